This is an optimization exercise on Yosys and OpenROAD, whose aim is small area and few clock cycles, not a production implementation. Only simulation tests tie the RTL to the original design; equivalence was not proved. Runs are listed by start time; runs that overlapped did not see each other's results, and the first one shown may already differ from the original design. Some runs may be left out. An edit can pass the tests and still lose a function that they never use.

[config.mk]
export PLATFORM = sky130hd
export DESIGN_NAME = Apply
export DESIGN_NICKNAME = Apply
export VERILOG_FILES = /design/flow/design.v
export SDC_FILE = /design/flow/constraint.sdc
export NUM_CORES = 4
export LEC_CHECK = 0
export CAP_MARGIN = 20
export CORE_MARGIN = 2
export CORE_UTILIZATION = 40
export PLACE_DENSITY = 0.6
export SLEW_MARGIN = 20
[run.sh]
#!/bin/bash
# synth_recipe.tcl (not shown) runs the flow's synth.tcl, then flattens the netlist and writes it again
# the make line also repeats each setting of config.mk as NAME=value (left out here)
make -C /OpenROAD-flow-scripts/flow DESIGN_CONFIG=/design/flow/config.mk WORK_HOME=/design/flow/orfs CLKGATE_MAP_FILE= SYNTH_SCRIPT=/design/flow/synth_recipe.tcl finish
[design.v]
`timescale 10 ns / 10 ns
module BufferedPipeline #(parameter
		DATA_END = 0
	)(
		input wire validIn,  
		input wire [DATA_END:0] dataIn,  
		input wire busyIn,	  
		input wire validOut,  
		output wire busyOut,  
		output wire [DATA_END:0] currentData,  
		output wire validData,  
		output wire memoryTransfer,  
		input clk,
		input reset
	);
reg [DATA_END:0] inputData,storedData;
reg validInput,validStored;
assign busyOut = validStored;  
assign validData = validInput;
assign currentData = inputData;  
assign memoryTransfer = (validOut & !busyIn);  
always @(posedge clk)
begin
	if(!validInput)  
	begin
		if(validIn)
		begin
			inputData <= dataIn;
			validInput <= 1'b1;
		end
	end
	else if(memoryTransfer)  
	begin
		if(validStored)  
		begin
			inputData <= storedData;
			storedData <= 0;  
			validStored <= 1'b0;
		end
		else if(validIn)  
		begin
			inputData <= dataIn;
			validInput <= 1'b1;  
		end
		else 
		begin
			validInput <= 1'b0;  
			inputData <= 0;
		end
	end
	else if(validIn & !validStored)  
	begin
		storedData <= dataIn;
		validStored <= 1'b1; 
	end
	if(reset)
	begin
		validInput <= 1'b0;
		validStored <= 1'b0;
		inputData <= 0;
		storedData <= 0;
	end
end
endmodule
module MultiCycleBufferedPipeline #(parameter
		DATA_END = 0,
		MAXIMUM_CYCLES_BITS = 8
	)(
		input wire validIn,
		input wire [DATA_END:0] dataIn,
		input wire busyIn,
		output wire busyOut,
		output wire [DATA_END:0] currentData,
		output wire validData,
		output wire [MAXIMUM_CYCLES_BITS-1:0] currentCycles,
		input  wire [MAXIMUM_CYCLES_BITS-1:0] maximumCycles,
		input wire increment,		 
		output wire memoryTransfer,  
		output wire earlyEnd,
		output wire validOut, 		 
		input clk,
		input reset
	);
reg [MAXIMUM_CYCLES_BITS-1:0] cycleCounter;
assign currentCycles = cycleCounter;
assign validOut = (validData & (earlyEnd | (cycleCounter == maximumCycles)));
assign earlyEnd = ((cycleCounter + 1 == maximumCycles) & increment & !busyIn);
BufferedPipeline #(.DATA_END(DATA_END)) pipeline(
		.validIn(validIn),
		.dataIn(dataIn),
		.busyIn(busyIn),
		.validOut(earlyEnd | validOut),  
		.busyOut(busyOut),
		.currentData(currentData),
		.validData(validData),
		.memoryTransfer(memoryTransfer),
		.clk(clk),
		.reset(reset)
	);
always @(posedge clk)
begin
	if(increment)
	begin
		cycleCounter <= cycleCounter + 1;
	end
	if(reset | memoryTransfer | earlyEnd)  
	begin
		cycleCounter <= 0;
	end
end
endmodule
module FSMBufferedPipeline #(parameter
		DATA_END = 0,
		MAXIMUM_STATE_BITS = 8
	)(
		input wire validIn,
		input wire [DATA_END:0] dataIn,
		input wire busyIn,
		output wire busyOut,
		output wire [DATA_END:0] currentData,
		output wire validData,
		output reg [MAXIMUM_STATE_BITS-1:0] currentState,
		input  wire [MAXIMUM_STATE_BITS-1:0] nextState,
		output wire memoryTransfer,  
		input wire validOut,
		input clk,
		input reset
	);
BufferedPipeline #(.DATA_END(DATA_END)) pipeline(
		.validIn(validIn),
		.dataIn(dataIn),
		.busyIn(busyIn),
		.validOut(validOut), 
		.busyOut(busyOut),
		.currentData(currentData),
		.validData(validData),
		.memoryTransfer(memoryTransfer),
		.clk(clk),
		.reset(reset)
	);
wire cannotProgress = (validOut & busyIn);
always @(posedge clk)
begin
	if(validData & !cannotProgress)  
	begin
		currentState <= nextState;
	end
	if(reset)
	begin
		currentState <= 0;
	end
end
endmodule
`timescale 10 ns / 10 ns
module AndTerminalCase(
		input wire [29:0] f,
		input wire [29:0] g,
		output wire hit,
		output reg [29:0] result
	);
wire equal_f_zero,equal_g_zero,equal_negate,equal_f_g,equal_g_one,equal_f_one;
assign equal_f_zero = (f == 30'h3fffffff);
assign equal_g_zero = (g == 30'h3fffffff);
assign equal_negate = ((f[29:1] == g[29:1] && f[0] != g[0]));
assign equal_f_g = (f == g);
assign equal_g_one = (g == 30'h3ffffffe);
assign equal_f_one = (f == 30'h3ffffffe);
wire return_zero,return_f,return_g;
assign return_zero = (equal_f_zero | equal_g_zero | equal_negate);
assign return_f = (equal_f_g | equal_g_one);
assign return_g = equal_f_one;
assign hit = (return_zero | return_f | return_g);
always @*
begin
	casez({return_zero,return_f,return_g})  
	3'b000: begin
		result = 30'h00000000;  
	end
	3'b001: begin
		result = g;
	end
	3'b01?: begin
		result = f;
	end
	3'b1??: begin
		result = 30'h3fffffff;
	end
	endcase
end
endmodule
`timescale 10 ns / 10 ns
module ExistTerminalCase(
		input wire [29:0] f,
		input wire [10-1:0] top,
		input wire [10-1:0] cubeLastVar,
		output wire hit,
		output wire [29:0] result
	);
wire topBigger,equal_f_zero,equal_f_one;
assign topBigger = (top > cubeLastVar);
assign equal_f_zero = (f == 30'h3fffffff);
assign equal_f_one = (f == 30'h3ffffffe);
assign hit = (topBigger | equal_f_zero | equal_f_one);
assign result = f;
endmodule
module ExistTerminalCaseNoVar(
		input wire [29:0] f,
		output wire hit,
		output wire [29:0] result
	);
wire equal_f_zero,equal_f_one;
assign equal_f_zero = (f == 30'h3fffffff);
assign equal_f_one = (f == 30'h3ffffffe);
assign hit = (equal_f_zero | equal_f_one);
assign result = f;
endmodule
`timescale 10 ns / 10 ns
module AbstractTerminalCase(
		input wire [29:0] f,
		input wire [29:0] g,
		output wire hit,
		output wire [29:0] result
	);
wire equal_f_zero,equal_g_zero,equal_negate,equal_f_one,equal_g_one;
assign equal_f_zero = (f == 30'h3fffffff);
assign equal_g_zero = (g == 30'h3fffffff);
assign equal_negate = ((f[29:1] == g[29:1] && f[0] != g[0]));
assign equal_f_one = (f == 30'h3ffffffe);
assign equal_g_one = (g == 30'h3ffffffe);
wire return_zero,return_one;
assign return_zero = (equal_f_zero | equal_g_zero | equal_negate);
assign return_one = (equal_f_one && equal_g_one);
assign hit = (return_zero | return_one);
assign result = return_one ? 30'h3ffffffe : 30'h3fffffff;
endmodule
`timescale 10 ns / 10 ns
module ApplySimpleCasesNoVar(
		input wire [(2-1):0] typeIn,
		input wire [29:0] f,
		input wire [29:0] g,
		output reg [(2-1):0] outType,
		output reg [29:0] outF,
		output reg [29:0] outG,
		output reg hit,
		output reg [29:0] result
	);
wire equal_f_one,equal_f_g,equal_g_one;
assign equal_f_one = (f == 30'h3ffffffe);
assign equal_f_g = (f == g);
assign equal_g_one = (g == 30'h3ffffffe);
wire typeEqualAbstract,transformExistG,transformExistF;
assign typeEqualAbstract = (typeIn == 2);
assign transformExistG = (equal_f_one | equal_f_g);
assign transformExistF = equal_g_one;
reg checkExistGSimpleCase;
always @*
begin
	checkExistGSimpleCase = 0;
	casez({typeEqualAbstract,transformExistG,transformExistF})
	4'b11?: begin
		checkExistGSimpleCase = 1;
		outF = g;
		outG = 30'h3fffffff;  
		outType = 1;
	end
	4'b101:begin
		outF = f; 
		outG = 30'h3fffffff;  
		outType = 1;
	end
	default:begin
		outF = f;
		outG = g;
		outType = typeIn;
	end
	endcase
end
wire andHit;
wire [29:0] andResult;
AndTerminalCase terminalAnd(
		.f(f),
		.g(g),
		.hit(andHit),
		.result(andResult));
wire existHit;
wire [29:0] existResult;
ExistTerminalCaseNoVar terminalExist(
		.f(f),
		.hit(existHit),
		.result(existResult));
wire transformedExistHit;
wire [29:0] transformedExistResult;
ExistTerminalCaseNoVar transformedTerminalExist(  
		.f(g),
		.hit(transformedExistHit),
		.result(transformedExistResult));
wire abstractHit;
wire [29:0] abstractResult;
AbstractTerminalCase terminalAbstract(
		.f(f),
		.g(g),
		.hit(abstractHit),
		.result(abstractResult));
wire existFinalHit;
wire [29:0] existFinalResult;
assign existFinalHit = (checkExistGSimpleCase ? transformedExistHit : existHit);
assign existFinalResult = (checkExistGSimpleCase ? transformedExistResult : existResult);
always @*
begin
	case(typeIn)
		0:begin
			hit = andHit;
			result = andResult;
		end
		1:begin
			hit = existFinalHit;
			result = existFinalResult;
		end
		2:begin
			hit = abstractHit;
			result = abstractResult;
		end
		3:begin
			hit = (f == 30'h3fffffff | f == 30'h3ffffffe);
			result = f;
		end
		default:begin
			hit = 1'b0;
			result = 30'h00000000;  
		end
	endcase
end
endmodule
`timescale 10 ns / 10 ns
module ApplySimpleCases(
		input wire [(2-1):0] typeIn,
		input wire [29:0] f,
		input wire [29:0] g,
		input wire [10-1:0] top,
		input wire [10-1:0] cubeLastVar,
		output reg [(2-1):0]  outType,
		output reg [29:0] outF,
		output reg [29:0] outG,
		output reg hit,
		output reg [29:0] result
	);
wire topBigger,equal_f_one,equal_f_g,equal_g_one;
assign topBigger = (top > cubeLastVar);
assign equal_f_one = (f == 30'h3ffffffe);
assign equal_f_g = (f == g);
assign equal_g_one = (g == 30'h3ffffffe);
wire typeEqualAbstract,transformAnd,transformExistG,transformExistF;
assign typeEqualAbstract = (typeIn == 2);
assign transformAnd = topBigger;
assign transformExistG = (equal_f_one | equal_f_g);
assign transformExistF = equal_g_one;
reg checkExistGSimpleCase;
always @*
begin
	checkExistGSimpleCase = 0;
	casez({typeEqualAbstract,transformAnd,transformExistG,transformExistF})
	4'b11??: begin
		outF = f;
		outG = g;
		outType = 0;
	end
	4'b101?: begin
		checkExistGSimpleCase = 1;
		outF = g;
		outG = 30'h3fffffff;  
		outType = 1;
	end
	4'b1001:begin
		outF = f; 
		outG = 30'h3fffffff;  
		outType = 1;
	end
	default:begin
		outF = f;
		outG = g;
		outType = typeIn;
	end
	endcase
end
wire andHit;
wire [29:0] andResult;
AndTerminalCase terminalAnd(
		.f(f),
		.g(g),
		.hit(andHit),
		.result(andResult));
wire existHit;
wire [29:0] existResult;
ExistTerminalCase terminalExist(
		.f(f),
		.top(top),
		.cubeLastVar(cubeLastVar),
		.hit(existHit),
		.result(existResult));
wire transformedExistHit;
wire [29:0] transformedExistResult;
ExistTerminalCase transformedTerminalExist(  
		.f(g),
		.top(top),
		.cubeLastVar(cubeLastVar),
		.hit(transformedExistHit),
		.result(transformedExistResult));
wire abstractHit;
wire [29:0] abstractResult;
AbstractTerminalCase terminalAbstract(
		.f(f),
		.g(g),
		.hit(abstractHit),
		.result(abstractResult));
wire existFinalHit;
wire [29:0] existFinalResult;
assign existFinalHit = (checkExistGSimpleCase ? transformedExistHit : existHit);
assign existFinalResult = (checkExistGSimpleCase ? transformedExistResult : existResult);
always @*
begin
	case(typeIn)
		0:begin
			hit = andHit;
			result = andResult;
		end
		1:begin
			hit = existFinalHit;
			result = existFinalResult;
		end
		2:begin
			hit = abstractHit;
			result = abstractResult;
		end
		3:begin
			hit = (f == 30'h3fffffff | f == 30'h3ffffffe);
			result = f;
		end
		default:begin
			hit = 1'b0;
			result = 30'h00000000;  
		end
	endcase
end
endmodule
`timescale 10 ns / 10 ns
module Apply (
		input wire [29:0] f,
		input wire [29:0] g,
		input wire [(2-1):0]  typeIn,
		input wire valid,
		input wire negate,
		input [2:0] index,
		output wire applyBusy,
		output wire simpleCaseHit,
		output wire [29:0] simpleCaseResult,
		output wire [29:0] fn,
		output wire [29:0] fnv,
		output wire [29:0] gn,
		output wire [29:0] gnv,
		output wire quantifyOut,
		output wire [29:0] outF,
		output wire [29:0] outG,
		output wire [(2-1):0] outType,
		output wire [10-1:0] topOut,
		output wire validOut,
		output wire negateOut,
		input wire applyBusyIn,
		output wire [2:0] outIndex,
		input wire insertValueIntoSimpleCache,
		input wire [18-1:0] simpleCacheIndex,
		input wire [2-1:0] simpleCacheValue, 
		input wire [15:0] avs_config_address, 
		input wire avs_config_write,
		input wire [31:0] avs_config_writedata,
		input wire avs_config_read,
		output wire [31:0] avs_config_readdata,
		output wire avs_config_readdatavalid,
		output wire avs_config_waitrequest,
		output reg [127:0] aso_var_request_data,
		input wire aso_var_request_ready,
		output reg aso_var_request_valid,
		output reg [127:0] aso_node_request_data,
		input wire aso_node_request_ready,
		output reg aso_node_request_valid,
		output reg [127:0] aso_cache_request_data,
		input wire aso_cache_request_ready,
		output reg aso_cache_request_valid,
		input wire [95:0] asi_result_data,
		input wire [1:0] asi_result_channel,
		output wire asi_result_ready,
		input wire asi_result_valid,
		input wire [15:0] asi_var_data,
		output wire asi_var_ready,
		input wire asi_var_valid,
		input wire clk,
		input wire reset
	);
assign avs_config_waitrequest = 1'b0;
assign asi_var_ready = 1'b1;
assign asi_result_ready = 1'b1;
reg [10-1:0] cubeLastVar;
reg [31:0] quantify [1:0];  
reg [1:0] simpleCache [63:0];  
reg [10-1:0] nextVar [63:0];  
reg doInsertValueIntoSimpleCache;
reg [18-1:0] storedSimpleCacheIndex;
reg [2-1:0] storedSimpleCacheValue; 
always @(posedge clk)
begin
	doInsertValueIntoSimpleCache <= insertValueIntoSimpleCache;
	storedSimpleCacheIndex <= simpleCacheIndex;
	storedSimpleCacheValue <= simpleCacheValue; 
	if(doInsertValueIntoSimpleCache)
	begin
		simpleCache[storedSimpleCacheIndex[5:0]] <= storedSimpleCacheValue;
	end
	if(reset)
	begin
		doInsertValueIntoSimpleCache <= 0;
		storedSimpleCacheIndex <= 0;
		storedSimpleCacheValue <= 0;
	end
end
reg hpsPerformWrite;
reg hpsCubeLastVarOperation;
reg [15:0] hpsQuantifyIndex;
reg [31:0] valueToWriteOrRead,quantifyValueRead;
reg hpsPerformRead;
reg hpsReturnData;
reg quantifyDoRead,hpsPerformNextVarRead;
reg hpsPerformNextVarWrite;
reg [10-1:0] hpsNextVarIndex,valueForNextVar,hpsNextVarIndexToRead;
localparam 	SET_CUBE_LAST_VAR = 15'h0005,
			SET_QUANTIFY = 128,
			SET_NEXT_VAR = 256;
always @(posedge clk)
begin
	hpsPerformWrite <= 1'b0;
	hpsCubeLastVarOperation <= 1'b0;
	hpsQuantifyIndex <= 0;
	valueToWriteOrRead <= 0;
	hpsPerformRead <= 1'b0;
	hpsReturnData <= 1'b0;
	quantifyDoRead <= 0;
	hpsPerformNextVarWrite <= 1'b0;
	hpsPerformNextVarRead <= 1'b0;
	if(avs_config_write)
	begin
		if(avs_config_address >= SET_NEXT_VAR)
		begin
			hpsPerformNextVarWrite <= 1'b1;
			hpsNextVarIndex <= avs_config_address - SET_NEXT_VAR;
			valueForNextVar <= avs_config_writedata; 
		end
		else if(avs_config_address >= SET_QUANTIFY)
		begin
			hpsPerformWrite <= 1'b1;
			hpsQuantifyIndex <= avs_config_address - SET_QUANTIFY;
			valueToWriteOrRead <= avs_config_writedata;
		end
		else 
		if(avs_config_address == SET_CUBE_LAST_VAR)
		begin
			hpsPerformWrite <= 1'b1;
			hpsCubeLastVarOperation <= 1'b1;
			valueToWriteOrRead <= avs_config_writedata;
		end
	end
	if(hpsPerformNextVarWrite)
	begin
		nextVar[hpsNextVarIndex[5:0]] <= valueForNextVar;
	end
	if(avs_config_read)
	begin
		if(avs_config_address >= SET_NEXT_VAR)
		begin
			hpsPerformNextVarRead <= 1'b1;
			hpsNextVarIndexToRead <= avs_config_address - SET_NEXT_VAR;
		end
		else if(avs_config_address >= SET_QUANTIFY)
		begin
			hpsPerformRead <= 1'b1;
			hpsQuantifyIndex <= avs_config_address - SET_QUANTIFY;
		end
		else if(avs_config_address == SET_CUBE_LAST_VAR)
		begin
			hpsPerformRead <= 1'b1;
			hpsCubeLastVarOperation <= 1'b1;
		end
	end
	if(hpsPerformNextVarRead)
	begin
		hpsReturnData <= 1'b1;
		valueToWriteOrRead <= nextVar[hpsNextVarIndexToRead[5:0]];
	end
	if(hpsPerformWrite)
	begin
		if(hpsCubeLastVarOperation)
		begin
			cubeLastVar <= valueToWriteOrRead[11:0];
		end
		else 
		begin
			quantify[hpsQuantifyIndex[0]] <= valueToWriteOrRead;	
		end
	end
	else
	if(hpsPerformRead)
	begin
		if(hpsCubeLastVarOperation)
		begin
			hpsReturnData <= 1'b1;
			valueToWriteOrRead <= cubeLastVar;
		end
		else 
		begin
			quantifyValueRead <= quantify[hpsQuantifyIndex[0]];	
			quantifyDoRead <= 1;
		end
	end
	if(quantifyDoRead)
	begin
		hpsReturnData <= 1'b1;
		valueToWriteOrRead <= quantifyValueRead;
	end
	if(reset)
	begin
		quantifyValueRead <= 0;
		hpsNextVarIndex <= 0;
		valueForNextVar <= 0;
		hpsNextVarIndexToRead <= 0;
	end
end
assign avs_config_readdata = hpsReturnData ? valueToWriteOrRead : 0;
assign avs_config_readdatavalid = hpsReturnData;
reg [66:0] apply_input;
always @*
begin
	apply_input = 0;
	apply_input[2:0] = index;
	apply_input[3:3] = negate;
	apply_input[33:4] = f;
	apply_input[63:34] = g;
	apply_input[66:64] = typeIn;
end
wire stage_1_validData;
wire stage_21_busy;
wire [66:0] stage_1_data;
BufferedPipeline #(.DATA_END(66)) stage_1(
		.validIn(valid),
		.busyOut(applyBusy),
		.busyIn(stage_21_busy),
		.dataIn(apply_input),
		.validData(stage_1_validData),
		.currentData(stage_1_data),
		.memoryTransfer(),
		.validOut(stage_1_validData),
		.clk(clk),
		.reset(reset)
	);
wire [29:0] stage_1_f = stage_1_data[33:4];
wire [29:0] stage_1_g = stage_1_data[63:34];
wire [(2-1):0] stage_1_type = stage_1_data[66:64];
wire [29:0] stage_1_simpleResult;
wire stage_1_hit;
wire [(2-1):0] stage_1_typeOut;
wire [29:0] stage_1_fOut,stage_1_gOut;
ApplySimpleCasesNoVar stage_1_simple_case_no_var(
		.typeIn(stage_1_type),
		.f(stage_1_f),
		.g(stage_1_g),
		.outType(stage_1_typeOut),
		.outF(stage_1_fOut),
		.outG(stage_1_gOut),
		.hit(stage_1_hit),
		.result(stage_1_simpleResult)
	);
wire stage_1_f_bigger = (stage_1_f > stage_1_g);
wire stage_1_reorder = (stage_1_typeOut != 1 && stage_1_typeOut != 3);
wire [29:0] stage_1_finalF = (stage_1_reorder & stage_1_f_bigger) ? stage_1_gOut : stage_1_fOut;
wire [29:0] stage_1_finalG = (stage_1_reorder & stage_1_f_bigger) ? stage_1_fOut : stage_1_gOut;
reg [97:0] stage_12_data;
always @*
begin
	stage_12_data = 0;
	stage_12_data[2:0] = stage_1_data[2:0];
	stage_12_data[3:3] = stage_1_data[3:3];
	stage_12_data[33:4] = stage_1_finalF;
	stage_12_data[63:34] = stage_1_finalG;
	stage_12_data[66:64] = stage_1_typeOut;
	stage_12_data[96:67] = stage_1_simpleResult;
	stage_12_data[97:97] = stage_1_hit;
end
wire stage_2_validData;
wire stage_32_busy;
wire [97:0] stage_2_data;
reg stage_2_validOut;
wire [3:0] stage_2_state;
reg [3:0] stage_2_next_state;
FSMBufferedPipeline #(.DATA_END(97),.MAXIMUM_STATE_BITS(4)) stage_2(
		.validIn(stage_1_validData),
		.busyOut(stage_21_busy),
		.busyIn(stage_32_busy),
		.dataIn(stage_12_data),
		.validData(stage_2_validData),
		.currentData(stage_2_data),
		.currentState(stage_2_state),
		.nextState(stage_2_next_state),
		.memoryTransfer(),
		.validOut(stage_2_validOut),
		.clk(clk),
		.reset(reset)
	);
wire stage_2_responseValid = asi_var_valid;
reg [10-1:0] stage_2_stored_f_var,stage_2_stored_g_var;
reg stage_2_storeFirstRegister,stage_2_storeSecondRegister,stage_2_clearStoredRegisters;
always @(posedge clk)
begin
	if(stage_2_storeFirstRegister)
	begin
		stage_2_stored_f_var <= asi_var_data;
	end
	if(stage_2_storeSecondRegister)
	begin
		stage_2_stored_g_var <= asi_var_data;
	end
	if(stage_2_clearStoredRegisters)
	begin
		stage_2_stored_f_var <= 12'hfff;  
		stage_2_stored_g_var <= 12'hfff;
	end
	if(reset)
	begin
		stage_2_stored_f_var <= 0;
		stage_2_stored_g_var <= 0;
	end
end
wire stage_2_simpleCase = stage_2_data[97:97];
wire [29:0] stage_2_f = stage_2_data[33:4];
wire [29:0] stage_2_g = stage_2_data[63:34];
wire [(2-1):0] stage_2_type = stage_2_data[66:64];
always @*
begin
	stage_2_validOut = 1'b0;
	stage_2_next_state = 0;
	aso_var_request_data = 0;
	aso_var_request_valid = 0;
	stage_2_storeFirstRegister = 1'b0;
	stage_2_storeSecondRegister = 1'b0;
	stage_2_clearStoredRegisters = 1'b0;
	if(stage_2_validData)
	begin
		stage_2_next_state = stage_2_state;  
		casez(stage_2_state)
		4'b0000:begin  
			stage_2_clearStoredRegisters = 1'b1;
			if(stage_2_simpleCase)
			begin
				stage_2_validOut = 1'b1;
				stage_2_next_state = 0;
			end
			else
			begin
				aso_var_request_valid = 1'b1;
				aso_var_request_data[31:3] = stage_2_f[29:1];
				aso_var_request_data[2:0] = 3'b010;
				if(aso_var_request_ready)
				begin
					stage_2_next_state[0] = 1;  
					if(stage_2_type == 1 | stage_2_type == 3)
					begin
						stage_2_next_state[1] = 1;  
					end
				end
			end
		end
		4'b0001: begin  
			aso_var_request_valid = 1'b1;
			aso_var_request_data[31:3] = stage_2_g[29:1];
			aso_var_request_data[2:0] = 3'b010;
			if(stage_2_responseValid)
			begin
				stage_2_storeFirstRegister = 1'b1;
				stage_2_next_state[2] = 1;  
			end
			if(aso_var_request_ready)
			begin
				stage_2_next_state[1] = 1;  
			end
		end
		4'b001?: begin  
			if(stage_2_responseValid)
			begin
				stage_2_storeFirstRegister = 1'b1;
				stage_2_next_state[2] = 1;  
				if(stage_2_type == 1 | stage_2_type == 3)
				begin
					stage_2_next_state[3] = 1;  
				end
			end
		end
		4'b010?: begin  
			aso_var_request_valid = 1'b1;
			aso_var_request_data[31:3] = stage_2_g[29:1];
			aso_var_request_data[2:0] = 3'b010;
			if(aso_var_request_ready)
			begin
				stage_2_next_state[1] = 1;  
			end
		end
		4'b011?: begin  
			if(stage_2_responseValid)
			begin
				stage_2_storeSecondRegister = 1'b1;
				stage_2_next_state[3] = 1;  
			end
		end
		4'b1???: begin  
			stage_2_next_state = 0;
			stage_2_validOut = 1'b1;
		end
		endcase
	end
end
reg [109:0] stage_23_data;
wire [10-1:0] stage_2_top = (stage_2_stored_f_var < stage_2_stored_g_var ? stage_2_stored_f_var : stage_2_stored_g_var);
always @*
begin
	stage_23_data = 0;	
	stage_23_data[97:0] = stage_2_data;
	stage_23_data[109:100] = stage_2_top;
	stage_23_data[98:98] = (stage_2_stored_f_var == stage_2_top);
	stage_23_data[99:99] = (stage_2_stored_g_var == stage_2_top);
end
wire [109:0] stage_3_data;
wire stage_3_validData;
wire stage_43_busy;
BufferedPipeline #(.DATA_END(109)) stage_3(
		.validIn(stage_2_validOut),
		.dataIn(stage_23_data),
		.busyIn(stage_43_busy),
		.validOut(stage_3_validData),  
		.busyOut(stage_32_busy),
		.currentData(stage_3_data),
		.validData(stage_3_validData),
		.memoryTransfer(),
		.clk(clk),
		.reset(reset)
	);
wire [10-1:0] stage_3_top = stage_3_data[109:100];
wire [(2-1):0] stage_3_type = stage_3_data[66:64];
wire [29:0] stage_3_f = stage_3_data[33:4];
wire [29:0] stage_3_g = stage_3_data[63:34];
wire [29:0] stage_3_outF,stage_3_outG,stage_3_simpleResult;
wire [(2-1):0] stage_3_typeOut;
wire stage_3_hit;
ApplySimpleCases stage_3_simple_case(
		.typeIn(stage_3_type),
		.f(stage_3_f),
		.g(stage_3_g),
		.top(stage_3_top),
		.cubeLastVar(cubeLastVar),
		.outType(stage_3_typeOut),
		.outF(stage_3_outF),
		.outG(stage_3_outG),
		.hit(stage_3_hit),
		.result(stage_3_simpleResult)
	);
reg [120:0] stage_34_data;
wire [31:0] stage_3_quantifyData = quantify[stage_3_top[5]];
always @*
begin
	stage_34_data = 0;
	stage_34_data[109:0] = stage_3_data;
	stage_34_data[33:4] = stage_3_outF;
	stage_34_data[63:34] = stage_3_outG;
	stage_34_data[66:64] = stage_3_typeOut;
	stage_34_data[97:97] = stage_3_hit;  
	stage_34_data[96:67] = stage_3_simpleResult;
	stage_34_data[110:110] = stage_3_quantifyData[stage_3_top[4:0]];
	stage_34_data[120:111] = nextVar[stage_3_top[5:0]];
end
wire [120:0] stage_4_data;
wire stage_4_validData;
wire stage_54_busy;
BufferedPipeline #(.DATA_END(120)) stage_4(
		.validIn(stage_3_validData),
		.dataIn(stage_34_data),
		.busyIn(stage_54_busy),
		.validOut(stage_4_validData),  
		.busyOut(stage_43_busy),
		.currentData(stage_4_data),
		.validData(stage_4_validData),
		.memoryTransfer(),
		.clk(clk),
		.reset(reset)
	);
wire [29:0] stage_4_f = stage_4_data[33:4];
wire [29:0] stage_4_g = stage_4_data[63:34];
wire [(2-1):0] stage_4_type = stage_4_data[66:64];
wire stage_4_stored_quantify = stage_4_data[110:110];
wire [10-1:0] stage_4_top = stage_4_data[109:100];
wire [10-1:0] stage_4_nextTop = stage_4_data[120:111];
wire stage_4_quantify = (stage_4_type == 0 | stage_4_type == 3 ? 1'b0 : stage_4_stored_quantify);
reg [130:0] stage_45_data;
always @*
begin
	stage_45_data = 0;	
	stage_45_data[109:0] = stage_4_data[109:0];
	stage_45_data[110:110] = stage_4_quantify;
	stage_45_data[130:113] = ((stage_4_f + stage_4_g + stage_4_type) ^ stage_4_quantify);
	stage_45_data[112:111] = ((^stage_4_f) * 2 + (^stage_4_g) + stage_4_type + stage_4_quantify);
	stage_45_data[109:100] = (stage_4_type == 3 ? stage_4_nextTop : stage_4_top);
end
wire [130:0] stage_5_data;
wire stage_5_validData;
wire stage_65_busy;
BufferedPipeline #(.DATA_END(130)) stage_5(
		.validIn(stage_4_validData),
		.dataIn(stage_45_data),
		.busyIn(stage_65_busy),
		.validOut(stage_5_validData),  
		.busyOut(stage_54_busy),
		.currentData(stage_5_data),
		.validData(stage_5_validData),
		.memoryTransfer(),
		.clk(clk),
		.reset(reset)
	);
wire [18-1:0] stage_5_hashIndex = stage_5_data[130:113];
reg [132:0] stage_56_data;
always @*
begin
	stage_56_data = 0;	
	stage_56_data[130:0] = stage_5_data;
	stage_56_data[132:131] = simpleCache[stage_5_hashIndex[5:0]];
end
wire stage_6_validData;
wire stage_76_busy;
wire [132:0] stage_6_data;
reg stage_6_validOut;
wire [1:0] stage_6_state;
reg [1:0] stage_6_next_state;
FSMBufferedPipeline #(.DATA_END(132),.MAXIMUM_STATE_BITS(2)) stage_6(
		.validIn(stage_5_validData),
		.busyOut(stage_65_busy),
		.busyIn(stage_76_busy),
		.dataIn(stage_56_data),
		.validData(stage_6_validData),
		.currentData(stage_6_data),
		.currentState(stage_6_state),
		.nextState(stage_6_next_state),
		.memoryTransfer(),
		.validOut(stage_6_validOut),
		.clk(clk),
		.reset(reset)
	);
localparam [1:0] STAGE_6_ID = 2'b10;
wire stage_6_responseValid = (asi_result_valid & asi_result_channel == STAGE_6_ID);
reg [95:0] stage_6_storedCacheEntry;
reg stage_6_storeRegister;
always @(posedge clk)
begin
	if(stage_6_storeRegister)
	begin
		stage_6_storedCacheEntry <= asi_result_data;
	end
	if(reset)
	begin
		stage_6_storedCacheEntry <= 0;
	end
end
wire stage_6_simpleCase = stage_6_data[97:97];
wire [18-1:0] stage_6_cache_hash = stage_6_data[130:113];
wire [2-1:0] stage_6_simpleHash = stage_6_data[112:111];
wire [2-1:0] stage_6_storedSimpleHash = stage_6_data[132:131];
always @*
begin
	stage_6_validOut = 1'b0;
	stage_6_next_state = 0;
	aso_cache_request_data = 0;
	aso_cache_request_valid = 0;
	stage_6_storeRegister = 1'b0;
	if(stage_6_validData)
	begin
		stage_6_next_state = stage_6_state;  
		casez(stage_6_state)
		4'b00:begin  
			if(stage_6_simpleCase | stage_6_simpleHash != stage_6_storedSimpleHash)  
			begin
				stage_6_validOut = 1'b1;
				stage_6_next_state = 0;
			end
			else
			begin
				aso_cache_request_valid = 1'b1;
				aso_cache_request_data[31:3] = stage_6_cache_hash;
				aso_cache_request_data[2:0] = 3'b011;
				if(aso_cache_request_ready)
				begin
					stage_6_next_state[0] = 1;
				end
			end
		end
		4'b01: begin  
			if(stage_6_responseValid)
			begin
				stage_6_storeRegister = 1'b1;
				stage_6_next_state[1] = 1;  
			end
		end
		4'b1?: begin  
			stage_6_next_state = 0;
			stage_6_validOut = 1'b1;
		end
		endcase
	end
end
wire [29:0] stage_6_f = stage_6_data[33:4];
wire [29:0] stage_6_g = stage_6_data[63:34];
wire [(2-1):0] stage_6_type = stage_6_data[66:64];
wire stage_6_quantify = stage_6_data[110:110];
wire [29:0] stage_6_cache_result = stage_6_storedCacheEntry[93:64];
wire stage_6_equal_f = (stage_6_f == stage_6_storedCacheEntry[29:0]);
wire stage_6_equal_g = (stage_6_g == stage_6_storedCacheEntry[61:32]);
wire stage_6_equal_type = (stage_6_type == stage_6_storedCacheEntry[95:94]);
wire stage_6_equal_quantify = (stage_6_quantify == stage_6_storedCacheEntry[30:30]);
wire stage_6_equal_to_cache_entry = (stage_6_equal_f & stage_6_equal_g & stage_6_equal_type & stage_6_equal_quantify);
reg [132:0] stage_67_data;
always @*
begin
	stage_67_data = stage_6_data;	
	if(stage_6_equal_to_cache_entry & !stage_6_simpleCase & stage_6_simpleHash == stage_6_storedSimpleHash)
	begin
		stage_67_data[97:97] = 1;
		stage_67_data[96:67] = stage_6_cache_result;
	end
end
wire stage_7_validData;
wire [132:0] stage_7_data;
reg stage_7_validOut;
wire [3:0] stage_7_state;
reg [3:0] stage_7_next_state;
FSMBufferedPipeline #(.DATA_END(132),.MAXIMUM_STATE_BITS(4)) stage_7(
		.validIn(stage_6_validOut),
		.busyOut(stage_76_busy),
		.busyIn(applyBusyIn),
		.dataIn(stage_67_data),
		.validData(stage_7_validData),
		.currentData(stage_7_data),
		.currentState(stage_7_state),
		.nextState(stage_7_next_state),
		.memoryTransfer(),
		.validOut(stage_7_validOut),
		.clk(clk),
		.reset(reset)
	);
localparam [1:0] STAGE_7_ID = 2'b01;
wire stage_7_responseValid = (asi_result_valid & asi_result_channel == STAGE_7_ID);
wire [29:0] stage_7_f,stage_7_g;
assign stage_7_f = stage_7_data[33:4];
assign stage_7_g = stage_7_data[63:34];
wire stage_7_fetchF = stage_7_data[98:98];
wire stage_7_fetchG = stage_7_data[99:99];
reg [64-1:0] stage_7_stored_f_node,stage_7_stored_g_node;
reg stage_7_storeFirstRegister,stage_7_storeSecondRegister,stage_7_clearStoredRegisters;
wire stage_7_simpleCase = stage_7_data[97:97];
always @(posedge clk)
begin
	if(stage_7_storeFirstRegister)
	begin
		stage_7_stored_f_node <= asi_result_data;
	end
	if(stage_7_storeSecondRegister)
	begin
		stage_7_stored_g_node <= asi_result_data;
	end
	if(stage_7_clearStoredRegisters)
	begin
		stage_7_stored_f_node <= {2'b0,stage_7_f,2'b0,stage_7_f};
		stage_7_stored_g_node <= {2'b0,stage_7_g,2'b0,stage_7_g};
	end
	if(reset)
	begin
		stage_7_stored_f_node <= 0;
		stage_7_stored_g_node <= 0;
	end
end
always @*
begin
	stage_7_validOut = 1'b0;
	stage_7_next_state = 0;
	aso_node_request_data = 0;
	aso_node_request_valid = 0;
	stage_7_storeFirstRegister = 1'b0;
	stage_7_storeSecondRegister = 1'b0;
	stage_7_clearStoredRegisters = 1'b0;
	if(stage_7_validData)
	begin
		stage_7_next_state = stage_7_state;  
		casez(stage_7_state)
		4'b0000:begin  
			stage_7_clearStoredRegisters = 1'b1;
			if(stage_7_simpleCase)
			begin
				stage_7_validOut = 1'b1;
				stage_7_next_state = 0;
			end
			else
			begin
				aso_node_request_valid = 1'b1;
				aso_node_request_data[2:0] = 3'b001;  
				if(stage_7_fetchF)
				begin
					aso_node_request_data[31:3] = stage_7_f[29:1];
					if(aso_node_request_ready)
					begin
						stage_7_next_state[0] = 1;
					end
				end
				else 
				begin 
					aso_node_request_data[31:3] = stage_7_g[29:1];
					if(aso_node_request_ready)
					begin
						stage_7_next_state[0] = 1;
						stage_7_next_state[2] = 1;
						stage_7_next_state[1] = 1;
					end
				end
			end
		end
		4'b0001: begin  
			if(stage_7_fetchG)
			begin
				aso_node_request_valid = 1'b1;
				aso_node_request_data[31:3] = stage_7_g[29:1];
				aso_node_request_data[2:0] = 3'b001;
				if(aso_node_request_ready)
				begin
					stage_7_next_state[1] = 1;  
				end
			end
			if(stage_7_responseValid)
			begin
				stage_7_storeFirstRegister = 1'b1;
				stage_7_next_state[2] = 1;  
			end
		end
		4'b001?: begin  
			if(stage_7_responseValid)
			begin
				stage_7_storeFirstRegister = 1'b1;
				stage_7_next_state[2] = 1;  
			end
		end
		4'b010?: begin  
			if(stage_7_fetchG)
			begin
				aso_node_request_valid = 1'b1;
				aso_node_request_data[31:3] = stage_7_g[29:1];
				aso_node_request_data[2:0] = 3'b001;
				if(aso_node_request_ready)
				begin
					stage_7_next_state[1] = 1;  
				end
			end
			else 
			begin
				stage_7_next_state[1] = 1;
				stage_7_next_state[3] = 1;
			end
		end
		4'b011?: begin  
			if(stage_7_responseValid)
			begin
				stage_7_storeSecondRegister = 1'b1;
				stage_7_next_state[3] = 1;  
			end
		end
		4'b1???: begin  
			stage_7_next_state = 0;
			stage_7_validOut = 1'b1;
		end
		endcase
	end
end
wire [1:0] stage_7_type = stage_7_data[66:64];
wire stage_7_negateF = (stage_7_f[0]);
wire [29:0] stage_7_finalFn = {stage_7_stored_f_node[61:33],stage_7_stored_f_node[32] ^ (stage_7_fetchF & stage_7_negateF)};
wire [29:0] stage_7_finalFnv = {stage_7_stored_f_node[29:1],stage_7_stored_f_node[0] ^ (stage_7_fetchF & stage_7_negateF)};
wire [29:0] stage_7_finalGn = {stage_7_stored_g_node[61:33],stage_7_stored_g_node[32] ^ (stage_7_fetchG & stage_7_g[0])};
wire [29:0] stage_7_finalGnv = {stage_7_stored_g_node[29:1],stage_7_stored_g_node[0] ^ (stage_7_fetchG & stage_7_g[0])};
assign simpleCaseHit = stage_7_simpleCase; 
assign simpleCaseResult = stage_7_data[96:67];
assign quantifyOut = stage_7_data[110:110];
assign outType = stage_7_type;
assign fn = stage_7_finalFn;
assign fnv = stage_7_finalFnv;
assign gn = stage_7_finalGn;
assign gnv = stage_7_finalGnv;
assign outF = stage_7_data[33:4];
assign outG = stage_7_data[63:34];
assign topOut = stage_7_data[109:100];
assign validOut = stage_7_validOut;
assign negateOut = stage_7_data[3:3];
assign outIndex = stage_7_data[2:0];
endmodule
[constraint.sdc]
create_clock -name core_clock -period 10.0 [get_ports {clk}]
set_input_delay 2.0000 -clock core_clock [delete_from_list [all_inputs] [get_ports {clk}]]
set_output_delay 2.0000 -clock core_clock [all_outputs]
set_load 0.01 [all_outputs]
==> run_results.csv, run 1 <==
group,metric,value,unit
synthesis,synth_seq_cells,2626,
final_layout,multiInputGateArea,48400,sq um
global_route,grt_pass1_wl,541,mm
detailed_routing,drt_iter0_drc,9761,
synthesis,synthesis.yosys.warnings,13,
final_layout,area.sequential,61000,sq um
clocking,post_cts.resized_instances,0,
synthesis,synth_adder_area_share,0.991,%
run_status,run_status,"timing/DRC/antenna clean",
synthesis,synth_enable_flop_cells,842,
critical_path,timing_worst_setup_path_type,"flip-flop to primary output",
clocking,clock_tree.root_cell,"sky130_fd_sc_hd__clkbuf_16",
synthesis,yosys-mux-area-fraction,10.7,%
synthesis,netlist.top_cell.by_area,"sky130_fd_sc_hd__dfxtp_1",
critical_path,crit_slowest_cell,"sky130_fd_sc_hd__nor4_1",
detailed_routing,drcViolationCount,0,
timing,setup_repair_after_global_routing_missed_its_margin,"false",
synthesis,asyncSetResetFlopFracSynth,0,%
final_layout,nNetsFinal,11197,
job,cap_violations,0,
synthesis,synth_top_area_share,30.9,%
synthesis,synth_area_per_cell,10.6,sq um
place,place_hpwl,241,mm
final_layout,fillCellCount,26257,
floorplanning,initial_utilization,40.1,%
clocking,ctsLongestPathBuffers,4,
critical_path,path_delay_family,"buffers and inverters",
critical_path,path_max_fanout,29,
global_route,gr-usage-all-layers,23.9,%
clocking,cts_num_sinks,2626,
detailed_routing,final_routed_wirelength,367,mm
synthesis,netlist-cell-type-count,87,
floorplanning,die_area,293000,sq um
clocking,tritoncts,"yes",
timing,fmaxAchievable,167,MHz
floorplanning,io_count,913,
synthesis,syn_area,115000,sq um
detailed_routing,route.top_layer_used,"met5",
detailed_routing,met3_length,32.3,mm
timing,layout_min_cycle_time,5.98,ns
synthesis,ys_seq_area_share,52.8,%
synthesis,post-synth-top-count-cell,"sky130_fd_sc_hd__dfxtp_1",
critical_path,max_stage_delay,0.64,ns
clocking,clk_pin_slew_worst_paths,0.06,ns
floorplanning,die_x,541,microns
final_layout,drive_gt1_share,11.2,%
synthesis,synth_top_family_by_area,"compound AO/OA/AOI/OAI gates",
clocking,ctsHtreeMaxLevel,5,
detailed_routing,vias,88310,
synthesis,yosys-top-cells-count,"sky130_fd_sc_hd__dfxtp_1 (1784), sky130_fd_sc_hd__nor2_1 (1506), sky130_fd_sc_hd__nand2_1 (904)",
synthesis,synth_top_cells_by_area,"sky130_fd_sc_hd__dfxtp_1 (31%), sky130_fd_sc_hd__edfxtp_1 (22%), sky130_fd_sc_hd__mux4_2 (9.2%), sky130_fd_sc_hd__nor2_1 (4.9%), sky130_fd_sc_hd__a221oi_1 (3.3%)",
clocking,cts_hold_buffers,0,
synthesis,synth_cells,10893,
detailed_routing,route.detailed.vias_per_inst,5.94,
detailed_routing,drtAntennaViolNets,0,
global_route,grt_antenna_before_repair,16,
global_route,grt_max_degree,209,
synthesis,synth-simple-area-share,12.2,%
floorplanning,rows,197,
hold_path,hold_class,"flip-flop to flip-flop",
timing,worst_clock_skew,0.0941,ns
place,final_replace_weighted_congestion,0.895,
place,place.port_buffers,584,
detailed_routing,drt_first_pass_iters,6,
critical_path,worst_setup_path_end_kind,"primary output",
detailed_routing,drt-wirelength-per-cell,24.7,microns
timing,hold_viol_final,0,
timing,setup_viol_count_final,0,
timing,worst_slew_margin_rel,20.0,%
timing,finalSetupTns,0,ns
critical_path,worst-endpoint-arrival,3.98,ns
timing,final.period_utilization,59.8,%
critical_path,timing.critical_path.buf_inv,2,
detailed_routing,routedLengthMet1,157,mm
timing,timing_max_transition_violations_final,0,
synthesis,synth-compound-area-share,15.4,%
synthesis,postSynth.topFlopCell,"sky130_fd_sc_hd__dfxtp_1",
clocking,cts.repair_timing.setup_buffer_count,0,
global_route,grt_pass1_vias,81734,
critical_path,worstPathCellList,"nor4_1 -> nor2b_1 -> o21a_1 -> a21boi_2 -> buf_4 -> a22o_1 -> clkdlybuf4s50_1",
floorplanning,fp.coreArea,288000,sq um
clocking,cts_made_buffers,290,
synthesis,yosys.area_share.xor_xnor,1.38,%
critical_path,timing.critical_path.from_type,"flip-flop",
floorplanning,die_height,541,microns
global_route,grt_overflow,0,
detailed_routing,met2WireLength,162,mm
clocking,clock_latency,0.93,ns
critical_path,data_required_critical_path,8.00,ns
timing,worst_max_slew_pin_slew,1.20,ns
final_layout,syn_to_final_growth,14.0,%
## worst reg2reg max path, delay by kind of cell, from the launching register on
| family | cells | cell delay [ns] |
|---|---|---|
| compound gates | 3 | 1.30 |
| fa+ha+maj | 1 | 0.31 |
| buf+inv | 3 | 0.95 |
| flops | 1 | 0.57 |
| simple gates | 4 | 1.25 |
## state kept, by name (all words and copies together) (netlist names), 78 cells and up, named ones only
| signal | cells |
|---|---|
| nextVar | 640 |
| simpleCache | 128 |
| stage_3.inputData | 78 |
| stage_3.storedData | 78 |
| stage_4.inputData | 120 |
| stage_4.storedData | 120 |
| stage_5.inputData | 130 |
| stage_5.storedData | 130 |
| stage_6.pipeline.inputData | 132 |
| stage_6.pipeline.storedData | 132 |
| stage_6_storedCacheEntry | 93 |
| stage_7.pipeline.inputData | 110 |
| stage_7.pipeline.storedData | 110 |
## metal layers
metal / GRT usage [%] / up-vias
met5: 0 / -
met4: 9.31 / 6
met3: 4.35 / 605
met2: 35.9 / 4211
met1: 34.2 / 43938
li1: - / 39550
## cell families (layout without fill, tap and decap cells)
kind of cell,after synthesis,in the layout
other,2,313
buffers and inverters,1493,1372
XOR/XNOR,182,182
AO/OA/AOI/OAI,2544,2544
AND/OR/NAND/NOR,3315,3315
adder cells (fa/ha/maj),89,89
multiplexers,642,642
flip-flops,2626,2626
## cells in the final DEF, fill, tap and decap left out, types with 134 or more instances in the layout
cell type and count:
sky130_fd_sc_hd__o21ai_0 306, sky130_fd_sc_hd__a22oi_1 476, sky130_fd_sc_hd__nor3_1 491, sky130_fd_sc_hd__mux4_2 473, sky130_fd_sc_hd__a211oi_1 158, sky130_fd_sc_hd__a221oi_1 438, sky130_fd_sc_hd__conb_1 307, sky130_fd_sc_hd__dfxtp_1 1773
sky130_fd_sc_hd__buf_4 163, sky130_fd_sc_hd__clkbuf_16 299, sky130_fd_sc_hd__nor2_1 1500, sky130_fd_sc_hd__nand2_1 896, sky130_fd_sc_hd__a31oi_1 175, sky130_fd_sc_hd__clkdlybuf4s50_1 583, sky130_fd_sc_hd__edfxtp_1 842, sky130_fd_sc_hd__a21oi_1 501
sky130_fd_sc_hd__mux2i_1 134
## path summary, 6_finish.rpt
kind,startpoint,endpoint,slack (ns),depth (start not counted)
max reg2reg,stage_1.inputData[46]$_SDFFE_PP0P_,stage_2.pipeline.inputData[8]$_SDFFE_PP0P_,5.54,11
min reg2reg,valueToWriteOrRead[13]$_DFF_P_,quantify[0][13]$_DFFE_PP_,0.38,0
min,valueToWriteOrRead[13]$_DFF_P_,quantify[0][13]$_DFFE_PP_,0.38,0
max,stage_7.currentState[1]$_SDFFE_PP0P_,aso_node_request_data[27],4.02,7
## area by class of cell
type	instances	area share, %
clock inverter	106	0.932
sequential	2626	46.4
inverter	91	0.263
timing repair buffer	760	5.57
antenna	6	0.0114
clock buffer	415	6.46
multi-input combinational	7079	36.8
tap	3781	3.59
## through the flow
| stage | cells | cell area, sq um | util (%) | setup WS [ns] | hold WS, ns |
|---|---|---|---|---|---|
| final | 14864 | 132000 | 45.8 | 4.02 | 0.379 |
| after global routing | 14863 | 132000 | 45.8 | 3.92 | 0.400 |
| after CTS | 14852 | 131000 | 45.7 | 3.98 | 0.383 |
| after detailed placement | 14331 | 122000 | 42.3 | 4.85 | 0.430 |
| after global placement | 14329 | 122000 | 42.3 | 4.74 | 0.426 |
| after floorplan | 11198 | 117000 | - | 5.82 | 0.415 |
Testbench counts, summed over its fixed seeds: cycles 26,729.
Power of run 1 is not shown: the default activity estimate is doubtful for this run.
==> run 2, diff against run 1 <==
==> design.v (replaced) <==
`timescale 10 ns / 10 ns
module BufferedPipeline #(parameter
		DATA_END = 0
	)(
		input wire validIn,  
		input wire [DATA_END:0] dataIn,  
		input wire busyIn,	  
		input wire validOut,  
		output wire busyOut,  
		output wire [DATA_END:0] currentData,  
		output wire validData,  
		output wire memoryTransfer,  
		input clk,
		input reset
	);
reg [DATA_END:0] inputData,storedData;
reg validInput,validStored;
assign busyOut = validStored;  
assign validData = validInput;
assign currentData = inputData;  
assign memoryTransfer = (validOut & !busyIn);  
always @(posedge clk)
begin
	if(!validInput)  
	begin
		if(validIn)
		begin
			inputData <= dataIn;
			validInput <= 1'b1;
		end
	end
	else if(memoryTransfer)  
	begin
		if(validStored)  
		begin
			inputData <= storedData;
			storedData <= 0;  
			validStored <= 1'b0;
		end
		else if(validIn)  
		begin
			inputData <= dataIn;
			validInput <= 1'b1;  
		end
		else 
		begin
			validInput <= 1'b0;  
			inputData <= 0;
		end
	end
	else if(validIn & !validStored)  
	begin
		storedData <= dataIn;
		validStored <= 1'b1; 
	end
	if(reset)
	begin
		validInput <= 1'b0;
		validStored <= 1'b0;
		inputData <= 0;
		storedData <= 0;
	end
end
endmodule
module MultiCycleBufferedPipeline #(parameter
		DATA_END = 0,
		MAXIMUM_CYCLES_BITS = 8
	)(
		input wire validIn,
		input wire [DATA_END:0] dataIn,
		input wire busyIn,
		output wire busyOut,
		output wire [DATA_END:0] currentData,
		output wire validData,
		output wire [MAXIMUM_CYCLES_BITS-1:0] currentCycles,
		input  wire [MAXIMUM_CYCLES_BITS-1:0] maximumCycles,
		input wire increment,		 
		output wire memoryTransfer,  
		output wire earlyEnd,
		output wire validOut, 		 
		input clk,
		input reset
	);
reg [MAXIMUM_CYCLES_BITS-1:0] cycleCounter;
assign currentCycles = cycleCounter;
assign validOut = (validData & (earlyEnd | (cycleCounter == maximumCycles)));
assign earlyEnd = ((cycleCounter + 1 == maximumCycles) & increment & !busyIn);
BufferedPipeline #(.DATA_END(DATA_END)) pipeline(
		.validIn(validIn),
		.dataIn(dataIn),
		.busyIn(busyIn),
		.validOut(earlyEnd | validOut),  
		.busyOut(busyOut),
		.currentData(currentData),
		.validData(validData),
		.memoryTransfer(memoryTransfer),
		.clk(clk),
		.reset(reset)
	);
always @(posedge clk)
begin
	if(increment)
	begin
		cycleCounter <= cycleCounter + 1;
	end
	if(reset | memoryTransfer | earlyEnd)  
	begin
		cycleCounter <= 0;
	end
end
endmodule
module FSMBufferedPipeline #(parameter
		DATA_END = 0,
		MAXIMUM_STATE_BITS = 8
	)(
		input wire validIn,
		input wire [DATA_END:0] dataIn,
		input wire busyIn,
		output wire busyOut,
		output wire [DATA_END:0] currentData,
		output wire validData,
		output reg [MAXIMUM_STATE_BITS-1:0] currentState,
		input  wire [MAXIMUM_STATE_BITS-1:0] nextState,
		output wire memoryTransfer,  
		input wire validOut,
		input clk,
		input reset
	);
BufferedPipeline #(.DATA_END(DATA_END)) pipeline(
		.validIn(validIn),
		.dataIn(dataIn),
		.busyIn(busyIn),
		.validOut(validOut), 
		.busyOut(busyOut),
		.currentData(currentData),
		.validData(validData),
		.memoryTransfer(memoryTransfer),
		.clk(clk),
		.reset(reset)
	);
wire cannotProgress = (validOut & busyIn);
always @(posedge clk)
begin
	if(validData & !cannotProgress)  
	begin
		currentState <= nextState;
	end
	if(reset)
	begin
		currentState <= 0;
	end
end
endmodule
`timescale 10 ns / 10 ns
module AndTerminalCase(
		input wire [29:0] f,
		input wire [29:0] g,
		output wire hit,
		output reg [29:0] result
	);
wire equal_f_zero,equal_g_zero,equal_negate,equal_f_g,equal_g_one,equal_f_one;
assign equal_f_zero = (f == 30'h3fffffff);
assign equal_g_zero = (g == 30'h3fffffff);
assign equal_negate = ((f[29:1] == g[29:1] && f[0] != g[0]));
assign equal_f_g = (f == g);
assign equal_g_one = (g == 30'h3ffffffe);
assign equal_f_one = (f == 30'h3ffffffe);
wire return_zero,return_f,return_g;
assign return_zero = (equal_f_zero | equal_g_zero | equal_negate);
assign return_f = (equal_f_g | equal_g_one);
assign return_g = equal_f_one;
assign hit = (return_zero | return_f | return_g);
always @*
begin
	casez({return_zero,return_f,return_g})  
	3'b000: begin
		result = 30'h00000000;  
	end
	3'b001: begin
		result = g;
	end
	3'b01?: begin
		result = f;
	end
	3'b1??: begin
		result = 30'h3fffffff;
	end
	endcase
end
endmodule
`timescale 10 ns / 10 ns
module ExistTerminalCase(
		input wire [29:0] f,
		input wire [10-1:0] top,
		input wire [10-1:0] cubeLastVar,
		output wire hit,
		output wire [29:0] result
	);
wire topBigger,equal_f_zero,equal_f_one;
assign topBigger = (top > cubeLastVar);
assign equal_f_zero = (f == 30'h3fffffff);
assign equal_f_one = (f == 30'h3ffffffe);
assign hit = (topBigger | equal_f_zero | equal_f_one);
assign result = f;
endmodule
module ExistTerminalCaseNoVar(
		input wire [29:0] f,
		output wire hit,
		output wire [29:0] result
	);
wire equal_f_zero,equal_f_one;
assign equal_f_zero = (f == 30'h3fffffff);
assign equal_f_one = (f == 30'h3ffffffe);
assign hit = (equal_f_zero | equal_f_one);
assign result = f;
endmodule
`timescale 10 ns / 10 ns
module AbstractTerminalCase(
		input wire [29:0] f,
		input wire [29:0] g,
		output wire hit,
		output wire [29:0] result
	);
wire equal_f_zero,equal_g_zero,equal_negate,equal_f_one,equal_g_one;
assign equal_f_zero = (f == 30'h3fffffff);
assign equal_g_zero = (g == 30'h3fffffff);
assign equal_negate = ((f[29:1] == g[29:1] && f[0] != g[0]));
assign equal_f_one = (f == 30'h3ffffffe);
assign equal_g_one = (g == 30'h3ffffffe);
wire return_zero,return_one;
assign return_zero = (equal_f_zero | equal_g_zero | equal_negate);
assign return_one = (equal_f_one && equal_g_one);
assign hit = (return_zero | return_one);
assign result = return_one ? 30'h3ffffffe : 30'h3fffffff;
endmodule
`timescale 10 ns / 10 ns
module ApplySimpleCasesNoVar(
		input wire [(2-1):0] typeIn,
		input wire [29:0] f,
		input wire [29:0] g,
		output reg [(2-1):0] outType,
		output reg [29:0] outF,
		output reg [29:0] outG,
		output reg hit,
		output reg [29:0] result
	);
wire equal_f_one,equal_f_g,equal_g_one;
assign equal_f_one = (f == 30'h3ffffffe);
assign equal_f_g = (f == g);
assign equal_g_one = (g == 30'h3ffffffe);
wire typeEqualAbstract,transformExistG,transformExistF;
assign typeEqualAbstract = (typeIn == 2);
assign transformExistG = (equal_f_one | equal_f_g);
assign transformExistF = equal_g_one;
reg checkExistGSimpleCase;
always @*
begin
	checkExistGSimpleCase = 0;
	casez({typeEqualAbstract,transformExistG,transformExistF})
	4'b11?: begin
		checkExistGSimpleCase = 1;
		outF = g;
		outG = 30'h3fffffff;  
		outType = 1;
	end
	4'b101:begin
		outF = f; 
		outG = 30'h3fffffff;  
		outType = 1;
	end
	default:begin
		outF = f;
		outG = g;
		outType = typeIn;
	end
	endcase
end
wire andHit;
wire [29:0] andResult;
AndTerminalCase terminalAnd(
		.f(f),
		.g(g),
		.hit(andHit),
		.result(andResult));
wire existHit;
wire [29:0] existResult;
ExistTerminalCaseNoVar terminalExist(
		.f(f),
		.hit(existHit),
		.result(existResult));
wire transformedExistHit;
wire [29:0] transformedExistResult;
ExistTerminalCaseNoVar transformedTerminalExist(  
		.f(g),
		.hit(transformedExistHit),
		.result(transformedExistResult));
wire abstractHit;
wire [29:0] abstractResult;
AbstractTerminalCase terminalAbstract(
		.f(f),
		.g(g),
		.hit(abstractHit),
		.result(abstractResult));
wire existFinalHit;
wire [29:0] existFinalResult;
assign existFinalHit = (checkExistGSimpleCase ? transformedExistHit : existHit);
assign existFinalResult = (checkExistGSimpleCase ? transformedExistResult : existResult);
always @*
begin
	case(typeIn)
		0:begin
			hit = andHit;
			result = andResult;
		end
		1:begin
			hit = existFinalHit;
			result = existFinalResult;
		end
		2:begin
			hit = abstractHit;
			result = abstractResult;
		end
		3:begin
			hit = (f == 30'h3fffffff | f == 30'h3ffffffe);
			result = f;
		end
		default:begin
			hit = 1'b0;
			result = 30'h00000000;  
		end
	endcase
end
endmodule
`timescale 10 ns / 10 ns
module ApplySimpleCases(
		input wire [(2-1):0] typeIn,
		input wire [29:0] f,
		input wire [29:0] g,
		input wire [10-1:0] top,
		input wire [10-1:0] cubeLastVar,
		output reg [(2-1):0]  outType,
		output reg [29:0] outF,
		output reg [29:0] outG,
		output reg hit,
		output reg [29:0] result
	);
wire topBigger,equal_f_one,equal_f_g,equal_g_one;
assign topBigger = (top > cubeLastVar);
assign equal_f_one = (f == 30'h3ffffffe);
assign equal_f_g = (f == g);
assign equal_g_one = (g == 30'h3ffffffe);
wire typeEqualAbstract,transformAnd,transformExistG,transformExistF;
assign typeEqualAbstract = (typeIn == 2);
assign transformAnd = topBigger;
assign transformExistG = (equal_f_one | equal_f_g);
assign transformExistF = equal_g_one;
reg checkExistGSimpleCase;
always @*
begin
	checkExistGSimpleCase = 0;
	casez({typeEqualAbstract,transformAnd,transformExistG,transformExistF})
	4'b11??: begin
		outF = f;
		outG = g;
		outType = 0;
	end
	4'b101?: begin
		checkExistGSimpleCase = 1;
		outF = g;
		outG = 30'h3fffffff;  
		outType = 1;
	end
	4'b1001:begin
		outF = f; 
		outG = 30'h3fffffff;  
		outType = 1;
	end
	default:begin
		outF = f;
		outG = g;
		outType = typeIn;
	end
	endcase
end
wire andHit;
wire [29:0] andResult;
AndTerminalCase terminalAnd(
		.f(f),
		.g(g),
		.hit(andHit),
		.result(andResult));
wire existHit;
wire [29:0] existResult;
ExistTerminalCase terminalExist(
		.f(f),
		.top(top),
		.cubeLastVar(cubeLastVar),
		.hit(existHit),
		.result(existResult));
wire transformedExistHit;
wire [29:0] transformedExistResult;
ExistTerminalCase transformedTerminalExist(  
		.f(g),
		.top(top),
		.cubeLastVar(cubeLastVar),
		.hit(transformedExistHit),
		.result(transformedExistResult));
wire abstractHit;
wire [29:0] abstractResult;
AbstractTerminalCase terminalAbstract(
		.f(f),
		.g(g),
		.hit(abstractHit),
		.result(abstractResult));
wire existFinalHit;
wire [29:0] existFinalResult;
assign existFinalHit = (checkExistGSimpleCase ? transformedExistHit : existHit);
assign existFinalResult = (checkExistGSimpleCase ? transformedExistResult : existResult);
always @*
begin
	case(typeIn)
		0:begin
			hit = andHit;
			result = andResult;
		end
		1:begin
			hit = existFinalHit;
			result = existFinalResult;
		end
		2:begin
			hit = abstractHit;
			result = abstractResult;
		end
		3:begin
			hit = (f == 30'h3fffffff | f == 30'h3ffffffe);
			result = f;
		end
		default:begin
			hit = 1'b0;
			result = 30'h00000000;  
		end
	endcase
end
endmodule
`timescale 10 ns / 10 ns
module Apply (
		input wire [29:0] f,
		input wire [29:0] g,
		input wire [(2-1):0]  typeIn,
		input wire valid,
		input wire negate,
		input [2:0] index,
		output wire applyBusy,
		output wire simpleCaseHit,
		output wire [29:0] simpleCaseResult,
		output wire [29:0] fn,
		output wire [29:0] fnv,
		output wire [29:0] gn,
		output wire [29:0] gnv,
		output wire quantifyOut,
		output wire [29:0] outF,
		output wire [29:0] outG,
		output wire [(2-1):0] outType,
		output wire [10-1:0] topOut,
		output wire validOut,
		output wire negateOut,
		input wire applyBusyIn,
		output wire [2:0] outIndex,
		input wire insertValueIntoSimpleCache,
		input wire [18-1:0] simpleCacheIndex,
		input wire [2-1:0] simpleCacheValue,
		input wire [15:0] avs_config_address,
		input wire avs_config_write,
		input wire [31:0] avs_config_writedata,
		input wire avs_config_read,
		output wire [31:0] avs_config_readdata,
		output wire avs_config_readdatavalid,
		output wire avs_config_waitrequest,
		output reg [127:0] aso_var_request_data,
		input wire aso_var_request_ready,
		output reg aso_var_request_valid,
		output reg [127:0] aso_node_request_data,
		input wire aso_node_request_ready,
		output reg aso_node_request_valid,
		output reg [127:0] aso_cache_request_data,
		input wire aso_cache_request_ready,
		output reg aso_cache_request_valid,
		input wire [95:0] asi_result_data,
		input wire [1:0] asi_result_channel,
		output wire asi_result_ready,
		input wire asi_result_valid,
		input wire [15:0] asi_var_data,
		output wire asi_var_ready,
		input wire asi_var_valid,
		input wire clk,
		input wire reset
	);
localparam LN = 3;        
localparam NSLOT = 1 << LN;
localparam LD = 2;        
localparam ND = 1 << LD;
assign avs_config_waitrequest = 1'b0;
assign asi_var_ready = 1'b1;
assign asi_result_ready = 1'b1;
reg [10-1:0] cubeLastVar;
reg [31:0] quantify [1:0];
reg [1:0] simpleCache [63:0];
reg [10-1:0] nextVar [63:0];
always @(posedge clk)
begin
	if(insertValueIntoSimpleCache)
		simpleCache[simpleCacheIndex[5:0]] <= simpleCacheValue;
end
wire cfgNext = (avs_config_address[15:8] != 0);
wire cfgQuant = !cfgNext & avs_config_address[7];
wire cfgCube = (avs_config_address == 16'd5);
always @(posedge clk)
begin
	if(avs_config_write)
	begin
		if(cfgNext)
			nextVar[avs_config_address[5:0]] <= avs_config_writedata[9:0];
		else if(cfgQuant)
			quantify[avs_config_address[0]] <= avs_config_writedata;
		else if(cfgCube)
			cubeLastVar <= avs_config_writedata[9:0];
	end
end
wire [10-1:0] vTop;
wire [5:0] tableAddr = avs_config_read ? {(cfgQuant ? avs_config_address[0] : avs_config_address[5]), avs_config_address[4:0]} : vTop[5:0];
wire [10-1:0] nextVarRead = nextVar[tableAddr];
wire [31:0] quantWord = quantify[tableAddr[5]];
wire quantBit = quantWord[vTop[4:0]];
reg readValid;
reg [31:0] readData;
always @(posedge clk)
begin
	readValid <= avs_config_read & (cfgNext | cfgQuant | cfgCube);
	if(cfgNext)
		readData <= {22'b0, nextVarRead};
	else if(cfgQuant)
		readData <= quantWord;
	else
		readData <= {22'b0, cubeLastVar};
	if(reset)
		readValid <= 1'b0;
end
assign avs_config_readdata = readData;
assign avs_config_readdatavalid = readValid;
wire [29:0] sF [0:NSLOT-1];   
wire [29:0] sG [0:NSLOT-1];
wire [(2-1):0] sTy [0:NSLOT-1];   
wire sNeg [0:NSLOT-1];
wire [2:0] sIdx [0:NSLOT-1];
wire [10-1:0] sTop [0:NSLOT-1];   
wire sFF [0:NSLOT-1];
wire sFG [0:NSLOT-1];
wire sTB [0:NSLOT-1];             
wire sQ [0:NSLOT-1];
wire sHit [0:NSLOT-1];            
wire sHitC [0:NSLOT-1];           
wire sAlloc [0:NSLOT-1];
wire sVDone [0:NSLOT-1];
wire sPDone [0:NSLOT-1];
wire sCPend [0:NSLOT-1];
reg [LN-1:0] tail, head, pvp;
localparam [29:0] ZERO = 30'h3fffffff;
localparam [29:0] ONE = 30'h3ffffffe;
reg s1v, s1st;
reg [29:0] s1f, s1g;
reg [(2-1):0] s1ty;
reg s1neg;
reg [2:0] s1idx;
wire eqFZ = (s1f == ZERO);
wire eqGZ = (s1g == ZERO);
wire eqFO = (s1f == ONE);
wire eqGO = (s1g == ONE);
wire eqFG = (s1f == s1g);
wire eqNeg = (s1f[29:1] == s1g[29:1] && s1f[0] != s1g[0]);
reg s1_hit;
reg [29:0] s1_result, s1_fOut, s1_gOut;
reg [(2-1):0] s1_type;
always @*
begin
	s1_hit = 1'b0;
	s1_result = s1f;
	s1_type = s1ty;
	s1_fOut = s1f;
	s1_gOut = s1g;
	case(s1ty)
	0: begin
		s1_hit = eqFZ | eqGZ | eqNeg | eqFG | eqGO | eqFO;
		s1_result = (eqFZ | eqGZ | eqNeg) ? ZERO : (eqFG | eqGO) ? s1f : s1g;
	end
	2: begin
		s1_hit = eqFZ | eqGZ | eqNeg | (eqFO & eqGO);
		s1_result = (eqFO & eqGO) ? ONE : ZERO;
		if(eqFO | eqFG)
		begin
			s1_type = 1;
			s1_fOut = s1g;
			s1_gOut = ZERO;
		end
		else if(eqGO)
		begin
			s1_type = 1;
			s1_gOut = ZERO;
		end
	end
	default: begin  
		s1_hit = eqFZ | eqFO;
	end
	endcase
end
wire s1_need2 = !s1_type[0];     
wire s1_swap = s1_need2 & (s1f > s1g);
wire [29:0] s1_finalF = s1_swap ? s1_gOut : s1_fOut;
wire [29:0] s1_finalG = s1_swap ? s1_fOut : s1_gOut;
reg [LN:0] tq [0:NSLOT-1];
reg [LN-1:0] tqHead, tqTail;
wire robFull = sAlloc[tail];
reg s1push, s1done;
always @*
begin
	s1push = 1'b0;
	s1done = 1'b0;
	aso_var_request_valid = 1'b0;
	aso_var_request_data = 0;
	aso_var_request_data[2:0] = 3'b010;
	aso_var_request_data[31:3] = s1st ? s1_finalG[29:1] : s1_finalF[29:1];
	if(s1v)
	begin
		if(!s1st)
		begin
			if(s1_hit)
			begin
				s1push = !robFull;
				s1done = !robFull;
			end
			else
			begin
				aso_var_request_valid = !robFull;
				if(aso_var_request_ready & !robFull)
				begin
					s1push = 1'b1;
					s1done = !s1_need2;
				end
			end
		end
		else
		begin
			aso_var_request_valid = 1'b1;
			s1done = aso_var_request_ready;
		end
	end
end
assign applyBusy = s1v & !s1done;
always @(posedge clk)
begin
	if(s1push & !s1done)
		s1st <= 1'b1;
	if(s1done)
	begin
		s1v <= 1'b0;
		s1st <= 1'b0;
	end
	if(valid & !applyBusy)
	begin
		s1v <= 1'b1;
		s1st <= 1'b0;
		s1f <= f;
		s1g <= g;
		s1ty <= typeIn;
		s1neg <= negate;
		s1idx <= index;
	end
	if(reset)
	begin
		s1v <= 1'b0;
		s1st <= 1'b0;
	end
end
reg vFirst;
reg [10-1:0] vTmp;
wire [LN-1:0] vSlot = tq[tqHead][LN-1:0];
wire vNeed2 = tq[tqHead][LN];
wire vLast = asi_var_valid & (!vNeed2 | vFirst);
wire [10-1:0] vF = vNeed2 ? vTmp : asi_var_data[9:0];
wire [10-1:0] vG = vNeed2 ? asi_var_data[9:0] : 10'h3ff;
assign vTop = (vF < vG) ? vF : vG;
wire vTB = (vTop > cubeLastVar);
wire [(2-1):0] vTy = sTy[vSlot];
wire vQ = quantBit & ((vTy == 1) | ((vTy == 2) & !vTB));
wire [10-1:0] vTopOut = (vTy == 3) ? nextVarRead : vTop;
always @(posedge clk)
begin
	if(asi_var_valid & vNeed2 & !vFirst)
	begin
		vFirst <= 1'b1;
		vTmp <= asi_var_data[9:0];
	end
	if(vLast)
	begin
		vFirst <= 1'b0;
		tqHead <= tqHead + 1'b1;
	end
	if(s1push & !s1_hit)
	begin
		tq[tqTail] <= {s1_need2, tail};
		tqTail <= tqTail + 1'b1;
	end
	if(reset)
	begin
		vFirst <= 1'b0;
		tqHead <= 0;
		tqTail <= 0;
	end
end
wire pValid = sAlloc[pvp] & !sPDone[pvp];
wire [29:0] pF = sF[pvp];
wire [29:0] pG = sG[pvp];
wire [(2-1):0] pTy1 = sTy[pvp];
wire pTB = sTB[pvp];
wire pQ = sQ[pvp];
wire pFF = sFF[pvp];
wire pFG = sFG[pvp];
wire pHit3 = (pTy1 == 1) & pTB;
wire [(2-1):0] pTy = ((pTy1 == 2) & pTB) ? 0 : pTy1;
wire [18-1:0] pHash = ((pF + pG + pTy) ^ pQ);
wire [1:0] pSimpleHash = ((^pF) * 2 + (^pG) + pTy + pQ);
wire pNeedC = (pSimpleHash == simpleCache[pHash[5:0]]);
reg [LN-1:0] cq [0:NSLOT-1];
reg [LN-1:0] cqHead, cqTail;
reg [LD:0] nCredit;     
wire nSpace = (nCredit != ND);
reg pCDone, pNFDone, pNGDone;
reg pAdvance, pCIssue, pNIssue, pNIsF, pFirst;
always @*
begin
	pAdvance = 1'b0;
	pCIssue = 1'b0;
	pNIssue = 1'b0;
	pFirst = 1'b0;
	pNIsF = pFF & !pNFDone;
	aso_cache_request_valid = 1'b0;
	aso_cache_request_data = 0;
	aso_cache_request_data[2:0] = 3'b011;
	aso_cache_request_data[3+18-1:3] = pHash;
	aso_node_request_valid = 1'b0;
	aso_node_request_data = 0;
	aso_node_request_data[2:0] = 3'b001;
	aso_node_request_data[31:3] = pNIsF ? pF[29:1] : pG[29:1];
	if(pValid)
	begin
		if(sHit[pvp] | (sVDone[pvp] & pHit3))
			pAdvance = 1'b1;
		else if(sVDone[pvp])
		begin
			pFirst = !(pCDone | pNFDone | pNGDone);
			aso_cache_request_valid = pNeedC & !pCDone;
			pCIssue = aso_cache_request_valid & aso_cache_request_ready;
			aso_node_request_valid = ((pFF & !pNFDone) | (pFG & !pNGDone)) & nSpace;
			pNIssue = aso_node_request_valid & aso_node_request_ready;
			pAdvance = (!pNeedC | pCDone | pCIssue) &
			           (!pFF | pNFDone | (pNIssue & pNIsF)) &
			           (!pFG | pNGDone | (pNIssue & !pNIsF));
		end
	end
end
always @(posedge clk)
begin
	if(pCIssue)
	begin
		pCDone <= 1'b1;
		cq[cqTail] <= pvp;
		cqTail <= cqTail + 1'b1;
	end
	if(pNIssue)
	begin
		if(pNIsF)
			pNFDone <= 1'b1;
		else
			pNGDone <= 1'b1;
	end
	if(cAns)
		cqHead <= cqHead + 1'b1;
	if(pAdvance)
	begin
		pvp <= pvp + 1'b1;
		pCDone <= 1'b0;
		pNFDone <= 1'b0;
		pNGDone <= 1'b0;
	end
	if(reset)
	begin
		pvp <= 0;
		pCDone <= 1'b0;
		pNFDone <= 1'b0;
		pNGDone <= 1'b0;
		cqHead <= 0;
		cqTail <= 0;
	end
end
wire cAns = asi_result_valid & (asi_result_channel == 2'b10);
wire [LN-1:0] cSlot = cq[cqHead];
wire [(2-1):0] cTy = ((sTy[cSlot] == 2) & sTB[cSlot]) ? 0 : sTy[cSlot];
wire cEqual = (sF[cSlot] == asi_result_data[29:0]) & (sG[cSlot] == asi_result_data[61:32]) &
              (cTy == asi_result_data[95:94]) & (sQ[cSlot] == asi_result_data[30]);
wire nAns = asi_result_valid & (asi_result_channel == 2'b01);
reg [59:0] nBuf [0:ND-1];
reg [LD-1:0] nHead, nTail;
reg [LD:0] nCount;      
always @(posedge clk)
begin
	if(nAns)
	begin
		nBuf[nTail] <= {asi_result_data[61:32], asi_result_data[29:0]};
		nTail <= nTail + 1'b1;
	end
	if(reset)
		nTail <= 0;
end
wire [29:0] hF = sF[head];
wire [29:0] hG = sG[head];
wire [(2-1):0] hTy1 = sTy[head];
wire hTB = sTB[head];
wire hHit = sHit[head] | ((hTy1 == 1) & hTB);
wire hFF = sFF[head];
wire hFG = sFG[head];
wire [1:0] hNeed = hHit ? 2'd0 : ({1'b0, hFF} + {1'b0, hFG});
wire hReady = sAlloc[head] & sPDone[head] & !sCPend[head] & (nCount >= {{(LD-1){1'b0}}, hNeed});
assign validOut = hReady;
wire deliver = hReady & !applyBusyIn;
wire [59:0] n0 = nBuf[nHead];
wire [59:0] n1 = nBuf[nHead + 1'b1];
wire [59:0] fNode = hFF ? n0 : {hF, hF};
wire [59:0] gNode = hFG ? (hFF ? n1 : n0) : {hG, hG};
wire fNeg = hFF & hF[0];
wire gNeg = hFG & hG[0];
assign simpleCaseHit = hHit | sHitC[head];
assign simpleCaseResult = hF;
assign fn = {fNode[59:31], fNode[30] ^ fNeg};
assign fnv = {fNode[29:1], fNode[0] ^ fNeg};
assign gn = {gNode[59:31], gNode[30] ^ gNeg};
assign gnv = {gNode[29:1], gNode[0] ^ gNeg};
assign quantifyOut = sQ[head];
assign outF = hF;
assign outG = hG;
assign outType = ((hTy1 == 2) & hTB) ? 0 : hTy1;
assign topOut = sTop[head];
assign negateOut = sNeg[head];
assign outIndex = sIdx[head];
wire [1:0] nPop = deliver ? hNeed : 2'd0;
always @(posedge clk)
begin
	nHead <= nHead + nPop;
	nCount <= nCount + nAns - nPop;
	nCredit <= nCredit + pNIssue - nPop;
	if(deliver)
		head <= head + 1'b1;
	if(s1push)
		tail <= tail + 1'b1;
	if(reset)
	begin
		nHead <= 0;
		nCount <= 0;
		nCredit <= 0;
		head <= 0;
		tail <= 0;
	end
end
genvar i;
generate
for(i = 0; i < NSLOT; i = i + 1)
begin : slot
	wire pushHere = s1push & (tail == i);
	wire varHere = vLast & (vSlot == i);
	wire cacheHere = cAns & (cSlot == i);
	reg [29:0] rF, rG;
	reg [(2-1):0] rTy;
	reg rNeg, rFF, rFG, rTB, rQ, rHit, rHitC, rAlloc, rVDone, rPDone, rCPend;
	reg [2:0] rIdx;
	reg [10-1:0] rTop;
	assign sF[i] = rF;
	assign sG[i] = rG;
	assign sTy[i] = rTy;
	assign sNeg[i] = rNeg;
	assign sIdx[i] = rIdx;
	assign sTop[i] = rTop;
	assign sFF[i] = rFF;
	assign sFG[i] = rFG;
	assign sTB[i] = rTB;
	assign sQ[i] = rQ;
	assign sHit[i] = rHit;
	assign sHitC[i] = rHitC;
	assign sAlloc[i] = rAlloc;
	assign sVDone[i] = rVDone;
	assign sPDone[i] = rPDone;
	assign sCPend[i] = rCPend;
	always @(posedge clk)
	begin
		if(pushHere)
		begin
			rF <= s1_hit ? s1_result : s1_finalF;
			rG <= s1_finalG;
			rTy <= s1_type;
			rNeg <= s1neg;
			rIdx <= s1idx;
			rHit <= s1_hit;
			rHitC <= 1'b0;
			rVDone <= 1'b0;
			rPDone <= 1'b0;
			rCPend <= 1'b0;
			rTB <= 1'b0;
			rAlloc <= 1'b1;
		end
		if(varHere)
		begin
			rTop <= vTopOut;
			rFF <= (vF == vTop);
			rFG <= (vG == vTop);
			rTB <= vTB;
			rQ <= vQ;
			rVDone <= 1'b1;
		end
		if(pFirst & (pvp == i))
			rCPend <= pNeedC;
		if(pAdvance & (pvp == i))
			rPDone <= 1'b1;
		if(cacheHere)
		begin
			rCPend <= 1'b0;
			if(cEqual)
			begin
				rHitC <= 1'b1;
				rF <= asi_result_data[93:64];
			end
		end
		if(deliver & (head == i))
			rAlloc <= 1'b0;
		if(reset)
			rAlloc <= 1'b0;
	end
end
endgenerate
endmodule
==> run 2 against run 1 <==
Against the previous run:
- still clean
- register-to-register slack got worse by 4.2 ns
- final cell count is 15% lower
- non-clock buffer count up 79
- global-route usage up 5.7 points
- fmax decreased by 39%
- wire length grew 5.4%
- critical path type unchanged
==> run_results.csv, run 2 <==
group,metric,value,unit
clocking,clock_tree.root_cell,"sky130_fd_sc_hd__clkbuf_16",
critical_path,timing.critical_path.from_type,"flip-flop",
detailed_routing,drcViolationCount,0,
critical_path,worst-endpoint-arrival,7.74,ns
critical_path,r2r-end,"slot[0].rQ$_DFFE_PP_",
final_layout,drive_gt1_share,13.5,%
global_route,grt_max_degree,121,
timing,finalSetupTns,0,ns
timing,layout_min_cycle_time,9.74,ns
final_layout,top_library_cells_by_usage_in_the_layout_fill_and_taps_aside,"sky130_fd_sc_hd__nand2_1 (1624), sky130_fd_sc_hd__edfxtp_1 (1622), sky130_fd_sc_hd__clkdlybuf4s50_1 (569)",
synthesis,synth_seq_cells,1978,
synthesis,ys_seq_area_share,56.6,%
critical_path,crit_slowest_cell,"sky130_fd_sc_hd__fa_1",
global_route,grt_antenna_before_repair,31,
synthesis,yosys-top-cells-count,"sky130_fd_sc_hd__nand2_1 (1627), sky130_fd_sc_hd__edfxtp_1 (1622), sky130_fd_sc_hd__nor2_1 (517)",
critical_path,worst-r2r-cell-count,26,
floorplanning,fp.coreArea,245000,sq um
final_layout,largest_register_ffs,640,
synthesis,syn_area,98600,sq um
critical_path,crit_start,"pvp[1]$_SDFFE_PP0P_",
synthesis,synth_area_per_cell,11.2,sq um
global_route,grt_pass1_wl,537,mm
timing,setup_repair_after_global_routing_missed_its_margin,"false",
clocking,cts_made_buffers,208,
place,place_hpwl,256,mm
synthesis,netlist-cell-type-count,97,
detailed_routing,drt-wirelength-per-cell,30.7,microns
synthesis,asyncSetResetFlopFracSynth,0,%
synthesis,postSynth.topFlopCell,"sky130_fd_sc_hd__edfxtp_1",
floorplanning,initial_utilization,40.2,%
place,place.port_buffers,580,
timing,final.period_utilization,97.4,%
job,cap_violations,0,
critical_path,worstSetupEndpoint,"aso_cache_request_valid",
final_layout,syn_to_final_growth,15.9,%
timing,fmaxAchievable,103,MHz
synthesis,netlist.top_cell.by_area,"sky130_fd_sc_hd__edfxtp_1",
clocking,ctsHtreeMaxLevel,4,
critical_path,reg2reg_setup_slack,1.35,ns
hold_path,hold_path.startpoint,"slot[0].rVDone$_SDFFE_PP1P_",
final_layout,layout.cells.most_common,"sky130_fd_sc_hd__nand2_1",
synthesis,post-synth-top-count-cell,"sky130_fd_sc_hd__nand2_1",
clocking,ctsLongestPathBuffers,3,
detailed_routing,final_routed_wirelength,387,mm
floorplanning,io_count,913,
global_route,gr-usage-all-layers,29.6,%
clocking,clock_latency,0.92,ns
detailed_routing,drt_iter0_drc,11977,
critical_path,data_required_critical_path,8.00,ns
clocking,cts_hold_buffers,0,
timing,setup_viol_count_final,0,
critical_path,worst_setup_path_end_kind,"primary output",
timing,worst_max_slew_pin_slew,1.32,ns
synthesis,synth_top_area_share,49.4,%
global_route,grt_overflow,0,
clocking,clk_pin_slew_worst_paths,0.06,ns
floorplanning,die_x,501,microns
synthesis,synth_top_cells_by_area,"sky130_fd_sc_hd__edfxtp_1 (49%), sky130_fd_sc_hd__dfxtp_1 (7.2%), sky130_fd_sc_hd__nand2_1 (6.2%), sky130_fd_sc_hd__mux2_2 (4.5%), sky130_fd_sc_hd__mux4_2 (3.2%)",
timing,worst_clock_skew,0.0830,ns
run_status,run_status,"timing/DRC/antenna clean",
detailed_routing,drt_first_pass_iters,22,
hold_path,hold_class,"flip-flop to flip-flop",
synthesis,synthesis.yosys.warnings,1,
critical_path,max_stage_delay,0.80,ns
timing,timing_max_transition_violations_final,0,
global_route,grt_pass1_vias,72932,
synthesis,synth_enable_flop_cells,1622,
place,final_replace_weighted_congestion,0.992,
clocking,cts_num_sinks,1978,
floorplanning,rows,182,
detailed_routing,drtAntennaViolNets,0,
critical_path,timing_worst_setup_path_type,"flip-flop to primary output",
detailed_routing,route.detailed.vias_per_inst,6.15,
synthesis,synth_cells,8785,
critical_path,path_max_fanout,29,
floorplanning,die_height,501,microns
timing,worst_slew_margin_rel,11.4,%
timing,hold_viol_final,0,
critical_path,worstPathCellList,"ha_1 -> ha_4 -> buf_4 -> a222oi_1 -> a41o_1 -> inv_1 -> fa_1 -> ha_1 -> fa_1 -> and2_2 -> o21ai_0 -> a21oi_1 -> a222oi_1 -> and4_1 -> a41o_1 -> or4_1 -> and3_1 -> nand2_2 -> nor2_1 -> clkdlybuf4s50_1",
final_layout,nNetsFinal,9579,
floorplanning,die_area,251000,sq um
clocking,tritoncts,"yes",
detailed_routing,vias,77556,
-- run 2: cell types whose count changed after synthesis, moves of 170 or more --
cell	change
sky130_fd_sc_hd__edfxtp_1	+780
sky130_fd_sc_hd__a22oi_1	-347
sky130_fd_sc_hd__dfxtp_1	-1428
sky130_fd_sc_hd__nor3_1	-414
sky130_fd_sc_hd__nor2_1	-989
sky130_fd_sc_hd__clkbuf_1	-372
sky130_fd_sc_hd__mux4_2	-335
sky130_fd_sc_hd__a222oi_1	+170
sky130_fd_sc_hd__mux2_2	+362
sky130_fd_sc_hd__nand2_1	+723
sky130_fd_sc_hd__nand3_1	+195
sky130_fd_sc_hd__a21oi_1	-240
sky130_fd_sc_hd__a221oi_1	-382
-- run 2: kinds of logic (layout without fill, tap and decap cells) --
family	count (synthesis)	count (layout)	share of synthesized area [%]
fa+ha+maj	123	123	1.61
mux	715	715	9.58
compound gates	1762	1762	12.3
flops	1978	1978	56.6
buf+inv	1140	1422	5.86
simple gates	2927	2928	12.8
xor+xnor	138	138	1.27
other cells	2	325	0.00762
-- run 2: final cells by class --
type	count	area [sq um]
multi-input cells	5977	38700
diodes	14	35.0
flip-flops and latches	1978	55900
repair buffers	839	7930
clock inverters	129	1330
well taps	3220	4030
inverters	192	731
clock buffers	262	5700
fillers	22130	131000
-- run 2: repair_timing --
item,in CTS,in global routing
setup buffers,1,0
endpoints found under the setup margin,1,2
pin swaps,1,1
gates resized for setup,1,4
gates cloned,0,1
-- run 2: layer usage --
| metal | up-vias | share of wire, % | GRT usage [%] |
|---|---|---|---|
| met5 | - | 0.056 | 0 |
| met4 | 32 | 8.1 | 20.3 |
| met3 | 1199 | 11 | 7.79 |
| met2 | 5280 | 44 | 45.7 |
| met1 | 37976 | 36 | 36.4 |
| li1 | 33069 | - | - |
-- run 2: through the flow --
step | hold WS [ns] | setup WS (ns) | utilization, % | cells | area (sq um)
2_1_floorplan | 0.419 | 1.54 | - | 9094 | 99800
3_3_place_gp | 0.429 | 0.932 | 43.6 | 12202 | 107000
3_5_place_dp | 0.431 | 0.830 | 43.7 | 12203 | 107000
4_1_cts | 0.442 | 0.0443 | 46.5 | 12595 | 114000
5_1_grt | 0.456 | 0.0146 | 46.6 | 12599 | 114000
6_report | 0.443 | 0.262 | 46.6 | 12611 | 114000
-- run 2: critical path: cells and delay by family, from the launching register on --
kind	cells	cell delay [ns]
flops	1	0.52
buf+inv	3	1.06
compound gates	6	1.27
simple gates	6	1.55
fa+ha+maj	5	2.40
-- run 2: worst min-delay path by stage --
stage	end	slack, ns	depth (start not counted)
after floorplan	slot[0].rVDone$_SDFFE_PP1P_	0.42	2
after CTS	slot[0].rVDone$_SDFFE_PP1P_	0.44	2
final	slot[0].rVDone$_SDFFE_PP1P_	0.44	2
after global placement	slot[0].rVDone$_SDFFE_PP1P_	0.43	2
after global routing	slot[5].rVDone$_SDFFE_PP1P_	0.46	2
after detailed placement	slot[0].rVDone$_SDFFE_PP1P_	0.43	2
Testbench counts for the RTL of run 2, summed over its fixed seeds: cycles 11,866.
Power of run 2 is not shown: the default activity estimate is doubtful for this run.
==> run 3, diff against run 2 <==
--- a/design.v
+++ b/design.v
@@ -733,8 +733,11 @@
 reg [LN-1:0] cqHead, cqTail;
 reg [LD:0] nCredit;     
 wire nSpace = (nCredit != ND);
-reg pCDone, pNFDone, pNGDone;
+reg pCDone, pNFDone, pNGDone, pEval, pNeedCR;
+reg [18-1:0] pHashR;
 reg pAdvance, pCIssue, pNIssue, pNIsF, pFirst;
+wire pNodesDone = (!pFF | pNFDone | (pNIssue & pNIsF)) &
+                  (!pFG | pNGDone | (pNIssue & !pNIsF));
 always @*
 begin
 	pAdvance = 1'b0;
@@ -745,7 +748,7 @@
 	aso_cache_request_valid = 1'b0;
 	aso_cache_request_data = 0;
 	aso_cache_request_data[2:0] = 3'b011;
-	aso_cache_request_data[3+18-1:3] = pHash;
+	aso_cache_request_data[3+18-1:3] = pHashR;
 	aso_node_request_valid = 1'b0;
 	aso_node_request_data = 0;
 	aso_node_request_data[2:0] = 3'b001;
@@ -756,19 +759,23 @@
 			pAdvance = 1'b1;
 		else if(sVDone[pvp])
 		begin
-			pFirst = !(pCDone | pNFDone | pNGDone);
-			aso_cache_request_valid = pNeedC & !pCDone;
+			pFirst = !pEval;
+			aso_cache_request_valid = pEval & pNeedCR & !pCDone;
 			pCIssue = aso_cache_request_valid & aso_cache_request_ready;
 			aso_node_request_valid = ((pFF & !pNFDone) | (pFG & !pNGDone)) & nSpace;
 			pNIssue = aso_node_request_valid & aso_node_request_ready;
-			pAdvance = (!pNeedC | pCDone | pCIssue) &
-			           (!pFF | pNFDone | (pNIssue & pNIsF)) &
-			           (!pFG | pNGDone | (pNIssue & !pNIsF));
+			pAdvance = (pEval ? (!pNeedCR | pCDone | pCIssue) : !pNeedC) & pNodesDone;
 		end
 	end
 end
 always @(posedge clk)
 begin
+	if(pFirst)
+	begin
+		pEval <= 1'b1;
+		pNeedCR <= pNeedC;
+		pHashR <= pHash;
+	end
 	if(pCIssue)
 	begin
 		pCDone <= 1'b1;
@@ -787,6 +794,7 @@
 	if(pAdvance)
 	begin
 		pvp <= pvp + 1'b1;
+		pEval <= 1'b0;
 		pCDone <= 1'b0;
 		pNFDone <= 1'b0;
 		pNGDone <= 1'b0;
@@ -794,6 +802,7 @@
 	if(reset)
 	begin
 		pvp <= 0;
+		pEval <= 1'b0;
 		pCDone <= 1'b0;
 		pNFDone <= 1'b0;
 		pNGDone <= 1'b0;
@@ -828,11 +837,13 @@
 wire hFF = sFF[head];
 wire hFG = sFG[head];
 wire [1:0] hNeed = hHit ? 2'd0 : ({1'b0, hFF} + {1'b0, hFG});
-wire hReady = sAlloc[head] & sPDone[head] & !sCPend[head] & (nCount >= {{(LD-1){1'b0}}, hNeed});
+wire [LD:0] nAvail = nCount + nAns;
+wire hReady = sAlloc[head] & sPDone[head] & !sCPend[head] & (nAvail >= {{(LD-1){1'b0}}, hNeed});
 assign validOut = hReady;
 wire deliver = hReady & !applyBusyIn;
-wire [59:0] n0 = nBuf[nHead];
-wire [59:0] n1 = nBuf[nHead + 1'b1];
+wire [59:0] nLive = {asi_result_data[61:32], asi_result_data[29:0]};
+wire [59:0] n0 = (nCount == 0) ? nLive : nBuf[nHead];
+wire [59:0] n1 = (nCount == 1) ? nLive : nBuf[nHead + 1'b1];
 wire [59:0] fNode = hFF ? n0 : {hF, hF};
 wire [59:0] gNode = hFG ? (hFF ? n1 : n0) : {hG, hG};
 wire fNeg = hFF & hF[0];
--- a/config.mk
+++ b/config.mk
@@ -8,5 +8,8 @@
 export CAP_MARGIN = 20
 export CORE_MARGIN = 2
 export CORE_UTILIZATION = 40
+export CTS_BUF_LIST = sky130_fd_sc_hd__clkbuf_16
+export CTS_CLUSTER_DIAMETER = 100
+export CTS_CLUSTER_SIZE = 24
 export PLACE_DENSITY = 0.6
 export SLEW_MARGIN = 20
==> run 3 against run 2 <==
Against the previous run:
- non-clock buffer count decreased by 3
- flip-flop and latch count increased by 20
- final cell count decreased by 1.6%
- setup slack improved by 1.2 ns
- register-to-register slack improved by 0.17 ns
- clock skew increased by 0.020 ns
- highest routed layer unchanged
==> run_results.csv, run 3 <==
group,metric,value,unit
clocking,ctsLongestPathBuffers,3,
detailed_routing,met3_length,45.4,mm
synthesis,postSynth.topFlopCell,"sky130_fd_sc_hd__edfxtp_1",
critical_path,worst_setup_path_end_kind,"primary output",
clocking,tritoncts,"yes",
detailed_routing,drt_iter0_drc,12299,
synthesis,netlist-cell-type-count,93,
final_layout,fin_area,113000,sq um
synthesis,post-synth-top-count-cell,"sky130_fd_sc_hd__edfxtp_1",
critical_path,timing.critical_path.from_type,"flip-flop",
place,place_hpwl,270,mm
timing,setup_repair_after_global_routing_missed_its_margin,"false",
clocking,clk_pin_slew_worst_paths,0.09,ns
synthesis,asyncSetResetFlopFracSynth,0,%
detailed_routing,drt-wirelength-per-cell,31.9,microns
critical_path,crit_slowest_cell,"sky130_fd_sc_hd__and2_4",
detailed_routing,met2WireLength,174,mm
timing,finalSetupTns,0,ns
critical_path,worst-endpoint-arrival,6.58,ns
detailed_routing,route.top_layer_used,"met5",
floorplanning,io_count,913,
global_route,grt_max_degree,196,
floorplanning,die_height,506,microns
timing,layout_min_cycle_time,8.58,ns
timing,worst_slack,1.42,ns
detailed_routing,drt_first_pass_iters,12,
critical_path,r2r-end,"slot[4].rPDone$_SDFFE_PP1P_",
clocking,clock_latency,0.87,ns
floorplanning,initial_utilization,40.1,%
critical_path,worstPathCellList,"inv_1 -> ha_1 -> and2_4 -> nor3_1 -> nand2_4 -> buf_4 -> nand4_1 -> o21ai_4 -> buf_4 -> nand2_1 -> o21ai_0 -> clkdlybuf4s50_1",
detailed_routing,drcViolationCount,0,
place,post-place-ws,1.49,ns
floorplanning,fp.coreArea,251000,sq um
timing,setup_viol_count_final,0,
global_route,grt_pass1_wl,548,mm
final_layout,drive_gt1_share,11.8,%
final_layout,layout.cells.most_common,"sky130_fd_sc_hd__edfxtp_1",
global_route,grt_overflow,0,
clocking,ctsHtreeMaxLevel,3,
synthesis,synth_top_cells_by_area,"sky130_fd_sc_hd__edfxtp_1 (49%), sky130_fd_sc_hd__dfxtp_1 (7.1%), sky130_fd_sc_hd__nand2_1 (4.3%), sky130_fd_sc_hd__mux4_2 (4.1%), sky130_fd_sc_hd__mux2_2 (3.8%)",
run_status,run_status,"timing/DRC/antenna clean",
synthesis,ys_seq_area_share,56.0,%
place,post_dp_cell_area,110000,sq um
critical_path,max_stage_delay,0.84,ns
critical_path,reg2reg_setup_slack,1.52,ns
detailed_routing,vias,77659,
floorplanning,die_x,506,microns
timing,final.period_utilization,85.8,%
timing,worst_max_slew_pin_slew,1.29,ns
clocking,post_cts.resized_instances,0,
critical_path,crit-reg2reg-launch,"pvp[2]$_SDFFE_PP0P_",
detailed_routing,final_routed_wirelength,396,mm
floorplanning,die_area,256000,sq um
critical_path,worst-r2r-cell-count,21,
final_layout,finalNonFillerCells,12404,
critical_path,worst_path_most_repeated_cell,"sky130_fd_sc_hd__buf_4",
detailed_routing,drtAntennaViolNets,0,
synthesis,synth_top_area_share,48.9,%
timing,hold_viol_final,0,
synthesis,synth_area_per_cell,11.7,sq um
synthesis,synth_seq_cells,1998,
place,placedCellCount,12179,
synthesis,synth_cells,8615,
critical_path,data_required_critical_path,8.00,ns
critical_path,timing_worst_setup_path_type,"flip-flop to primary output",
final_layout,fillCellCount,22657,
synthesis,synth_enable_flop_cells,1641,
clocking,clock_tree.root_cell,"sky130_fd_sc_hd__clkbuf_16",
floorplanning,rows,184,
timing,timing_max_transition_violations_final,0,
final_layout,nNetsFinal,9322,
critical_path,crit_start,"head[0]$_SDFFE_PP0N_",
timing,worst_slew_margin_rel,13.7,%
place,place.port_buffers,580,
global_route,grt_pass1_vias,71916,
job,cap_violations,0,
final_layout,top_library_cells_by_usage_in_the_layout_fill_and_taps_aside,"sky130_fd_sc_hd__edfxtp_1 (1641), sky130_fd_sc_hd__nand2_1 (1147), sky130_fd_sc_hd__nor2_1 (666)",
final_layout,syn_to_final_growth,12.3,%
global_route,gr-usage-all-layers,29.6,%
synthesis,syn_area,101000,sq um
timing,fmaxAchievable,117,MHz
clocking,cts.repair_timing.setup_buffer_count,0,
place,final_replace_weighted_congestion,1.02,
critical_path,path_max_fanout,89,
clocking,cts_made_buffers,104,
synthesis,yosys-top-cells-count,"sky130_fd_sc_hd__edfxtp_1 (1641), sky130_fd_sc_hd__nand2_1 (1150), sky130_fd_sc_hd__nor2_1 (682)",
detailed_routing,route.detailed.vias_per_inst,6.26,
timing,worst_clock_skew,0.103,ns
hold_path,hold_class,"flip-flop to flip-flop",
synthesis,synthesis.yosys.warnings,1,
detailed_routing,routedLengthMet1,152,mm
clocking,cts_num_sinks,1998,
final_layout,largest_register_ffs,640,
clocking,cts_hold_buffers,0,
critical_path,worstSetupEndpoint,"gnv[12]",
synthesis,netlist.top_cell.by_area,"sky130_fd_sc_hd__edfxtp_1",
global_route,grt_antenna_before_repair,42,
==> run 3: cell count changes after synthesis, sizes merged, moves of 54 or more <==
| cell | change |
|---|---|
| nor2 | +166 |
| mux2 | +120 |
| nand4 | -97 |
| o21ai | +54 |
| nand3 | -103 |
| a21oi | +98 |
| nand2 | -479 |
| mux2i | +133 |
| a31oi | -95 |
==> run 3: metrics by stage <==
| stage | hold slack (ns) | util [%] |
|---|---|---|
| 2_1_floorplan | 0.421 | - |
| 3_3_place_gp | 0.427 | 43.7 |
| 3_5_place_dp | 0.434 | 43.7 |
| 4_1_cts | 0.449 | 45.0 |
| 5_1_grt | 0.464 | 45.1 |
| 6_report | 0.446 | 45.1 |
==> run 3: logic make-up after synthesis <==
group / after synthesis / synth area share, %
xor gates and xnor gates: 134 / 1.22
AOI/OAI and AO/OA: 1843 / 12.4
adders and majority gates: 123 / 1.57
and+or+nand+nor: 2437 / 10.4
other: 2 / 0.00745
buffers and inverters: 1066 / 5.36
DFF: 1998 / 56.0
muxes: 1012 / 13.0
==> run 3: how the worst min path moves through the flow <==
stage,from,end,depth (start not counted)
after global placement,slot[0].rHitC$_DFF_P_,slot[0].rHitC$_DFF_P_,1
after CTS,slot[4].rVDone$_SDFFE_PP1P_,slot[4].rVDone$_SDFFE_PP1P_,2
final,slot[4].rVDone$_SDFFE_PP1P_,slot[4].rVDone$_SDFFE_PP1P_,2
after global routing,slot[5].rVDone$_SDFFE_PP1P_,slot[5].rVDone$_SDFFE_PP1P_,2
after floorplan,slot[0].rHitC$_DFF_P_,slot[0].rHitC$_DFF_P_,1
after detailed placement,slot[4].rVDone$_SDFFE_PP1P_,slot[4].rVDone$_SDFFE_PP1P_,2
==> run 3: worst max-delay path, delay by kind of cell (launching register included) <==
kind / cells / cell delay, ns
flip-flops: 1 / 0.38
AO/OA/AOI/OAI: 2 / 0.50
AND/OR/NAND/NOR: 5 / 2.11
adder cells (fa/ha/maj): 1 / 0.44
buffers and inverters: 4 / 2.14
==> run 3: per-layer routing <==
metal  vias to the layer above  GRT usage [%]
met5                         -              0
met4                        24           15.3
met3                      1030           7.05
met2                      5402           45.0
met1                     38549           39.5
li1                      32654              -
==> run 3: final cells by class <==
cell class	count	area (sq um)	area share (%)
tap	3348	4190	3.70
clock inverter	91	763	0.674
clock buffer	106	2650	2.34
multi-input combinational	5860	40700	35.9
antenna	25	62.6	0.0553
timing repair buffer	836	7870	6.95
sequential	1998	56400	49.9
inverter	140	529	0.468
Testbench counts for the RTL of run 3, summed over its fixed seeds: cycles 11,769.
Power of run 3 is not shown: the default activity estimate is doubtful for this run.
==> run 4, diff against run 3 <==
--- a/config.mk
+++ b/config.mk
@@ -8,8 +8,8 @@
 export CAP_MARGIN = 20
 export CORE_MARGIN = 2
 export CORE_UTILIZATION = 40
-export CTS_BUF_LIST = sky130_fd_sc_hd__clkbuf_16
-export CTS_CLUSTER_DIAMETER = 100
-export CTS_CLUSTER_SIZE = 24
+export CTS_BUF_LIST = sky130_fd_sc_hd__clkbuf_8 sky130_fd_sc_hd__clkbuf_16
+export CTS_CLUSTER_DIAMETER = 80
+export CTS_CLUSTER_SIZE = 20
 export PLACE_DENSITY = 0.6
 export SLEW_MARGIN = 20
==> run 4 against run 3 <==
Against the previous run:
- sequential share of layout area decreased by 0.43 points
- synthesized area unchanged
- final cell count increased by 0.15%
- critical path depth unchanged
- final area increased by 0.87%
- synthesized cell count unchanged
- core utilization increased by 0.39 points
- die area unchanged
- global-route usage increased by 0.12 points
- register-to-register slack got worse by 0.04 ns
- critical path type unchanged
- largest cell class unchanged
==> run_results.csv, run 4 <==
group,metric,value,unit
critical_path,timing.critical_path.from_type,"flip-flop",
clocking,clk_pin_slew_worst_paths,0.08,ns
clocking,cts.repair_timing.setup_buffer_count,0,
global_route,grt_antenna_before_repair,38,
critical_path,worst-r2r-cell-count,21,
global_route,grt_max_degree,196,
hold_path,timing.hold.worst_endpoint,"slot[1].rVDone$_SDFFE_PP1P_",
synthesis,synth_seq_cells,1998,
final_layout,fin_area,114000,sq um
critical_path,reg2reg_setup_slack,1.48,ns
timing,fmaxAchievable,117,MHz
timing,hold_viol_final,0,
clocking,clock_latency,0.88,ns
synthesis,netlist-cell-type-count,93,
synthesis,ys_seq_area_share,56.0,%
global_route,grt_overflow,0,
clocking,ctsLongestPathBuffers,3,
global_route,grt_pass1_vias,72394,
synthesis,synth_top_cells_by_area,"sky130_fd_sc_hd__edfxtp_1 (49%), sky130_fd_sc_hd__dfxtp_1 (7.1%), sky130_fd_sc_hd__nand2_1 (4.3%), sky130_fd_sc_hd__mux4_2 (4.1%), sky130_fd_sc_hd__mux2_2 (3.8%)",
final_layout,nNetsFinal,9351,
critical_path,worst-endpoint-arrival,6.56,ns
timing,setup_viol_count_final,0,
place,place_hpwl,270,mm
synthesis,synth_cells,8615,
synthesis,synth_top_area_share,48.9,%
timing,layout_min_cycle_time,8.56,ns
timing,worst_clock_skew,0.0776,ns
synthesis,syn_area,101000,sq um
floorplanning,rows,184,
synthesis,synth_area_per_cell,11.7,sq um
critical_path,timing_worst_setup_path_type,"flip-flop to primary output",
place,post_dp_cell_area,110000,sq um
clocking,cts_made_buffers,134,
synthesis,postSynth.topFlopCell,"sky130_fd_sc_hd__edfxtp_1",
synthesis,yosys-top-cells-count,"sky130_fd_sc_hd__edfxtp_1 (1641), sky130_fd_sc_hd__nand2_1 (1150), sky130_fd_sc_hd__nor2_1 (682)",
floorplanning,fp.coreArea,251000,sq um
final_layout,top_library_cells_by_usage_in_the_layout_fill_and_taps_aside,"sky130_fd_sc_hd__edfxtp_1 (1641), sky130_fd_sc_hd__nand2_1 (1147), sky130_fd_sc_hd__nor2_1 (666)",
place,final_replace_weighted_congestion,1.02,
synthesis,synth_enable_flop_cells,1641,
clocking,cts_hold_buffers,0,
final_layout,syn_to_final_growth,13.3,%
global_route,grt_pass1_wl,549,mm
final_layout,finalNonFillerCells,12423,
detailed_routing,final_routed_wirelength,397,mm
timing,timing_max_transition_violations_final,0,
timing,worst_max_slew_pin_slew,1.33,ns
critical_path,crit-reg2reg-launch,"pvp[2]$_SDFFE_PP0P_",
detailed_routing,drt_first_pass_iters,12,
detailed_routing,drtAntennaViolNets,0,
clocking,ctsHtreeMaxLevel,4,
final_layout,drive_gt1_share,12.3,%
final_layout,layout.cells.most_common,"sky130_fd_sc_hd__edfxtp_1",
timing,setup_repair_after_global_routing_missed_its_margin,"false",
detailed_routing,route.detailed.vias_per_inst,6.26,
critical_path,data_required_critical_path,8.00,ns
clocking,post_cts.resized_instances,0,
floorplanning,initial_utilization,40.1,%
detailed_routing,drt_iter0_drc,12332,
place,placedCellCount,12179,
critical_path,worst_setup_path_end_kind,"primary output",
final_layout,largest_register_ffs,640,
hold_path,min_path_cells,2,
floorplanning,die_area,256000,sq um
floorplanning,die_x,506,microns
timing,timing.hold.ws,0.447,ns
timing,finalSetupTns,0,ns
synthesis,synthesis.yosys.warnings,1,
synthesis,asyncSetResetFlopFracSynth,0,%
detailed_routing,drcViolationCount,0,
detailed_routing,drt-wirelength-per-cell,32.0,microns
place,place.port_buffers,580,
critical_path,r2r-end,"slot[1].rPDone$_SDFFE_PP1P_",
timing,final.period_utilization,85.6,%
final_layout,fillCellCount,22506,
clocking,clock_tree.root_cell,"sky130_fd_sc_hd__clkbuf_16",
clocking,tritoncts,"yes",
global_route,gr-usage-all-layers,29.8,%
timing,worst_slew_margin_rel,10.8,%
floorplanning,io_count,913,
synthesis,netlist.top_cell.by_area,"sky130_fd_sc_hd__edfxtp_1",
synthesis,post-synth-top-count-cell,"sky130_fd_sc_hd__edfxtp_1",
job,cap_violations,0,
critical_path,path_max_fanout,89,
hold_path,hold_path.startpoint,"slot[1].rVDone$_SDFFE_PP1P_",
detailed_routing,vias,77712,
hold_path,hold_class,"flip-flop to flip-flop",
run_status,run_status,"timing/DRC/antenna clean",
clocking,cts_num_sinks,1998,
floorplanning,die_height,506,microns
==> run 4: layout make-up <==
type                            instances  area, sq um  share of cell area, %
Tap cell                             3348         4190                   3.67
Antenna cell                           14         35.0                 0.0307
Clock inverter                         92         1060                  0.931
Timing Repair Buffer                  835         7860                   6.89
Sequential cell                      1998        56400                   49.4
Multi-Input combinational cell       5860        40700                   35.6
Inverter                              140          529                  0.464
Clock buffer                          136         3380                   2.96
==> run 4: worst max path at each step <==
stage | from | slack (ns) | end | cells after the start
5_1_grt | s1g[16]$_DFFE_PP_ | 1.22 | aso_var_request_data[16] | 13
3_5_place_dp | asi_var_data[6] | 1.49 | slot[6].rTop[1]$_DFFE_PP_ | 19
6_report | head[0]$_SDFFE_PP0N_ | 1.44 | gnv[12] | 12
2_1_floorplan | pvp[2]$_SDFFE_PP0P_ | 2.12 | pvp[2]$_SDFFE_PP0P_ | 34
4_1_cts | head[0]$_SDFFE_PP0N_ | 1.49 | gnv[12] | 12
3_3_place_gp | asi_var_data[6] | 1.58 | slot[2].rTop[1]$_DFFE_PP_ | 19
==> run 4: metrics by stage <==
| stage | utilization (%) | setup slack [ns] |
|---|---|---|
| floorplan | - | 2.12 |
| global placement | 43.7 | 1.58 |
| detailed placement | 43.7 | 1.49 |
| CTS | 45.5 | 1.49 |
| global route | 45.5 | 1.22 |
| finish | 45.5 | 1.44 |
==> run 4: kinds of logic after synthesis <==
| group | share of synthesized area (%) |
|---|---|
| other | 0.00745 |
| buffers and inverters | 5.36 |
| AO/OA/AOI/OAI | 12.4 |
| AND/OR/NAND/NOR | 10.4 |
| XOR/XNOR | 1.22 |
| flip-flops | 56.0 |
| adder cells (fa/ha/maj) | 1.57 |
| multiplexers | 13.0 |
==> run 4: critical path, stage by stage (launching register included) <==
cell and delay [ns]:
sky130_fd_sc_hd__dfxtp_1 0.37, sky130_fd_sc_hd__inv_1 0.14, sky130_fd_sc_hd__ha_1 0.45, sky130_fd_sc_hd__and2_4 0.83, sky130_fd_sc_hd__nor3_1 0.17, sky130_fd_sc_hd__nand2_4 0.44, sky130_fd_sc_hd__buf_4 0.63, sky130_fd_sc_hd__nand4_1 0.29
sky130_fd_sc_hd__o21ai_4 0.18, sky130_fd_sc_hd__buf_4 0.71, sky130_fd_sc_hd__nand2_1 0.36, sky130_fd_sc_hd__o21ai_0 0.33, sky130_fd_sc_hd__clkdlybuf4s50_1 0.65
==> run 4: per-layer routing <==
layer	routed length (microns)	up-vias	track usage [%]
li1	-	32723	-
met1	152000	38501	39.3
met2	173000	5387	45.0
met3	46800	1071	7.74
met4	24600	30	15.6
met5	229	-	0
Power of run 4 is not shown: the default activity estimate is doubtful for this run.
==> run 5, diff against run 4 <==
--- a/design.v
+++ b/design.v
@@ -716,14 +716,17 @@
 		tqTail <= 0;
 	end
 end
-wire pValid = sAlloc[pvp] & !sPDone[pvp];
-wire [29:0] pF = sF[pvp];
-wire [29:0] pG = sG[pvp];
-wire [(2-1):0] pTy1 = sTy[pvp];
-wire pTB = sTB[pvp];
-wire pQ = sQ[pvp];
-wire pFF = sFF[pvp];
-wire pFG = sFG[pvp];
+wire cAns = asi_result_valid & (asi_result_channel == 2'b10);
+wire [LN-1:0] cSlot;
+wire [LN-1:0] rdSlot = cAns ? cSlot : pvp;
+wire pValid = sAlloc[pvp] & !sPDone[pvp] & !cAns;
+wire [29:0] pF = sF[rdSlot];
+wire [29:0] pG = sG[rdSlot];
+wire [(2-1):0] pTy1 = sTy[rdSlot];
+wire pTB = sTB[rdSlot];
+wire pQ = sQ[rdSlot];
+wire pFF = sFF[rdSlot];
+wire pFG = sFG[rdSlot];
 wire pHit3 = (pTy1 == 1) & pTB;
 wire [(2-1):0] pTy = ((pTy1 == 2) & pTB) ? 0 : pTy1;
 wire [18-1:0] pHash = ((pF + pG + pTy) ^ pQ);
@@ -810,11 +813,9 @@
 		cqTail <= 0;
 	end
 end
-wire cAns = asi_result_valid & (asi_result_channel == 2'b10);
-wire [LN-1:0] cSlot = cq[cqHead];
-wire [(2-1):0] cTy = ((sTy[cSlot] == 2) & sTB[cSlot]) ? 0 : sTy[cSlot];
-wire cEqual = (sF[cSlot] == asi_result_data[29:0]) & (sG[cSlot] == asi_result_data[61:32]) &
-              (cTy == asi_result_data[95:94]) & (sQ[cSlot] == asi_result_data[30]);
+assign cSlot = cq[cqHead];
+wire cEqual = (pF == asi_result_data[29:0]) & (pG == asi_result_data[61:32]) &
+              (pTy == asi_result_data[95:94]) & (pQ == asi_result_data[30]);
 wire nAns = asi_result_valid & (asi_result_channel == 2'b01);
 reg [59:0] nBuf [0:ND-1];
 reg [LD-1:0] nHead, nTail;
--- a/config.mk
+++ b/config.mk
@@ -8,8 +8,8 @@
 export CAP_MARGIN = 20
 export CORE_MARGIN = 2
 export CORE_UTILIZATION = 40
-export CTS_BUF_LIST = sky130_fd_sc_hd__clkbuf_8 sky130_fd_sc_hd__clkbuf_16
-export CTS_CLUSTER_DIAMETER = 80
-export CTS_CLUSTER_SIZE = 20
+export CTS_BUF_LIST = sky130_fd_sc_hd__clkbuf_16
+export CTS_CLUSTER_DIAMETER = 100
+export CTS_CLUSTER_SIZE = 24
 export PLACE_DENSITY = 0.6
 export SLEW_MARGIN = 20
==> run 5 against run 4 <==
Against the previous run:
- critical endpoint is now aso_node_request_data[21]
- global-route usage fell by 3.5 points
- wire length fell by 14%
- sequential share of layout area rose by 1.7 points
- critical path type is now input port to primary output
- highest routed layer unchanged
- still clean
- synthesized area fell by 2.3%
- critical path depth rose by 1
- final cell count fell by 6.2%
- register-to-register slack got worse by 0.13 ns
- synthesized cell count fell by 7.6%
- core utilization fell by 0.50 points
- setup slack got worse by 0.44 ns
- first-iteration DRC count fell by 20%
- fmax fell by 4.9%
==> run_results.csv, run 5 <==
group,metric,value,unit
synthesis,netlist.top_cell.by_area,"sky130_fd_sc_hd__edfxtp_1",
final_layout,nNetsFinal,8706,
floorplanning,fp.coreArea,245000,sq um
synthesis,synth_enable_flop_cells,1641,
timing,setup_repair_after_global_routing_missed_its_margin,"false",
timing,layout_min_cycle_time,9.01,ns
run_status,run_status,"timing/DRC/antenna clean",
final_layout,fillCellCount,21982,
timing,hold_viol_final,0,
synthesis,synth_seq_cells,1998,
place,final_replace_weighted_congestion,0.947,
detailed_routing,final_routed_wirelength,342,mm
synthesis,yosys-top-cells-count,"sky130_fd_sc_hd__edfxtp_1 (1641), sky130_fd_sc_hd__nand2_1 (965), sky130_fd_sc_hd__mux2_2 (573)",
floorplanning,rows,182,
place,place_hpwl,231,mm
hold_path,hold_path.startpoint,"slot[3].rHitC$_DFF_P_",
timing,finalSetupTns,0,ns
synthesis,synth_cells,7962,
critical_path,worst-endpoint-arrival,7.01,ns
final_layout,drive_gt1_share,14.5,%
timing,setup_viol_count_final,0,
detailed_routing,drt-wirelength-per-cell,29.3,microns
hold_path,timing.hold.worst_endpoint,"slot[3].rHitC$_DFF_P_",
critical_path,data_required_critical_path,8.00,ns
clocking,post_cts.resized_instances,0,
synthesis,netlist-cell-type-count,103,
synthesis,ys_seq_area_share,57.3,%
synthesis,post-synth-top-count-cell,"sky130_fd_sc_hd__edfxtp_1",
floorplanning,die_height,500,microns
global_route,grt_overflow,0,
hold_path,hold_class,"flip-flop to flip-flop",
clocking,cts_num_sinks,1998,
timing,worst_slew_margin_rel,18.6,%
clocking,tritoncts,"yes",
final_layout,fin_area,110000,sq um
place,place.port_buffers,580,
final_layout,syn_to_final_growth,12.1,%
synthesis,synth_area_per_cell,12.4,sq um
clocking,cts_made_buffers,102,
floorplanning,die_area,250000,sq um
clocking,ctsLongestPathBuffers,3,
timing,fmaxAchievable,111,MHz
detailed_routing,drt_first_pass_iters,10,
critical_path,reg2reg_setup_slack,1.35,ns
synthesis,synth_top_area_share,50.1,%
floorplanning,initial_utilization,40.1,%
global_route,grt_max_degree,100,
detailed_routing,drt_iter0_drc,9842,
place,post_dp_cell_area,107000,sq um
timing,final.period_utilization,90.1,%
timing,worst_max_slew_pin_slew,1.22,ns
final_layout,multiInputGateArea,38300,sq um
global_route,grt_pass1_wl,480,mm
detailed_routing,vias,70005,
floorplanning,die_x,500,microns
detailed_routing,route.detailed.vias_per_inst,6.01,
final_layout,layout.cells.most_common,"sky130_fd_sc_hd__edfxtp_1",
synthesis,synth_top_cells_by_area,"sky130_fd_sc_hd__edfxtp_1 (50%), sky130_fd_sc_hd__dfxtp_1 (7.3%), sky130_fd_sc_hd__mux2_2 (6.6%), sky130_fd_sc_hd__nand2_1 (3.7%), sky130_fd_sc_hd__mux4_2 (3.5%)",
clocking,cts_hold_buffers,0,
clocking,clock_tree.root_cell,"sky130_fd_sc_hd__clkbuf_16",
global_route,gr-usage-all-layers,26.2,%
global_route,grt_antenna_before_repair,36,
detailed_routing,drtAntennaViolNets,0,
synthesis,asyncSetResetFlopFracSynth,0,%
clocking,cts.repair_timing.setup_buffer_count,0,
clocking,ctsHtreeMaxLevel,3,
critical_path,worst_setup_path_end_kind,"primary output",
floorplanning,io_count,913,
final_layout,area.sequential,56400,sq um
clocking,clk_pin_slew_worst_paths,0.09,ns
job,cap_violations,0,
global_route,grt_pass1_vias,65909,
timing,timing_max_transition_violations_final,0,
final_layout,top_library_cells_by_usage_in_the_layout_fill_and_taps_aside,"sky130_fd_sc_hd__edfxtp_1 (1641), sky130_fd_sc_hd__nand2_1 (962), sky130_fd_sc_hd__mux2_2 (572)",
critical_path,worst-r2r-cell-count,20,
hold_path,min_path_cells,2,
critical_path,timing.critical_path.from_type,"input port",
detailed_routing,drcViolationCount,0,
synthesis,syn_area,98500,sq um
clocking,clock_latency,0.84,ns
critical_path,r2r-end,"slot[6].rPDone$_SDFFE_PP1P_",
timing,worst_clock_skew,0.0725,ns
synthesis,synthesis.yosys.warnings,1,
critical_path,timing_worst_setup_path_type,"input port to primary output",
final_layout,largest_register_ffs,640,
critical_path,path_max_fanout,30,
synthesis,postSynth.topFlopCell,"sky130_fd_sc_hd__edfxtp_1",
-- run 5: cell types whose count changed in the layout (fill, tap and decap cells not counted), sizes merged, moves of 51 or more --
cell and change:
a41oi -55, a21oi -85, a222oi -68, mux2 +165, nor2 -117, and3 +66
o21ai -287, a31oi +51, nand2 -176, a211oi +80
-- run 5: kinds of logic after synthesis --
logic type      synth area share, %
compound gates                 10.3
flops                          57.3
simple gates                   9.34
mux                            14.6
other cells                 0.00763
fa+ha+maj                      1.61
buf+inv                        5.45
xor+xnor                       1.46
-- run 5: layer usage --
metal / wire length, microns / GRT usage, % / up-vias
li1: - / - / 30223
met1: 135000 / 35.3 / 35039
met2: 154000 / 40.6 / 4084
met3: 34900 / 5.37 / 647
met4: 18000 / 12.4 / 12
met5: 84 / 0 / -
-- run 5: cell type report --
type | count | area share, %
Sequential cell | 1998 | 51.1
Multi-Input combinational cell | 5274 | 34.7
Timing Repair Buffer | 807 | 6.96
Tap cell | 3220 | 3.65
Clock buffer | 104 | 2.36
Clock inverter | 90 | 0.686
Inverter | 141 | 0.493
Antenna cell | 21 | 0.0476
-- run 5: through the flow --
| step | util (%) | setup WS [ns] | hold slack [ns] | cells |
|---|---|---|---|---|
| 6_report | 45.0 | 0.994 | 0.450 | 11655 |
| 5_1_grt | 45.0 | 0.876 | 0.464 | 11647 |
| 4_1_cts | 45.0 | 1.20 | 0.447 | 11634 |
| 3_5_place_dp | 43.6 | 0.351 | 0.432 | 11440 |
| 3_3_place_gp | 43.6 | 0.402 | 0.426 | 11439 |
| 2_1_floorplan | - | 1.32 | 0.417 | 8271 |
-- run 5: worst max-delay path, cell delays in order --
cell and delay [ns]:
sky130_fd_sc_hd__clkdlybuf4s50_1 0.49, sky130_fd_sc_hd__and3b_1 0.31, sky130_fd_sc_hd__nor2_1 0.63, sky130_fd_sc_hd__a21o_2 0.39, sky130_fd_sc_hd__buf_12 0.30, sky130_fd_sc_hd__nand2_1 0.16
sky130_fd_sc_hd__o21ai_0 0.17, sky130_fd_sc_hd__nor2_1 0.06, sky130_fd_sc_hd__a31oi_1 0.35, sky130_fd_sc_hd__or3_1 0.74, sky130_fd_sc_hd__buf_4 0.39, sky130_fd_sc_hd__mux2i_1 0.28
sky130_fd_sc_hd__clkdlybuf4s50_1 0.68
-- run 5: worst max path at each step --
stage | start | endpoint | slack, ns | cells after the start
after CTS | asi_result_channel[0] | aso_node_request_data[21] | 1.20 | 13
after detailed placement | asi_result_channel[0] | slot[6].rPDone$_SDFFE_PP1P_ | 0.35 | 23
final | asi_result_channel[0] | aso_node_request_data[21] | 0.99 | 13
after global placement | asi_result_channel[1] | slot[6].rPDone$_SDFFE_PP1P_ | 0.40 | 21
after floorplan | asi_result_channel[0] | slot[0].rPDone$_SDFFE_PP1P_ | 1.32 | 27
after global routing | asi_result_channel[0] | slot[6].rPDone$_SDFFE_PP1P_ | 0.88 | 27
Testbench counts for the RTL of run 5, summed over its fixed seeds: cycles 11,869.
Power of run 5 is not shown: the default activity estimate is doubtful for this run.
==> run 6, diff against run 5 <==
--- a/design.v
+++ b/design.v
@@ -564,6 +564,7 @@
 wire sPDone [0:NSLOT-1];
 wire sCPend [0:NSLOT-1];
 reg [LN-1:0] tail, head, pvp;
+wire cAns = asi_result_valid & (asi_result_channel == 2'b10);
 localparam [29:0] ZERO = 30'h3fffffff;
 localparam [29:0] ONE = 30'h3ffffffe;
 reg s1v, s1st;
@@ -634,13 +635,13 @@
 		begin
 			if(s1_hit)
 			begin
-				s1push = !robFull;
-				s1done = !robFull;
+				s1push = !robFull & !cAns;
+				s1done = !robFull & !cAns;
 			end
 			else
 			begin
-				aso_var_request_valid = !robFull;
-				if(aso_var_request_ready & !robFull)
+				aso_var_request_valid = !robFull & !cAns;
+				if(aso_var_request_ready & !robFull & !cAns)
 				begin
 					s1push = 1'b1;
 					s1done = !s1_need2;
@@ -716,7 +717,6 @@
 		tqTail <= 0;
 	end
 end
-wire cAns = asi_result_valid & (asi_result_channel == 2'b10);
 wire [LN-1:0] cSlot;
 wire [LN-1:0] rdSlot = cAns ? cSlot : pvp;
 wire pValid = sAlloc[pvp] & !sPDone[pvp] & !cAns;
@@ -814,6 +814,7 @@
 	end
 end
 assign cSlot = cq[cqHead];
+wire [29:0] fBus = cAns ? asi_result_data[93:64] : (s1_hit ? s1_result : s1_finalF);
 wire cEqual = (pF == asi_result_data[29:0]) & (pG == asi_result_data[61:32]) &
               (pTy == asi_result_data[95:94]) & (pQ == asi_result_data[30]);
 wire nAns = asi_result_valid & (asi_result_channel == 2'b01);
@@ -913,7 +914,7 @@
 	begin
 		if(pushHere)
 		begin
-			rF <= s1_hit ? s1_result : s1_finalF;
+			rF <= fBus;
 			rG <= s1_finalG;
 			rTy <= s1_type;
 			rNeg <= s1neg;
@@ -945,7 +946,7 @@
 			if(cEqual)
 			begin
 				rHitC <= 1'b1;
-				rF <= asi_result_data[93:64];
+				rF <= fBus;
 			end
 		end
 		if(deliver & (head == i))
==> run 6 against run 5 <==
Against the previous run:
- still clean on timing, DRC and antenna
- fmax fell by 3.5%
- core utilization rose by 0.14 points
- first-iteration DRC count rose by 1.9%
- clock skew rose by 0.013 ns
==> run_results.csv, run 6 <==
group,metric,value,unit
synthesis,synth_enable_flop_cells,1641,
synthesis,synth_top_area_share,51.6,%
timing,setup_repair_after_global_routing_missed_its_margin,"false",
critical_path,worstSetupEndpoint,"pEval$_SDFFE_PP0P_",
critical_path,worst_path_most_repeated_cell,"sky130_fd_sc_hd__buf_4",
clocking,tritoncts,"yes",
clocking,clock_latency,0.85,ns
detailed_routing,drcViolationCount,0,
critical_path,path_max_fanout,15,
critical_path,data_required_critical_path,10.66,ns
critical_path,reg2reg_setup_slack,0.99,ns
clocking,cts_made_buffers,99,
clocking,clock_tree.root_cell,"sky130_fd_sc_hd__clkbuf_16",
detailed_routing,drt-wirelength-per-cell,29.9,microns
synthesis,synth_seq_cells,1998,
synthesis,yosys-top-cells-count,"sky130_fd_sc_hd__edfxtp_1 (1641), sky130_fd_sc_hd__nand2_1 (932), sky130_fd_sc_hd__nor2_1 (576)",
critical_path,worst-endpoint-arrival,9.99,ns
clocking,cts_hold_buffers,0,
synthesis,postSynth.topFlopCell,"sky130_fd_sc_hd__edfxtp_1",
timing,worst_clock_skew,0.0853,ns
critical_path,max_stage_delay,0.83,ns
floorplanning,io_count,913,
floorplanning,rows,179,
run_status,run_status,"timing/DRC/antenna clean",
timing,layout_min_cycle_time,9.33,ns
floorplanning,die_x,493,microns
synthesis,syn_area,95500,sq um
synthesis,netlist.top_cell.by_area,"sky130_fd_sc_hd__edfxtp_1",
detailed_routing,route.detailed.vias_per_inst,6.01,
final_layout,layout.cells.most_common,"sky130_fd_sc_hd__edfxtp_1",
clocking,clk_pin_slew_worst_paths,0.10,ns
timing,worst_max_slew_pin_slew,1.25,ns
final_layout,drive_gt1_share,14.5,%
timing,timing_max_transition_violations_final,0,
critical_path,crit_slowest_cell,"sky130_fd_sc_hd__xnor2_1",
detailed_routing,drtAntennaViolNets,0,
floorplanning,die_area,243000,sq um
synthesis,synth_area_per_cell,12.5,sq um
floorplanning,fp.coreArea,238000,sq um
critical_path,timing.critical_path.from_type,"input port",
timing,final.period_utilization,93.3,%
global_route,grt_pass1_wl,471,mm
place,place_hpwl,231,mm
floorplanning,die_height,493,microns
detailed_routing,drt_iter0_drc,10028,
detailed_routing,vias,67796,
global_route,grt_max_degree,110,
job,cap_violations,0,
clocking,ctsLongestPathBuffers,3,
synthesis,synthesis.yosys.warnings,1,
critical_path,worst_setup_path_end_kind,"flip-flop",
critical_path,timing_worst_setup_path_type,"input port to flip-flop",
final_layout,nNetsFinal,8405,
clocking,post_cts.resized_instances,0,
timing,hold_viol_final,0,
global_route,gr-usage-all-layers,26.7,%
timing,fmaxAchievable,107,MHz
synthesis,post-synth-top-count-cell,"sky130_fd_sc_hd__edfxtp_1",
critical_path,worst-r2r-cell-count,25,
synthesis,synth_cells,7608,
synthesis,ys_seq_area_share,59.1,%
final_layout,top_library_cells_by_usage_in_the_layout_fill_and_taps_aside,"sky130_fd_sc_hd__edfxtp_1 (1641), sky130_fd_sc_hd__nand2_1 (931), sky130_fd_sc_hd__nor2_1 (572)",
synthesis,synth_top_cells_by_area,"sky130_fd_sc_hd__edfxtp_1 (52%), sky130_fd_sc_hd__dfxtp_1 (7.5%), sky130_fd_sc_hd__mux2_2 (5.0%), sky130_fd_sc_hd__mux4_2 (4.6%), sky130_fd_sc_hd__nand2_1 (3.7%)",
timing,setup_viol_count_final,0,
final_layout,syn_to_final_growth,12.4,%
final_layout,largest_register_ffs,640,
synthesis,netlist-cell-type-count,119,
clocking,ctsHtreeMaxLevel,3,
timing,worst_slew_margin_rel,15.9,%
detailed_routing,drt_first_pass_iters,9,
critical_path,crit_start,"asi_result_channel[0]",
detailed_routing,final_routed_wirelength,337,mm
hold_path,hold_class,"flip-flop to flip-flop",
critical_path,r2r-end,"pEval$_SDFFE_PP0P_",
place,final_replace_weighted_congestion,0.950,
global_route,grt_antenna_before_repair,24,
synthesis,asyncSetResetFlopFracSynth,0,%
clocking,cts_num_sinks,1998,
global_route,grt_pass1_vias,63478,
floorplanning,initial_utilization,40.2,%
global_route,grt_overflow,0,
clocking,cts.repair_timing.setup_buffer_count,0,
timing,finalSetupTns,0,ns
place,place.port_buffers,580,
## run 6: cell type report
class | count | area (sq um)
timing repair buffer | 831 | 7800
tap | 3167 | 3960
fill | 21391 | 130000
antenna | 5 | 12.5
clock buffer | 99 | 2480
sequential | 1998 | 56400
multi-input combinational | 4952 | 35400
inverter | 141 | 538
clock inverter | 88 | 617
## run 6: worst min-delay path by stage
stage | to | slack, ns | cells past startpoint | startpoint
2_1_floorplan | slot[5].rVDone$_SDFFE_PP1P_ | 0.42 | 2 | slot[5].rVDone$_SDFFE_PP1P_
3_3_place_gp | slot[3].rVDone$_SDFFE_PP1P_ | 0.43 | 2 | slot[3].rVDone$_SDFFE_PP1P_
3_5_place_dp | slot[3].rVDone$_SDFFE_PP1P_ | 0.43 | 2 | slot[3].rVDone$_SDFFE_PP1P_
4_1_cts | slot[3].rVDone$_SDFFE_PP1P_ | 0.45 | 2 | slot[3].rVDone$_SDFFE_PP1P_
5_1_grt | slot[3].rVDone$_SDFFE_PP1P_ | 0.47 | 2 | slot[3].rVDone$_SDFFE_PP1P_
6_report | slot[3].rVDone$_SDFFE_PP1P_ | 0.46 | 2 | slot[3].rVDone$_SDFFE_PP1P_
## run 6: cells by family (layout without fill, tap and decap cells)
| logic type | Yosys count | count (layout) | share of synthesized area, % |
|---|---|---|---|
| AND/OR/NAND/NOR | 2188 | 2188 | 10.0 |
| flip-flops | 1998 | 1998 | 59.1 |
| AO/OA/AOI/OAI | 1296 | 1296 | 9.89 |
| buffers and inverters | 967 | 1159 | 5.50 |
| multiplexers | 874 | 874 | 12.3 |
| XOR/XNOR | 160 | 160 | 1.52 |
| adder cells (fa/ha/maj) | 123 | 123 | 1.66 |
| other | 2 | 316 | 0.00787 |
## run 6: metal layers
metal  vias up  GRT usage [%]  part of all wire [%]
li1      28927              -                     -
met1     34020           36.5                    39
met2      4184           41.6                    45
met3       651           5.24                    11
met4        14           11.2                   4.7
met5         -              0                 0.028
## run 6: critical path, delay by kind of cell
| kind | cells | cell delay, ns |
|---|---|---|
| adder cells (fa/ha/maj) | 3 | 1.22 |
| AO/OA/AOI/OAI | 11 | 2.75 |
| buffers and inverters | 7 | 1.66 |
| XOR/XNOR | 1 | 0.83 |
| AND/OR/NAND/NOR | 7 | 1.50 |
## run 6: metrics by stage
stage | cells | cell area, sq um | hold slack (ns) | worst slack (ns) | util (%)
5_1_grt | 11279 | 107000 | 0.471 | 0.513 | 45.1
6_report | 11281 | 107000 | 0.457 | 0.672 | 45.1
4_1_cts | 11274 | 107000 | 0.450 | 1.06 | 45.1
3_3_place_gp | 11087 | 104000 | 0.430 | 0.219 | 43.8
3_5_place_dp | 11087 | 104000 | 0.435 | 0.273 | 43.8
2_1_floorplan | 7917 | 96600 | 0.422 | 1.62 | -
Testbench counts for the RTL of run 6, summed over its fixed seeds: cycles 11,857.
Power of run 6 is not shown: the default activity estimate is doubtful for this run.
==> run 7, diff against run 6 <==
--- a/config.mk
+++ b/config.mk
@@ -11,5 +11,5 @@
 export CTS_BUF_LIST = sky130_fd_sc_hd__clkbuf_16
 export CTS_CLUSTER_DIAMETER = 100
 export CTS_CLUSTER_SIZE = 24
-export PLACE_DENSITY = 0.6
+export PLACE_DENSITY = 0.7
 export SLEW_MARGIN = 20
==> run 7 against run 6 <==
Against the previous run:
- die area unchanged
- setup slack better by 0.073 ns
- global-route usage down 0.74 points
==> run_results.csv, run 7 <==
group,metric,value,unit
timing,finalSetupTns,0,ns
floorplanning,die_area,243000,sq um
timing,setup_repair_after_global_routing_missed_its_margin,"false",
critical_path,worst_setup_path_end_kind,"flip-flop",
timing,layout_min_cycle_time,9.25,ns
place,post-place-ws,0.224,ns
clocking,ctsHtreeMaxLevel,3,
synthesis,synth_area_per_cell,12.5,sq um
detailed_routing,drt_iter0_drc,10540,
detailed_routing,route.detailed.vias_per_inst,6.07,
global_route,grt_antenna_before_repair,35,
final_layout,layout.cells.most_common,"sky130_fd_sc_hd__edfxtp_1",
place,place_hpwl,227,mm
timing,worst_slew_margin_rel,15.0,%
critical_path,path_max_fanout,20,
place,place.port_buffers,580,
floorplanning,die_x,493,microns
timing,hold_viol_final,0,
final_layout,fin_area,107000,sq um
clocking,clock_tree.root_cell,"sky130_fd_sc_hd__clkbuf_16",
global_route,grt_pass1_wl,461,mm
global_route,gr-usage-all-layers,26.0,%
clocking,ctsLongestPathBuffers,3,
global_route,grt_max_degree,210,
timing,worst_slack,0.746,ns
floorplanning,initial_utilization,40.2,%
clocking,tritoncts,"yes",
synthesis,syn_area,95500,sq um
detailed_routing,vias,68297,
synthesis,synth_enable_flop_cells,1641,
timing,setup_viol_count_final,0,
clocking,clock_latency,0.84,ns
clocking,clk_pin_slew_worst_paths,0.10,ns
hold_path,hold_path.startpoint,"slot[7].rVDone$_SDFFE_PP1P_",
synthesis,yosys-top-cells-count,"sky130_fd_sc_hd__edfxtp_1 (1641), sky130_fd_sc_hd__nand2_1 (932), sky130_fd_sc_hd__nor2_1 (576)",
final_layout,nNetsFinal,8392,
place,final_replace_weighted_congestion,0.962,
floorplanning,rows,179,
global_route,grt_pass1_vias,63931,
place,post_dp_cell_area,104000,sq um
clocking,post_cts.resized_instances,0,
critical_path,reg2reg_setup_slack,1.30,ns
synthesis,synthesis.yosys.warnings,1,
synthesis,synth_top_cells_by_area,"sky130_fd_sc_hd__edfxtp_1 (52%), sky130_fd_sc_hd__dfxtp_1 (7.5%), sky130_fd_sc_hd__mux2_2 (5.0%), sky130_fd_sc_hd__mux4_2 (4.6%), sky130_fd_sc_hd__nand2_1 (3.7%)",
timing,timing_max_transition_violations_final,0,
final_layout,syn_to_final_growth,12.2,%
hold_path,min_path_cells,2,
critical_path,crit_slowest_cell,"sky130_fd_sc_hd__o31ai_2",
detailed_routing,drt-wirelength-per-cell,29.3,microns
synthesis,synth_top_area_share,51.6,%
run_status,run_status,"timing/DRC/antenna clean",
clocking,cts_hold_buffers,0,
detailed_routing,drtAntennaViolNets,0,
final_layout,drive_gt1_share,14.5,%
critical_path,worst-endpoint-arrival,9.87,ns
synthesis,netlist.top_cell.by_area,"sky130_fd_sc_hd__edfxtp_1",
detailed_routing,final_routed_wirelength,330,mm
floorplanning,io_count,913,
critical_path,worst_path_most_repeated_cell,"sky130_fd_sc_hd__mux2i_1",
synthesis,synth_seq_cells,1998,
critical_path,r2r-end,"pvp[0]$_SDFFE_PP0P_",
timing,worst_max_slew_pin_slew,1.26,ns
critical_path,worst-r2r-cell-count,23,
clocking,cts.repair_timing.setup_buffer_count,0,
critical_path,timing_worst_setup_path_type,"input port to flip-flop",
timing,worst_clock_skew,0.133,ns
detailed_routing,drt_first_pass_iters,8,
global_route,grt_overflow,0,
synthesis,post-synth-top-count-cell,"sky130_fd_sc_hd__edfxtp_1",
final_layout,top_library_cells_by_usage_in_the_layout_fill_and_taps_aside,"sky130_fd_sc_hd__edfxtp_1 (1641), sky130_fd_sc_hd__nand2_1 (931), sky130_fd_sc_hd__clkdlybuf4s50_1 (568)",
detailed_routing,drcViolationCount,0,
final_layout,largest_register_ffs,640,
hold_path,timing.hold.worst_endpoint,"slot[7].rVDone$_SDFFE_PP1P_",
clocking,cts_num_sinks,1998,
synthesis,synth_cells,7608,
timing,final.period_utilization,92.5,%
synthesis,ys_seq_area_share,59.1,%
job,cap_violations,0,
critical_path,timing.critical_path.from_type,"input port",
clocking,cts_made_buffers,98,
timing,fmaxAchievable,108,MHz
synthesis,postSynth.topFlopCell,"sky130_fd_sc_hd__edfxtp_1",
synthesis,netlist-cell-type-count,119,
critical_path,data_required_critical_path,10.61,ns
hold_path,hold_class,"flip-flop to flip-flop",
floorplanning,die_height,493,microns
critical_path,max_stage_delay,0.77,ns
floorplanning,fp.coreArea,238000,sq um
synthesis,asyncSetResetFlopFracSynth,0,%
-- run 7: cell families (layout without fill, tap and decap cells) --
logic type               after synthesis  after routing  share of synthesized area [%]
flip-flops                          1998           1998                           59.1
XOR/XNOR                             160            160                           1.52
AND/OR/NAND/NOR                     2188           2188                           10.0
buffers and inverters                967           1132                           5.50
other                                  2            320                        0.00787
adder cells (fa/ha/maj)              123            123                           1.66
AO/OA/AOI/OAI                       1296           1296                           9.89
multiplexers                         874            874                           12.3
-- run 7: routing by layer --
layer  up-vias  GRT usage (%)  share of wire (%)
li1      28875              -                  -
met1     33939           34.5                 37
met2      4641           39.6                 44
met3       812           7.03                 13
met4        30           12.1                5.3
met5         -              0              0.060
-- run 7: metrics by stage --
stage / instances / hold slack (ns) / util [%]
2_1_floorplan: 7917 / 0.422 / -
3_3_place_gp: 11076 / 0.431 / 43.8
3_5_place_dp: 11076 / 0.436 / 43.8
4_1_cts: 11248 / 0.450 / 45.0
5_1_grt: 11250 / 0.479 / 45.1
6_report: 11258 / 0.452 / 45.1
-- run 7: worst max path at each step --
stage | from | endpoint | slack, ns | cells past startpoint
6_report | asi_result_channel[0] | pvp[0]$_SDFFE_PP0P_ | 0.75 | 27
3_3_place_gp | asi_result_channel[1] | pvp[1]$_SDFFE_PP0P_ | 0.26 | 26
4_1_cts | asi_result_channel[1] | pvp[0]$_SDFFE_PP0P_ | 1.04 | 25
2_1_floorplan | asi_result_channel[0] | slot[4].rPDone$_SDFFE_PP1P_ | 1.62 | 33
5_1_grt | asi_result_channel[1] | pvp[1]$_SDFFE_PP0P_ | 0.51 | 26
3_5_place_dp | asi_result_channel[1] | pCDone$_SDFFE_PP0P_ | 0.22 | 25
-- run 7: critical path, delay by kind of cell --
family | cells | cell delay, ns
buffers and inverters | 5 | 1.46
adders and majority gates | 2 | 0.72
AOI/OAI and AO/OA | 8 | 2.69
xor gates and xnor gates | 2 | 1.02
muxes | 3 | 0.73
and+or+nand+nor | 7 | 1.19
-- run 7: layout make-up --
cell class,instances,area (sq um)
Antenna cell,9,22.5
Clock buffer,98,2450
Clock inverter,74,526
Fill cell,21119,131000
Inverter,141,539
Multi-Input combinational cell,4952,35400
Sequential cell,1998,56400
Tap cell,3167,3960
Timing Repair Buffer,819,7750
Power of run 7 is not shown: the default activity estimate is doubtful for this run.
==> run 8, diff against run 7 <==
--- a/config.mk
+++ b/config.mk
@@ -11,5 +11,5 @@
 export CTS_BUF_LIST = sky130_fd_sc_hd__clkbuf_16
 export CTS_CLUSTER_DIAMETER = 100
 export CTS_CLUSTER_SIZE = 24
-export PLACE_DENSITY = 0.7
+export PLACE_DENSITY = 0.8
 export SLEW_MARGIN = 20
==> run 8 against run 7 <==
Against the previous run:
- first-iteration DRC count is 10% higher
- die area stayed put
- final area hardly changed
- critical path depth is 2 higher
- setup slack better by 0.042 ns
- critical path type unchanged
- critical endpoint is now pEval$_SDFFE_PP0P_
- largest cell class unchanged
==> run_results.csv, run 8 <==
group,metric,value,unit
floorplanning,io_count,913,
timing,setup_repair_after_global_routing_missed_its_margin,"false",
clocking,tritoncts,"yes",
timing,worst_clock_skew,0.117,ns
hold_path,hold_class,"flip-flop to flip-flop",
final_layout,fillCellCount,20679,
synthesis,synth_top_cells_by_area,"sky130_fd_sc_hd__edfxtp_1 (52%), sky130_fd_sc_hd__dfxtp_1 (7.5%), sky130_fd_sc_hd__mux2_2 (5.0%), sky130_fd_sc_hd__mux4_2 (4.6%), sky130_fd_sc_hd__nand2_1 (3.7%)",
detailed_routing,drt_iter0_drc,11624,
clocking,ctsLongestPathBuffers,3,
clocking,cts.repair_timing.setup_buffer_count,0,
synthesis,synth_area_per_cell,12.5,sq um
job,cap_violations,0,
synthesis,synth_top_area_share,51.6,%
synthesis,post-synth-top-count-cell,"sky130_fd_sc_hd__edfxtp_1",
critical_path,path_max_fanout,17,
synthesis,synthesis.yosys.warnings,1,
final_layout,nNetsFinal,8371,
floorplanning,rows,179,
synthesis,netlist-cell-type-count,119,
floorplanning,die_height,493,microns
floorplanning,fp.coreArea,238000,sq um
floorplanning,die_x,493,microns
final_layout,syn_to_final_growth,12.2,%
floorplanning,initial_utilization,40.2,%
final_layout,multiInputGateArea,35500,sq um
critical_path,timing_worst_setup_path_type,"input port to flip-flop",
timing,layout_min_cycle_time,9.21,ns
final_layout,drive_gt1_share,14.3,%
synthesis,postSynth.topFlopCell,"sky130_fd_sc_hd__edfxtp_1",
clocking,clock_latency,0.85,ns
synthesis,syn_area,95500,sq um
critical_path,worst_setup_path_end_kind,"flip-flop",
clocking,ctsHtreeMaxLevel,3,
clocking,clk_pin_slew_worst_paths,0.10,ns
detailed_routing,vias,69675,
critical_path,worst_path_most_repeated_cell,"sky130_fd_sc_hd__buf_4",
clocking,cts_made_buffers,99,
detailed_routing,route.detailed.vias_per_inst,6.19,
critical_path,data_required_critical_path,10.63,ns
final_layout,area.sequential,56400,sq um
detailed_routing,drt-wirelength-per-cell,29.2,microns
place,final_replace_weighted_congestion,1.01,
clocking,cts_hold_buffers,0,
critical_path,timing.critical_path.from_type,"input port",
timing,setup_viol_count_final,0,
clocking,clock_tree.root_cell,"sky130_fd_sc_hd__clkbuf_16",
synthesis,ys_seq_area_share,59.1,%
timing,final.period_utilization,92.1,%
run_status,run_status,"timing/DRC/antenna clean",
timing,timing_max_transition_violations_final,0,
place,place.port_buffers,580,
global_route,grt_pass1_vias,65436,
detailed_routing,drtAntennaViolNets,0,
critical_path,max_stage_delay,0.80,ns
clocking,post_cts.resized_instances,0,
synthesis,yosys-top-cells-count,"sky130_fd_sc_hd__edfxtp_1 (1641), sky130_fd_sc_hd__nand2_1 (932), sky130_fd_sc_hd__nor2_1 (576)",
detailed_routing,drcViolationCount,0,
global_route,grt_overflow,0,
clocking,cts_num_sinks,1998,
global_route,grt_antenna_before_repair,37,
global_route,gr-usage-all-layers,25.8,%
critical_path,crit_slowest_cell,"sky130_fd_sc_hd__o31ai_2",
global_route,grt_max_degree,95,
critical_path,path_delay_family,"compound AO/OA/AOI/OAI gates",
final_layout,largest_register_ffs,640,
synthesis,synth_cells,7608,
detailed_routing,final_routed_wirelength,329,mm
synthesis,asyncSetResetFlopFracSynth,0,%
timing,fmaxAchievable,109,MHz
place,place_hpwl,227,mm
synthesis,synth_enable_flop_cells,1641,
critical_path,worst-endpoint-arrival,9.85,ns
timing,worst_slew_margin_rel,14.5,%
floorplanning,die_area,243000,sq um
synthesis,synth_seq_cells,1998,
detailed_routing,drt_first_pass_iters,13,
timing,hold_viol_final,0,
timing,worst_max_slew_pin_slew,1.28,ns
final_layout,top_library_cells_by_usage_in_the_layout_fill_and_taps_aside,"sky130_fd_sc_hd__edfxtp_1 (1641), sky130_fd_sc_hd__nand2_1 (931), sky130_fd_sc_hd__clkdlybuf4s50_1 (569)",
timing,finalSetupTns,0,ns
final_layout,layout.cells.most_common,"sky130_fd_sc_hd__edfxtp_1",
synthesis,netlist.top_cell.by_area,"sky130_fd_sc_hd__edfxtp_1",
global_route,grt_pass1_wl,460,mm
critical_path,timing.critical_path.buf_inv,7,
## run 8: cell counts after synthesis
No cell type changed its count.
## run 8: cell families after synthesis
family                     Yosys count  synth area share [%]
and+or+nand+nor                   2188                  10.0
DFF                               1998                  59.1
AOI/OAI and AO/OA                 1296                  9.89
buffers and inverters              967                  5.50
muxes                              874                  12.3
xor gates and xnor gates           160                  1.52
adders and majority gates          123                  1.66
other                                2               0.00787
## run 8: area by class of cell
class                           instances  area share, %
Antenna cell                           12         0.0280
Clock buffer                          100           2.34
Clock inverter                         85          0.602
Inverter                              141          0.499
Multi-Input combinational cell       4952           33.1
Sequential cell                      1998           52.7
Tap cell                             3167           3.70
Timing Repair Buffer                  797           7.01
## run 8: metrics by stage
step           setup WS (ns)  util (%)  hold WS (ns)  cell area [sq um]  instances
2_1_floorplan           1.62         -         0.422              96600       7917
3_3_place_gp           0.325      43.7         0.434             104000      11052
3_5_place_dp           0.259      43.7         0.444             104000      11053
4_1_cts                 1.04      45.0         0.458             107000      11238
5_1_grt                0.533      45.1         0.492             107000      11243
6_report               0.787      45.1         0.459             107000      11252
## run 8: worst paths after layout
kind	start	end	slack, ns	cells after the start
worst min-delay path	slot[2].rVDone$_SDFFE_PP1P_	slot[2].rVDone$_SDFFE_PP1P_	0.46	2
worst max register to register	flip-flop	pEval$_SDFFE_PP0P_	1.17	26
worst max-delay path	asi_result_valid	pEval$_SDFFE_PP0P_	0.79	29
worst min register to register	slot[2].rVDone$_SDFFE_PP1P_	slot[2].rVDone$_SDFFE_PP1P_	0.46	2
## run 8: per-layer routing
layer	GRT usage (%)	vias to the layer above	share of wire [%]
li1	-	28843	-
met1	32.7	33941	35
met5	0	-	0.059
met4	14.9	32	6.8
met2	38.9	5770	44
met3	7.99	1089	14
## run 8: tightest hold or removal path, stage by stage (launching register included)
cell and delay (ns):
sky130_fd_sc_hd__dfxtp_1 0.33, sky130_fd_sc_hd__nand2_1 0.05, sky130_fd_sc_hd__nand2_1 0.04
Power of run 8 is not shown: the default activity estimate is doubtful for this run.
==> run 9, diff against run 8 <==
--- a/config.mk
+++ b/config.mk
@@ -7,9 +7,9 @@
 export LEC_CHECK = 0
 export CAP_MARGIN = 20
 export CORE_MARGIN = 2
-export CORE_UTILIZATION = 40
+export CORE_UTILIZATION = 55
 export CTS_BUF_LIST = sky130_fd_sc_hd__clkbuf_16
 export CTS_CLUSTER_DIAMETER = 100
 export CTS_CLUSTER_SIZE = 24
-export PLACE_DENSITY = 0.8
+export PLACE_DENSITY = 0.7
 export SLEW_MARGIN = 20
==> run 9 against run 8 <==
Against the previous run:
- largest cell class unchanged
- die area shrank 27%
- still clean
- setup slack lost 0.12 ns
- final area shrank 1.3%
- sequential share of layout area grew 0.68 points
==> run_results.csv, run 9 <==
group,metric,value,unit
critical_path,max_stage_delay,0.63,ns
synthesis,postSynth.topFlopCell,"sky130_fd_sc_hd__edfxtp_1",
critical_path,timing.critical_path.buf_inv,8,
final_layout,top_library_cells_by_usage_in_the_layout_fill_and_taps_aside,"sky130_fd_sc_hd__edfxtp_1 (1641), sky130_fd_sc_hd__nand2_1 (931), sky130_fd_sc_hd__clkdlybuf4s50_1 (567)",
final_layout,largest_register_ffs,640,
detailed_routing,route.detailed.vias_per_inst,6.57,
hold_path,timing.hold.worst_endpoint,"slot[0].rVDone$_SDFFE_PP1P_",
floorplanning,io_count,913,
floorplanning,rows,152,
synthesis,post-synth-top-count-cell,"sky130_fd_sc_hd__edfxtp_1",
timing,timing_max_transition_violations_final,0,
critical_path,data_required_critical_path,10.63,ns
timing,worst_slew_margin_rel,14.9,%
clocking,cts.repair_timing.setup_buffer_count,0,
critical_path,timing.critical_path.from_type,"input port",
clocking,ctsHtreeMaxLevel,3,
timing,layout_min_cycle_time,9.34,ns
synthesis,netlist.top_cell.by_area,"sky130_fd_sc_hd__edfxtp_1",
clocking,cts_made_buffers,94,
global_route,grt_overflow,0,
final_layout,fin_area,106000,sq um
timing,setup_repair_after_global_routing_missed_its_margin,"false",
detailed_routing,drcViolationCount,0,
critical_path,worst-r2r-cell-count,28,
place,place_hpwl,219,mm
clocking,clk_pin_slew_worst_paths,0.11,ns
global_route,gr-usage-all-layers,35.1,%
hold_path,min_path_cells,2,
critical_path,crit_slowest_cell,"sky130_fd_sc_hd__o32ai_4",
detailed_routing,drt_first_pass_iters,10,
critical_path,reg2reg_setup_slack,1.04,ns
synthesis,yosys.area_share.xor_xnor,1.52,%
final_layout,finalNonFillerCells,10388,
clocking,clock_tree.root_cell,"sky130_fd_sc_hd__clkbuf_16",
clocking,post_cts.resized_instances,0,
synthesis,ys_seq_area_share,59.1,%
critical_path,worst_setup_path_end_kind,"flip-flop",
timing,worst_clock_skew,0.0484,ns
timing,worst_max_slew_pin_slew,1.26,ns
job,cap_violations,0,
floorplanning,die_area,177000,sq um
synthesis,yosys-top-cells-count,"sky130_fd_sc_hd__edfxtp_1 (1641), sky130_fd_sc_hd__nand2_1 (932), sky130_fd_sc_hd__nor2_1 (576)",
synthesis,yosys-mux-area-fraction,12.3,%
global_route,grt_pass1_vias,63631,
clocking,tritoncts,"yes",
clocking,clock_latency,0.78,ns
floorplanning,die_height,421,microns
timing,fmaxAchievable,107,MHz
critical_path,path_delay_family,"compound AO/OA/AOI/OAI gates",
synthesis,synth_top_family_by_area,"multiplexers",
detailed_routing,final_routed_wirelength,319,mm
synthesis,synth-simple-area-share,10.0,%
timing,final.period_utilization,93.4,%
floorplanning,initial_utilization,55.5,%
global_route,grt_pass1_wl,449,mm
place,final_replace_weighted_congestion,0.983,
synthesis,synth_enable_flop_cells,1641,
place,post_dp_cell_area,103000,sq um
synthesis,synth_area_per_cell,12.5,sq um
synthesis,syn_area,95500,sq um
run_status,run_status,"timing/DRC/antenna clean",
place,place.port_buffers,580,
critical_path,timing_worst_setup_path_type,"input port to flip-flop",
hold_path,hold_path.startpoint,"slot[0].rVDone$_SDFFE_PP1P_",
final_layout,postLayoutCoreUtil,61.4,%
timing,hold_viol_final,0,
synthesis,synth-compound-area-share,9.89,%
floorplanning,die_x,421,microns
timing,finalSetupTns,0,ns
detailed_routing,drt-wirelength-per-cell,30.7,microns
detailed_routing,drt_iter0_drc,10525,
timing,setup_viol_count_final,0,
detailed_routing,drtAntennaViolNets,0,
synthesis,synth_top_cells_by_area,"sky130_fd_sc_hd__edfxtp_1 (52%), sky130_fd_sc_hd__dfxtp_1 (7.5%), sky130_fd_sc_hd__mux2_2 (5.0%), sky130_fd_sc_hd__mux4_2 (4.6%), sky130_fd_sc_hd__nand2_1 (3.7%)",
critical_path,r2r-end,"pNFDone$_SDFFE_PP0P_",
clocking,cts_hold_buffers,0,
detailed_routing,vias,68277,
clocking,cts_num_sinks,1998,
final_layout,fillCellCount,13296,
place,placedCellCount,10215,
critical_path,path_max_fanout,15,
final_layout,drive_gt1_share,14.3,%
synthesis,synthesis.yosys.warnings,1,
synthesis,netlist-cell-type-count,119,
hold_path,hold_class,"flip-flop to flip-flop",
final_layout,layout.cells.most_common,"sky130_fd_sc_hd__edfxtp_1",
critical_path,worst_path_most_repeated_cell,"sky130_fd_sc_hd__buf_4",
synthesis,synth_seq_cells,1998,
global_route,grt_antenna_before_repair,16,
final_layout,syn_to_final_growth,10.8,%
global_route,grt_max_degree,154,
floorplanning,fp.coreArea,172000,sq um
synthesis,asyncSetResetFlopFracSynth,0,%
synthesis,synth_top_area_share,51.6,%
critical_path,worst-endpoint-arrival,9.97,ns
synthesis,synth_cells,7608,
clocking,ctsLongestPathBuffers,3,
final_layout,nNetsFinal,8385,
synthesis,synth_adder_area_share,1.66,%
[run 9: cell count changes in the layout (fill, tap and decap cells not counted), sizes merged]
| cell | delta |
|---|---|
| buf | +21 |
| inv | -11 |
| diode | -7 |
| clkbuf | -5 |
| clkinv | -3 |
| clkdlybuf4s50 | -2 |
[run 9: area by class of cell]
class / count / area, sq um / area share [%]
Multi-Input combinational cell: 4952 / 35400 / 33.5
Antenna cell: 5 / 12.5 / 0.0118
Inverter: 141 / 537 / 0.508
Sequential cell: 1998 / 56400 / 53.4
Tap cell: 2310 / 2890 / 2.73
Clock inverter: 71 / 415 / 0.393
Timing Repair Buffer: 816 / 7640 / 7.22
Clock buffer: 95 / 2380 / 2.25
[run 9: worst min-delay path: cells and delay by family, from the launching register on]
family	cells	cell delay (ns)
and+or+nand+nor	2	0.10
DFF	1	0.33
[run 9: kinds of logic (layout without fill, tap and decap cells)]
group | Yosys count | count (layout)
muxes | 874 | 874
and+or+nand+nor | 2188 | 2188
other | 2 | 316
DFF | 1998 | 1998
buffers and inverters | 967 | 1123
adders and majority gates | 123 | 123
AOI/OAI and AO/OA | 1296 | 1296
xor gates and xnor gates | 160 | 160
[run 9: worst max-delay path by stage]
stage | end | cells after the start | startpoint | slack (ns)
after floorplan | slot[4].rPDone$_SDFFE_PP1P_ | 33 | asi_result_channel[0] | 1.62
after global placement | pvp[1]$_SDFFE_PP0P_ | 29 | asi_result_channel[0] | 0.23
after detailed placement | pvp[1]$_SDFFE_PP0P_ | 30 | asi_result_channel[0] | 0.22
after CTS | pNFDone$_SDFFE_PP0P_ | 30 | asi_result_channel[0] | 0.98
after global routing | pvp[1]$_SDFFE_PP0P_ | 32 | asi_result_channel[0] | 0.38
final | pNFDone$_SDFFE_PP0P_ | 30 | asi_result_channel[0] | 0.66
[run 9: routing by layer]
metal	routed length, microns	up-vias	track usage, %
met4	20900	24	19.9
met1	117000	33911	47.0
met5	207	-	0
met2	142000	4660	52.8
met3	38900	820	8.03
li1	-	28862	-
[run 9: stage by stage]
stage / setup slack [ns] / hold slack, ns
2_1_floorplan: 1.62 / 0.422
6_report: 0.664 / 0.459
3_3_place_gp: 0.235 / 0.433
3_5_place_dp: 0.217 / 0.439
4_1_cts: 0.976 / 0.455
5_1_grt: 0.375 / 0.483
Power of run 9 is not shown: the default activity estimate is doubtful for this run.

-- static timing again, ports no longer ideal --
In the flow no input, the clock included, has a driving cell. The finished layouts below were timed again as built, in two steps. Step 1: set_driving_cell puts a clkbuf_16 on clk and a buf_2 on each other input, an assumption about the parent block. Step 2, shift: input delay + t, output delay - t, t = (earliest + latest rising clock arrival at the registers) / 2. This alone moves slack from input paths to output paths. a / b / c = ideal ports / drivers / drivers and shift; a / b = the first two.
run	t (ns)	setup WS [ns]	worst setup path at the end
run 1	0.991	4.020 / 3.920 / 4.910	register to output
run 2	0.986	0.262 / 0.157 / 0.829	input to register
run 3	0.939	1.421 / 1.299 / 1.293	input to register
run 4	0.962	1.438 / 1.321 / 1.274	input to register
run 5	0.911	0.994 / 0.963 / 0.187	input to register
run 6	0.900	0.672 / 0.743 / -0.158	input to register
run 7	0.868	0.746 / 0.818 / -0.050	input to register
run 8	0.894	0.787 / 0.859 / -0.035	input to register
run 9	0.847	0.664 / 0.728 / -0.120	input to register
Met with ideal ports but missed after step 2: setup timing in run 6, run 7, run 8 and run 9. The setup slack of run 6, which loses most, moves by +0.071 ns with the drivers and by -0.830 ns with both steps.
